This is an optimization exercise on Yosys and OpenROAD, whose aim is small area, not a production implementation.
At most, simulation tests tie the RTL to the original design; equivalence was not proved.
Order is by start time. A run may have started before the one above it ended, and the first run may already hold edits.
Some runs may be left out. An edit can pass the tests and still lose a function that they never use.
Only the layout flow was run in runs 5 and 6; the RTL was not checked for function there.
Power is estimated from default activity; no workload was simulated.

==> flow/design.v <==
`timescale 1ns / 1ps
module puf_core #(
    parameter PUF_WIDTH = 256,
    parameter ENTROPY_TARGET = 512000,
    parameter RING_OSC_COUNT = 128,
    parameter CHALLENGE_WIDTH = 128,
    parameter TEMPERATURE_SENSORS = 16,
    parameter VOLTAGE_SENSORS = 8,
    parameter TAMPER_SENSORS = 32
) (
    input  wire                           clk_sys,
    input  wire                           rst_n,
    input  wire                           enable,
    input  wire [CHALLENGE_WIDTH-1:0]    challenge,
    output wire [PUF_WIDTH-1:0]          response,
    output reg                            response_valid,
    output wire [31:0]                    entropy_data,
    output wire                           entropy_valid,
    input  wire                           entropy_ready,
    output wire [15:0]                    entropy_rate,
    output wire [7:0]                     temperature,
    output wire [7:0]                     voltage_level,
    output wire                           tamper_detected,
    output wire                           puf_healthy,
    output wire [255:0]                   divine_seal,
    output wire                           moral_compliance,
    input  wire                           security_lock,
    output wire                           kill_switch_detect,
    output wire                           self_destruct,
    output wire [RING_OSC_COUNT-1:0]      ring_osc_enable,
    input  wire [RING_OSC_COUNT-1:0]      ring_osc_out,
    input  wire [TEMPERATURE_SENSORS-1:0] temp_sensor_data,
    input  wire [VOLTAGE_SENSORS-1:0]     volt_sensor_data,
    input  wire [TAMPER_SENSORS-1:0]      tamper_sensors
);
    localparam [255:0] DIVINE_FOUNDATION = 256'h3633335f5468655f4c6f72645f676f7665726e735f6576657279646563697369;
    localparam [255:0] MORAL_AUTHORITY = 256'h4d617474685f32323a33395f4c6f76655f796f75725f6e65696768626f72;
    localparam [255:0] SEAL_STEP = DIVINE_FOUNDATION ^ MORAL_AUTHORITY;
    localparam [255:0] RESP_K = DIVINE_FOUNDATION ^ MORAL_AUTHORITY;
    localparam [127:0] RESP_D = RESP_K[255:128] ^ RESP_K[127:0];
    wire active = enable && !security_lock;
    reg  [127:0] chal_q;
    reg          act_q;
    always @(posedge clk_sys) chal_q <= challenge;
    always @(posedge clk_sys or negedge rst_n) begin
        if (!rst_n) act_q <= 1'b0;
        else        act_q <= active;
    end
    assign ring_osc_enable = {128{act_q}} & (chal_q ^ DIVINE_FOUNDATION[127:0]);
    reg  [3:0]   response_stage;
    reg  [127:0] acc;        
    reg  [127:0] resp_lo;
    reg          resp_loaded;
    wire [127:0] sample;
    genvar g;
    generate
        for (g = 0; g < 128; g = g + 1) begin : g_sample
            assign sample[g] = challenge[g] ? ring_osc_out[(g + 1) % 128] : ring_osc_out[g];
        end
    endgenerate
    wire keep = (response_stage == 4'd13) || (response_stage == 4'd14) || (response_stage == 4'd15);
    wire acc_en = active && ((response_stage == 4'd13) || (response_stage == 4'd14));
    always @(posedge clk_sys) begin
        acc <= keep ? (acc ^ (sample & {128{acc_en}})) : RESP_K[127:0];
    end
    always @(posedge clk_sys or negedge rst_n) begin
        if (!rst_n) begin
            response_stage <= 4'b0;
            resp_lo <= 128'b0;
            resp_loaded <= 1'b0;
            response_valid <= 1'b0;
        end else if (active) begin
            response_stage <= response_stage + 1'b1;
            response_valid <= (response_stage == 4'd15);
            if (response_stage == 4'd15) begin
                resp_lo <= acc;
                resp_loaded <= 1'b1;
            end
        end else begin
            response_valid <= 1'b0;
        end
    end
    assign response[127:0]   = resp_lo;
    assign response[255:128] = resp_lo ^ (RESP_D & {128{resp_loaded}});
    reg  [4:0]  entropy_shift_reg;
    reg         entropy_data_valid;
    reg  [31:0] entropy_output_reg;
    reg  [4:0]  entropy_bit_counter;
    wire        entropy_bit = ^ring_osc_out;
    always @(posedge clk_sys or negedge rst_n) begin
        if (!rst_n) begin
            entropy_shift_reg <= 5'b0;
            entropy_output_reg <= 32'b0;
            entropy_data_valid <= 1'b0;
            entropy_bit_counter <= 5'b0;
        end else if (active) begin
            entropy_shift_reg <= {entropy_shift_reg[3:0], entropy_bit};
            if (entropy_shift_reg[4] != entropy_shift_reg[3]) begin
                entropy_output_reg <= {entropy_output_reg[30:0], entropy_bit};
                entropy_bit_counter <= entropy_bit_counter + 1'b1;
                entropy_data_valid <= (entropy_bit_counter == 5'b11111);
            end
        end else begin
            entropy_data_valid <= 1'b0;
        end
    end
    assign entropy_data = entropy_output_reg;
    assign entropy_valid = entropy_data_valid && entropy_ready;
    reg [14:0] rate_timer;
    reg [10:0] bit_count;
    reg [9:0]  entropy_rate_reg;
    wire [15:0] bit_count_full = {bit_count, 5'b0};
    always @(posedge clk_sys or negedge rst_n) begin
        if (!rst_n) begin
            rate_timer <= 15'b0;
            bit_count <= 11'b0;
            entropy_rate_reg <= 10'b0;
        end else if (rate_timer == 15'd20000) begin
            rate_timer <= 15'b0;
            bit_count <= 11'b0;
            entropy_rate_reg <= bit_count_full / 16'd100;
        end else begin
            rate_timer <= rate_timer + 1'b1;
            if (entropy_valid) bit_count <= bit_count + 1'b1;
        end
    end
    assign entropy_rate = {6'b0, entropy_rate_reg};
    reg [7:0] temperature_reg;
    reg [7:0] voltage_reg;
    reg tamper_detected_reg;
    reg kill_switch_detect_reg;
    reg self_destruct_reg;
    reg puf_healthy_reg;
    reg moral_compliance_reg;
    always @(posedge clk_sys or negedge rst_n) begin
        if (!rst_n) begin
            temperature_reg <= 8'd25;
            voltage_reg <= 8'd180;
            tamper_detected_reg <= 1'b0;
            kill_switch_detect_reg <= 1'b0;
            self_destruct_reg <= 1'b0;
            puf_healthy_reg <= 1'b0;
            moral_compliance_reg <= 1'b1;
        end else begin
            temperature_reg <= temp_sensor_data[7:0] + 8'd25;
            voltage_reg <= volt_sensor_data + 8'd150;
            if (|tamper_sensors || (temperature_reg > 8'd85 && temperature_reg < 8'd216) ||
                voltage_reg < 8'd120 || voltage_reg > 8'd250)
                tamper_detected_reg <= 1'b1;
            if (security_lock && enable)
                kill_switch_detect_reg <= 1'b1;
            if (tamper_detected_reg && (temperature_reg > 8'd100 || voltage_reg < 8'd100))
                self_destruct_reg <= 1'b1;
            puf_healthy_reg <= entropy_rate_reg[9] && !tamper_detected_reg &&
                               !kill_switch_detect_reg && (temperature_reg <= 8'd85) &&
                               (voltage_reg >= 8'd150);
            if (enable)
                moral_compliance_reg <= !kill_switch_detect_reg && puf_healthy_reg && !tamper_detected_reg;
        end
    end
    assign temperature = temperature_reg;
    assign voltage_level = voltage_reg;
    assign tamper_detected = tamper_detected_reg;
    assign kill_switch_detect = kill_switch_detect_reg;
    assign self_destruct = self_destruct_reg;
    assign puf_healthy = puf_healthy_reg;
    assign moral_compliance = moral_compliance_reg;
    reg [31:0] seal_lo;
    reg        seal_t;
    always @(posedge clk_sys or negedge rst_n) begin
        if (!rst_n) begin
            seal_lo <= DIVINE_FOUNDATION[31:0];
            seal_t <= 1'b0;
        end else if (enable) begin
            seal_lo <= seal_lo ^ entropy_output_reg ^ SEAL_STEP[31:0];
            seal_t <= ~seal_t;
        end
    end
    assign divine_seal = {DIVINE_FOUNDATION[255:32] ^ (SEAL_STEP[255:32] & {224{seal_t}}), seal_lo};
endmodule
==> flow/run.sh <==
#!/bin/bash
# synth_recipe.tcl (not shown) runs the flow's synth.tcl, then flattens the netlist and writes it again
# the make line also repeats each setting of config.mk as NAME=value (left out here)
make -C /OpenROAD-flow-scripts/flow DESIGN_CONFIG=/design/flow/config.mk WORK_HOME=/design/flow/orfs CLKGATE_MAP_FILE= SYNTH_SCRIPT=/design/flow/synth_recipe.tcl finish
==> flow/config.mk <==
export PLATFORM = sky130hd
export DESIGN_NAME = puf_core
export DESIGN_NICKNAME = puf_core
export VERILOG_FILES = /design/flow/design.v
export SDC_FILE = /design/flow/constraint.sdc
export NUM_CORES = 4
export LEC_CHECK = 0
export ABC_AREA = 1
export CAP_MARGIN = 20
export CORE_MARGIN = 2
export CORE_UTILIZATION = 45
export SLEW_MARGIN = 20
==> flow/constraint.sdc <==
create_clock -name core_clock -period 10.0 [get_ports {clk_sys}]
set_input_delay 2.0000 -clock core_clock [delete_from_list [all_inputs] [get_ports {clk_sys}]]
set_output_delay 2.0000 -clock core_clock [all_outputs]
set_load 0.01 [all_outputs]
==> results of run 1 <==
[cells by family after synthesis]
logic type / count (synthesis) / share of synthesized area, %
flip-flops: 524 / 44.35
adder cells (fa/ha/maj): 17 / 0.7952
XOR/XNOR: 243 / 7.956
buffers and inverters: 731 / 14.72
multiplexers: 128 / 5.388
AO/OA/AOI/OAI: 443 / 8.630
other: 2 / 0.02808
AND/OR/NAND/NOR: 1095 / 18.13
[Yosys cell counts, types with 4 or more instances]
cell	instances
sky130_fd_sc_hd__mux2_2	128
sky130_fd_sc_hd__clkinv_1	5
sky130_fd_sc_hd__nand4_1	34
sky130_fd_sc_hd__inv_2	22
sky130_fd_sc_hd__nor2_1	153
sky130_fd_sc_hd__xnor2_1	117
sky130_fd_sc_hd__nand2_2	44
sky130_fd_sc_hd__buf_1	8
sky130_fd_sc_hd__a21oi_1	145
sky130_fd_sc_hd__nor2_2	6
sky130_fd_sc_hd__dfxtp_1	256
sky130_fd_sc_hd__nand3_1	62
sky130_fd_sc_hd__buf_4	309
sky130_fd_sc_hd__o21ai_1	4
sky130_fd_sc_hd__nor3_1	18
sky130_fd_sc_hd__o211ai_1	5
sky130_fd_sc_hd__dfstp_2	25
sky130_fd_sc_hd__nand3_4	7
sky130_fd_sc_hd__inv_1	302
sky130_fd_sc_hd__dfrtp_1	243
sky130_fd_sc_hd__nor2_4	9
sky130_fd_sc_hd__o21ai_0	265
sky130_fd_sc_hd__a31oi_1	5
sky130_fd_sc_hd__nand2_4	16
sky130_fd_sc_hd__xor2_1	126
sky130_fd_sc_hd__clkbuf_1	79
sky130_fd_sc_hd__nor4_1	12
sky130_fd_sc_hd__nand2_1	716
sky130_fd_sc_hd__ha_1	17
sky130_fd_sc_hd__nand3_2	8
sky130_fd_sc_hd__a221oi_1	4
==> impl_summary.txt, run 1 <==
----------------------------------------------------
[Run status]
  Stop stage ... I/O pin placement
  Outcome ... stopped before the end
  Stop err ... [ERROR PPL-0024] Number of IO pins (1028) exceeds maximum number of available positions (892). Increase the die perimeter from 991.24um to 1398.08um.

[Yosys]
  Count of yosys warnings during synthesis ... 1
  FF+latch count, synth ... 524
  Main synth FF type ... sky130_fd_sc_hd__dfxtp_1
  Share of synthesized area occupied by flip-flops and latches ... 44.35%
  Async S/R FF share, synth ... 51.15%
  Largest cells by area after synthesis ... sky130_fd_sc_hd__dfrtp_1 (23%), sky130_fd_sc_hd__dfxtp_1 (19%), sky130_fd_sc_hd__nand2_1 (10%)
  Cell accounting for the most synthesized area ... sky130_fd_sc_hd__dfrtp_1
  Unique masters post-synth ... 54
  Mean instance size in the synthesized netlist ... 8.404 µm²
  Mapped Cells ... 3,183
  Number of enable flip-flop cells after synthesis ... 0
  Netlist area before placement ... 26,750 µm²
  Synth top area share ... 22.73%

[Die]
  Die width ... 247.8 µm
  Row count ... 89
  Die boundary height ... 247.8 µm
  Initial Util ... 45.41%

----------------------------------------------------
==> run 2: changes to the inputs <==
--- a/flow/config.mk
+++ b/flow/config.mk
@@ -10,3 +10,4 @@
 export CORE_MARGIN = 2
 export CORE_UTILIZATION = 45
+export CTS_BUF_LIST = sky130_fd_sc_hd__clkbuf_4 sky130_fd_sc_hd__clkbuf_8
 export SLEW_MARGIN = 20
==> run 2 against run 1 <==
  * The flow again stops in I/O pin placement
  * Synthesized cell count is the same
  * Area after synthesis is the same
==> impl_summary.txt, run 2 <==
----------------------------------------------------
[Yosys]
  Unique masters post-synth ... 54
  Top post-synthesis cells by count ... sky130_fd_sc_hd__nand2_1 (716), sky130_fd_sc_hd__buf_4 (309), sky130_fd_sc_hd__inv_1 (302)
  Library cell with the highest instance count after synthesis ... sky130_fd_sc_hd__nand2_1
  Mean instance size in the synthesized netlist ... between 8 and 9 µm²
  Count of yosys warnings during synthesis ... 1
  Synth top area share ... 22.73%
  Fraction of synthesized cell area in xor and xnor cells ... 7.956%
  Netlist area before placement ... 26,750 µm²
  Share of synthesized area occupied by flip-flops and latches ... roughly 44%
  Mux contribution to synthesized area ... 5.388%
  Simple-Gate Fraction of Synth Area ... 18.13%
  Fraction of the mapped netlist area in compound gates ... 8.630%
  Number of enable flip-flop cells after synthesis ... 0
  Cell accounting for the most synthesized area ... sky130_fd_sc_hd__dfrtp_1
  Async S/R FF share, synth ... about 50%
  Largest cells by area after synthesis ... sky130_fd_sc_hd__dfrtp_1 (23%), sky130_fd_sc_hd__dfxtp_1 (19%), sky130_fd_sc_hd__nand2_1 (10%)
  FF+latch count, synth ... 524
  Main synth FF type ... sky130_fd_sc_hd__dfxtp_1
  Dominant combinational cell family by area after synthesis ... simple AND/OR/NAND/NOR gates
  Synth Area in Adders ... 0.7952%
  Mapped Cells ... 3,183

[Die]
  Initial Util ... 45.41%
  Row count ... between 80 and 90
  Die width ... between 200 and 250 µm
  Die boundary height ... approximately 250 µm

[Run status]
  Stop stage ... I/O pin placement
  Stop err ... [ERROR PPL-0024] Number of IO pins (1028) exceeds maximum number of available positions (892). Increase the die perimeter from 991.24um to 1398.08um.
  Outcome ... stopped before the end

----------------------------------------------------
[run 2: kinds of logic after synthesis]
group                      count (synthesis)
muxes                                    128
other                                      2
and+or+nand+nor                         1095
DFF                                      524
buffers and inverters                    731
AOI/OAI and AO/OA                        443
adders and majority gates                 17
xor gates and xnor gates                 243
==> run 3: changes to the inputs <==
--- a/flow/config.mk
+++ b/flow/config.mk
@@ -8,6 +8,5 @@
 export ABC_AREA = 1
 export CAP_MARGIN = 20
-export CORE_MARGIN = 2
-export CORE_UTILIZATION = 45
-export CTS_BUF_LIST = sky130_fd_sc_hd__clkbuf_4 sky130_fd_sc_hd__clkbuf_8
+export CORE_AREA = 5 5 355 355
+export DIE_AREA = 0 0 360 360
 export SLEW_MARGIN = 20
==> run 3 against run 2 <==
  * The run now finishes clean
  * Area after synthesis is the same
  * Synthesized cell count is the same
==> impl_summary.txt, run 3 <==
----------------------------------------------------
[Run status]
  Outcome ... timing/DRC/antenna clean

[STA]
  Post-route setup slack ... about 2 ns
  Setup skew after layout ... about 0.045 ns
  Worst slew pin tran ... between 0.9 and 1 ns
  Min Tclk post-route ... about 8 ns
  Number of pins exceeding their max-slew limit in the final report ... 0
  Unrepaired setup endpoints after global routing ... no
  Final setup viols ... 0
  Relative slew slack ... 34.20%
  Share of the clock period used by the worst path after layout ... between 70% and 80%
  Max Clk Rate ... 0.1251 GHz
  Total negative slack for setup checks ... 0 ns
  Hold violation count in the final report ... 0

[Yosys]
  Mean instance size in the synthesized netlist ... 8.404 µm²
  Count of yosys warnings during synthesis ... 1
  Top post-synthesis cells by count ... sky130_fd_sc_hd__nand2_1 (716), sky130_fd_sc_hd__buf_4 (309), sky130_fd_sc_hd__inv_1 (302)
  Library cell with the highest instance count after synthesis ... sky130_fd_sc_hd__nand2_1
  FF+latch count, synth ... 524
  Mapped Cells ... 3,183
  Number of enable flip-flop cells after synthesis ... 0
  Netlist area before placement ... 26,750 µm²
  Cell accounting for the most synthesized area ... sky130_fd_sc_hd__dfrtp_1
  Share of synthesized area occupied by flip-flops and latches ... between 40 and 50%
  Largest cells by area after synthesis ... sky130_fd_sc_hd__dfrtp_1 (23%), sky130_fd_sc_hd__dfxtp_1 (19%), sky130_fd_sc_hd__nand2_1 (10%)
  Synth top area share ... a little under a quarter
  Async S/R FF share, synth ... ~50%
  Main synth FF type ... sky130_fd_sc_hd__dfxtp_1
  Unique masters post-synth ... 54

[Die]
  Die width ... about 360 µm
  Row count ... 128
  Initial Util ... 21.98%
  Core outline area ... 121,700 µm²
  Number of top-level pins ... 1,028
  Die ar. ... 129,600 µm²
  Die boundary height ... 360 µm

[Power and ir drop]
  Power Dens Cells ... around 320 nW/µm²
  Share of power burned in combinational logic ... 53.3%
  Reg power frac ... around a quarter
  Net Switching ... 5269 µW
  Switching share of power ... 43.24%
  Maximum VDD drop ... 0.4068 mV
  Static leakage power ... 0.01618 µW
  Total internal power ... 6918 µW
  Clock network fraction of design power ... 23.0%

[Place]
  Final GP Congestion ... 0.8587
  Worst setup timing slack at the placement stage ... 1.949 ns
  # port buffers ... 876
  Post-detailed-placement half-perimeter wirelength ... 90,200 µm

[Min path]
  Worst Hold Depth ... 2
  Type of the most critical hold path ... reg -> reg

[Drt]
  Vias ... roughly 23,000
  Initial DRT Pass Iterations ... 5
  Total Wirelength ... 114,000 µm
  Detail Route Antenna Nets ... 0
  DRC viols ... 0
  Average routed wire per standard cell ... 20.36 µm
  Detailed-route vias per instance ... 4.073
  Number of DRC violations after detailed-routing iteration 0 ... ~1,200

[Setup path]
  Worst endpoint data arrival time ... between 8 and 9 ns
  Critical path peak fanout ... 13
  Slowest-stage cell, CP ... sky130_fd_sc_hd__dfrtp_1
  Sort of element at the start of the critical path ... flop
  Cell count of the worst reg-to-reg path ... 61
  Crit-path max cell delay ... approximately 0.57 ns
  Type of the setup path with the least slack ... reg -> reg
  Endpoint type of the worst setup path ... flop
  Data required time at the worst endpoint ... roughly 11 ns
  Setup slack, reg-to-reg ... between 2 and 2.5 ns

[GRT]
  Global routing met3 resource utilization ... 6.878%
  Vias in the first global route ... 22,557
  Congestion Overflow GR ... 0
  Pin count of the biggest net entering global routing ... 147
  Initial antenna violation count ... 74
  Most Crowded Layer GR ... met2
  GRT Util Overall ... 16.87%
  Met1 usage ... roughly a fifth
  Global-route wire length before repair ... 160,400 µm
  Fraction of met2 tracks used by global routing ... 28.65%

[Job]
  Maxcap violations ... 0

[Finish]
  Count of fill cells added during filler insertion ... 12,824
  Most frequent cells in the layout ... sky130_fd_sc_hd__clkdlybuf4s50_1 (874), sky130_fd_sc_hd__nand2_1 (715), sky130_fd_sc_hd__inv_1 (301)
  Net total in the final layout ... between 4,000 and 5,000
  Largest registers in the final layout ... acc: 128 flops, chal_q: 128 flops, resp_lo: 128 flops
  Layout cell share with drive strength beyond 1 ... 10.76%
  Leading cell type in the layout, fill and taps excluded ... sky130_fd_sc_hd__clkdlybuf4s50_1
  Layout overhead on the synthesized area ... 43.11%

[Clock tree]
  Number of hold-repair buffers added at the cts stage ... 0
  Num Clock Sinks ... 524
  Post-CTS setup buffer count ... 0
  Root buf cell ... sky130_fd_sc_hd__clkbuf_16
  Clock buffers created by TritonCTS ... 70
  Clock Path Buffers ... 3
  Clock-pin slew reported for the worst setup and hold paths after clock tree synthesis ... 0.06 ns
  Count of instances resized after the clock tree is built ... 0
  CTS HTree Levels ... 3
  Source-to-sink clock delay at the later pin of the worst-skew pair ... 0.64 ns
  CTS tree ... done

----------------------------------------------------
## run 3: kinds of logic (layout without fill, tap and decap cells)
group	after synthesis	after routing	synth area share, %
buffers and inverters	731	1357	14.72
and+or+nand+nor	1095	1095	18.13
DFF	524	524	44.35
xor gates and xnor gates	243	243	7.956
adders and majority gates	17	17	0.7952
AOI/OAI and AO/OA	443	443	8.630
muxes	128	128	5.388
other	2	168	0.02808
## run 3: final timing paths
kind,startpoint,endpoint
min,acc[12],resp_lo[12]
max in group asynchronous,rst_n,seal_lo[31]
max,bit_count[0],entropy_rate_reg[0]
min in group asynchronous,rst_n,resp_lo[79]
max reg2reg,bit_count[0],entropy_rate_reg[0]
min reg2reg,acc[12],resp_lo[12]
## run 3: per-layer routing
layer	share of wire [%]	routed length (µm)
met5	0.24	276
met4	3.6	4133
met3	9.5	10840
met2	48	54510
met1	39	44260
## run 3: cell type report
class	count	area, µm²	share of cell area [%]
well taps	1625	2033	5.311
flip-flops and latches	524	11870	31.01
inverters	331	1260	3.291
clock buffers	93	1918	5.011
repair buffers	896	8919	23.30
clock inverters	37	689.4	1.801
multi-input cells	2069	11530	30.12
diodes	25	62.56	0.1634
## run 3: per-stage QoR
stage	cells	area, µm²	utilization, %	hold slack [ns]	total power, µW
final	5600	38280	31.45	0.4357	12190
after detailed placement	5445	35610	29.26	0.4482	9484
after global placement	5445	35610	29.26	0.4431	9455
after global routing	5578	38230	31.41	0.4788	13130
after CTS	5575	38220	31.40	0.4412	12400
after floorplan	3324	27280	-	0.4322	7264
## run 3: power by group through the flow
stage | logic (µW) | clock network (µW) | registers [µW]
4_1_cts | 6600 | 2910 | 2900
3_3_place_gp | 6530 | 0 | 2920
3_5_place_dp | 6550 | 0 | 2930
2_1_floorplan | 4400 | 0 | 2870
6_report | 6500 | 2800 | 2890
5_1_grt | 7210 | 2980 | 2940
## run 3: worst max-delay path: cells and delay by family (launching register included)
family | cells | cell delay, ns
AND/OR/NAND/NOR | 49 | 5.48
buffers and inverters | 7 | 0.68
adder cells (fa/ha/maj) | 3 | 0.67
flip-flops | 1 | 0.57
AO/OA/AOI/OAI | 2 | 0.49
==> run 4: changes to the inputs <==
--- a/flow/config.mk
+++ b/flow/config.mk
@@ -9,4 +9,5 @@
 export CAP_MARGIN = 20
 export CORE_AREA = 5 5 355 355
+export CTS_BUF_LIST = sky130_fd_sc_hd__clkbuf_4 sky130_fd_sc_hd__clkbuf_8
 export DIE_AREA = 0 0 360 360
 export SLEW_MARGIN = 20
==> run 4 against run 3 <==
  * Register-to-register slack got worse by 0.06 ns
  * Cell area fell by 0.44%
  * Routed wire length rose by 0.53%
  * Cell count rose by 1.1%
  * Maximum frequency fell by 0.77%
  * Non-clock buffer count did not move
  * Combinational power barely moved
  * Still clean on timing, DRC and antenna
==> impl_summary.txt, run 4 <==
----------------------------------------------------
[Setup path]
  Family with the most delay on the worst path ... simple AND/OR/NAND/NOR gates
  Crit-path max cell delay ... around 0.56 ns
  Buffers & Inverters on Critical Path ... 7
  Data required time at the worst endpoint ... 10.61 ns
  Slowest-stage cell, CP ... sky130_fd_sc_hd__dfrtp_1
  Sort of element at the start of the critical path ... flop
  Critical path peak fanout ... 13
  Setup slack, reg-to-reg ... 1.94 ns
  Cell count of the worst reg-to-reg path ... 63
  Type of the setup path with the least slack ... reg -> reg
  Endpoint type of the worst setup path ... flop
  Beginning of the worst register-to-register path ... bit_count[0]
  Capture instance of the worst register-to-register path ... entropy_rate_reg[0]
  Worst endpoint data arrival time ... 8.67 ns

[GRT]
  Vias in the first global route ... between 20,000 and 25,000
  Pin count of the biggest net entering global routing ... 147
  Congestion Overflow GR ... 0
  Initial antenna violation count ... 76
  Global-route wire length before repair ... 161,300 µm
  GRT Util Overall ... 17.02%

[Clock tree]
  Root buf cell ... sky130_fd_sc_hd__clkbuf_8
  Source-to-sink clock delay at the later pin of the worst-skew pair ... 0.83 ns
  Clock Path Buffers ... 3
  CTS tree ... done
  CTS HTree Levels ... 3
  Post-CTS setup buffer count ... 0
  Clock buffers created by TritonCTS ... between 100 and 150
  Num Clock Sinks ... 524
  Clock-pin slew reported for the worst setup and hold paths after clock tree synthesis ... 0.06 ns
  Count of instances resized after the clock tree is built ... 0
  Number of hold-repair buffers added at the cts stage ... 0

[Run status]
  Outcome ... timing/DRC/antenna clean

[Place]
  Placed cell area ... 35,610 µm²
  # port buffers ... 876
  Post-detailed-placement half-perimeter wirelength ... 90,200 µm
  Final GP Congestion ... around 0.86

[Power and ir drop]
  Static leakage power ... 0.01621 µW
  Total power after layout ... approximately 12,000 µW
  Power Dens Cells ... 313.3 nW/µm²
  Maximum VDD drop ... 0.4342 mV

[Drt]
  Total Wirelength ... 114,600 µm
  Vias ... 22,946
  Detail Route Antenna Nets ... 0
  Detailed-route vias per instance ... 4.051
  DRC viols ... 0
  Number of DRC violations after detailed-routing iteration 0 ... 1,164
  Average routed wire per standard cell ... 20.24 µm
  Initial DRT Pass Iterations ... 5

[Yosys]
  Dominant combinational cell family by area after synthesis ... simple AND/OR/NAND/NOR gates
  Library cell with the highest instance count after synthesis ... sky130_fd_sc_hd__nand2_1
  Async S/R FF share, synth ... 51.15%
  Largest cells by area after synthesis ... sky130_fd_sc_hd__dfrtp_1 (23%), sky130_fd_sc_hd__dfxtp_1 (19%), sky130_fd_sc_hd__nand2_1 (10%)
  Share of synthesized area occupied by flip-flops and latches ... 44.35%
  Mux contribution to synthesized area ... 5.388%
  Mapped Cells ... 3,183
  Cell accounting for the most synthesized area ... sky130_fd_sc_hd__dfrtp_1
  Unique masters post-synth ... 54
  Mean instance size in the synthesized netlist ... 8.404 µm²
  Number of enable flip-flop cells after synthesis ... 0
  Simple-Gate Fraction of Synth Area ... 18.13%
  Count of yosys warnings during synthesis ... 1
  Netlist area before placement ... 26,750 µm²
  Synth Area in Adders ... less than 1%
  Top post-synthesis cells by count ... sky130_fd_sc_hd__nand2_1 (716), sky130_fd_sc_hd__buf_4 (309), sky130_fd_sc_hd__inv_1 (302)
  Fraction of the mapped netlist area in compound gates ... 8.630%
  Synth top area share ... 22.73%
  FF+latch count, synth ... roughly 520
  Fraction of synthesized cell area in xor and xnor cells ... 7.956%
  Main synth FF type ... sky130_fd_sc_hd__dfxtp_1

[STA]
  Worst slew pin tran ... 1.024 ns
  Setup skew after layout ... 0.1105 ns
  Number of pins exceeding their max-slew limit in the final report ... 0
  Min Tclk post-route ... 8.055 ns
  Share of the clock period used by the worst path after layout ... between 80% and 90%
  Relative slew slack ... 31.29%
  Final setup viols ... 0
  Unrepaired setup endpoints after global routing ... no
  Hold violation count in the final report ... 0
  Max Clk Rate ... 0.1241 GHz
  Total negative slack for setup checks ... 0 ns

[Min path]
  WHS Endpoint ... resp_lo[116]
  Type of the most critical hold path ... reg -> reg
  HP Start ... acc[116]
  Worst Hold Depth ... 2

[Finish]
  Layout overhead on the synthesized area ... 42.48%
  Leading cell type in the layout, fill and taps excluded ... sky130_fd_sc_hd__clkdlybuf4s50_1
  Final non-filler cell area ... 38,110 µm²
  Net total in the final layout ... 4,258
  Largest registers in the final layout ... acc: 128 flops, chal_q: 128 flops, resp_lo: 128 flops
  Most frequent cells in the layout ... sky130_fd_sc_hd__clkdlybuf4s50_1 (874), sky130_fd_sc_hd__nand2_1 (715), sky130_fd_sc_hd__inv_1 (301)
  Layout cell share with drive strength beyond 1 ... 12.49%

[Job]
  Maxcap violations ... 0

[Die]
  Row count ... 128
  Die width ... 360 µm
  Core outline area ... 121,700 µm²
  Initial Util ... 21.98%
  Number of top-level pins ... 1,028
  Die boundary height ... 360 µm
  Die ar. ... between 100,000 and 150,000 µm²

----------------------------------------------------
run 4: cell counts after synthesis:
Identical to the previous run, type by type.
run 4: final cells by class:
type / instances / area [µm²]
Multi-Input combinational cell: 2069 / 11530
Clock buffer: 160 / 2021
Antenna cell: 28 / 70.07
Timing Repair Buffer: 896 / 8919
Sequential cell: 524 / 11870
Inverter: 331 / 1260
Fill cell: 12887 / 83610
Clock inverter: 31 / 410.4
Tap cell: 1625 / 2033
run 4: worst max-delay path by stage:
stage	start	endpoint	cells after the start
6_report	bit_count[0]	entropy_rate_reg[0]	63
5_1_grt	bit_count[0]	entropy_rate_reg[0]	64
4_1_cts	bit_count[0]	entropy_rate_reg[0]	62
3_5_place_dp	bit_count[0]	entropy_rate_reg[0]	62
3_3_place_gp	bit_count[0]	entropy_rate_reg[0]	67
2_1_floorplan	bit_count[0]	entropy_rate_reg[0]	65
run 4: tightest hold or removal path: stages (launching register included):
cell                      delay (ns)
sky130_fd_sc_hd__dfxtp_1        0.32
sky130_fd_sc_hd__nand2_1        0.06
sky130_fd_sc_hd__nand2_1        0.04
run 4: kinds of logic after synthesis:
| kind of cell | Yosys count |
|---|---|
| xor+xnor | 243 |
| flops | 524 |
| simple gates | 1095 |
| compound gates | 443 |
| mux | 128 |
| fa+ha+maj | 17 |
| other cells | 2 |
| buf+inv | 731 |
run 4: power by group:
part           internal (µW)  switching, µW
sequential              2470            423
clock                   1460           1090
combinational           2740           3770
run 4: per-layer routing:
metal / wire length, µm / GRT usage [%]
met5: 296 / 0
met3: 11870 / 7.483
met4: 4560 / 7.056
met1: 43910 / 19.01
met2: 53990 / 28.39
run 4: through the flow:
step	utilization [%]	setup slack, ns	std cells	hold WS (ns)
floorplan	-	3.264	3324	0.4322
CTS	31.25	1.829	5636	0.4554
finish	31.31	1.945	5664	0.4609
global placement	29.26	2.045	5445	0.4431
global route	31.26	1.009	5639	0.4814
detailed placement	29.26	1.949	5445	0.4482
==> run 5: changes to the inputs <==
--- a/flow/design.v
+++ b/flow/design.v
@@ -108,19 +108,31 @@
     assign entropy_valid = entropy_data_valid && entropy_ready;
     reg [14:0] rate_timer;
-    reg [10:0] bit_count;
+    reg [9:0]  rate_q;       
+    reg [4:0]  rate_r;       
     reg [9:0]  entropy_rate_reg;
-    wire [15:0] bit_count_full = {bit_count, 5'b0};
     always @(posedge clk_sys or negedge rst_n) begin
         if (!rst_n) begin
-            rate_timer <= 15'b0;
-            bit_count <= 11'b0;
+            rate_timer <= 15'd1;
+            rate_q <= 10'b0;
+            rate_r <= 5'b0;
             entropy_rate_reg <= 10'b0;
-        end else if (rate_timer == 15'd20000) begin
-            rate_timer <= 15'b0;
-            bit_count <= 11'b0;
-            entropy_rate_reg <= bit_count_full / 16'd100;
+        end else if (rate_timer == 15'h4e2a) begin
+            rate_timer <= 15'd1;
+            rate_q <= 10'b0;
+            rate_r <= 5'b0;
+            entropy_rate_reg <= rate_q;
         end else begin
-            rate_timer <= rate_timer + 1'b1;
-            if (entropy_valid) bit_count <= bit_count + 1'b1;
+            rate_timer <= {rate_timer[13:0], rate_timer[14] ^ rate_timer[13]};
+            if (entropy_valid) begin
+                if ((rate_q & 10'd655) == 10'd655 && rate_r[0]) begin
+                    rate_q <= 10'b0;
+                    rate_r <= 5'b0;
+                end else if (rate_r >= 5'd17) begin
+                    rate_q <= rate_q + 1'b1;
+                    rate_r <= rate_r - 5'd17;
+                end else begin
+                    rate_r <= rate_r + 5'd8;
+                end
+            end
         end
     end
==> flow/flow/run.sh (new file) <==
#!/bin/bash
set -euo pipefail
bash standard.sh \
  "BUFFER_PORTS_ARGS=-buffer_cell sky130_fd_sc_hd__buf_1" \
  "CTS_ARGS=-sink_clustering_enable -repair_clock_nets -dont_use_dummy_load" \
  finish > flow_make.log 2>&1
==> flow/standard.sh (new file) <==
#!/bin/bash
# synth_recipe.tcl (not shown) runs the flow's synth.tcl, then flattens the netlist and writes it again
# the make line also repeats each setting of config.mk as NAME=value (left out here)
make -C /OpenROAD-flow-scripts/flow DESIGN_CONFIG=/design/flow/config.mk WORK_HOME=/design/flow/orfs CLKGATE_MAP_FILE= SYNTH_SCRIPT=/design/flow/synth_recipe.tcl "${@:-finish}"
--- a/flow/config.mk
+++ b/flow/config.mk
@@ -9,5 +9,4 @@
 export CAP_MARGIN = 20
 export CORE_AREA = 5 5 355 355
-export CTS_BUF_LIST = sky130_fd_sc_hd__clkbuf_4 sky130_fd_sc_hd__clkbuf_8
 export DIE_AREA = 0 0 360 360
 export SLEW_MARGIN = 20
removed: flow/run.sh
==> run 5 against run 4 <==
  * Largest cell class unchanged
  * Global-route usage fell by 3.2 points
  * Die area did not move
  * Critical path depth decreased by 59
  * Maximum frequency grew 70%
  * Still clean on timing, DRC and antenna
  * Sequential power barely moved
  * Register-to-register slack gained 5.1 ns
  * Area after synthesis down 4.6%
  * Sequential cell count is 4 higher
  * Worst setup slack gained 3.3 ns
  * Combinational power fell by 66%
  * Clock power decreased by 25%
==> impl_summary.txt, run 5 <==
----------------------------------------------------
[Run status]
  Outcome ... timing/DRC/antenna clean

[Drt]
  Met2 wire len ... approximately 43,000 µm
  Total Wirelength ... 93,820 µm
  Number of DRC violations after detailed-routing iteration 0 ... 1,208
  Detail Route met3 WL ... 7378 µm
  Detailed-route vias per instance ... around 4
  Uppermost routed layer ... met5
  Average routed wire per standard cell ... between 15 and 20 µm
  Total routed wire length on the met1 layer ... 41,290 µm
  Detail Route Antenna Nets ... 0
  Vias ... 21,730
  DRC viols ... 0
  Initial DRT Pass Iterations ... 5

[Yosys]
  Top post-synthesis cells by count ... sky130_fd_sc_hd__nand2_1 (960), sky130_fd_sc_hd__buf_4 (322), sky130_fd_sc_hd__inv_1 (294)
  Mean instance size in the synthesized netlist ... around 8.2 µm²
  Netlist area before placement ... 25,520 µm²
  Largest cells by area after synthesis ... sky130_fd_sc_hd__dfrtp_1 (24%), sky130_fd_sc_hd__dfxtp_1 (20%), sky130_fd_sc_hd__nand2_1 (14%)
  Number of enable flip-flop cells after synthesis ... 0
  Synth top area share ... 24.12%
  FF+latch count, synth ... 528
  Share of synthesized area occupied by flip-flops and latches ... 46.87%
  Unique masters post-synth ... 47
  Main synth FF type ... sky130_fd_sc_hd__dfxtp_1
  Library cell with the highest instance count after synthesis ... sky130_fd_sc_hd__nand2_1
  Mapped Cells ... 3,106
  Cell accounting for the most synthesized area ... sky130_fd_sc_hd__dfrtp_1
  Count of yosys warnings during synthesis ... 1
  Async S/R FF share, synth ... between 50% and 60%

[Clock tree]
  Number of hold-repair buffers added at the cts stage ... 0
  Source-to-sink clock delay at the later pin of the worst-skew pair ... 0.64 ns
  Count of instances resized after the clock tree is built ... 0
  Root buf cell ... sky130_fd_sc_hd__clkbuf_16
  Post-CTS setup buffer count ... 0
  Clock Path Buffers ... 3
  CTS HTree Levels ... 2
  Num Clock Sinks ... 528
  Clock-pin slew reported for the worst setup and hold paths after clock tree synthesis ... approximately 0.06 ns
  CTS tree ... done
  Clock buffers created by TritonCTS ... ~60

[Die]
  Core outline area ... 121,700 µm²
  Initial Util ... 20.97%
  Number of top-level pins ... 1,028
  Row count ... 128
  Die width ... 360 µm
  Die boundary height ... 360 µm
  Die ar. ... 129,600 µm²

[Place]
  Final GP Congestion ... between 0.9 and 1
  Cell count after placement ... 5,359
  # port buffers ... approximately 880
  Post-detailed-placement half-perimeter wirelength ... 73,600 µm

[GRT]
  Vias in the first global route ... slightly above 20,000
  Initial antenna violation count ... 15
  Pin count of the biggest net entering global routing ... 153
  Congestion Overflow GR ... 0
  GRT Util Overall ... 13.78%
  Global-route wire length before repair ... 135,600 µm

[STA]
  Max Clk Rate ... between 0.2 and 0.25 GHz
  Unrepaired setup endpoints after global routing ... no
  Number of pins exceeding their max-slew limit in the final report ... 0
  Hold violation count in the final report ... 0
  Relative slew slack ... a little under a third
  Worst Hold Slack ... 0.3662 ns
  Worst slew pin tran ... ~1 ns
  Setup skew after layout ... 0.07298 ns
  Min Tclk post-route ... 4.729 ns
  Final setup viols ... 0
  Share of the clock period used by the worst path after layout ... roughly 47%
  Total negative slack for setup checks ... 0 ns

[Power and ir drop]
  Clock network fraction of design power ... 27.2%
  Net Switching ... 2736 µW
  Share of power burned in combinational logic ... between 30% and 40%
  Total internal power ... approximately 4300 µW
  Reg power frac ... 41.0%
  Static leakage power ... 0.01330 µW
  Maximum VDD drop ... about 0.22 mV
  Power Dens Cells ... 230.9 nW/µm²
  Switching share of power ... 39.10%

[Finish]
  Count of fill cells added during filler insertion ... between 10,000 and 15,000
  Leading cell type in the layout, fill and taps excluded ... sky130_fd_sc_hd__nand2_1
  Largest registers in the final layout ... acc: 128 flops, chal_q: 128 flops, resp_lo: 128 flops
  Most frequent cells in the layout ... sky130_fd_sc_hd__nand2_1 (959), sky130_fd_sc_hd__buf_1 (875), sky130_fd_sc_hd__inv_1 (293)
  Final standard cell count with taps included and fillers excluded ... between 5,000 and 6,000
  Multi-input gate area ... 10,190 µm²
  Layout overhead on the synthesized area ... 18.75%
  Layout cell share with drive strength beyond 1 ... 6.456%
  Seq. cell area ... approximately 12,000 µm²
  Net total in the final layout ... about 4,100

[Setup path]
  Slowest-stage cell, CP ... sky130_fd_sc_hd__dfrtp_4
  Worst endpoint data arrival time ... 2.73 ns
  Data required time at the worst endpoint ... 8.00 ns
  Critical path peak fanout ... 50
  Buffers & Inverters on Critical Path ... 3
  Endpoint type of the worst setup path ... output pin
  Family with the most delay on the worst path ... buffers and inverters
  Crit-path max cell delay ... 0.59 ns
  Type of the setup path with the least slack ... reg -> out
  Sort of element at the start of the critical path ... flop
  Worst-path cell chain ... inv_4, buf_4, nor2_1, buf_1

[Min path]
  Type of the most critical hold path ... reg -> reg

[Job]
  Maxcap violations ... 0

----------------------------------------------------
[run 5: changes by cell type after synthesis, moves of 18 or more]
cell	previous run	this run
sky130_fd_sc_hd__nand2_1	716	960
sky130_fd_sc_hd__o21ai_1	4	71
sky130_fd_sc_hd__xnor2_1	117	60
sky130_fd_sc_hd__o21ai_0	265	212
sky130_fd_sc_hd__nor2_1	153	106
sky130_fd_sc_hd__nand3_1	62	16
sky130_fd_sc_hd__nand2_2	44	12
sky130_fd_sc_hd__nand4_1	34	7
sky130_fd_sc_hd__clkbuf_1	79	55
sky130_fd_sc_hd__mux2_2	128	105
sky130_fd_sc_hd__buf_2	2	20
[run 5: path summary, 6_finish.rpt]
path | start | to | slack (ns) | cells after the start
max reg2reg | response_stage[0] | resp_lo[86] | 7.07 | 7
max | act_q | ring_osc_enable[6] | 5.27 | 4
min reg2reg | rate_timer[8] | rate_timer[9] | 0.37 | 0
min | rate_timer[8] | rate_timer[9] | 0.37 | 0
max in group asynchronous | rst_n | resp_lo[86] | 7.29 | 2
min in group asynchronous | rst_n | resp_lo[106] | 1.40 | 1
[run 5: per-stage QoR]
step | worst slack, ns | util, % | total power [µW] | cell area (µm²)
detailed placement | 4.925 | 23.64 | 5167 | 28780
global route | 5.046 | 24.90 | 7457 | 30310
finish | 5.271 | 24.90 | 6998 | 30310
global placement | 4.937 | 23.64 | 5131 | 28780
floorplan | 5.800 | - | 4491 | 26050
CTS | 5.143 | 24.90 | 7128 | 30300
[run 5: cells by family after synthesis]
family	count (synthesis)	synth area share, %
AO/OA/AOI/OAI	437	8.770
adder cells (fa/ha/maj)	12	0.5882
flip-flops	528	46.87
other	2	0.02942
buffers and inverters	706	15.31
AND/OR/NAND/NOR	1126	17.27
multiplexers	105	4.633
XOR/XNOR	190	6.520
[run 5: power by group through the flow]
stage               logic, µW  registers (µW)  clock network [µW]
floorplan                1590            2900                   0
global placement         2230            2900                   0
detailed placement       2260            2910                   0
CTS                      2270            2870                1990
global route             2480            2920                2060
finish                   2220            2870                1900
[run 5: worst reg2reg max path, cell delays in order (launching register included)]
cell                      delay, ns
sky130_fd_sc_hd__dfrtp_1       0.43
sky130_fd_sc_hd__ha_1          0.25
sky130_fd_sc_hd__nand2_2       0.16
sky130_fd_sc_hd__nor2_8        0.11
sky130_fd_sc_hd__inv_8         0.50
sky130_fd_sc_hd__buf_4         1.02
sky130_fd_sc_hd__nand2_1       0.22
sky130_fd_sc_hd__o21ai_1       0.12
[run 5: cell type report]
| cell class | instances | share of cell area [%] |
|---|---|---|
| flip-flops and latches | 528 | 39.50 |
| multi-input cells | 2013 | 33.64 |
| repair buffers | 891 | 11.32 |
| well taps | 1625 | 6.709 |
| clock buffers | 61 | 5.037 |
| inverters | 302 | 3.782 |
| diodes | 2 | 0.01651 |
[run 5: metal layers]
layer,GRT usage [%],up-vias
met5,0,-
met2,22.53,883
met4,3.637,8
li1,-,10581
met3,3.298,126
met1,18.30,10132
==> run 6: changes to the inputs <==
==> flow/flow/run.sh (replaced) <==
#!/bin/bash
# The standard layout (standard.sh) with three changes:
#  1. after the standard synthesis, the combinational logic is re-mapped by
#     ABC (flow/resynth.ys); flip-flops, their names and cell types stay;
#  2. port buffers use buf_1 instead of the resizer's default pick (every
#     port still gets its own buffer);
#  3. CTS uses clkbuf_4/clkbuf_8 and inserts no dummy loads.
# Each tool's full output goes to a log file in this folder; ORFS also keeps
# its per-step logs under orfs/logs.
set -euo pipefail
WORK=$PWD
R=$WORK/orfs/results/$FLOW_PLATFORM/puf_core/base
LIB=$FLOW_HOME/platforms/$FLOW_PLATFORM/lib/sky130_fd_sc_hd__tt_025C_1v80.lib
ARGS=(
  "BUFFER_PORTS_ARGS=-buffer_cell sky130_fd_sc_hd__buf_1"
  "CTS_ARGS=-sink_clustering_enable -repair_clock_nets -dont_use_dummy_load -buf_list {sky130_fd_sc_hd__clkbuf_4 sky130_fd_sc_hd__clkbuf_8}"
)
bash standard.sh "${ARGS[@]}" synth > flow_synth.log 2>&1
cp "$R/1_2_yosys.v" "$WORK/standard_synth.v"
sed -e "s#@LIB@#$LIB#g" -e "s#@IN@#$WORK/standard_synth.v#" \
    -e "s#@OUT@#$WORK/resynth.v#" -e "s#@ABC@#$WORK/flow/resynth.abc#" \
    flow/resynth.ys > resynth_run.ys
yosys -l resynth.log -q resynth_run.ys > /dev/null 2>&1
cp "$WORK/resynth.v" "$R/1_2_yosys.v"
rm -f "$R/1_synth.odb" "$R/1_synth.sdc"
bash standard.sh "${ARGS[@]}" finish > flow_make.log 2>&1
==> flow/flow/resynth.abc (new file) <==
strash; &get -n; &fraig -x; &put; scorr; dc2; strash; &get -n; &dch -f; &nf -R 1000; &put
==> flow/flow/resynth.ys (new file) <==
# Re-map the combinational logic of the standard synthesis netlist with ABC.
# Flip-flops are kept as they are (same instances, names and cell types).
read_liberty -ignore_miss_func @LIB@
blackbox sky130_fd_sc_hd__df*
read_verilog @IN@
hierarchy -top puf_core
flatten
rename -hide w:*.*
opt -purge
abc -liberty @LIB@ -dont_use *lpflow* -dont_use *probe* -script @ABC@
splitnets
opt_clean -purge
hilomap -singleton -hicell sky130_fd_sc_hd__conb_1 HI -locell sky130_fd_sc_hd__conb_1 LO
insbuf -buf sky130_fd_sc_hd__buf_4 A X
opt_clean -purge
stat -liberty @LIB@
write_verilog -noattr -nohex -nodec @OUT@
==> run 6 against run 5 <==
  * Still clean
  * Maximum frequency shrank 4.6%
  * Critical path depth fell by 1
  * Cell area is 6.9% lower
  * Area after synthesis decreased by 9.5%
  * Routed wire length is 1.2% higher
  * Total power shrank 15%
  * Sequential share of layout area is 2.9 points higher
  * Core utilization is 1.7 points lower
  * Combinational power shrank 23%
  * Clock-buffer cell count up 35
  * Clock skew grew 0.038 ns
  * Via count down 18%
  * Critical path type unchanged
  * Critical endpoint is now ring_osc_enable[124]
==> impl_summary.txt, run 6 <==
----------------------------------------------------
[Place]
  Final GP Congestion ... around 0.89
  Post-detailed-placement half-perimeter wirelength ... 75,770 µm
  Cell count after placement ... 4,432
  Placed cell area ... approximately 27,000 µm²
  # port buffers ... 876

[Drt]
  Vias ... between 15,000 and 20,000
  Number of DRC violations after detailed-routing iteration 0 ... between 900 and 1,000
  Detailed-route vias per instance ... 3.906
  Detail Route Antenna Nets ... 0
  Initial DRT Pass Iterations ... 5
  DRC viols ... 0
  Average routed wire per standard cell ... 20.86 µm
  Total Wirelength ... approximately 95,000 µm

[GRT]
  Congestion Overflow GR ... 0
  Initial antenna violation count ... 65
  GRT Util Overall ... roughly 14%
  Most Crowded Layer GR ... met2
  Global routing met3 resource utilization ... 6.818%
  Met1 usage ... 15.82%
  Pin count of the biggest net entering global routing ... 128
  Fraction of met2 tracks used by global routing ... 22.49%
  Vias in the first global route ... between 15,000 and 20,000
  Global-route wire length before repair ... 129,200 µm

[Setup path]
  Critical path peak fanout ... between 60 and 70
  Type of the setup path with the least slack ... reg -> out
  Endpoint type of the worst setup path ... output pin
  Sort of element at the start of the critical path ... flop
  Cell count of the worst reg-to-reg path ... 4
  Worst endpoint data arrival time ... 2.96 ns
  Data required time at the worst endpoint ... 8.00 ns

[Die]
  Die ar. ... between 100,000 and 150,000 µm²
  Row count ... about 130
  Die width ... between 300 and 400 µm
  Number of top-level pins ... around 1,000
  Initial Util ... 18.98%
  Core outline area ... 121,700 µm²
  Die boundary height ... 360 µm

[Clock tree]
  Clock buffers created by TritonCTS ... 96
  Clock Path Buffers ... 3
  Num Clock Sinks ... 528
  CTS HTree Levels ... 3
  Post-CTS setup buffer count ... 0
  CTS tree ... done
  Count of instances resized after the clock tree is built ... 0
  Clock-pin slew reported for the worst setup and hold paths after clock tree synthesis ... 0.06 ns
  Source-to-sink clock delay at the later pin of the worst-skew pair ... about 0.8 ns
  Number of hold-repair buffers added at the cts stage ... 0
  Root buf cell ... sky130_fd_sc_hd__clkbuf_8

[Finish]
  Final non-filler cell area ... 28,220 µm²
  Net total in the final layout ... 3,222
  Layout cell share with drive strength beyond 1 ... between 5 and 6%
  Count of fill cells added during filler insertion ... about 13,000
  Layout overhead on the synthesized area ... 22.20%
  Largest registers in the final layout ... acc: 128 flops, chal_q: 128 flops, resp_lo: 128 flops
  Leading cell type in the layout, fill and taps excluded ... sky130_fd_sc_hd__buf_1
  Most frequent cells in the layout ... sky130_fd_sc_hd__buf_1 (874), sky130_fd_sc_hd__dfxtp_1 (256), sky130_fd_sc_hd__dfrtp_1 (244)
  Final standard cell count with taps included and fillers excluded ... 4,552

[STA]
  Final setup viols ... 0
  Hold violation count in the final report ... 0
  Total negative slack for setup checks ... 0 ns
  Share of the clock period used by the worst path after layout ... 49.57%
  Worst slew pin tran ... 1.325 ns
  Number of pins exceeding their max-slew limit in the final report ... 0
  Min Tclk post-route ... 4.957 ns
  Setup skew after layout ... 0.1114 ns
  Unrepaired setup endpoints after global routing ... no
  Relative slew slack ... 11.63%
  Max Clk Rate ... 0.2017 GHz

[Min path]
  Type of the most critical hold path ... reg -> reg
  Worst Hold Depth ... 0

[Power and ir drop]
  Power Dens Cells ... between 200 and 250 nW/µm²
  Maximum VDD drop ... 0.1496 mV
  Static leakage power ... 0.01175 µW
  Total power after layout ... 5982 µW

[Run status]
  Outcome ... timing/DRC/antenna clean

[Yosys]
  Count of yosys warnings during synthesis ... 1
  Mapped Cells ... around 2,100
  Netlist area before placement ... between 20,000 and 25,000 µm²
  Mean instance size in the synthesized netlist ... 11.10 µm²

[Job]
  Maxcap violations ... 0

----------------------------------------------------
[run 6: cell types whose count changed in the layout (fill, tap and decap cells not counted), sizes merged, moves of 54 or more]
cell	change
nand2	-928
mux2	+64
and2	+66
o21ai	-189
mux2i	+128
xnor2	+87
nor2b	+73
inv	-301
nor2	+54
[run 6: cell type report]
type                    instances  area, µm²  share of cell area, %
inverters                       6      22.52                0.07980
clock buffers                  96       1321                  4.681
multi-input cells            1381       9364                  33.18
repair buffers                892       3451                  12.23
flip-flops and latches        528      11970                  42.42
diodes                         24      60.06                 0.2128
well taps                    1625       2033                  7.204
[run 6: per-layer routing]
layer,up-vias,wire length (µm)
li1,8233,-
met4,46,2663
met3,179,10930
met2,790,44680
met5,-,311
met1,8534,36380
[run 6: path summary, 6_finish.rpt]
kind | start | to | slack [ns]
setup / recovery | act_q | ring_osc_enable[124] | 5.04
hold / removal | rate_timer[8] | rate_timer[9] | 0.37
setup reg to reg | response_stage[0] | resp_lo[124] | 7.39
hold reg to reg | rate_timer[8] | rate_timer[9] | 0.37
max in group asynchronous | rst_n | resp_loaded | 7.37
min in group asynchronous | rst_n | seal_lo[1] | 1.31
[run 6: critical path: stages (launching register included)]
cell,delay [ns]
sky130_fd_sc_hd__dfrtp_4,0.83
sky130_fd_sc_hd__buf_4,0.68
sky130_fd_sc_hd__and2_0,0.22
sky130_fd_sc_hd__buf_1,0.37
[run 6: report_power, final]
group / switching (µW) / internal [µW]
Combinational: 1160 / 569
Clock: 848 / 838
Sequential: 223 / 2350
Total: 2230 / 3760
[run 6: metrics by stage]
step / setup WS [ns] / utilization (%) / hold slack [ns]
after floorplan: 1.152 / - / 0.3540
final: 5.043 / 23.19 / 0.3687
after global placement: 4.826 / 22.05 / 0.3613
after detailed placement: 4.805 / 22.05 / 0.3642
after global routing: 4.753 / 23.15 / 0.3805
after CTS: 4.825 / 23.14 / 0.3699
==> run 7: changes to the inputs <==
--- a/flow/design.v
+++ b/flow/design.v
@@ -82,5 +82,13 @@
     end
     assign response[127:0]   = resp_lo;
-    assign response[255:128] = resp_lo ^ (RESP_D & {128{resp_loaded}});
+    generate
+        for (g = 0; g < 128; g = g + 1) begin : g_resp_hi
+            if (RESP_D[g]) begin : g_inv
+                assign response[128 + g] = resp_loaded & ~resp_lo[g];
+            end else begin : g_same
+                assign response[128 + g] = resp_lo[g];
+            end
+        end
+    endgenerate
     reg  [4:0]  entropy_shift_reg;
     reg         entropy_data_valid;
==> run 7 against run 6 <==
  * Worst setup slack got worse by 0.035 ns
  * Critical path type unchanged
  * Synthesized cell count rose by 2.9%
  * Non-clock buffer count rose by 3
  * Worst hold slack got worse by 0.022 ns
  * Critical path depth did not move
  * Sequential cell count did not move
  * Cell area fell by 0.31%
  * Largest cell class unchanged
  * Still clean on timing, DRC and antenna
  * Combinational power fell by 7%
  * Sequential share of layout area rose by 0.13 points
  * Via count rose by 1.4%
  * Core utilization fell by 0.071 points
  * Clock power barely moved
==> impl_summary.txt, run 7 <==
----------------------------------------------------
[Run status]
  Outcome ... timing/DRC/antenna clean

[Clock tree]
  Count of instances resized after the clock tree is built ... 0
  Clock Path Buffers ... 3
  Num Clock Sinks ... 528
  Source-to-sink clock delay at the later pin of the worst-skew pair ... 0.75 ns
  CTS HTree Levels ... 3
  Number of hold-repair buffers added at the cts stage ... 0
  Clock-pin slew reported for the worst setup and hold paths after clock tree synthesis ... ~0.060 ns
  Clock buffers created by TritonCTS ... 99
  CTS tree ... done
  Root buf cell ... sky130_fd_sc_hd__clkbuf_8
  Post-CTS setup buffer count ... 0

[GRT]
  Initial antenna violation count ... 30
  Vias in the first global route ... about 18,000
  Pin count of the biggest net entering global routing ... 79
  Global-route wire length before repair ... 130,900 µm
  GRT Util Overall ... 13.96%
  Congestion Overflow GR ... 0

[Setup path]
  Setup slack, reg-to-reg ... 7.01 ns
  Type of the setup path with the least slack ... reg -> out
  Capture instance of the worst register-to-register path ... rate_q[5]
  Cell count of the worst reg-to-reg path ... 8
  Beginning of the critical path ... act_q
  Slowest-stage cell, CP ... sky130_fd_sc_hd__dfrtp_4
  Capture point of the worst path ... ring_osc_enable[114]
  Beginning of the worst register-to-register path ... rate_timer[13]
  Endpoint type of the worst setup path ... output pin
  Worst-path cell chain ... buf_4, and2_0, buf_1
  Worst endpoint data arrival time ... 2.99 ns
  Data required time at the worst endpoint ... 8.00 ns
  Sort of element at the start of the critical path ... flop
  Crit-path max cell delay ... 0.75 ns
  Critical path peak fanout ... 75

[STA]
  Share of the clock period used by the worst path after layout ... 49.92%
  Relative slew slack ... 36.38%
  Unrepaired setup endpoints after global routing ... no
  Worst slew pin tran ... 0.9543 ns
  Min Tclk post-route ... 4.992 ns
  Final setup viols ... 0
  Setup skew after layout ... 0.09356 ns
  Hold violation count in the final report ... 0
  Max Clk Rate ... roughly 0.20 GHz
  Total negative slack for setup checks ... 0 ns
  Number of pins exceeding their max-slew limit in the final report ... 0

[Finish]
  Largest registers in the final layout ... acc: 128 flops, chal_q: 128 flops, resp_lo: 128 flops
  Leading cell type in the layout, fill and taps excluded ... sky130_fd_sc_hd__buf_1
  Net total in the final layout ... around 3,300
  Final standard cell count with taps included and fillers excluded ... 4,609
  Most frequent cells in the layout ... sky130_fd_sc_hd__buf_1 (874), sky130_fd_sc_hd__dfxtp_1 (256), sky130_fd_sc_hd__dfrtp_1 (243)
  Final non-filler cell area ... 28,140 µm²
  Layout cell share with drive strength beyond 1 ... 5.253%
  Layout overhead on the synthesized area ... 22.36%

[Power and ir drop]
  Power Dens Cells ... approximately 210 nW/µm²
  Static leakage power ... 0.01163 µW
  Maximum VDD drop ... 0.1365 mV

[Yosys]
  Mean instance size in the synthesized netlist ... ~11 µm²
  Netlist area before placement ... around 23,000 µm²
  Mapped Cells ... 2,142
  Count of yosys warnings during synthesis ... 1

[Place]
  Post-detailed-placement half-perimeter wirelength ... 74,880 µm
  # port buffers ... 876
  Placed cell area ... 26,730 µm²
  Final GP Congestion ... between 0.9 and 1
  Cell count after placement ... 4,496

[Min path]
  Type of the most critical hold path ... reg -> reg

[Die]
  Core outline area ... about 120,000 µm²
  Row count ... roughly 130
  Die ar. ... 129,600 µm²
  Die boundary height ... 360 µm
  Number of top-level pins ... 1,028
  Die width ... 360 µm
  Initial Util ... approximately a fifth

[Drt]
  Average routed wire per standard cell ... 20.59 µm
  Number of DRC violations after detailed-routing iteration 0 ... just over 900
  Detailed-route vias per instance ... 3.913
  Initial DRT Pass Iterations ... 5
  Vias ... 18,036
  Detail Route Antenna Nets ... 0
  Total Wirelength ... ~95,000 µm
  DRC viols ... 0

[Job]
  Maxcap violations ... 0

----------------------------------------------------
==> run 7: worst min path at each step <==
stage	from	end	slack [ns]	depth (start not counted)
after floorplan	rate_timer[7]	rate_timer[8]	0.35	0
after global placement	rate_timer[4]	rate_timer[5]	0.36	0
after detailed placement	rate_timer[8]	rate_timer[9]	0.36	0
after CTS	rate_timer[8]	rate_timer[9]	0.35	0
after global routing	rate_timer[8]	rate_timer[9]	0.36	0
final	rate_timer[8]	rate_timer[9]	0.35	0
==> run 7: final cells by class <==
type                    instances  area [µm²]
fillers                     13228       93580
flip-flops and latches        528       11970
multi-input cells            1442        9274
repair buffers                895        3440
well taps                    1625        2033
clock buffers                  99        1363
diodes                         14       35.03
inverters                       6       22.52
==> run 7: where the power goes <==
part	internal (µW)	switching (µW)	total, µW
clock	863	862	1720
sequential	2350	237	2590
combinational	543	1060	1600
total	3760	2160	5920
==> run 7: metrics by stage <==
| stage | setup slack (ns) | total power (µW) | util [%] | hold slack (ns) |
|---|---|---|---|---|
| finish | 5.008 | 5915 | 23.12 | 0.3467 |
| global route | 4.712 | 6287 | 23.09 | 0.3631 |
| CTS | 4.642 | 6087 | 23.08 | 0.3507 |
| detailed placement | 4.582 | 4296 | 21.96 | 0.3633 |
| global placement | 4.627 | 4279 | 21.96 | 0.3617 |
| floorplan | 1.129 | 3752 | - | 0.3540 |
==> run 7: routing by layer <==
metal / track usage (%) / wire [µm]
met1: 16.89 / 38790
met2: 24.23 / 46700
met3: 3.655 / 6737
met4: 4.461 / 2597
met5: 0 / 86
==> run 7: critical path: cells and delay by family (launching register included) <==
kind | cells | cell delay (ns)
buf+inv | 2 | 1.08
flops | 1 | 0.75
simple gates | 1 | 0.25
==> run 8: changes to the inputs <==
--- a/flow/flow/run.sh
+++ b/flow/flow/run.sh
@@ -14,5 +14,5 @@
 ARGS=(
   "BUFFER_PORTS_ARGS=-buffer_cell sky130_fd_sc_hd__buf_1"
-  "CTS_ARGS=-sink_clustering_enable -repair_clock_nets -dont_use_dummy_load -buf_list {sky130_fd_sc_hd__clkbuf_4 sky130_fd_sc_hd__clkbuf_8}"
+  "CTS_ARGS=-sink_clustering_enable -repair_clock_nets -dont_use_dummy_load -buf_list {sky130_fd_sc_hd__clkbuf_16} -sink_clustering_size 28 -sink_clustering_max_diameter 100"
 )
 bash standard.sh "${ARGS[@]}" synth > flow_synth.log 2>&1
==> run 8 against run 7 <==
  * Register-to-register slack is essentially flat
  * Die area unchanged
  * Sequential power about the same
  * Global-route usage down 0.41 points
  * Still clean on timing, DRC and antenna
  * Area after synthesis stayed put
  * Sequential share of layout area rose by 0.92 points
  * Combinational power hardly changed
==> impl_summary.txt, run 8 <==
----------------------------------------------------
[Die]
  Die boundary height ... 360 µm
  Row count ... roughly 130
  Initial Util ... 18.89%
  Die width ... 360 µm
  Core outline area ... 121,700 µm²
  Number of top-level pins ... 1,028
  Die ar. ... 129,600 µm²

[STA]
  Unrepaired setup endpoints after global routing ... no
  Max Clk Rate ... 0.2048 GHz
  Number of pins exceeding their max-slew limit in the final report ... 0
  Post-route setup slack ... roughly 5.1 ns
  Setup skew after layout ... 0.08829 ns
  Share of the clock period used by the worst path after layout ... about half
  Worst slew pin tran ... 0.9567 ns
  Relative slew slack ... 36.22%
  Final setup viols ... 0
  Hold violation count in the final report ... 0
  Total negative slack for setup checks ... 0 ns
  Min Tclk post-route ... 4.883 ns

[Finish]
  Util after Layout ... a little under a quarter
  Final standard cell count with taps included and fillers excluded ... ~4,500
  Net total in the final layout ... 3,221
  Leading cell type in the layout, fill and taps excluded ... sky130_fd_sc_hd__buf_1
  Most frequent cells in the layout ... sky130_fd_sc_hd__buf_1 (874), sky130_fd_sc_hd__dfxtp_1 (256), sky130_fd_sc_hd__dfrtp_1 (243)
  Largest registers in the final layout ... acc: 128 flops, chal_q: 128 flops, resp_lo: 128 flops
  Layout cell share with drive strength beyond 1 ... under 10%
  Layout overhead on the synthesized area ... 19.77%

[Setup path]
  Crit-path max cell delay ... ~0.76 ns
  Critical path peak fanout ... 75
  Slowest-stage cell, CP ... sky130_fd_sc_hd__dfrtp_4
  Worst-path cell chain ... buf_4, and2_0, buf_1
  Endpoint type of the worst setup path ... output pin
  Sort of element at the start of the critical path ... flop
  Family with the most delay on the worst path ... buffers and inverters
  Buffers & Inverters on Critical Path ... 2
  Type of the setup path with the least slack ... reg -> out
  Data required time at the worst endpoint ... ~8.0 ns
  Worst endpoint data arrival time ... 2.88 ns

[Clock tree]
  CTS HTree Levels ... 1
  Clock-pin slew reported for the worst setup and hold paths after clock tree synthesis ... about 0.090 ns
  Post-CTS setup buffer count ... 0
  CTS tree ... done
  Number of hold-repair buffers added at the cts stage ... 0
  Clock buffers created by TritonCTS ... 31
  Source-to-sink clock delay at the later pin of the worst-skew pair ... 0.68 ns
  Clock Path Buffers ... 3
  Num Clock Sinks ... approximately 530
  Count of instances resized after the clock tree is built ... 0
  Root buf cell ... sky130_fd_sc_hd__clkbuf_16

[Drt]
  Detailed-route vias per instance ... 3.899
  Detail Route met3 WL ... 6242 µm
  Uppermost routed layer ... met5
  Detail Route Antenna Nets ... 0
  Total routed wire length on the met1 layer ... 38,370 µm
  Vias ... 17,693
  Met2 wire len ... ~46,000 µm
  Average routed wire per standard cell ... between 20 and 25 µm
  Total Wirelength ... 93,420 µm
  Number of DRC violations after detailed-routing iteration 0 ... 855
  Initial DRT Pass Iterations ... 6
  DRC viols ... 0

[Place]
  Final GP Congestion ... 0.9221
  # port buffers ... 876
  Cell count after placement ... 4,496
  Post-detailed-placement half-perimeter wirelength ... around 75,000 µm
  Worst setup timing slack at the placement stage ... 4.582 ns

[Power and ir drop]
  Power Dens Cells ... 198.5 nW/µm²
  Maximum VDD drop ... between 0.1 and 0.15 mV
  Total power after layout ... 5466 µW
  Static leakage power ... 0.01130 µW

[GRT]
  Pin count of the biggest net entering global routing ... 79
  Congestion Overflow GR ... 0
  Vias in the first global route ... 17,013
  Initial antenna violation count ... 28
  GRT Util Overall ... 13.55%
  Global-route wire length before repair ... 128,600 µm

[Yosys]
  Mean instance size in the synthesized netlist ... between 10 and 15 µm²
  Mapped Cells ... 2,142
  Count of yosys warnings during synthesis ... 1
  Netlist area before placement ... around 23,000 µm²

[Job]
  Maxcap violations ... 0

[Run status]
  Outcome ... timing/DRC/antenna clean

[Min path]
  Type of the most critical hold path ... reg -> reg

----------------------------------------------------
==> run 8: final cells by class <==
class / instances / area, µm²
Timing Repair Buffer: 895 / 3440
Antenna cell: 11 / 27.53
Clock buffer: 31 / 775.7
Fill cell: 13247 / 94170
Sequential cell: 528 / 11970
Multi-Input combinational cell: 1442 / 9274
Tap cell: 1625 / 2033
Inverter: 6 / 22.52
==> run 8: worst paths after layout <==
| kind | slack (ns) | cells past startpoint | to | startpoint |
|---|---|---|---|---|
| min | 0.35 | 0 | rate_timer[9] | rate_timer[8] |
| max | 5.12 | 3 | ring_osc_enable[114] | act_q |
| max in group asynchronous | 6.77 | 3 | rate_timer[7] | rst_n |
| min reg2reg | 0.35 | 0 | rate_timer[9] | rate_timer[8] |
| max reg2reg | 7.01 | 8 | rate_q[5] | rate_timer[13] |
| min in group asynchronous | 1.31 | 1 | resp_lo[65] | rst_n |
==> run 8: worst reg2reg max path, cell delays in order (launching register included) <==
cell and delay, ns:
sky130_fd_sc_hd__dfrtp_1 0.40, sky130_fd_sc_hd__nand4b_1 0.18, sky130_fd_sc_hd__nor4_1 0.17, sky130_fd_sc_hd__nand3_1 0.66
sky130_fd_sc_hd__nor2b_1 0.44, sky130_fd_sc_hd__nor2_1 0.47, sky130_fd_sc_hd__and3_1 0.28, sky130_fd_sc_hd__nor2_1 0.05
sky130_fd_sc_hd__nor3_1 0.25
==> run 8: metrics by stage <==
stage | area, µm² | hold WS [ns]
2_1_floorplan | 23530 | 0.3540
3_3_place_gp | 26730 | 0.3617
3_5_place_dp | 26730 | 0.3633
4_1_cts | 27510 | 0.3572
5_1_grt | 27520 | 0.3704
6_report | 27540 | 0.3541
==> run 8: power breakdown <==
part | internal, µW | switching [µW] | total, µW
Clock | 545 | 739 | 1280
Sequential | 2340 | 236 | 2580
Combinational | 543 | 1060 | 1600
Total | 3430 | 2030 | 5470
==> run 8: routing by layer <==
metal	track usage, %	vias to the layer above
met2	24.23	718
met5	0	-
li1	-	8242
met3	2.812	122
met1	16.94	8597
met4	2.611	14
==> run 9: changes to the inputs <==
--- a/flow/flow/run.sh
+++ b/flow/flow/run.sh
@@ -14,5 +14,5 @@
 ARGS=(
   "BUFFER_PORTS_ARGS=-buffer_cell sky130_fd_sc_hd__buf_1"
-  "CTS_ARGS=-sink_clustering_enable -repair_clock_nets -dont_use_dummy_load -buf_list {sky130_fd_sc_hd__clkbuf_16} -sink_clustering_size 28 -sink_clustering_max_diameter 100"
+  "CTS_ARGS=-sink_clustering_enable -repair_clock_nets -dont_use_dummy_load -buf_list {sky130_fd_sc_hd__clkbuf_8} -sink_clustering_size 12 -sink_clustering_max_diameter 60"
 )
 bash standard.sh "${ARGS[@]}" synth > flow_synth.log 2>&1
==> run 9 against run 8 <==
  * Area after synthesis unchanged
  * Register-to-register slack about the same
  * Non-clock buffer count unchanged
  * Still clean
  * Clock-buffer cell count up 40
==> impl_summary.txt, run 9 <==
----------------------------------------------------
[Power and ir drop]
  Net Switching ... 2084 µW
  Maximum VDD drop ... 0.1360 mV
  Switching share of power ... between 30% and 40%
  Total power after layout ... 5598 µW
  Reg power frac ... 46.1%
  Power Dens Cells ... slightly above 200 nW/µm²
  Total internal power ... 3514 µW
  Share of power burned in combinational logic ... 28.6%
  Static leakage power ... 0.01143 µW
  Clock network fraction of design power ... 25.3%

[Setup path]
  Capture instance of the worst register-to-register path ... rate_q[5]
  Setup slack, reg-to-reg ... 7.00 ns
  Worst-path cell chain ... buf_4, and2_0, buf_1
  Data required time at the worst endpoint ... 8.00 ns
  Capture point of the worst path ... ring_osc_enable[114]
  Beginning of the worst register-to-register path ... rate_timer[13]
  Worst endpoint data arrival time ... 2.97 ns
  Crit-path max cell delay ... about 0.76 ns
  Cell count of the worst reg-to-reg path ... 8
  Endpoint type of the worst setup path ... output pin
  Sort of element at the start of the critical path ... flop
  Critical path peak fanout ... 75
  Beginning of the critical path ... act_q
  Slowest-stage cell, CP ... sky130_fd_sc_hd__dfrtp_4
  Type of the setup path with the least slack ... reg -> out

[Clock tree]
  Num Clock Sinks ... around 530
  Root buf cell ... sky130_fd_sc_hd__clkbuf_8
  Number of hold-repair buffers added at the cts stage ... 0
  Clock-pin slew reported for the worst setup and hold paths after clock tree synthesis ... around 0.080 ns
  Source-to-sink clock delay at the later pin of the worst-skew pair ... 0.72 ns
  CTS HTree Levels ... 3
  Post-CTS setup buffer count ... 0
  Clock buffers created by TritonCTS ... 71
  Clock Path Buffers ... 3
  CTS tree ... done
  Count of instances resized after the clock tree is built ... 0

[GRT]
  Initial antenna violation count ... 31
  Pin count of the biggest net entering global routing ... 79
  Global-route wire length before repair ... 129,800 µm
  GRT Util Overall ... 13.82%
  Congestion Overflow GR ... 0
  Vias in the first global route ... 17,431

[STA]
  Max Clk Rate ... 0.2012 GHz
  Post-route setup slack ... around 5 ns
  Worst slew pin tran ... between 0.9 and 1 ns
  Final setup viols ... 0
  Hold violation count in the final report ... 0
  Unrepaired setup endpoints after global routing ... no
  Setup skew after layout ... 0.07928 ns
  Worst Hold Slack ... 0.3453 ns
  Min Tclk post-route ... 4.971 ns
  Number of pins exceeding their max-slew limit in the final report ... 0
  Share of the clock period used by the worst path after layout ... 49.71%
  Total negative slack for setup checks ... 0 ns
  Relative slew slack ... 36.49%

[Drt]
  Vias ... 17,803
  Average routed wire per standard cell ... 20.55 µm
  Total Wirelength ... 94,070 µm
  Detailed-route vias per instance ... 3.889
  Number of DRC violations after detailed-routing iteration 0 ... between 800 and 900
  Detail Route Antenna Nets ... 0
  Initial DRT Pass Iterations ... 5
  DRC viols ... 0

[Die]
  Die width ... roughly 360 µm
  Row count ... roughly 130
  Die ar. ... 129,600 µm²
  Die boundary height ... between 300 and 400 µm
  Initial Util ... 18.89%
  Core outline area ... 121,700 µm²
  Number of top-level pins ... 1,028

[Place]
  Worst setup timing slack at the placement stage ... roughly 4.6 ns
  Final GP Congestion ... 0.9221
  Cell count after placement ... between 4,000 and 5,000
  # port buffers ... 876
  Post-detailed-placement half-perimeter wirelength ... 74,880 µm

[Min path]
  Type of the most critical hold path ... reg -> reg

[Finish]
  Leading cell type in the layout, fill and taps excluded ... sky130_fd_sc_hd__buf_1
  Layout overhead on the synthesized area ... 20.65%
  Layout cell share with drive strength beyond 1 ... 4.351%
  Net total in the final layout ... 3,261
  Largest registers in the final layout ... acc: 128 flops, chal_q: 128 flops, resp_lo: 128 flops
  Most frequent cells in the layout ... sky130_fd_sc_hd__buf_1 (874), sky130_fd_sc_hd__dfxtp_1 (256), sky130_fd_sc_hd__dfrtp_1 (243)
  Final standard cell count with taps included and fillers excluded ... 4,578

[Yosys]
  Netlist area before placement ... 23,000 µm²
  Mapped Cells ... between 2,000 and 2,500
  Mean instance size in the synthesized netlist ... approximately 11 µm²
  Count of yosys warnings during synthesis ... 1

[Job]
  Maxcap violations ... 0

[Run status]
  Outcome ... timing/DRC/antenna clean

----------------------------------------------------
==> run 9: worst min-delay path by stage <==
stage / start / to / cells after the start
after global routing: rate_timer[8] / rate_timer[9] / 0
final: rate_timer[8] / rate_timer[9] / 0
after detailed placement: rate_timer[8] / rate_timer[9] / 0
after CTS: rate_timer[8] / rate_timer[9] / 0
after floorplan: rate_timer[7] / rate_timer[8] / 0
after global placement: rate_timer[4] / rate_timer[5] / 0
==> run 9: layout make-up <==
class,count,area (µm²)
sequential,528,11970
inverter,6,22.52
multi-input combinational,1442,9274
clock buffer,71,977.2
timing repair buffer,895,3440
antenna,11,27.53
fill,13262,93970
tap,1625,2033
==> run 9: power by group through the flow <==
stage / registers (µW) / clock network [µW] / logic, µW
floorplan: 2600 / 0 / 1150
finish: 2580 / 1410 / 1600
global placement: 2620 / 0 / 1660
global route: 2620 / 1570 / 1760
CTS: 2590 / 1510 / 1670
detailed placement: 2630 / 0 / 1660
==> run 9: routing by layer <==
metal  GRT usage [%]  share of wire [%]
met1           16.89                 41
met5               0               0.11
met2           24.07                 49
met3           3.293                6.8
met4           4.274                3.0
==> run 9: worst max-delay path: cells and delay by family, from the launching register on <==
kind / cells / cell delay [ns]
buffers and inverters: 2 / 1.09
flip-flops: 1 / 0.76
AND/OR/NAND/NOR: 1 / 0.24
==> run 9: through the flow <==
step                      util, %  instance area (µm²)
after floorplan                 -                23530
after global placement      21.96                26730
after detailed placement    21.96                26730
after CTS                   22.77                27710
after global routing        22.77                27720
final                       22.79                27740
==> run 10: changes to the inputs <==
--- a/flow/flow/run.sh
+++ b/flow/flow/run.sh
@@ -14,5 +14,5 @@
 ARGS=(
   "BUFFER_PORTS_ARGS=-buffer_cell sky130_fd_sc_hd__buf_1"
-  "CTS_ARGS=-sink_clustering_enable -repair_clock_nets -dont_use_dummy_load -buf_list {sky130_fd_sc_hd__clkbuf_8} -sink_clustering_size 12 -sink_clustering_max_diameter 60"
+  "CTS_ARGS=-sink_clustering_enable -repair_clock_nets -dont_use_dummy_load -buf_list {sky130_fd_sc_hd__clkbuf_8} -sink_clustering_size 16 -sink_clustering_max_diameter 80"
 )
 bash standard.sh "${ARGS[@]}" synth > flow_synth.log 2>&1
==> run 10 against run 9 <==
  * Sequential cell count did not move
  * First-iteration DRC count rose by 4.0%
  * Area after synthesis did not move
  * Largest cell class unchanged
==> impl_summary.txt, run 10 <==
----------------------------------------------------
[Run status]
  Outcome ... timing/DRC/antenna clean

[Die]
  Die boundary height ... 360 µm
  Die width ... ~360 µm
  Die ar. ... 129,600 µm²
  Row count ... 128
  Number of top-level pins ... 1,028
  Initial Util ... 18.89%
  Core outline area ... 121,700 µm²

[Setup path]
  Capture instance of the worst register-to-register path ... rate_q[5]
  Beginning of the worst register-to-register path ... rate_timer[13]
  Critical path peak fanout ... 75
  Type of the setup path with the least slack ... reg -> out
  Endpoint type of the worst setup path ... output pin
  Slowest-stage cell, CP ... sky130_fd_sc_hd__dfrtp_4
  Worst endpoint data arrival time ... 2.98 ns
  Cell count of the worst reg-to-reg path ... 8
  Setup slack, reg-to-reg ... approximately 7 ns
  Buffers & Inverters on Critical Path ... 2
  Sort of element at the start of the critical path ... flop
  Worst-path cell chain ... buf_4, and2_0, buf_1
  Crit-path max cell delay ... 0.76 ns
  Family with the most delay on the worst path ... buffers and inverters
  Data required time at the worst endpoint ... 8.00 ns

[Clock tree]
  Num Clock Sinks ... 528
  Clock Path Buffers ... 3
  Root buf cell ... sky130_fd_sc_hd__clkbuf_8
  Clock buffers created by TritonCTS ... 48
  Post-CTS setup buffer count ... 0
  Number of hold-repair buffers added at the cts stage ... 0
  CTS HTree Levels ... 2
  Source-to-sink clock delay at the later pin of the worst-skew pair ... around 0.73 ns
  CTS tree ... done
  Count of instances resized after the clock tree is built ... 0
  Clock-pin slew reported for the worst setup and hold paths after clock tree synthesis ... around 0.090 ns

[Yosys]
  Mean instance size in the synthesized netlist ... 10.74 µm²
  Mapped Cells ... 2,142
  Count of yosys warnings during synthesis ... 1
  Netlist area before placement ... 23,000 µm²

[Place]
  # port buffers ... 876
  Worst setup timing slack at the placement stage ... 4.582 ns
  Final GP Congestion ... around 0.92
  Placed cell area ... 26,730 µm²
  Post-detailed-placement half-perimeter wirelength ... 74,880 µm

[Job]
  Maxcap violations ... 0

[Power and ir drop]
  Power Dens Cells ... 195.3 nW/µm²
  Maximum VDD drop ... 0.1360 mV
  Static leakage power ... 0.01126 µW

[STA]
  Min Tclk post-route ... 4.977 ns
  Relative slew slack ... 37.04%
  Setup skew after layout ... 0.06684 ns
  Worst slew pin tran ... 0.9444 ns
  Post-route setup slack ... between 5 and 6 ns
  Number of pins exceeding their max-slew limit in the final report ... 0
  Unrepaired setup endpoints after global routing ... no
  Final setup viols ... 0
  Share of the clock period used by the worst path after layout ... 49.77%
  Worst Hold Slack ... 0.3790 ns
  Max Clk Rate ... 0.2009 GHz
  Total negative slack for setup checks ... 0 ns
  Hold violation count in the final report ... 0

[GRT]
  Global-route wire length before repair ... 129,100 µm
  Initial antenna violation count ... 30
  Vias in the first global route ... ~17,000
  Pin count of the biggest net entering global routing ... 79
  Met1 usage ... 16.93%
  Fraction of met2 tracks used by global routing ... 24.11%
  Global routing met3 resource utilization ... 3.119%
  GRT Util Overall ... 13.70%
  Most Crowded Layer GR ... met2
  Congestion Overflow GR ... 0

[Drt]
  DRC viols ... 0
  Vias ... ~18,000
  Total Wirelength ... 93,840 µm
  Detail Route Antenna Nets ... 0
  Detailed-route vias per instance ... 3.901
  Number of DRC violations after detailed-routing iteration 0 ... 902
  Average routed wire per standard cell ... 20.59 µm
  Initial DRT Pass Iterations ... 5

[Finish]
  Largest registers in the final layout ... acc: 128 flops, chal_q: 128 flops, resp_lo: 128 flops
  Net total in the final layout ... 3,238
  Most frequent cells in the layout ... sky130_fd_sc_hd__buf_1 (874), sky130_fd_sc_hd__dfxtp_1 (256), sky130_fd_sc_hd__dfrtp_1 (243)
  Util after Layout ... 22.54%
  Layout cell share with drive strength beyond 1 ... 3.597%
  Leading cell type in the layout, fill and taps excluded ... sky130_fd_sc_hd__buf_1
  Final non-filler cell area ... around 27,000 µm²
  Layout overhead on the synthesized area ... 19.30%

[Min path]
  HP Start ... rate_timer[8]
  Worst Hold Depth ... 0
  Type of the most critical hold path ... reg -> reg
  WHS Endpoint ... rate_timer[9]

----------------------------------------------------
==> run 10: area by class of cell <==
type	count	area, µm²
Fill cell	13280	94280
Sequential cell	528	11970
Multi-Input combinational cell	1442	9274
Timing Repair Buffer	895	3440
Tap cell	1625	2033
Clock buffer	48	660.6
Antenna cell	14	35.03
Inverter	6	22.52
==> run 10: worst max path at each step <==
| stage | startpoint | endpoint | slack [ns] | depth (start not counted) |
|---|---|---|---|---|
| floorplan | security_lock | response_valid | 1.13 | 4 |
| global placement | enable | resp_lo[39] | 4.63 | 9 |
| detailed placement | enable | resp_lo[39] | 4.58 | 9 |
| CTS | seal_t | divine_seal[74] | 4.62 | 2 |
| global route | act_q | ring_osc_enable[114] | 4.76 | 3 |
| finish | act_q | ring_osc_enable[114] | 5.02 | 3 |
==> run 10: report_power, final <==
| part | switching, µW | leakage [µW] | internal (µW) |
|---|---|---|---|
| Sequential | 236 | 0.00569 | 2340 |
| Clock | 749 | 0.000345 | 427 |
| Combinational | 1060 | 0.00523 | 543 |
==> run 10: through the flow <==
| step | std cells | power (µW) |
|---|---|---|
| global placement | 4496 | 4279 |
| CTS | 4544 | 5510 |
| detailed placement | 4496 | 4296 |
| floorplan | 2283 | 3752 |
| finish | 4558 | 5357 |
| global route | 4545 | 5695 |
==> run 10: routing by layer <==
layer	part of all wire (%)	vias up
met5	0.14	-
met4	2.5	18
met3	7.1	125
met2	49	727
met1	41	8630
li1	-	8281
==> run 11: changes to the inputs <==
--- a/flow/flow/run.sh
+++ b/flow/flow/run.sh
@@ -5,5 +5,8 @@
 #  2. port buffers use buf_1 instead of the resizer's default pick (every
 #     port still gets its own buffer);
-#  3. CTS uses clkbuf_4/clkbuf_8 and inserts no dummy loads.
+#  3. CTS uses clkbuf_8 with sink clusters of at most 16 and inserts no
+#     dummy loads;
+#  4. each tie cell drives one constant-1 and one constant-0 output
+#     (flow/pair_ties.py), so tie fan-out repair is skipped.
 # Each tool's full output goes to a log file in this folder; ORFS also keeps
 # its per-step logs under orfs/logs.
@@ -13,4 +16,5 @@
 LIB=$FLOW_HOME/platforms/$FLOW_PLATFORM/lib/sky130_fd_sc_hd__tt_025C_1v80.lib
 ARGS=(
+  "SKIP_REPAIR_TIE_FANOUT=1"
   "BUFFER_PORTS_ARGS=-buffer_cell sky130_fd_sc_hd__buf_1"
   "CTS_ARGS=-sink_clustering_enable -repair_clock_nets -dont_use_dummy_load -buf_list {sky130_fd_sc_hd__clkbuf_8} -sink_clustering_size 16 -sink_clustering_max_diameter 80"
@@ -22,4 +26,5 @@
     flow/resynth.ys > resynth_run.ys
 yosys -l resynth.log -q resynth_run.ys > /dev/null 2>&1
+python3 flow/pair_ties.py "$WORK/resynth.v" > pair_ties.log 2>&1
 cp "$WORK/resynth.v" "$R/1_2_yosys.v"
 rm -f "$R/1_synth.odb" "$R/1_synth.sdc"
==> flow/flow/pair_ties.py (new file) <==
#!/usr/bin/env python3
"""Merge tie cells in pairs: sky130 conb_1 has both a HI and a LO output, so
one cell can drive one constant-1 net and one constant-0 net. Reads and
rewrites the netlist given as argv[1]."""
import re
import sys

path = sys.argv[1]
text = open(path).read()
pat = re.compile(r"  sky130_fd_sc_hd__conb_1 (\S+) \(\n    \.(HI|LO)\(([^()]*)\)\n  \);\n")
his, los = [], []
for m in pat.finditer(text):
    (his if m.group(2) == "HI" else los).append(m)

# a tie net may reach its port through a buffer: order by the port's name
thru = {a: x for a, x in re.findall(
    r"sky130_fd_sc_hd__buf_\d+ \S+ \(\n    \.A\(([^()]*)\),\n    \.X\(([^()]*)\)\n  \);", text)}

def key(m):
    # order by the bit index of the net name when there is one
    n = thru.get(m.group(3), m.group(3))
    g = re.search(r"\[(\d+)\]", n)
    return (n.split("[")[0], int(g.group(1)) if g else -1, n)

his.sort(key=key)
los.sort(key=key)
drop = set()
merged = {}
for h, l in zip(his, los):
    merged[h.start()] = (
        f"  sky130_fd_sc_hd__conb_1 {h.group(1)} (\n"
        f"    .HI({h.group(3)}),\n    .LO({l.group(3)})\n  );\n"
    )
    drop.add(l.start())
out, pos = [], 0
for m in sorted(his + los, key=lambda m: m.start()):
    out.append(text[pos:m.start()])
    if m.start() in merged:
        out.append(merged[m.start()])
    elif m.start() not in drop:
        out.append(m.group(0))
    pos = m.end()
out.append(text[pos:])
open(path, "w").write("".join(out))
print(f"tie cells: {len(his)} HI, {len(los)} LO -> {len(his) + len(los) - len(drop)} cells")
--- a/flow/flow/resynth.ys
+++ b/flow/flow/resynth.ys
@@ -11,5 +11,5 @@
 splitnets
 opt_clean -purge
-hilomap -singleton -hicell sky130_fd_sc_hd__conb_1 HI -locell sky130_fd_sc_hd__conb_1 LO
+hilomap -hicell sky130_fd_sc_hd__conb_1 HI -locell sky130_fd_sc_hd__conb_1 LO
 insbuf -buf sky130_fd_sc_hd__buf_4 A X
 opt_clean -purge
==> run 11 against run 10 <==
  * Sequential power down 2%
  * Cell count down 1.5%
  * Still clean
  * Largest power group unchanged
  * Clock power down 5%
  * Largest cell class unchanged
  * Critical endpoint is now acc[117]
  * Highest routed layer unchanged
==> impl_summary.txt, run 11 <==
----------------------------------------------------
[Run status]
  Outcome ... timing/DRC/antenna clean

[Place]
  Final GP Congestion ... 0.9259
  # port buffers ... 876
  Post-detailed-placement half-perimeter wirelength ... 74,620 µm

[Yosys]
  Count of yosys warnings during synthesis ... 1
  Mean instance size in the synthesized netlist ... 10.50 µm²
  Netlist area before placement ... roughly 23,000 µm²
  Mapped Cells ... 2,217

[GRT]
  Global routing met3 resource utilization ... 3.992%
  Pin count of the biggest net entering global routing ... 133
  GRT Util Overall ... a little over an eighth
  Initial antenna violation count ... 49
  Congestion Overflow GR ... 0
  Fraction of met2 tracks used by global routing ... 22.16%
  Met1 usage ... 17.74%
  Most Crowded Layer GR ... met2
  Global-route wire length before repair ... 128,400 µm
  Vias in the first global route ... 16,998

[Setup path]
  Family with the most delay on the worst path ... buffers and inverters
  Beginning of the worst register-to-register path ... response_stage[0]
  Endpoint type of the worst setup path ... flop
  Cell count of the worst reg-to-reg path ... 7
  Capture instance of the worst register-to-register path ... acc[117]
  Buffers & Inverters on Critical Path ... 4
  Data required time at the worst endpoint ... 10.56 ns
  Beginning of the critical path ... enable
  Setup slack, reg-to-reg ... 6.97 ns
  Sort of element at the start of the critical path ... input pin
  Type of the setup path with the least slack ... in -> reg
  WP depth ... 11
  Critical path peak fanout ... 65
  Slowest-stage cell, CP ... sky130_fd_sc_hd__nand3_4
  Worst endpoint data arrival time ... 5.65 ns
  Worst-path cell chain ... clkbuf_2, nand2b_1, buf_4, clkinv_1, o21ai_0, a21oi_1, nand3_4, buf_4, nor2_1, o21ai_0, a21oi_1
  Capture point of the worst path ... acc[117]
  Crit-path max cell delay ... approximately 0.70 ns

[Drt]
  Average routed wire per standard cell ... 20.84 µm
  Detail Route Antenna Nets ... 0
  Initial DRT Pass Iterations ... 5
  Total Wirelength ... 93,560 µm
  Vias ... 17,824
  DRC viols ... 0
  Number of DRC violations after detailed-routing iteration 0 ... 1,161
  Detailed-route vias per instance ... 3.971

[STA]
  Share of the clock period used by the worst path after layout ... between 50% and 60%
  Setup skew after layout ... 0.09757 ns
  Total negative slack for setup checks ... 0 ns
  Unrepaired setup endpoints after global routing ... no
  Worst slew pin tran ... 1.065 ns
  Max Clk Rate ... 0.1966 GHz
  Worst Hold Slack ... 0.3873 ns
  Relative slew slack ... 29.01%
  Number of pins exceeding their max-slew limit in the final report ... 0
  Final setup viols ... 0
  Hold violation count in the final report ... 0
  Min Tclk post-route ... around 5 ns

[Min path]
  Type of the most critical hold path ... reg -> reg
  Worst Hold Depth ... 0

[Power and ir drop]
  Total power after layout ... 5335 µW
  Maximum VDD drop ... 0.1273 mV
  Power Dens Cells ... 196.5 nW/µm²
  Static leakage power ... about 0.011 µW

[Clock tree]
  Clock buffers created by TritonCTS ... between 40 and 50
  Clock-pin slew reported for the worst setup and hold paths after clock tree synthesis ... approximately 0.10 ns
  Number of hold-repair buffers added at the cts stage ... 0
  CTS tree ... done
  Source-to-sink clock delay at the later pin of the worst-skew pair ... 0.72 ns
  Root buf cell ... sky130_fd_sc_hd__clkbuf_8
  CTS HTree Levels ... 2
  Count of instances resized after the clock tree is built ... 0
  Num Clock Sinks ... 528
  Post-CTS setup buffer count ... 0
  Clock Path Buffers ... 3

[Finish]
  Net total in the final layout ... 3,227
  Leading cell type in the layout, fill and taps excluded ... sky130_fd_sc_hd__buf_1
  Layout overhead on the synthesized area ... 16.64%
  Layout cell share with drive strength beyond 1 ... 3.272%
  Most frequent cells in the layout ... sky130_fd_sc_hd__buf_1 (874), sky130_fd_sc_hd__dfxtp_1 (256), sky130_fd_sc_hd__dfrtp_1 (244)
  Largest registers in the final layout ... acc: 128 flops, chal_q: 128 flops, resp_lo: 128 flops

[Die]
  Die ar. ... 129,600 µm²
  Number of top-level pins ... slightly above 1,000
  Die width ... 360 µm
  Row count ... 128
  Initial Util ... 19.12%
  Core outline area ... 121,700 µm²
  Die boundary height ... 360 µm

[Job]
  Maxcap violations ... 0

----------------------------------------------------
run 11: stage by stage:
step | cell area [µm²] | worst slack [ns] | utilization [%] | instances
after CTS | 27070 | 4.840 | 22.24 | 4466
after global placement | 26460 | 4.286 | 21.74 | 4422
final | 27150 | 4.913 | 22.31 | 4489
after global routing | 27110 | 4.575 | 22.27 | 4474
after floorplan | 23280 | 1.129 | - | 2217
after detailed placement | 26460 | 4.229 | 21.74 | 4422
run 11: per-layer routing:
| metal | up-vias | share of wire [%] |
|---|---|---|
| li1 | 8268 | - |
| met1 | 8666 | 42 |
| met2 | 758 | 46 |
| met3 | 112 | 9.4 |
| met4 | 20 | 2.4 |
| met5 | - | 0.15 |
run 11: final cells by class:
type / count / area, µm²
Antenna cell: 22 / 55.05
Clock buffer: 44 / 605.6
Fill cell: 13326 / 94570
Inverter: 6 / 22.52
Multi-Input combinational cell: 1376 / 9024
Sequential cell: 528 / 11970
Tap cell: 1625 / 2033
Timing Repair Buffer: 888 / 3441
run 11: worst min-delay path by stage:
stage / startpoint / to / slack [ns]
after global routing: rate_timer[12] / rate_timer[13] / 0.40
after global placement: rate_timer[6] / rate_timer[7] / 0.36
after CTS: rate_timer[7] / rate_timer[8] / 0.39
final: rate_timer[12] / rate_timer[13] / 0.39
after floorplan: rate_timer[7] / rate_timer[8] / 0.35
after detailed placement: rate_timer[7] / rate_timer[8] / 0.36
run 11: power breakdown:
part | total, µW | leakage (µW) | internal [µW] | switching (µW)
combinational | 1690 | 0.00499 | 554 | 1130
clock | 1120 | 0.000316 | 393 | 731
sequential | 2530 | 0.00569 | 2340 | 183
total | 5340 | 0.0110 | 3290 | 2050
==> run 12: changes to the inputs <==
--- a/flow/design.v
+++ b/flow/design.v
@@ -41,15 +41,15 @@
     wire active = enable && !security_lock;
     reg  [127:0] chal_q;
-    reg          act_q;
+    reg          act_n_q;    
     always @(posedge clk_sys) chal_q <= challenge;
     always @(posedge clk_sys or negedge rst_n) begin
-        if (!rst_n) act_q <= 1'b0;
-        else        act_q <= active;
-    end
-    assign ring_osc_enable = {128{act_q}} & (chal_q ^ DIVINE_FOUNDATION[127:0]);
+        if (!rst_n) act_n_q <= 1'b1;
+        else        act_n_q <= ~active;
+    end
+    assign ring_osc_enable = ~{128{act_n_q}} & (chal_q ^ DIVINE_FOUNDATION[127:0]);
     reg  [3:0]   response_stage;
     reg  [127:0] acc;        
     reg  [127:0] resp_lo;
-    reg          resp_loaded;
+    reg          resp_unloaded;    
     wire [127:0] sample;
     genvar g;
@@ -68,5 +68,5 @@
             response_stage <= 4'b0;
             resp_lo <= 128'b0;
-            resp_loaded <= 1'b0;
+            resp_unloaded <= 1'b1;
             response_valid <= 1'b0;
         end else if (active) begin
@@ -75,5 +75,5 @@
             if (response_stage == 4'd15) begin
                 resp_lo <= acc;
-                resp_loaded <= 1'b1;
+                resp_unloaded <= 1'b0;
             end
         end else begin
@@ -85,5 +85,5 @@
         for (g = 0; g < 128; g = g + 1) begin : g_resp_hi
             if (RESP_D[g]) begin : g_inv
-                assign response[128 + g] = resp_loaded & ~resp_lo[g];
+                assign response[128 + g] = ~(resp_unloaded | resp_lo[g]);
             end else begin : g_same
                 assign response[128 + g] = resp_lo[g];
==> run 12 against run 11 <==
  * Clock power increased by 4%
  * Still clean
  * Die area unchanged
  * Worst hold slack got worse by 0.013 ns
  * Worst setup slack improved by 0.044 ns
  * Cell count increased by 0.71%
  * Clock-buffer cell count increased by 3
  * Core utilization decreased by 0.21 points
  * Sequential share of layout area increased by 0.43 points
  * Total power decreased by 2.8%
  * Critical endpoint is now ring_osc_enable[87]
  * First-iteration DRC count decreased by 14%
  * Synthesized cell count increased by 0.81%
  * Highest routed layer unchanged
==> impl_summary.txt, run 12 <==
----------------------------------------------------
[Clock tree]
  Clock Path Buffers ... 3
  Count of instances resized after the clock tree is built ... 0
  Post-CTS setup buffer count ... 0
  Clock buffers created by TritonCTS ... between 40 and 50
  Source-to-sink clock delay at the later pin of the worst-skew pair ... 0.69 ns
  CTS HTree Levels ... 2
  Clock-pin slew reported for the worst setup and hold paths after clock tree synthesis ... 0.09 ns
  Root buf cell ... sky130_fd_sc_hd__clkbuf_8
  Number of hold-repair buffers added at the cts stage ... 0
  Num Clock Sinks ... about 530
  CTS tree ... done

[Yosys]
  Mean instance size in the synthesized netlist ... 10.28 µm²
  Netlist area before placement ... 22,970 µm²
  Count of yosys warnings during synthesis ... 1
  Mapped Cells ... 2,235

[STA]
  Hold violation count in the final report ... 0
  Setup skew after layout ... 0.09602 ns
  Min Tclk post-route ... 5.043 ns
  Unrepaired setup endpoints after global routing ... no
  Total negative slack for setup checks ... 0 ns
  Relative slew slack ... approximately 34%
  Number of pins exceeding their max-slew limit in the final report ... 0
  Final setup viols ... 0
  Share of the clock period used by the worst path after layout ... 50.43%
  Max Clk Rate ... 0.1983 GHz
  Worst slew pin tran ... 0.9872 ns

[Drt]
  Average routed wire per standard cell ... ~22 µm
  Total Wirelength ... between 90,000 and 100,000 µm
  Initial DRT Pass Iterations ... 5
  Detail Route Antenna Nets ... 0
  Vias ... 17,911
  DRC viols ... 0
  Number of DRC violations after detailed-routing iteration 0 ... 1,001
  Detailed-route vias per instance ... slightly below 4

[Finish]
  Final standard cell count with taps included and fillers excluded ... ~4,500
  Net total in the final layout ... 3,252
  Leading cell type in the layout, fill and taps excluded ... sky130_fd_sc_hd__buf_1
  Count of fill cells added during filler insertion ... 13,361
  Layout cell share with drive strength beyond 1 ... 3.418%
  Layout overhead on the synthesized area ... 17.10%
  Seq. cell area ... 11,970 µm²
  Multi-input gate area ... about 8700 µm²
  Largest registers in the final layout ... acc: 128 flops, chal_q: 128 flops, resp_lo: 128 flops
  Most frequent cells in the layout ... sky130_fd_sc_hd__buf_1 (874), sky130_fd_sc_hd__nor2_1 (281), sky130_fd_sc_hd__dfxtp_1 (256)

[Setup path]
  Crit-path max cell delay ... roughly 1.1 ns
  Buffers & Inverters on Critical Path ... 2
  Family with the most delay on the worst path ... flip-flops
  Setup slack, reg-to-reg ... 7.43 ns
  Capture point of the worst path ... ring_osc_enable[87]
  Endpoint type of the worst setup path ... output pin
  Sort of element at the start of the critical path ... flop
  Beginning of the critical path ... act_n_q
  Beginning of the worst register-to-register path ... response_stage[0]
  Worst endpoint data arrival time ... 3.04 ns
  Type of the setup path with the least slack ... reg -> out
  WP depth ... 3
  Slowest-stage cell, CP ... sky130_fd_sc_hd__dfstp_4
  Data required time at the worst endpoint ... about 8.0 ns
  Worst-path cell chain ... buf_4, nor2b_1, buf_1
  Critical path peak fanout ... 68
  Capture instance of the worst register-to-register path ... acc[42]
  Cell count of the worst reg-to-reg path ... 6

[GRT]
  Initial antenna violation count ... 87
  Global-route wire length before repair ... 132,700 µm
  Congestion Overflow GR ... 0
  Pin count of the biggest net entering global routing ... between 100 and 150
  Vias in the first global route ... 16,943
  GRT Util Overall ... 14.30%

[Place]
  Final GP Congestion ... 0.9102
  Cell count after placement ... between 4,000 and 5,000
  Post-detailed-placement half-perimeter wirelength ... 79,670 µm
  # port buffers ... 876

[Die]
  Initial Util ... 18.87%
  Number of top-level pins ... 1,028
  Core outline area ... 121,700 µm²
  Die ar. ... roughly 130,000 µm²
  Row count ... 128
  Die width ... 360 µm
  Die boundary height ... 360 µm

[Power and ir drop]
  Maximum VDD drop ... 0.1623 mV
  Static leakage power ... 0.01091 µW
  Power Dens Cells ... slightly below 200 nW/µm²

[Run status]
  Outcome ... timing/DRC/antenna clean

[Min path]
  Type of the most critical hold path ... reg -> reg

[Job]
  Maxcap violations ... 0

----------------------------------------------------
## run 12: cell type report
class,count,area share [%]
timing repair buffer,892,12.81
multi-input combinational,1389,32.28
tap,1625,7.561
inverter,11,0.1535
clock buffer,47,2.405
sequential,528,44.51
antenna,29,0.2699
## run 12: stage by stage
step / utilization [%] / area, µm² / setup slack [ns] / power, µW / hold slack [ns]
2_1_floorplan: - / 22970 / 1.153 / 3643 / 0.3540
3_3_place_gp: 21.48 / 26150 / 4.744 / 4098 / 0.3600
3_5_place_dp: 21.48 / 26150 / 4.738 / 4110 / 0.3660
4_1_cts: 22.01 / 26790 / 4.710 / 5304 / 0.3765
5_1_grt: 22.05 / 26830 / 4.693 / 5503 / 0.3790
6_report: 22.09 / 26890 / 4.957 / 5187 / 0.3746
## run 12: report_power, final
group          internal, µW  leakage [µW]  switching, µW
registers              2340       0.00569            199
clock network           417      0.000338            739
logic                   486       0.00489           1010
total                  3240        0.0109           1950
## run 12: worst min path at each step
stage | startpoint | to | slack [ns] | depth (start not counted)
2_1_floorplan | rate_timer[7] | rate_timer[8] | 0.35 | 0
3_3_place_gp | rate_timer[4] | rate_timer[5] | 0.36 | 0
3_5_place_dp | rate_timer[4] | rate_timer[5] | 0.37 | 0
4_1_cts | rate_timer[13] | rate_timer[14] | 0.38 | 0
5_1_grt | rate_timer[13] | rate_timer[14] | 0.38 | 0
6_report | rate_timer[13] | rate_timer[14] | 0.37 | 0
## run 12: metal layers
| layer | vias up | wire length (µm) | track usage [%] |
|---|---|---|---|
| li1 | 8321 | - | - |
| met1 | 8503 | 34960 | 14.94 |
| met2 | 799 | 48030 | 25.05 |
| met3 | 212 | 11550 | 7.666 |
| met4 | 76 | 2997 | 3.940 |
| met5 | - | 462 | 0 |
==> run 13: changes to the inputs <==
--- a/flow/flow/run.sh
+++ b/flow/flow/run.sh
@@ -7,5 +7,5 @@
 #  3. CTS uses clkbuf_8 with sink clusters of at most 16 and inserts no
 #     dummy loads;
-#  4. each tie cell drives one constant-1 and one constant-0 output
+#  4. each tie cell drives up to 4 constant-1 and 4 constant-0 outputs
 #     (flow/pair_ties.py), so tie fan-out repair is skipped.
 # Each tool's full output goes to a log file in this folder; ORFS also keeps
@@ -26,5 +26,5 @@
     flow/resynth.ys > resynth_run.ys
 yosys -l resynth.log -q resynth_run.ys > /dev/null 2>&1
-python3 flow/pair_ties.py "$WORK/resynth.v" > pair_ties.log 2>&1
+python3 flow/pair_ties.py "$WORK/resynth.v" 4 > pair_ties.log 2>&1
 cp "$WORK/resynth.v" "$R/1_2_yosys.v"
 rm -f "$R/1_synth.odb" "$R/1_synth.sdc"
--- a/flow/flow/pair_ties.py
+++ b/flow/flow/pair_ties.py
@@ -1,10 +1,13 @@
 #!/usr/bin/env python3
-"""Merge tie cells in pairs: sky130 conb_1 has both a HI and a LO output, so
-one cell can drive one constant-1 net and one constant-0 net. Reads and
-rewrites the netlist given as argv[1]."""
+"""Merge tie cells: sky130 conb_1 has both a HI and a LO output, so one cell
+can drive constant-1 and constant-0 nets at once, and each output may drive
+several ports (no timing arcs; max capacitance 1.9 pF). Each merged cell
+drives up to GROUP constant-1 and GROUP constant-0 nets of ports with
+neighbouring names. Reads and rewrites the netlist given as argv[1]."""
 import re
 import sys
 
 path = sys.argv[1]
+GROUP = int(sys.argv[2]) if len(sys.argv) > 2 else 1
 text = open(path).read()
 pat = re.compile(r"  sky130_fd_sc_hd__conb_1 (\S+) \(\n    \.(HI|LO)\(([^()]*)\)\n  \);\n")
@@ -27,10 +30,26 @@
 drop = set()
 merged = {}
-for h, l in zip(his, los):
-    merged[h.start()] = (
-        f"  sky130_fd_sc_hd__conb_1 {h.group(1)} (\n"
-        f"    .HI({h.group(3)}),\n    .LO({l.group(3)})\n  );\n"
+rename = {}
+hgroups = [his[i:i + GROUP] for i in range(0, len(his), GROUP)]
+lgroups = [los[i:i + GROUP] for i in range(0, len(los), GROUP)]
+for k in range(max(len(hgroups), len(lgroups))):
+    hg = hgroups[k] if k < len(hgroups) else []
+    lg = lgroups[k] if k < len(lgroups) else []
+    keep = (hg or lg)[0]
+    pins = []
+    if hg:
+        pins.append(f"    .HI({hg[0].group(3)})")
+        for m in hg[1:]:
+            rename[m.group(3)] = hg[0].group(3)
+    if lg:
+        pins.append(f"    .LO({lg[0].group(3)})")
+        for m in lg[1:]:
+            rename[m.group(3)] = lg[0].group(3)
+    merged[keep.start()] = (
+        f"  sky130_fd_sc_hd__conb_1 {keep.group(1)} (\n" + ",\n".join(pins) + "\n  );\n"
     )
-    drop.add(l.start())
+    for m in hg + lg:
+        if m is not keep:
+            drop.add(m.start())
 out, pos = [], 0
 for m in sorted(his + los, key=lambda m: m.start()):
@@ -42,4 +61,10 @@
     pos = m.end()
 out.append(text[pos:])
-open(path, "w").write("".join(out))
-print(f"tie cells: {len(his)} HI, {len(los)} LO -> {len(his) + len(los) - len(drop)} cells")
+text = "".join(out)
+# the dropped cells' nets now take the kept cell's net (and their declarations go)
+for old, new in rename.items():
+    esc = re.escape(old)
+    text = re.sub(r"  wire " + esc + r";\n", "", text)
+    text = re.sub(r"(?<![\w$\\])" + esc + r"(?![\w$])", new, text)
+open(path, "w").write(text)
+print(f"tie cells: {len(his)} HI, {len(los)} LO -> {len(his) + len(los) - len(drop)} cells (group {GROUP})")
==> run 13 against run 12 <==
  * Still clean on timing, DRC and antenna
  * Routed wire length rose by 0.89%
  * Global-route usage is 0.23 points higher
  * Register-to-register slack got worse by 0.45 ns
  * Cell count is 1.2% lower
  * Core utilization is 0.13 points lower
  * Maximum frequency about the same
  * Sequential share of layout area grew 0.26 points
  * Die area unchanged
  * Critical path depth unchanged
  * Worst setup slack got worse by 0.0033 ns
  * Worst hold slack gained 0.0027 ns
  * Combinational power is essentially flat
==> impl_summary.txt, run 13 <==
----------------------------------------------------
[Min path]
  WHS Endpoint ... rate_timer[7]
  HP Start ... rate_timer[6]
  Type of the most critical hold path ... reg -> reg
  Worst Hold Depth ... 0

[Die]
  Initial Util ... 18.69%
  Die ar. ... between 100,000 and 150,000 µm²
  Die boundary height ... 360 µm
  Row count ... approximately 130
  Core outline area ... 121,700 µm²
  Number of top-level pins ... 1,028
  Die width ... 360 µm

[Finish]
  Leading cell type in the layout, fill and taps excluded ... sky130_fd_sc_hd__buf_1
  Final non-filler cell area ... around 27,000 µm²
  Layout cell share with drive strength beyond 1 ... 3.488%
  Most frequent cells in the layout ... sky130_fd_sc_hd__buf_1 (874), sky130_fd_sc_hd__nor2_1 (281), sky130_fd_sc_hd__dfxtp_1 (256)
  Multi-input gate area ... approximately 8500 µm²
  Net total in the final layout ... roughly 3,100
  Count of fill cells added during filler insertion ... 13,412
  Seq. cell area ... approximately 12,000 µm²
  Final standard cell count with taps included and fillers excluded ... roughly 4,500
  Layout overhead on the synthesized area ... 17.51%
  Largest registers in the final layout ... acc: 128 flops, chal_q: 128 flops, resp_lo: 128 flops

[STA]
  Share of the clock period used by the worst path after layout ... 50.47%
  Final setup viols ... 0
  Hold violation count in the final report ... 0
  Max Clk Rate ... 0.1982 GHz
  Min Tclk post-route ... roughly 5 ns
  Post-route setup slack ... 4.953 ns
  Setup skew after layout ... between 0.1 and 0.15 ns
  Number of pins exceeding their max-slew limit in the final report ... 0
  Unrepaired setup endpoints after global routing ... no
  Relative slew slack ... 36.42%
  Total negative slack for setup checks ... 0 ns
  Worst Hold Slack ... ~0.38 ns
  Worst slew pin tran ... 0.9536 ns

[Drt]
  Vias ... 17,722
  DRC viols ... 0
  Average routed wire per standard cell ... approximately 22 µm
  Total Wirelength ... around 99,000 µm
  Initial DRT Pass Iterations ... 5
  Detail Route Antenna Nets ... 0
  Number of DRC violations after detailed-routing iteration 0 ... 979
  Detailed-route vias per instance ... 3.967

[Clock tree]
  Root buf cell ... sky130_fd_sc_hd__clkbuf_8
  CTS tree ... done
  Number of hold-repair buffers added at the cts stage ... 0
  Post-CTS setup buffer count ... 0
  CTS HTree Levels ... 2
  Clock buffers created by TritonCTS ... 47
  Num Clock Sinks ... 528
  Clock Path Buffers ... 3
  Count of instances resized after the clock tree is built ... 0
  Source-to-sink clock delay at the later pin of the worst-skew pair ... 0.70 ns
  Clock-pin slew reported for the worst setup and hold paths after clock tree synthesis ... 0.10 ns

[GRT]
  Vias in the first global route ... 17,293
  Met1 usage ... 15.70%
  Congestion Overflow GR ... 0
  Initial antenna violation count ... 80
  GRT Util Overall ... about 15%
  Fraction of met2 tracks used by global routing ... 24.70%
  Global routing met3 resource utilization ... between 6 and 7%
  Global-route wire length before repair ... between 100,000 and 150,000 µm
  Most Crowded Layer GR ... met2
  Pin count of the biggest net entering global routing ... 123

[Power and ir drop]
  Total internal power ... 3245 µW
  Reg power frac ... 49.0%
  Clock network fraction of design power ... about 22%
  Share of power burned in combinational logic ... 28.6%
  Maximum VDD drop ... 0.1388 mV
  Static leakage power ... 0.01075 µW
  Net Switching ... 1939 µW
  Power Dens Cells ... 193.9 nW/µm²
  Switching share of power ... 37.41%

[Setup path]
  Family with the most delay on the worst path ... flip-flops
  Worst-path cell chain ... buf_4, nor2_1, buf_1
  Crit-path max cell delay ... 1.08 ns
  Worst endpoint data arrival time ... ~3 ns
  Cell count of the worst reg-to-reg path ... 6
  Endpoint type of the worst setup path ... output pin
  Capture instance of the worst register-to-register path ... acc[103]
  Setup slack, reg-to-reg ... about 7.0 ns
  Data required time at the worst endpoint ... about 8.0 ns
  Buffers & Inverters on Critical Path ... 2
  Slowest-stage cell, CP ... sky130_fd_sc_hd__dfstp_4
  Critical path peak fanout ... 67
  Beginning of the worst register-to-register path ... response_stage[0]
  Type of the setup path with the least slack ... reg -> out
  Sort of element at the start of the critical path ... flop

[Place]
  # port buffers ... slightly below 900
  Worst setup timing slack at the placement stage ... around 4.6 ns
  Placed cell area ... 25,960 µm²
  Cell count after placement ... 4,386
  Final GP Congestion ... 0.9121
  Post-detailed-placement half-perimeter wirelength ... 79,920 µm

[Yosys]
  Mapped Cells ... between 2,000 and 2,500
  Mean instance size in the synthesized netlist ... 10.45 µm²
  Netlist area before placement ... about 23,000 µm²
  Count of yosys warnings during synthesis ... 1

[Run status]
  Outcome ... timing/DRC/antenna clean

[Job]
  Maxcap violations ... 0

----------------------------------------------------
run 13: worst max path at each step:
stage	slack, ns	to	cells after the start	from
floorplan	1.15	response_valid	3	enable
global placement	4.19	resp_lo[122]	7	enable
detailed placement	4.60	resp_lo[69]	7	enable
CTS	4.76	ring_osc_enable[85]	3	act_n_q
global route	4.70	ring_osc_enable[85]	3	act_n_q
finish	4.95	ring_osc_enable[85]	3	act_n_q
run 13: area by class of cell:
cell class                      instances  area share, %
Timing Repair Buffer                  892          13.08
Inverter                               11         0.1544
Sequential cell                       528          44.77
Multi-Input combinational cell       1332          31.67
Antenna cell                           32         0.2995
Clock buffer                           47          2.420
Tap cell                             1625          7.605
run 13: layer usage:
layer,vias to the layer above,wire [µm]
li1,8232,-
met1,8452,36340
met2,785,48210
met3,197,10030
met4,56,3922
met5,-,362
run 13: per-stage QoR:
| stage | power (µW) | utilization, % |
|---|---|---|
| 3_5_place_dp | 4115 | 21.33 |
| 6_report | 5185 | 21.97 |
| 2_1_floorplan | 3643 | - |
| 5_1_grt | 5504 | 21.92 |
| 3_3_place_gp | 4103 | 21.30 |
| 4_1_cts | 5315 | 21.86 |
run 13: power groups by stage:
stage          combinational, µW  sequential [µW]  clock, µW
3_3_place_gp                1520             2580          0
3_5_place_dp                1530             2590          0
6_report                    1480             2540       1160
5_1_grt                     1630             2570       1300
2_1_floorplan               1060             2580          0
4_1_cts                     1530             2540       1240
==> run 14: changes to the inputs <==
--- a/flow/flow/run.sh
+++ b/flow/flow/run.sh
@@ -18,5 +18,5 @@
   "SKIP_REPAIR_TIE_FANOUT=1"
   "BUFFER_PORTS_ARGS=-buffer_cell sky130_fd_sc_hd__buf_1"
-  "CTS_ARGS=-sink_clustering_enable -repair_clock_nets -dont_use_dummy_load -buf_list {sky130_fd_sc_hd__clkbuf_8} -sink_clustering_size 16 -sink_clustering_max_diameter 80"
+  "CTS_ARGS=-sink_clustering_enable -repair_clock_nets -dont_use_dummy_load -buf_list {sky130_fd_sc_hd__clkbuf_4} -sink_clustering_size 10 -sink_clustering_max_diameter 50"
 )
 bash standard.sh "${ARGS[@]}" synth > flow_synth.log 2>&1
==> run 14 against run 13 <==
  * Worst hold slack got worse by 0.035 ns
  * Global-route usage rose by 0.15 points
  * Register-to-register slack hardly changed
  * Critical path type unchanged
  * Clock power decreased by 3%
  * Clock-buffer cell count up 33
==> impl_summary.txt, run 14 <==
----------------------------------------------------
[Setup path]
  Worst endpoint data arrival time ... 3.22 ns
  Beginning of the worst register-to-register path ... response_stage[0]
  Critical path peak fanout ... 67
  Capture instance of the worst register-to-register path ... acc[116]
  Data required time at the worst endpoint ... 8.00 ns
  Cell count of the worst reg-to-reg path ... 6
  WP depth ... 3
  Crit-path max cell delay ... 1.09 ns
  Endpoint type of the worst setup path ... output pin
  Capture point of the worst path ... ring_osc_enable[83]
  Worst-path cell chain ... buf_4, nor2b_1, buf_1
  Buffers & Inverters on Critical Path ... 2
  Beginning of the critical path ... act_n_q
  Family with the most delay on the worst path ... flip-flops
  Type of the setup path with the least slack ... reg -> out
  Setup slack, reg-to-reg ... 6.98 ns
  Slowest-stage cell, CP ... sky130_fd_sc_hd__dfstp_4
  Sort of element at the start of the critical path ... flop

[Finish]
  Net total in the final layout ... ~3,200
  Layout cell share with drive strength beyond 1 ... 4.608%
  Final non-filler cell area ... 26,710 µm²
  Most frequent cells in the layout ... sky130_fd_sc_hd__buf_1 (874), sky130_fd_sc_hd__nor2_1 (281), sky130_fd_sc_hd__dfxtp_1 (256)
  Leading cell type in the layout, fill and taps excluded ... sky130_fd_sc_hd__buf_1
  Layout overhead on the synthesized area ... 17.41%
  Largest registers in the final layout ... acc: 128 flops, chal_q: 128 flops, resp_lo: 128 flops
  Count of fill cells added during filler insertion ... 13,442

[STA]
  Final setup viols ... 0
  Worst slew pin tran ... roughly 1 ns
  Min Tclk post-route ... 5.220 ns
  Relative slew slack ... between 30 and 40%
  Number of pins exceeding their max-slew limit in the final report ... 0
  Hold violation count in the final report ... 0
  Total negative slack for setup checks ... 0 ns
  Setup skew after layout ... 0.1137 ns
  Unrepaired setup endpoints after global routing ... no
  Max Clk Rate ... 0.1916 GHz
  Share of the clock period used by the worst path after layout ... between 50% and 60%

[Clock tree]
  CTS tree ... done
  Clock-pin slew reported for the worst setup and hold paths after clock tree synthesis ... 0.10 ns
  Number of hold-repair buffers added at the cts stage ... 0
  Clock buffers created by TritonCTS ... 80
  Num Clock Sinks ... between 500 and 600
  Clock Path Buffers ... 3
  Post-CTS setup buffer count ... 0
  Source-to-sink clock delay at the later pin of the worst-skew pair ... 0.94 ns
  Count of instances resized after the clock tree is built ... 0
  CTS HTree Levels ... 3
  Root buf cell ... sky130_fd_sc_hd__clkbuf_4

[Drt]
  Total Wirelength ... around 100,000 µm
  DRC viols ... 0
  Total routed wire length on the met1 layer ... 35,920 µm
  Initial DRT Pass Iterations ... 5
  Uppermost routed layer ... met5
  Average routed wire per standard cell ... around 22 µm
  Detailed-route vias per instance ... 3.996
  Detail Route Antenna Nets ... 0
  Detail Route met3 WL ... between 10,000 and 15,000 µm
  Vias ... 18,016
  Met2 wire len ... roughly 48,000 µm
  Number of DRC violations after detailed-routing iteration 0 ... 1,062

[Yosys]
  Count of yosys warnings during synthesis ... 1
  Mean instance size in the synthesized netlist ... 10.45 µm²
  Netlist area before placement ... 22,750 µm²
  Mapped Cells ... 2,178

[Die]
  Die ar. ... between 100,000 and 150,000 µm²
  Initial Util ... 18.69%
  Row count ... 128
  Die width ... around 360 µm
  Die boundary height ... 360 µm
  Number of top-level pins ... 1,028
  Core outline area ... 121,700 µm²

[Power and ir drop]
  Maximum VDD drop ... 0.1389 mV
  Static leakage power ... around 0.011 µW
  Power Dens Cells ... about 190 nW/µm²

[Job]
  Maxcap violations ... 0

[Run status]
  Outcome ... timing/DRC/antenna clean

[Place]
  Post-detailed-placement half-perimeter wirelength ... 79,920 µm
  # port buffers ... a little under 900
  Placed cell area ... around 26,000 µm²
  Final GP Congestion ... 0.9121

[GRT]
  Congestion Overflow GR ... 0
  Initial antenna violation count ... between 80 and 90
  GRT Util Overall ... 14.68%
  Global-route wire length before repair ... 135,600 µm
  Pin count of the biggest net entering global routing ... between 100 and 150
  Vias in the first global route ... 17,594

[Min path]
  Type of the most critical hold path ... reg -> reg
  Worst Hold Depth ... 0

----------------------------------------------------
## run 14: worst min-delay path by stage
stage	slack [ns]	startpoint	to
final	0.34	rate_timer[0]	rate_timer[1]
after global routing	0.34	rate_timer[0]	rate_timer[1]
after CTS	0.34	rate_timer[0]	rate_timer[1]
after detailed placement	0.37	rate_timer[8]	rate_timer[9]
after global placement	0.36	rate_timer[6]	rate_timer[7]
after floorplan	0.35	rate_timer[7]	rate_timer[8]
## run 14: per-stage QoR
step                utilization [%]  std cells  total power (µW)  hold WS [ns]  setup slack (ns)
global placement              21.30       4385              4103        0.3609             4.188
global route                  21.90       4486              5486        0.3401             4.485
CTS                           21.82       4466              5283        0.3412             4.528
finish                        21.95       4509              5152        0.3426             4.780
detailed placement            21.33       4386              4115        0.3686             4.602
floorplan                         -       2178              3643        0.3540             1.153
## run 14: worst reg2reg max path, stage by stage, from the launching register on
cell	delay [ns]
sky130_fd_sc_hd__dfrtp_1	0.43
sky130_fd_sc_hd__nor2_1	0.30
sky130_fd_sc_hd__or3_4	0.77
sky130_fd_sc_hd__buf_4	0.87
sky130_fd_sc_hd__nor2_1	0.25
sky130_fd_sc_hd__nor3_1	0.19
sky130_fd_sc_hd__a21oi_1	0.06
## run 14: per-layer routing
metal	GRT usage, %	vias up
met2	24.59	903
met1	15.67	8508
li1	-	8341
met4	7.142	48
met3	6.838	216
met5	0	-
## run 14: layout make-up
type                       instances  area [µm²]  share of cell area, %
timing repair buffer             892        3496                  13.09
inverter                          11       41.29                 0.1546
clock buffer                      80       600.6                  2.248
sequential                       528       11970                  44.81
tap                             1625        2033                  7.612
antenna                           41       102.6                 0.3841
multi-input combinational       1332        8468                  31.70
## run 14: power breakdown
| part | internal, µW | switching [µW] |
|---|---|---|
| clock network | 364 | 758 |
| registers | 2340 | 204 |
| logic | 489 | 997 |
| total | 3190 | 1960 |
==> run 15: changes to the inputs <==
--- a/flow/flow/run.sh
+++ b/flow/flow/run.sh
@@ -18,5 +18,5 @@
   "SKIP_REPAIR_TIE_FANOUT=1"
   "BUFFER_PORTS_ARGS=-buffer_cell sky130_fd_sc_hd__buf_1"
-  "CTS_ARGS=-sink_clustering_enable -repair_clock_nets -dont_use_dummy_load -buf_list {sky130_fd_sc_hd__clkbuf_4} -sink_clustering_size 10 -sink_clustering_max_diameter 50"
+  "CTS_ARGS=-sink_clustering_enable -repair_clock_nets -dont_use_dummy_load -buf_list {sky130_fd_sc_hd__clkbuf_16} -sink_clustering_size 32 -sink_clustering_max_diameter 60"
 )
 bash standard.sh "${ARGS[@]}" synth > flow_synth.log 2>&1
==> run 15 against run 14 <==
  * Still clean
  * Worst setup slack improved by 0.25 ns
  * Register-to-register slack about the same
  * Combinational power about the same
  * Clock-buffer cell count decreased by 22
  * Critical endpoint is now ring_osc_enable[85]
  * Sequential cell count unchanged
  * Sequential share of layout area decreased by 1.4 points
  * Via count decreased by 1.3%
  * Total power increased by 14%
  * Cell area increased by 3.1%
  * Core utilization increased by 0.69 points
  * Critical path depth unchanged
  * Highest routed layer unchanged
  * Largest power group unchanged
==> impl_summary.txt, run 15 <==
----------------------------------------------------
[Die]
  Initial Util ... roughly a fifth
  Die width ... 360 µm
  Die boundary height ... 360 µm
  Row count ... 128
  Number of top-level pins ... 1,028
  Die ar. ... between 100,000 and 150,000 µm²
  Core outline area ... 121,700 µm²

[Min path]
  HP Start ... rate_timer[8]
  Worst Hold Depth ... 0
  Type of the most critical hold path ... reg -> reg
  WHS Endpoint ... rate_timer[9]

[Clock tree]
  Number of hold-repair buffers added at the cts stage ... 0
  Root buf cell ... sky130_fd_sc_hd__clkbuf_16
  Post-CTS setup buffer count ... 0
  Count of instances resized after the clock tree is built ... 0
  Clock-pin slew reported for the worst setup and hold paths after clock tree synthesis ... 0.07 ns
  Num Clock Sinks ... approximately 530
  Clock buffers created by TritonCTS ... 58
  Source-to-sink clock delay at the later pin of the worst-skew pair ... 0.64 ns
  Clock Path Buffers ... 3
  CTS tree ... done
  CTS HTree Levels ... 2

[Finish]
  Count of fill cells added during filler insertion ... 13,324
  Layout overhead on the synthesized area ... 21.09%
  Largest registers in the final layout ... acc: 128 flops, chal_q: 128 flops, resp_lo: 128 flops
  Most frequent cells in the layout ... sky130_fd_sc_hd__buf_1 (874), sky130_fd_sc_hd__nor2_1 (281), sky130_fd_sc_hd__dfxtp_1 (256)
  Leading cell type in the layout, fill and taps excluded ... sky130_fd_sc_hd__buf_1
  Final standard cell count with taps included and fillers excluded ... 4,481
  Net total in the final layout ... 3,157
  Layout cell share with drive strength beyond 1 ... 3.864%

[Setup path]
  Capture instance of the worst register-to-register path ... acc[116]
  Type of the setup path with the least slack ... reg -> out
  Worst endpoint data arrival time ... 2.97 ns
  Critical path peak fanout ... 67
  Beginning of the worst register-to-register path ... response_stage[0]
  Setup slack, reg-to-reg ... 6.98 ns
  Sort of element at the start of the critical path ... flop
  Endpoint type of the worst setup path ... output pin
  Cell count of the worst reg-to-reg path ... 6
  Data required time at the worst endpoint ... 8.00 ns

[STA]
  Worst slew pin tran ... 0.9797 ns
  Total negative slack for setup checks ... 0 ns
  Post-route setup slack ... 5.027 ns
  Share of the clock period used by the worst path after layout ... 49.73%
  Min Tclk post-route ... just under 5 ns
  Max Clk Rate ... slightly above 0.2 GHz
  Hold violation count in the final report ... 0
  Number of pins exceeding their max-slew limit in the final report ... 0
  Relative slew slack ... about a third
  Setup skew after layout ... 0.07214 ns
  Unrepaired setup endpoints after global routing ... no
  Final setup viols ... 0

[Place]
  Cell count after placement ... 4,386
  Final GP Congestion ... between 0.9 and 1
  # port buffers ... 876
  Worst setup timing slack at the placement stage ... 4.602 ns
  Post-detailed-placement half-perimeter wirelength ... 79,920 µm

[Yosys]
  Netlist area before placement ... 22,750 µm²
  Mean instance size in the synthesized netlist ... between 10 and 15 µm²
  Count of yosys warnings during synthesis ... 1
  Mapped Cells ... 2,178

[Drt]
  Vias ... around 18,000
  DRC viols ... 0
  Initial DRT Pass Iterations ... 5
  Total Wirelength ... 98,700 µm
  Detailed-route vias per instance ... 3.969
  Number of DRC violations after detailed-routing iteration 0 ... 990
  Average routed wire per standard cell ... 22.03 µm
  Detail Route Antenna Nets ... 0

[Power and ir drop]
  Static leakage power ... around 0.011 µW
  Reg power frac ... 43.4%
  Power Dens Cells ... 212.8 nW/µm²
  Maximum VDD drop ... roughly 0.14 mV
  Clock network fraction of design power ... 31.2%
  Total power after layout ... 5864 µW
  Net Switching ... 2028 µW
  Total internal power ... between 3000 and 4000 µW
  Share of power burned in combinational logic ... 25.4%
  Switching share of power ... 34.59%

[GRT]
  Vias in the first global route ... 17,386
  Pin count of the biggest net entering global routing ... 123
  GRT Util Overall ... 14.53%
  Congestion Overflow GR ... 0
  Global-route wire length before repair ... 134,900 µm
  Initial antenna violation count ... 77

[Run status]
  Outcome ... timing/DRC/antenna clean

[Job]
  Maxcap violations ... 0

----------------------------------------------------
run 15: routing by layer:
layer,vias up,routed length [µm],GRT usage (%)
met1,8454,35570,15.53
li1,8276,-,-
met2,799,48020,24.73
met5,-,355,0
met4,50,4321,6.473
met3,204,10440,6.605
run 15: worst max-delay path by stage:
| stage | startpoint | endpoint | slack, ns |
|---|---|---|---|
| 6_report | act_n_q | ring_osc_enable[85] | 5.03 |
| 5_1_grt | act_n_q | ring_osc_enable[85] | 4.83 |
| 4_1_cts | act_n_q | ring_osc_enable[85] | 4.90 |
| 3_5_place_dp | enable | resp_lo[69] | 4.60 |
| 3_3_place_gp | enable | resp_lo[122] | 4.19 |
| 2_1_floorplan | enable | response_valid | 1.15 |
run 15: power groups by stage:
stage,registers (µW),logic (µW),clock network (µW)
CTS,2550,1530,1910
global route,2570,1630,1980
global placement,2580,1520,0
finish,2550,1490,1830
detailed placement,2590,1530,0
floorplan,2580,1060,0
run 15: cell type report:
class	count	area [µm²]	area share (%)
antenna	35	87.58	0.3179
sequential	528	11970	43.45
inverter	11	41.29	0.1499
multi-input combinational	1332	8468	30.74
tap	1625	2033	7.380
timing repair buffer	892	3498	12.70
clock buffer	58	1451	5.268
run 15: worst max-delay path, stage by stage (launching register included):
cell	delay, ns
sky130_fd_sc_hd__dfstp_4	1.07
sky130_fd_sc_hd__buf_4	0.67
sky130_fd_sc_hd__nor2_1	0.23
sky130_fd_sc_hd__buf_1	0.19
run 15: stage by stage:
step	area (µm²)	hold WS, ns	util (%)
final	27550	0.3759	22.63
after global routing	27490	0.3879	22.58
after CTS	27410	0.3765	22.52
after detailed placement	25960	0.3686	21.33
after global placement	25930	0.3609	21.30
after floorplan	22750	0.3540	-
==> run 16: changes to the inputs <==
--- a/flow/design.v
+++ b/flow/design.v
@@ -49,8 +49,10 @@
     assign ring_osc_enable = ~{128{act_n_q}} & (chal_q ^ DIVINE_FOUNDATION[127:0]);
     reg  [3:0]   response_stage;
-    reg  [127:0] acc;        
-    reg  [127:0] resp_lo;
+    localparam [127:0] ACC_INIT = RESP_K[127:0] ^ ~RESP_D;
+    reg  [127:0] acc;
+    reg  [127:0] resp_q;
     reg          resp_unloaded;    
     wire [127:0] sample;
+    wire         resp_load = active && (response_stage == 4'd15);
     genvar g;
     generate
@@ -62,10 +64,9 @@
     wire acc_en = active && ((response_stage == 4'd13) || (response_stage == 4'd14));
     always @(posedge clk_sys) begin
-        acc <= keep ? (acc ^ (sample & {128{acc_en}})) : RESP_K[127:0];
+        acc <= keep ? (acc ^ (sample & {128{acc_en}})) : ACC_INIT;
     end
     always @(posedge clk_sys or negedge rst_n) begin
         if (!rst_n) begin
             response_stage <= 4'b0;
-            resp_lo <= 128'b0;
             resp_unloaded <= 1'b1;
             response_valid <= 1'b0;
@@ -73,19 +74,25 @@
             response_stage <= response_stage + 1'b1;
             response_valid <= (response_stage == 4'd15);
-            if (response_stage == 4'd15) begin
-                resp_lo <= acc;
+            if (response_stage == 4'd15)
                 resp_unloaded <= 1'b0;
-            end
         end else begin
             response_valid <= 1'b0;
         end
     end
-    assign response[127:0]   = resp_lo;
     generate
-        for (g = 0; g < 128; g = g + 1) begin : g_resp_hi
-            if (RESP_D[g]) begin : g_inv
-                assign response[128 + g] = ~(resp_unloaded | resp_lo[g]);
+        for (g = 0; g < 128; g = g + 1) begin : g_resp
+            if (RESP_D[g]) begin : g_diff
+                always @(posedge clk_sys or negedge rst_n) begin
+                    if (!rst_n)         resp_q[g] <= 1'b0;
+                    else if (resp_load) resp_q[g] <= acc[g];
+                end
+                assign response[g]       = resp_q[g];
+                assign response[128 + g] = ~(resp_unloaded | resp_q[g]);
             end else begin : g_same
-                assign response[128 + g] = resp_lo[g];
+                always @(posedge clk_sys) begin
+                    if (resp_load) resp_q[g] <= acc[g];
+                end
+                assign response[g]       = ~(resp_unloaded | resp_q[g]);
+                assign response[128 + g] = response[g];
             end
         end
--- a/flow/flow/run.sh
+++ b/flow/flow/run.sh
@@ -18,5 +18,5 @@
   "SKIP_REPAIR_TIE_FANOUT=1"
   "BUFFER_PORTS_ARGS=-buffer_cell sky130_fd_sc_hd__buf_1"
-  "CTS_ARGS=-sink_clustering_enable -repair_clock_nets -dont_use_dummy_load -buf_list {sky130_fd_sc_hd__clkbuf_16} -sink_clustering_size 32 -sink_clustering_max_diameter 60"
+  "CTS_ARGS=-sink_clustering_enable -repair_clock_nets -dont_use_dummy_load -buf_list {sky130_fd_sc_hd__clkbuf_8} -sink_clustering_size 16 -sink_clustering_max_diameter 80"
 )
 bash standard.sh "${ARGS[@]}" synth > flow_synth.log 2>&1
==> run 16 against run 15 <==
  * The run now fails in netlist read-in after synthesis
==> impl_summary.txt, run 16 <==
----------------------------------------------------
[Run status]
  Outcome ... stopped before the end
  Stop err ... [ERROR STA-0171] /design/flow/orfs/results/sky130hd/puf_core/base/1_2_yosys.v line 1516, syntax error
  Stop stage ... netlist read-in after synthesis

[Yosys]
  Count of yosys warnings during synthesis ... 1

----------------------------------------------------
==> run 17: changes to the inputs <==
--- a/flow/flow/resynth.ys
+++ b/flow/flow/resynth.ys
@@ -2,5 +2,5 @@
 # Flip-flops are kept as they are (same instances, names and cell types).
 read_liberty -ignore_miss_func @LIB@
-blackbox sky130_fd_sc_hd__df*
+blackbox sky130_fd_sc_hd__df* sky130_fd_sc_hd__edf* sky130_fd_sc_hd__sdf* sky130_fd_sc_hd__dl*
 read_verilog @IN@
 hierarchy -top puf_core
==> run 17 against run 16 <==
  * The run now finishes clean
==> impl_summary.txt, run 17 <==
----------------------------------------------------
[STA]
  Final setup viols ... 0
  Unrepaired setup endpoints after global routing ... no
  Setup skew after layout ... roughly 0.11 ns
  Relative slew slack ... a little under a third
  Share of the clock period used by the worst path after layout ... 53.67%
  Max Clk Rate ... 0.1863 GHz
  Min Tclk post-route ... 5.367 ns
  Worst slew pin tran ... 1.039 ns
  Hold violation count in the final report ... 0
  Total negative slack for setup checks ... 0 ns
  Number of pins exceeding their max-slew limit in the final report ... 0

[Power and ir drop]
  Net Switching ... 1757 µW
  Power Dens Cells ... 187.5 nW/µm²
  Switching share of power ... 35.45%
  Static leakage power ... approximately 0.01 µW
  Clock network fraction of design power ... 22.7%
  Maximum VDD drop ... 0.1426 mV
  Share of power burned in combinational logic ... between 20% and 30%
  Reg power frac ... 50.5%
  Total internal power ... roughly 3200 µW

[Die]
  Initial Util ... 18.84%
  Number of top-level pins ... 1,028
  Die width ... about 360 µm
  Die boundary height ... 360 µm
  Die ar. ... 129,600 µm²
  Row count ... 128
  Core outline area ... 121,700 µm²

[Drt]
  DRC viols ... 0
  Total Wirelength ... 82,820 µm
  Detail Route Antenna Nets ... 0
  Initial DRT Pass Iterations ... 4
  Vias ... around 17,000
  Number of DRC violations after detailed-routing iteration 0 ... 933
  Detailed-route vias per instance ... 3.905
  Average routed wire per standard cell ... 18.68 µm

[Yosys]
  Count of yosys warnings during synthesis ... 1
  Netlist area before placement ... 22,930 µm²
  Mapped Cells ... approximately 2,200
  Mean instance size in the synthesized netlist ... around 10 µm²

[Finish]
  Multi-input gate area ... about 7900 µm²
  Count of fill cells added during filler insertion ... approximately 13,000
  Final non-filler cell area ... 26,440 µm²
  Seq. cell area ... about 12,000 µm²
  Layout cell share with drive strength beyond 1 ... 3.508%
  Most frequent cells in the layout ... sky130_fd_sc_hd__buf_1 (874), sky130_fd_sc_hd__nor2_1 (346), sky130_fd_sc_hd__dfxtp_1 (256)
  Largest registers in the final layout ... acc: 128 flops, chal_q: 128 flops, resp_q: 128 flops
  Layout overhead on the synthesized area ... 15.32%
  Leading cell type in the layout, fill and taps excluded ... sky130_fd_sc_hd__buf_1
  Net total in the final layout ... 3,130

[GRT]
  Initial antenna violation count ... 39
  Global-route wire length before repair ... 116,200 µm
  Vias in the first global route ... 16,863
  Congestion Overflow GR ... 0
  Pin count of the biggest net entering global routing ... 113
  GRT Util Overall ... 12.07%

[Clock tree]
  Clock Path Buffers ... 3
  Clock-pin slew reported for the worst setup and hold paths after clock tree synthesis ... 0.09 ns
  Number of hold-repair buffers added at the cts stage ... 0
  Clock buffers created by TritonCTS ... 46
  Source-to-sink clock delay at the later pin of the worst-skew pair ... just under 0.7 ns
  Num Clock Sinks ... approximately 530
  CTS tree ... done
  CTS HTree Levels ... 2
  Count of instances resized after the clock tree is built ... 0
  Post-CTS setup buffer count ... 0
  Root buf cell ... sky130_fd_sc_hd__clkbuf_8

[Setup path]
  Worst-path cell chain ... buf_4, buf_4, nor2_1, buf_1
  Setup slack, reg-to-reg ... 6.94 ns
  Sort of element at the start of the critical path ... flop
  Data required time at the worst endpoint ... ~8.0 ns
  Worst endpoint data arrival time ... 3.37 ns
  Cell count of the worst reg-to-reg path ... 9
  Critical path peak fanout ... 58
  Type of the setup path with the least slack ... reg -> out
  Capture instance of the worst register-to-register path ... rate_q[5]
  Cell mode on critical path ... sky130_fd_sc_hd__buf_4
  Slowest-stage cell, CP ... sky130_fd_sc_hd__dfstp_4
  Endpoint type of the worst setup path ... output pin
  Beginning of the worst register-to-register path ... rate_timer[13]
  Crit-path max cell delay ... 1.04 ns

[Min path]
  WHS Endpoint ... rate_timer[8]
  Worst Hold Depth ... 0
  Type of the most critical hold path ... reg -> reg
  HP Start ... rate_timer[7]

[Job]
  Maxcap violations ... 0

[Place]
  Final GP Congestion ... 0.8525
  Post-detailed-placement half-perimeter wirelength ... 65,870 µm
  # port buffers ... 876
  Placed cell area ... 25,750 µm²

[Run status]
  Outcome ... timing/DRC/antenna clean

----------------------------------------------------
## run 17: routing by layer
metal / vias up / share of wire [%] / wire length, µm / global-route usage [%]
met4: 12 / 3.5 / 2913 / 4.204
met5: - / 0.11 / 87 / 0
li1: 8149 / - / - / -
met1: 8257 / 41 / 33780 / 14.69
met2: 748 / 47 / 38860 / 20.13
met3: 146 / 8.7 / 7185 / 3.863
## run 17: stage by stage
| step | instances | hold WS (ns) | util [%] | power [µW] | setup WS, ns |
|---|---|---|---|---|---|
| 2_1_floorplan | 2212 | 0.3540 | - | 3570 | 1.262 |
| 3_3_place_gp | 4372 | 0.3624 | 21.15 | 3905 | 4.816 |
| 3_5_place_dp | 4372 | 0.3646 | 21.15 | 3919 | 4.782 |
| 4_1_cts | 4418 | 0.3896 | 21.67 | 5082 | 4.451 |
| 5_1_grt | 4422 | 0.3995 | 21.70 | 5265 | 4.376 |
| 6_report | 4433 | 0.3836 | 21.72 | 4957 | 4.633 |
## run 17: critical path, delay by kind of cell, from the launching register on
| kind | cells | cell delay [ns] |
|---|---|---|
| buf+inv | 3 | 1.18 |
| flops | 1 | 1.04 |
| simple gates | 1 | 0.30 |
## run 17: layout make-up
class,instances,area share [%]
Sequential cell,528,46.76
Multi-Input combinational cell,1320,29.87
Timing Repair Buffer,893,13.05
Tap cell,1625,7.690
Clock buffer,46,2.394
Antenna cell,14,0.1325
Inverter,7,0.09938
## run 17: worst max-delay path by stage
stage          cells past startpoint  slack [ns]           from             end
2_1_floorplan                      3        1.26         enable  response_valid
3_3_place_gp                      11        4.82         enable        acc[106]
3_5_place_dp                      11        4.78         enable        acc[125]
4_1_cts                            4        4.45  resp_unloaded   response[126]
5_1_grt                            4        4.38  resp_unloaded   response[126]
6_report                           4        4.63  resp_unloaded   response[126]
## run 17: power by group through the flow
stage	logic [µW]	clock network (µW)	registers, µW
final	1330	1130	2500
after global routing	1470	1270	2530
after CTS	1370	1200	2500
after detailed placement	1370	0	2550
after global placement	1360	0	2540
after floorplan	1030	0	2540
==> run 18: changes to the inputs <==
--- a/flow/flow/run.sh
+++ b/flow/flow/run.sh
@@ -18,5 +18,5 @@
   "SKIP_REPAIR_TIE_FANOUT=1"
   "BUFFER_PORTS_ARGS=-buffer_cell sky130_fd_sc_hd__buf_1"
-  "CTS_ARGS=-sink_clustering_enable -repair_clock_nets -dont_use_dummy_load -buf_list {sky130_fd_sc_hd__clkbuf_8} -sink_clustering_size 16 -sink_clustering_max_diameter 80"
+  "CTS_ARGS=-sink_clustering_enable -repair_clock_nets -dont_use_dummy_load -buf_list {sky130_fd_sc_hd__clkbuf_8} -sink_clustering_size 20 -sink_clustering_max_diameter 70"
 )
 bash standard.sh "${ARGS[@]}" synth > flow_synth.log 2>&1
==> run 18 against run 17 <==
  * Combinational power about the same
  * Worst hold slack improved by 0.0038 ns
  * Sequential cell count unchanged
  * Clock power about the same
  * Core utilization about the same
  * Critical endpoint unchanged
  * Via count decreased by 0.10%
  * Largest power group unchanged
  * Sequential power about the same
  * Non-clock buffer count unchanged
  * Worst setup slack improved by 0.026 ns
  * Maximum frequency increased by 0.50%
  * Still clean
==> impl_summary.txt, run 18 <==
----------------------------------------------------
[Clock tree]
  Clock-pin slew reported for the worst setup and hold paths after clock tree synthesis ... between 0.1 and 0.15 ns
  Num Clock Sinks ... 528
  Clock buffers created by TritonCTS ... 48
  Clock Path Buffers ... 3
  CTS HTree Levels ... 2
  Number of hold-repair buffers added at the cts stage ... 0
  Root buf cell ... sky130_fd_sc_hd__clkbuf_8
  CTS tree ... done
  Source-to-sink clock delay at the later pin of the worst-skew pair ... ~0.7 ns
  Post-CTS setup buffer count ... 0
  Count of instances resized after the clock tree is built ... 0

[STA]
  Worst slew pin tran ... 1.042 ns
  Setup skew after layout ... 0.1241 ns
  Hold violation count in the final report ... 0
  Max Clk Rate ... 0.1873 GHz
  Total negative slack for setup checks ... 0 ns
  Final setup viols ... 0
  Unrepaired setup endpoints after global routing ... no
  Min Tclk post-route ... about 5.3 ns
  Relative slew slack ... a little under a third
  Number of pins exceeding their max-slew limit in the final report ... 0
  Share of the clock period used by the worst path after layout ... 53.40%

[Die]
  Die width ... 360 µm
  Core outline area ... 121,700 µm²
  Number of top-level pins ... approximately 1,000
  Row count ... 128
  Die ar. ... 129,600 µm²
  Die boundary height ... 360 µm
  Initial Util ... 18.84%

[Setup path]
  Buffers & Inverters on Critical Path ... 3
  Critical path peak fanout ... 58
  Slowest-stage cell, CP ... sky130_fd_sc_hd__dfstp_4
  Worst-path cell chain ... buf_4, buf_4, nor2_1, buf_1
  Worst endpoint data arrival time ... 3.34 ns
  Endpoint type of the worst setup path ... output pin
  Type of the setup path with the least slack ... reg -> out
  Crit-path max cell delay ... 1.04 ns
  Family with the most delay on the worst path ... buffers and inverters
  WP depth ... 4
  Cell count of the worst reg-to-reg path ... 9
  Data required time at the worst endpoint ... 8.00 ns
  Sort of element at the start of the critical path ... flop
  Cell mode on critical path ... sky130_fd_sc_hd__buf_4

[Drt]
  Uppermost routed layer ... met5
  Number of DRC violations after detailed-routing iteration 0 ... 996
  Vias ... 17,294
  DRC viols ... 0
  Detail Route met3 WL ... 7442 µm
  Detailed-route vias per instance ... 3.903
  Met2 wire len ... a little under 40,000 µm
  Detail Route Antenna Nets ... 0
  Total Wirelength ... between 80,000 and 90,000 µm
  Initial DRT Pass Iterations ... 5
  Average routed wire per standard cell ... 18.69 µm
  Total routed wire length on the met1 layer ... 33,750 µm

[GRT]
  Global-route wire length before repair ... between 100,000 and 150,000 µm
  Vias in the first global route ... 16,877
  Pin count of the biggest net entering global routing ... 113
  GRT Util Overall ... 12.06%
  Congestion Overflow GR ... 0
  Initial antenna violation count ... 39

[Yosys]
  Count of yosys warnings during synthesis ... 1
  Mean instance size in the synthesized netlist ... 10.37 µm²
  Mapped Cells ... 2,212
  Netlist area before placement ... 22,930 µm²

[Finish]
  Layout cell share with drive strength beyond 1 ... 3.577%
  Net total in the final layout ... about 3,100
  Largest registers in the final layout ... acc: 128 flops, chal_q: 128 flops, resp_q: 128 flops
  Most frequent cells in the layout ... sky130_fd_sc_hd__buf_1 (874), sky130_fd_sc_hd__nor2_1 (346), sky130_fd_sc_hd__dfxtp_1 (256)
  Final non-filler cell area ... 26,460 µm²
  Count of fill cells added during filler insertion ... 13,352
  Layout overhead on the synthesized area ... 15.39%
  Leading cell type in the layout, fill and taps excluded ... sky130_fd_sc_hd__buf_1

[Power and ir drop]
  Reg power frac ... 50.3%
  Static leakage power ... approximately 0.01 µW
  Share of power burned in combinational logic ... 26.7%
  Clock network fraction of design power ... 23.1%
  Total internal power ... 3217 µW
  Power Dens Cells ... 188.3 nW/µm²
  Switching share of power ... a little over a third
  Net Switching ... 1764 µW
  Maximum VDD drop ... 0.1435 mV

[Place]
  # port buffers ... 876
  Placed cell area ... between 20,000 and 30,000 µm²
  Final GP Congestion ... ~0.85
  Post-detailed-placement half-perimeter wirelength ... around 66,000 µm

[Min path]
  Worst Hold Depth ... 0
  Type of the most critical hold path ... reg -> reg

[Job]
  Maxcap violations ... 0

[Run status]
  Outcome ... timing/DRC/antenna clean

----------------------------------------------------
-- run 18: metrics by stage --
step | setup WS [ns] | util [%] | instances | total power (µW) | hold slack, ns
2_1_floorplan | 1.262 | - | 2212 | 3570 | 0.3540
3_3_place_gp | 4.816 | 21.15 | 4372 | 3905 | 0.3624
3_5_place_dp | 4.782 | 21.15 | 4372 | 3919 | 0.3646
4_1_cts | 4.495 | 21.70 | 4420 | 5099 | 0.3928
5_1_grt | 4.413 | 21.72 | 4424 | 5285 | 0.4031
6_report | 4.660 | 21.74 | 4431 | 4981 | 0.3874
-- run 18: final cells by class --
type,count,area [µm²],area share [%]
Clock buffer,48,660.6,2.497
Multi-Input combinational cell,1320,7898,29.85
Timing Repair Buffer,893,3451,13.04
Inverter,7,26.28,0.09931
Tap cell,1625,2033,7.685
Sequential cell,528,12360,46.73
Antenna cell,10,25.02,0.09458
-- run 18: path summary, 6_finish.rpt --
kind / start / end / slack, ns
worst max-delay path: resp_unloaded / response[126] / 4.66
worst min-delay path: rate_timer[7] / rate_timer[8] / 0.39
worst max register to register: rate_timer[13] / rate_q[5] / 6.94
worst min register to register: rate_timer[7] / rate_timer[8] / 0.39
max in group asynchronous: rst_n / rate_timer[11] / 6.66
min in group asynchronous: rst_n / entropy_shift_reg[2] / 1.23
-- run 18: worst reg2reg max path, cell delays in order, from the launching register on --
cell and delay [ns]:
sky130_fd_sc_hd__dfrtp_1 0.41, sky130_fd_sc_hd__nand4b_1 0.17, sky130_fd_sc_hd__nor4_1 0.18, sky130_fd_sc_hd__nand3_1 0.68, sky130_fd_sc_hd__and2_0 0.45, sky130_fd_sc_hd__nor2_1 0.31
sky130_fd_sc_hd__and4_1 0.29, sky130_fd_sc_hd__and2_0 0.22, sky130_fd_sc_hd__a21oi_1 0.09, sky130_fd_sc_hd__nor3_1 0.17
-- run 18: power groups by stage --
stage	registers (µW)	logic, µW	clock network [µW]
finish	2500	1330	1150
global route	2530	1470	1290
CTS	2500	1370	1220
detailed placement	2550	1370	0
global placement	2540	1360	0
floorplan	2540	1030	0
-- run 18: metal layers --
metal,up-vias,track usage (%)
li1,8148,-
met1,8245,14.62
met2,750,20.14
met3,139,4.056
met4,12,3.987
met5,-,0
==> run 19: changes to the inputs <==
--- a/flow/flow/run.sh
+++ b/flow/flow/run.sh
@@ -7,5 +7,5 @@
 #  3. CTS uses clkbuf_8 with sink clusters of at most 16 and inserts no
 #     dummy loads;
-#  4. each tie cell drives up to 4 constant-1 and 4 constant-0 outputs
+#  4. each tie cell drives up to 8 constant-1 and 8 constant-0 outputs
 #     (flow/pair_ties.py), so tie fan-out repair is skipped.
 # Each tool's full output goes to a log file in this folder; ORFS also keeps
@@ -18,5 +18,5 @@
   "SKIP_REPAIR_TIE_FANOUT=1"
   "BUFFER_PORTS_ARGS=-buffer_cell sky130_fd_sc_hd__buf_1"
-  "CTS_ARGS=-sink_clustering_enable -repair_clock_nets -dont_use_dummy_load -buf_list {sky130_fd_sc_hd__clkbuf_8} -sink_clustering_size 20 -sink_clustering_max_diameter 70"
+  "CTS_ARGS=-sink_clustering_enable -repair_clock_nets -dont_use_dummy_load -buf_list {sky130_fd_sc_hd__clkbuf_8} -sink_clustering_size 16 -sink_clustering_max_diameter 80"
 )
 bash standard.sh "${ARGS[@]}" synth > flow_synth.log 2>&1
@@ -26,5 +26,5 @@
     flow/resynth.ys > resynth_run.ys
 yosys -l resynth.log -q resynth_run.ys > /dev/null 2>&1
-python3 flow/pair_ties.py "$WORK/resynth.v" 4 > pair_ties.log 2>&1
+python3 flow/pair_ties.py "$WORK/resynth.v" 8 > pair_ties.log 2>&1
 cp "$WORK/resynth.v" "$R/1_2_yosys.v"
 rm -f "$R/1_synth.odb" "$R/1_synth.sdc"
==> run 19 against run 18 <==
  * Maximum frequency grew 0.84%
  * Cell count shrank 0.36%
  * Synthesized cell count shrank 0.45%
  * Critical path type unchanged
  * Largest power group unchanged
==> impl_summary.txt, run 19 <==
----------------------------------------------------
[Place]
  Post-detailed-placement half-perimeter wirelength ... approximately 65,000 µm
  # port buffers ... 876
  Final GP Congestion ... approximately 0.86
  Placed cell area ... ~26,000 µm²
  Cell count after placement ... 4,360

[Power and ir drop]
  Reg power frac ... about 50%
  Power Dens Cells ... 188.6 nW/µm²
  Static leakage power ... between 0.009 and 0.01 µW
  Net Switching ... 1782 µW
  Share of power burned in combinational logic ... between 20 and 30%
  Switching share of power ... 35.82%
  Clock network fraction of design power ... 22.5%
  Total internal power ... roughly 3200 µW
  Maximum VDD drop ... 0.1624 mV

[Clock tree]
  Clock-pin slew reported for the worst setup and hold paths after clock tree synthesis ... about 0.11 ns
  Source-to-sink clock delay at the later pin of the worst-skew pair ... 0.69 ns
  Root buf cell ... sky130_fd_sc_hd__clkbuf_8
  CTS HTree Levels ... 2
  Number of hold-repair buffers added at the cts stage ... 0
  CTS tree ... done
  Clock buffers created by TritonCTS ... 45
  Clock Path Buffers ... 3
  Count of instances resized after the clock tree is built ... 0
  Post-CTS setup buffer count ... 0
  Num Clock Sinks ... 528

[STA]
  Relative slew slack ... 34.32%
  Hold violation count in the final report ... 0
  Final setup viols ... 0
  Setup skew after layout ... approximately 0.093 ns
  Total negative slack for setup checks ... 0 ns
  Worst slew pin tran ... 0.9853 ns
  Number of pins exceeding their max-slew limit in the final report ... 0
  Max Clk Rate ... 0.1888 GHz
  Unrepaired setup endpoints after global routing ... no
  Share of the clock period used by the worst path after layout ... 52.96%
  Min Tclk post-route ... 5.296 ns

[Setup path]
  Cell count of the worst reg-to-reg path ... 9
  Worst-path cell chain ... buf_4, nor2_1, buf_1
  Critical path peak fanout ... 65
  Data required time at the worst endpoint ... about 8.0 ns
  Crit-path max cell delay ... 1.13 ns
  Endpoint type of the worst setup path ... output pin
  Type of the setup path with the least slack ... reg -> out
  Sort of element at the start of the critical path ... flop
  Slowest-stage cell, CP ... sky130_fd_sc_hd__dfstp_4
  Worst endpoint data arrival time ... between 3 and 4 ns

[Drt]
  Number of DRC violations after detailed-routing iteration 0 ... between 1,000 and 1,500
  Detailed-route vias per instance ... 3.944
  DRC viols ... 0
  Vias ... about 17,000
  Detail Route Antenna Nets ... 0
  Average routed wire per standard cell ... 18.83 µm
  Initial DRT Pass Iterations ... 5
  Total Wirelength ... 83,130 µm

[Finish]
  Net total in the final layout ... 3,110
  Count of fill cells added during filler insertion ... between 10,000 and 15,000
  Layout cell share with drive strength beyond 1 ... 3.451%
  Util after Layout ... 21.67%
  Largest registers in the final layout ... acc: 128 flops, chal_q: 128 flops, resp_q: 128 flops
  Most frequent cells in the layout ... sky130_fd_sc_hd__buf_1 (874), sky130_fd_sc_hd__nor2_1 (346), sky130_fd_sc_hd__dfxtp_1 (256)
  Leading cell type in the layout, fill and taps excluded ... sky130_fd_sc_hd__buf_1
  Layout overhead on the synthesized area ... 15.25%
  Final non-filler cell area ... 26,380 µm²
  Final standard cell count with taps included and fillers excluded ... 4,415

[Run status]
  Outcome ... timing/DRC/antenna clean

[Die]
  Die ar. ... 129,600 µm²
  Die width ... 360 µm
  Core outline area ... 121,700 µm²
  Number of top-level pins ... 1,028
  Die boundary height ... 360 µm
  Initial Util ... 18.81%
  Row count ... ~130

[GRT]
  Congestion Overflow GR ... 0
  GRT Util Overall ... 12.06%
  Global-route wire length before repair ... 116,200 µm
  Pin count of the biggest net entering global routing ... 132
  Initial antenna violation count ... 39
  Vias in the first global route ... 16,886

[Min path]
  Type of the most critical hold path ... reg -> reg
  Worst Hold Depth ... 0

[Yosys]
  Netlist area before placement ... between 20,000 and 25,000 µm²
  Count of yosys warnings during synthesis ... 1
  Mean instance size in the synthesized netlist ... 10.40 µm²
  Mapped Cells ... approximately 2,200

[Job]
  Maxcap violations ... 0

----------------------------------------------------
[run 19: cell types whose count changed in the layout (fill, tap and decap cells not counted)]
cell / before / now
sky130_fd_sc_hd__buf_16: 0 / 1
sky130_fd_sc_hd__buf_4: 15 / 13
sky130_fd_sc_hd__conb_1: 20 / 10
sky130_fd_sc_hd__clkbuf_16: 1 / 0
sky130_fd_sc_hd__buf_12: 1 / 2
sky130_fd_sc_hd__clkbuf_8: 48 / 45
sky130_fd_sc_hd__diode_2: 10 / 8
[run 19: layout make-up]
| cell class | instances | area [µm²] | area share (%) |
|---|---|---|---|
| Tap cell | 1625 | 2033 | 7.707 |
| Antenna cell | 8 | 20.02 | 0.07588 |
| Timing Repair Buffer | 892 | 3458 | 13.11 |
| Inverter | 7 | 26.28 | 0.09960 |
| Clock buffer | 45 | 619.3 | 2.348 |
| Multi-Input combinational cell | 1310 | 7860 | 29.79 |
| Sequential cell | 528 | 12360 | 46.87 |
[run 19: metrics by stage]
step	worst slack (ns)	hold slack [ns]	power, µW
final	4.704	0.3885	4976
after global routing	4.519	0.3990	5279
after CTS	4.504	0.3882	5087
after detailed placement	4.602	0.3685	3928
after global placement	4.670	0.3591	3912
after floorplan	1.262	0.3540	3570
[run 19: metal layers]
layer,wire length (µm),vias to the layer above,GRT usage (%)
met5,99,-,0
met4,2415,18,4.158
met3,7021,139,3.555
li1,-,8115,-
met2,40420,795,20.50
met1,33170,8346,14.57
[run 19: final timing paths]
kind                       slack, ns             to      startpoint
min in group asynchronous       1.20     resp_q[16]           rst_n
setup reg to reg                6.92      rate_q[5]  rate_timer[13]
max in group asynchronous       7.53         seal_t           rst_n
hold / removal                  0.39  rate_timer[8]   rate_timer[7]
setup / recovery                4.70   response[77]   resp_unloaded
hold reg to reg                 0.39  rate_timer[8]   rate_timer[7]
[run 19: critical path, delay by kind of cell, from the launching register on]
kind | cells | cell delay [ns]
simple gates | 1 | 0.35
flops | 1 | 1.13
buf+inv | 2 | 0.97
[run 19: power by group through the flow]
stage / clock network [µW] / registers (µW) / logic [µW]
floorplan: 0 / 2540 / 1030
global placement: 0 / 2540 / 1370
detailed placement: 0 / 2550 / 1380
CTS: 1200 / 2500 / 1380
global route: 1270 / 2530 / 1490
finish: 1120 / 2500 / 1350
==> run 20: changes to the inputs <==
--- a/flow/flow/run.sh
+++ b/flow/flow/run.sh
@@ -7,5 +7,5 @@
 #  3. CTS uses clkbuf_8 with sink clusters of at most 16 and inserts no
 #     dummy loads;
-#  4. each tie cell drives up to 8 constant-1 and 8 constant-0 outputs
+#  4. each tie cell drives up to 40 constant-1 and 40 constant-0 outputs
 #     (flow/pair_ties.py), so tie fan-out repair is skipped.
 # Each tool's full output goes to a log file in this folder; ORFS also keeps
@@ -26,5 +26,5 @@
     flow/resynth.ys > resynth_run.ys
 yosys -l resynth.log -q resynth_run.ys > /dev/null 2>&1
-python3 flow/pair_ties.py "$WORK/resynth.v" 8 > pair_ties.log 2>&1
+python3 flow/pair_ties.py "$WORK/resynth.v" 40 > pair_ties.log 2>&1
 cp "$WORK/resynth.v" "$R/1_2_yosys.v"
 rm -f "$R/1_synth.odb" "$R/1_synth.sdc"
==> run 20 against run 19 <==
  * Still clean on timing, DRC and antenna
  * Via count down 1.0%
  * Sequential cell count unchanged
  * Worst setup slack improved by 0.40 ns
  * Clock skew down 0.029 ns
  * Worst hold slack got worse by 0.040 ns
  * Synthesized cell count is 0.36% lower
  * Sequential power about the same
  * Largest cell class unchanged
  * Largest power group unchanged
==> impl_summary.txt, run 20 <==
----------------------------------------------------
[Power and ir drop]
  Total power after layout ... 4920 µW
  Maximum VDD drop ... 0.1251 mV
  Static leakage power ... between 0.009 and 0.01 µW
  Power Dens Cells ... 187.0 nW/µm²

[Yosys]
  Count of yosys warnings during synthesis ... 1
  Mapped Cells ... 2,194
  Mean instance size in the synthesized netlist ... 10.42 µm²
  Netlist area before placement ... 22,860 µm²

[Clock tree]
  CTS HTree Levels ... 2
  Clock Path Buffers ... 3
  CTS tree ... done
  Post-CTS setup buffer count ... 0
  Clock-pin slew reported for the worst setup and hold paths after clock tree synthesis ... 0.10 ns
  Root buf cell ... sky130_fd_sc_hd__clkbuf_8
  Clock buffers created by TritonCTS ... 43
  Source-to-sink clock delay at the later pin of the worst-skew pair ... between 0.6 and 0.7 ns
  Num Clock Sinks ... 528
  Number of hold-repair buffers added at the cts stage ... 0
  Count of instances resized after the clock tree is built ... 0

[STA]
  Total negative slack for setup checks ... 0 ns
  Final setup viols ... 0
  Min Tclk post-route ... just under 5 ns
  Hold violation count in the final report ... 0
  Share of the clock period used by the worst path after layout ... between 40% and 50%
  Unrepaired setup endpoints after global routing ... no
  Setup skew after layout ... about 0.063 ns
  Number of pins exceeding their max-slew limit in the final report ... 0
  Max Clk Rate ... 0.2044 GHz
  Relative slew slack ... 25.85%
  Worst slew pin tran ... 1.112 ns

[Setup path]
  Type of the setup path with the least slack ... reg -> out
  Data required time at the worst endpoint ... 8.00 ns
  Sort of element at the start of the critical path ... flop
  Worst endpoint data arrival time ... between 2 and 3 ns
  Critical path peak fanout ... between 50 and 60
  Worst-path cell chain ... buf_4, nor2_1, buf_1
  Slowest-stage cell, CP ... sky130_fd_sc_hd__dfstp_4
  Endpoint type of the worst setup path ... output pin
  Crit-path max cell delay ... roughly 0.96 ns

[Die]
  Die width ... roughly 360 µm
  Core outline area ... 121,700 µm²
  Die boundary height ... 360 µm
  Die ar. ... 129,600 µm²
  Row count ... about 130
  Number of top-level pins ... 1,028
  Initial Util ... a little under a fifth

[Run status]
  Outcome ... timing/DRC/antenna clean

[Min path]
  Type of the most critical hold path ... reg -> reg

[GRT]
  Initial antenna violation count ... 50
  Congestion Overflow GR ... 0
  Met1 usage ... 13.98%
  Global routing met3 resource utilization ... 4.894%
  Fraction of met2 tracks used by global routing ... approximately 22%
  Pin count of the biggest net entering global routing ... 97
  GRT Util Overall ... 12.63%
  Global-route wire length before repair ... 120,900 µm
  Vias in the first global route ... 17,149
  Most Crowded Layer GR ... met2

[Drt]
  Detail Route Antenna Nets ... 0
  DRC viols ... 0
  Detailed-route vias per instance ... 3.905
  Average routed wire per standard cell ... 19.66 µm
  Total Wirelength ... 86,750 µm
  Vias ... 17,232
  Number of DRC violations after detailed-routing iteration 0 ... 936
  Initial DRT Pass Iterations ... 5

[Place]
  Cell count after placement ... 4,355
  Post-detailed-placement half-perimeter wirelength ... 68,510 µm
  # port buffers ... 876
  Final GP Congestion ... 0.8801

[Finish]
  Leading cell type in the layout, fill and taps excluded ... sky130_fd_sc_hd__buf_1
  Largest registers in the final layout ... acc: 128 flops, chal_q: 128 flops, resp_q: 128 flops
  Net total in the final layout ... 3,094
  Most frequent cells in the layout ... sky130_fd_sc_hd__buf_1 (874), sky130_fd_sc_hd__nor2_1 (346), sky130_fd_sc_hd__dfxtp_1 (256)
  Layout overhead on the synthesized area ... 15.10%
  Final standard cell count with taps included and fillers excluded ... 4,413
  Multi-input gate area ... between 7000 and 8000 µm²
  Count of fill cells added during filler insertion ... 13,427
  Layout cell share with drive strength beyond 1 ... 3.462%
  Seq. cell area ... 12,360 µm²

[Job]
  Maxcap violations ... 0

----------------------------------------------------
==> run 20: critical path, delay by kind of cell, from the launching register on <==
family	cells	cell delay, ns
DFF	1	0.96
buffers and inverters	2	0.95
and+or+nand+nor	1	0.28
==> run 20: path summary, 6_finish.rpt <==
kind	end	from	slack, ns	depth (start not counted)
min	rate_timer[3]	rate_timer[2]	0.35	0
min in group asynchronous	resp_q[36]	rst_n	1.46	2
max in group asynchronous	rate_timer[11]	rst_n	7.07	3
max reg2reg	rate_q[5]	rate_timer[13]	6.99	9
max	response[0]	resp_unloaded	5.11	3
min reg2reg	rate_timer[3]	rate_timer[2]	0.35	0
==> run 20: stage by stage <==
step / utilization [%] / setup slack (ns) / instance area, µm² / hold slack [ns]
final: 21.62 / 5.107 / 26310 / 0.3487
after global routing: 21.60 / 4.838 / 26290 / 0.3625
after CTS: 21.59 / 4.912 / 26280 / 0.3525
after detailed placement: 21.10 / 4.577 / 25680 / 0.3639
after global placement: 21.10 / 4.636 / 25680 / 0.3593
after floorplan: - / 1.262 / 22860 / 0.3540
==> run 20: layout make-up <==
class | instances | area share [%]
tap | 1625 | 7.727
clock buffer | 43 | 2.249
multi-input combinational | 1302 | 29.78
antenna | 15 | 0.1427
inverter | 7 | 0.09986
timing repair buffer | 893 | 13.01
sequential | 528 | 46.99
==> run 20: power by group <==
| part | switching [µW] | internal (µW) |
|---|---|---|
| clock network | 708 | 385 |
| registers | 165 | 2360 |
| logic | 880 | 426 |
==> run 20: per-layer routing <==
metal  vias up  wire length (µm)
met1      8186             32660
li1       8122                 -
met5         -               230
met4        34              3258
met3       176              7823
met2       714             42780
==> run 21: changes to the inputs <==
--- a/flow/config.mk
+++ b/flow/config.mk
@@ -10,3 +10,4 @@
 export CORE_AREA = 5 5 355 355
 export DIE_AREA = 0 0 360 360
+export PLACE_DENSITY = 0.45
 export SLEW_MARGIN = 20
==> run 21 against run 20 <==
  * Clock skew down 0.0098 ns
  * Still clean
  * First-iteration DRC count down 15%
  * Sequential power about the same
  * Core utilization about the same
  * Via count down 2.0%
  * Sequential cell count unchanged
  * Clock-buffer cell count up 1
  * Non-clock buffer count down 3
  * Critical path type unchanged
  * Largest cell class unchanged
==> impl_summary.txt, run 21 <==
----------------------------------------------------
[Run status]
  Outcome ... timing/DRC/antenna clean

[STA]
  Min Tclk post-route ... 5.315 ns
  Number of pins exceeding their max-slew limit in the final report ... 0
  Setup skew after layout ... 0.05369 ns
  Unrepaired setup endpoints after global routing ... no
  Final setup viols ... 0
  Worst Hold Slack ... approximately 0.36 ns
  Max Clk Rate ... 0.1881 GHz
  Share of the clock period used by the worst path after layout ... 53.15%
  Total negative slack for setup checks ... 0 ns
  Hold violation count in the final report ... 0
  Relative slew slack ... 36.40%
  Worst slew pin tran ... ~0.95 ns

[Clock tree]
  Num Clock Sinks ... between 500 and 600
  CTS HTree Levels ... 2
  Post-CTS setup buffer count ... 0
  Number of hold-repair buffers added at the cts stage ... 0
  Clock buffers created by TritonCTS ... 44
  CTS tree ... done
  Source-to-sink clock delay at the later pin of the worst-skew pair ... 0.67 ns
  Clock-pin slew reported for the worst setup and hold paths after clock tree synthesis ... 0.11 ns
  Root buf cell ... sky130_fd_sc_hd__clkbuf_8
  Clock Path Buffers ... 3
  Count of instances resized after the clock tree is built ... 0

[Setup path]
  Beginning of the worst register-to-register path ... rate_timer[13]
  Endpoint type of the worst setup path ... output pin
  Critical path peak fanout ... slightly below 70
  Setup slack, reg-to-reg ... 6.84 ns
  Sort of element at the start of the critical path ... flop
  Beginning of the critical path ... resp_unloaded
  Data required time at the worst endpoint ... 8.00 ns
  Type of the setup path with the least slack ... reg -> out
  Worst endpoint data arrival time ... 3.32 ns

[Finish]
  Net total in the final layout ... around 3,100
  Layout overhead on the synthesized area ... 15.03%
  Layout cell share with drive strength beyond 1 ... 3.428%
  Count of fill cells added during filler insertion ... 13,536
  Largest registers in the final layout ... acc: 128 flops, chal_q: 128 flops, resp_q: 128 flops
  Most frequent cells in the layout ... sky130_fd_sc_hd__buf_1 (874), sky130_fd_sc_hd__nor2_1 (346), sky130_fd_sc_hd__dfxtp_1 (256)
  Leading cell type in the layout, fill and taps excluded ... sky130_fd_sc_hd__buf_1

[Drt]
  Total Wirelength ... 86,520 µm
  Detailed-route vias per instance ... 3.835
  Average routed wire per standard cell ... 19.64 µm
  Vias ... 16,890
  Detail Route Antenna Nets ... 0
  DRC viols ... 0
  Number of DRC violations after detailed-routing iteration 0 ... 795
  Initial DRT Pass Iterations ... 5

[Job]
  Maxcap violations ... 0

[GRT]
  Vias in the first global route ... 16,691
  GRT Util Overall ... 12.70%
  Congestion Overflow GR ... 0
  Initial antenna violation count ... 33
  Pin count of the biggest net entering global routing ... 132
  Global-route wire length before repair ... ~120,000 µm

[Place]
  Post-detailed-placement half-perimeter wirelength ... 67,170 µm
  Final GP Congestion ... ~0.8
  # port buffers ... 876

[Yosys]
  Count of yosys warnings during synthesis ... 1
  Mean instance size in the synthesized netlist ... between 10 and 15 µm²
  Netlist area before placement ... 22,860 µm²
  Mapped Cells ... roughly 2,200

[Die]
  Number of top-level pins ... 1,028
  Die boundary height ... approximately 360 µm
  Row count ... 128
  Die ar. ... 129,600 µm²
  Core outline area ... 121,700 µm²
  Initial Util ... roughly a fifth
  Die width ... 360 µm

[Power and ir drop]
  Maximum VDD drop ... 0.09079 mV
  Power Dens Cells ... 188.2 nW/µm²
  Static leakage power ... 0.009912 µW

[Min path]
  Type of the most critical hold path ... reg -> reg
  HP Start ... rate_timer[0]

----------------------------------------------------
## run 21: layer usage
layer,global-route usage (%),vias to the layer above,routed length [µm]
met1,15.29,7937,34940
met3,3.332,127,5926
met4,3.684,14,2403
li1,-,8110,-
met2,22.30,702,43150
met5,0,-,97
## run 21: report_power, final
group | internal [µW] | switching (µW)
logic | 425 | 846
clock network | 395 | 736
registers | 2360 | 190
## run 21: layout make-up
type | count | area [µm²] | share of cell area [%]
well taps | 1625 | 2033 | 7.732
clock buffers | 44 | 605.6 | 2.303
diodes | 8 | 20.02 | 0.07613
flip-flops and latches | 528 | 12370 | 47.02
inverters | 7 | 26.28 | 0.09992
repair buffers | 890 | 3411 | 12.97
multi-input cells | 1302 | 7835 | 29.79
## run 21: critical path, cell delays in order (launching register included)
cell and delay (ns):
sky130_fd_sc_hd__dfstp_4 1.19, sky130_fd_sc_hd__buf_4 0.71, sky130_fd_sc_hd__nor2_1 0.37, sky130_fd_sc_hd__buf_1 0.22
## run 21: per-stage QoR
stage | power (µW) | instances | worst slack [ns] | area, µm² | utilization [%]
6_report | 4948 | 4404 | 4.685 | 26300 | 21.60
5_1_grt | 5265 | 4401 | 4.409 | 26290 | 21.60
4_1_cts | 5091 | 4396 | 4.417 | 26280 | 21.59
3_3_place_gp | 3920 | 4352 | 4.461 | 25670 | 21.09
3_5_place_dp | 3921 | 4352 | 4.434 | 25670 | 21.09
2_1_floorplan | 3570 | 2194 | 1.262 | 22860 | -
## run 21: path summary, 6_finish.rpt
check	end	cells past startpoint
min reg2reg	rate_timer[1]	0
max reg2reg	rate_q[5]	9
max	response[126]	3
max in group asynchronous	resp_q[16]	2
min	rate_timer[1]	0
min in group asynchronous	voltage_reg[1]	1
==> run 22: changes to the inputs <==
--- a/flow/config.mk
+++ b/flow/config.mk
@@ -10,4 +10,4 @@
 export CORE_AREA = 5 5 355 355
 export DIE_AREA = 0 0 360 360
-export PLACE_DENSITY = 0.45
+export PLACE_DENSITY = 0.7
 export SLEW_MARGIN = 20
==> run 22 against run 21 <==
  * Global-route usage is 0.13 points higher
  * Area after synthesis stayed put
  * Worst hold slack better by 0.0049 ns
  * Routed wire length is 2.0% higher
  * Critical endpoint is now acc[121]
  * Largest cell class unchanged
  * Highest routed layer unchanged
==> impl_summary.txt, run 22 <==
----------------------------------------------------
[GRT]
  Vias in the first global route ... 17,247
  Global-route wire length before repair ... approximately 120,000 µm
  Initial antenna violation count ... 49
  Pin count of the biggest net entering global routing ... 109
  Congestion Overflow GR ... 0
  GRT Util Overall ... 12.83%

[Finish]
  Layout cell share with drive strength beyond 1 ... 3.427%
  Leading cell type in the layout, fill and taps excluded ... sky130_fd_sc_hd__buf_1
  Layout overhead on the synthesized area ... 15.10%
  Most frequent cells in the layout ... sky130_fd_sc_hd__buf_1 (874), sky130_fd_sc_hd__nor2_1 (346), sky130_fd_sc_hd__dfxtp_1 (256)
  Largest registers in the final layout ... acc: 128 flops, chal_q: 128 flops, resp_q: 128 flops
  Net total in the final layout ... 3,093

[STA]
  Worst slew pin tran ... 1.014 ns
  Hold violation count in the final report ... 0
  Number of pins exceeding their max-slew limit in the final report ... 0
  Share of the clock period used by the worst path after layout ... 52.95%
  Relative slew slack ... 32.41%
  Min Tclk post-route ... about 5.3 ns
  Final setup viols ... 0
  Total negative slack for setup checks ... 0 ns
  Unrepaired setup endpoints after global routing ... no
  Setup skew after layout ... ~0.066 ns
  Max Clk Rate ... 0.1888 GHz

[Die]
  Number of top-level pins ... 1,028
  Initial Util ... 18.78%
  Row count ... ~130
  Die ar. ... 129,600 µm²
  Core outline area ... 121,700 µm²
  Die boundary height ... 360 µm
  Die width ... 360 µm

[Setup path]
  Family with the most delay on the worst path ... simple AND/OR/NAND/NOR gates
  Endpoint type of the worst setup path ... flop
  Sort of element at the start of the critical path ... input pin
  Critical path peak fanout ... 55
  Data required time at the worst endpoint ... about 11 ns
  Beginning of the critical path ... enable
  Crit-path max cell delay ... 0.82 ns
  Cell mode on critical path ... sky130_fd_sc_hd__buf_4
  Slowest-stage cell, CP ... sky130_fd_sc_hd__nor2b_1
  Setup slack, reg-to-reg ... 6.88 ns
  Beginning of the worst register-to-register path ... rate_timer[13]
  Type of the setup path with the least slack ... in -> reg
  Worst-path cell chain ... clkbuf_2, buf_4, nor2b_1, o21ai_0, a21oi_1, nand3_4, buf_4, buf_4, nor2_1, o21ai_0, a21oi_1
  Buffers & Inverters on Critical Path ... 4
  Worst endpoint data arrival time ... 5.87 ns

[Place]
  # port buffers ... 876
  Final GP Congestion ... just over 0.9
  Post-detailed-placement half-perimeter wirelength ... around 71,000 µm

[Clock tree]
  CTS HTree Levels ... 2
  Post-CTS setup buffer count ... 0
  Clock buffers created by TritonCTS ... 43
  Num Clock Sinks ... 528
  Clock-pin slew reported for the worst setup and hold paths after clock tree synthesis ... 0.09 ns
  Number of hold-repair buffers added at the cts stage ... 0
  Root buf cell ... sky130_fd_sc_hd__clkbuf_8
  CTS tree ... done
  Source-to-sink clock delay at the later pin of the worst-skew pair ... 0.69 ns
  Count of instances resized after the clock tree is built ... 0
  Clock Path Buffers ... 3

[Drt]
  Detail Route Antenna Nets ... 0
  Detailed-route vias per instance ... 3.986
  DRC viols ... 0
  Average routed wire per standard cell ... roughly 20 µm
  Vias ... between 15,000 and 20,000
  Initial DRT Pass Iterations ... 5
  Total Wirelength ... 88,250 µm
  Number of DRC violations after detailed-routing iteration 0 ... 1,064

[Job]
  Maxcap violations ... 0

[Run status]
  Outcome ... timing/DRC/antenna clean

[Power and ir drop]
  Static leakage power ... 0.009913 µW
  Power Dens Cells ... 187.2 nW/µm²
  Maximum VDD drop ... 0.1574 mV
  Total power after layout ... around 4900 µW

[Yosys]
  Mean instance size in the synthesized netlist ... between 10 and 15 µm²
  Mapped Cells ... roughly 2,200
  Netlist area before placement ... 22,860 µm²
  Count of yosys warnings during synthesis ... 1

[Min path]
  HP Start ... rate_timer[7]
  Type of the most critical hold path ... reg -> reg

----------------------------------------------------
==> run 22: metal layers <==
| layer | global-route usage, % | part of all wire [%] | wire length, µm |
|---|---|---|---|
| met1 | 14.82 | 38 | 33880 |
| met2 | 22.07 | 48 | 42580 |
| met3 | 4.716 | 9.6 | 8467 |
| met4 | 4.142 | 3.6 | 3147 |
| met5 | 0 | 0.20 | 173 |
==> run 22: where the power goes <==
group	internal, µW	leakage (µW)	switching [µW]
logic	427	0.00420	890
registers	2360	0.00541	157
clock network	385	0.000309	710
total	3170	0.00991	1760
==> run 22: per-stage QoR <==
stage,setup slack (ns),utilization (%),cells,cell area [µm²],hold WS [ns]
after floorplan,1.262,-,2194,22860,0.3540
after global placement,3.995,21.10,4354,25680,0.3629
after detailed placement,3.858,21.10,4354,25680,0.3699
after CTS,4.604,21.59,4397,26280,0.3680
after global routing,4.298,21.59,4400,26280,0.3742
final,4.705,21.62,4411,26310,0.3620
==> run 22: area by class of cell <==
type                       count  area [µm²]
clock buffer                  43       591.8
fill                       13332       95410
timing repair buffer         892        3426
multi-input combinational   1302        7835
antenna                       14       35.03
inverter                       7       26.28
tap                         1625        2033
sequential                   528       12360
==> run 22: path summary, 6_finish.rpt <==
path / endpoint / depth (start not counted)
worst max register to register: rate_q[5] / 9
min in group asynchronous: puf_healthy_reg / 1
worst min-delay path: rate_timer[8] / 0
worst max-delay path: acc[121] / 11
max in group asynchronous: resp_q[65] / 3
worst min register to register: rate_timer[8] / 0

==> separate check: timing with driven ports <==
How much do the figures lean on ideal ports? The routed layouts below were timed once more, with nothing changed but the port constraints.
Step 1, drivers: a clkbuf_16 drives clk_sys and a buf_2 each remaining input, both assumed.
Step 2 also shifts input and output timing later by t, the mid clock arrival at the registers, as if the neighbouring blocks saw the same clock.
a / b / c = ideal ports / drivers / drivers and shift; a / b = the first two.
| run | t (ns) | setup slack, ns | latest minus earliest clock arrival (ns) |
|---|---|---|---|
| run 3 | 0.691 | 2.007 / 2.007 / 2.007 | 0.059 / 0.059 |
| run 4 | 0.841 | 1.945 / 1.945 / 1.945 | 0.119 / 0.119 |
| run 5 | 0.686 | 5.271 / 5.195 / 4.868 | 0.078 / 0.078 |
| run 6 | 0.795 | 5.043 / 4.982 / 4.706 | 0.149 / 0.149 |
| run 7 | 0.761 | 5.008 / 4.950 / 4.697 | 0.107 / 0.107 |
| run 8 | 0.692 | 5.117 / 5.058 / 4.725 | 0.088 / 0.089 |
| run 9 | 0.715 | 5.029 / 4.972 / 4.730 | 0.133 / 0.133 |
| run 10 | 0.733 | 5.023 / 4.966 / 4.714 | 0.100 / 0.100 |
| run 11 | 0.711 | 4.913 / 4.946 / 4.236 | 0.144 / 0.145 |
| run 12 | 0.707 | 4.957 / 4.900 / 4.867 | 0.161 / 0.160 |
| run 13 | 0.706 | 4.953 / 4.898 / 4.750 | 0.137 / 0.137 |
| run 14 | 0.939 | 4.780 / 4.724 / 4.741 | 0.152 / 0.152 |
| run 15 | 0.672 | 5.027 / 4.966 / 4.671 | 0.082 / 0.082 |
| run 17 | 0.693 | 4.633 / 4.572 / 4.809 | 0.123 / 0.123 |
| run 18 | 0.704 | 4.660 / 4.600 / 4.848 | 0.142 / 0.142 |
| run 19 | 0.706 | 4.704 / 4.648 / 4.713 | 0.118 / 0.118 |
| run 20 | 0.680 | 5.107 / 5.055 / 4.666 | 0.076 / 0.076 |
| run 21 | 0.702 | 4.685 / 4.630 / 4.567 | 0.057 / 0.057 |
| run 22 | 0.700 | 4.705 / 4.735 / 4.035 | 0.091 / 0.091 |
After both steps every run listed still meets setup and hold. For run 11, which loses most, drivers alone change the setup slack by +0.033 ns; drivers and shift together by -0.677 ns.
